What follows belongs to an exercise in optimizing a design on an open flow for small area, a short achievable clock period and few clock cycles; a production flow would make more cautious choices.
Where RTL was checked, it was by simulation tests only, not by an equivalence proof against the original.
Order is by start time. A run may have started before the one above it ended, and the first run may already hold edits.
The series may have gaps, and a smaller design here may also do less where the tests do not look.
Function not checked in run 14: the RTL went through the layout flow alone.
Power and IR drop assume default switching activity.

**design/flow/design.v**
```verilog
module multiply(a,b,c);
parameter width=16;
parameter decimal=8;
input [width-1:0] a,b;
output [width-1:0] c;
wire[width*2-1:0] mul0,mul1,ones,ab;
assign ones=(~0);
assign mul0=a[width-1]?((ones<<width)|a):a;  
assign mul1=b[width-1]?((ones<<width)|b):b;
assign ab=mul0*mul1;
assign c=ab[width-1+decimal:decimal];
endmodule
module PE(clk,rst,ctl,i_in,i_w,i_out,o_in,o_w,o_out,buffer,mul);
parameter width=16;
parameter decimal=8;
input clk,rst;
input[1:0] ctl;
input[width-1:0] i_in,i_w;
input[width-1:0] i_out;
output reg[width-1:0] o_in,o_w;
output [width-1:0] o_out;
output reg[width-1:0] buffer;
output[width-1:0] mul;
multiply #(.width(width),.decimal(decimal)) m0(i_in,i_w,mul);
always@(posedge clk or negedge rst)begin
	if(!rst)begin
		o_in<=0;
		o_w<=0;
		buffer<=0;
	end
	else if(ctl == 0) begin  
        o_in<=i_in;
		o_w<=i_w;
		buffer<=0;
	end
	else if(ctl == 1) begin  
        buffer<=buffer+mul;
	    o_in<=i_in;
		o_w<=i_w;
	end
	else if(ctl == 2) begin  
	    buffer<=buffer+mul;
	    o_in<=i_in;
		o_w<=i_w;
	end
end
assign o_out = (ctl == 1)?buffer:(ctl == 2)?i_out:0;  
endmodule
module array(clk,rst,ctls,ins,ws,outs,buffer,d1,d2,d3,d4,d5,d6,d7,d8,d9,d10,d11,d12,d13,d14,d15,d16,row1_in_output
,mul1,mul2,mul3,mul4,mul5,mul6,mul7,mul8,mul9,mul10,mul11,mul12,mul13,mul14,mul15,mul16,checkpe01w,checkpe01in);
parameter width=16;
parameter decimal=8;
parameter rows=4;
parameter cols=4;
input clk,rst;
input[rows*cols*2-1:0] ctls;
input[cols*width-1:0] ins;
input[rows*width-1:0] ws;
output[cols*width-1:0] outs;
output[rows*cols*width-1:0] buffer;
output[width-1:0] d1;
output[width-1:0] d2;
output[width-1:0] d3;
output[width-1:0] d4;
output[width-1:0] d5;
output[width-1:0] d6;
output[width-1:0] d7;
output[width-1:0] d8;
output[width-1:0] d9;
output[width-1:0] d10;
output[width-1:0] d11;
output[width-1:0] d12;
output[width-1:0] d13;
output[width-1:0] d14;
output[width-1:0] d15;
output[width-1:0] d16;
output[cols*width-1:0] row1_in_output;
wire[rows*cols*width-1:0] muls;
output[width-1:0] mul1;
output[width-1:0] mul2;
output[width-1:0] mul3;
output[width-1:0] mul4;
output[width-1:0] mul5;
output[width-1:0] mul6;
output[width-1:0] mul7;
output[width-1:0] mul8;
output[width-1:0] mul9;
output[width-1:0] mul10;
output[width-1:0] mul11;
output[width-1:0] mul12;
output[width-1:0] mul13;
output[width-1:0] mul14;
output[width-1:0] mul15;
output[width-1:0] mul16;
assign mul1 = muls[width-1:0];
assign mul2 = muls[2*width-1:width];
assign mul3 = muls[3*width-1:2*width];
assign mul4 = muls[4*width-1:3*width];
assign mul5 = muls[5*width-1:4*width];
assign mul6 = muls[6*width-1:5*width];
assign mul7 = muls[7*width-1:6*width];
assign mul8 = muls[8*width-1:7*width];
assign mul9 = muls[9*width-1:8*width];
assign mul10 = muls[10*width-1:9*width];
assign mul11 = muls[11*width-1:10*width];
assign mul12 = muls[12*width-1:11*width];
assign mul13 = muls[13*width-1:12*width];
assign mul14 = muls[14*width-1:13*width];
assign mul15 = muls[15*width-1:14*width];
assign mul16 = muls[16*width-1:15*width];
assign d1 = buffer[width-1:0];
assign d2 = buffer[2*width-1:width];
assign d3 = buffer[3*width-1:2*width];
assign d4 = buffer[4*width-1:3*width];
assign d5 = buffer[5*width-1:4*width];
assign d6 = buffer[6*width-1:5*width];
assign d7 = buffer[7*width-1:6*width];
assign d8 = buffer[8*width-1:7*width];
assign d9 = buffer[9*width-1:8*width];
assign d10 = buffer[10*width-1:9*width];
assign d11 = buffer[11*width-1:10*width];
assign d12 = buffer[12*width-1:11*width];
assign d13 = buffer[13*width-1:12*width];
assign d14 = buffer[14*width-1:13*width];
assign d15 = buffer[15*width-1:14*width];
assign d16 = buffer[16*width-1:15*width];
output[width-1:0] checkpe01w;
output[width-1:0] checkpe01in;
wire [width-1:0] inwin[rows-1:0][cols-1:0];
wire [width-1:0] inwout[rows-1:0][cols-1:0];
wire [width-1:0] wwin[rows-1:0][cols-1:0];
wire [width-1:0] wwout[rows-1:0][cols-1:0];
wire [width-1:0] outwin[rows-1:0][cols-1:0];
wire [width-1:0] outwout[rows-1:0][cols-1:0];
assign checkpe01w = wwin[0][1];
assign checkpe01in = inwin[0][1];
genvar j;
generate
    for(j = 0; j<cols; j = j+1) begin: gentest
        assign row1_in_output[j*width+width-1:j*width] = inwin[1][j];
    end
endgenerate
genvar gr,gc;
generate
	for (gr=0; gr<rows; gr=gr+1) begin : genper
		for(gc=0;gc<cols;gc=gc+1)begin : genpec
			PE #(.width(width),.decimal(decimal)) PE_gi(clk,rst,ctls[2*((gc*rows)+gr)+1:2*((gc*rows)+gr)], 
			inwin[gr][gc],
			wwin[gr][gc],
			outwin[gr][gc],
			inwout[gr][gc],
			wwout[gr][gc],
			outwout[gr][gc],
			buffer[width*((gr*cols)+gc)+width-1:width*((gr*cols)+gc)],
			muls[width*((gr*cols)+gc)+width-1:width*((gr*cols)+gc)]
			);
		end
	end
endgenerate
reg[cols*width-1:0] ins_reg;
always@(posedge clk or negedge rst)
begin
    if(!rst) 
        ins_reg <= 0;
    else
        ins_reg <= ins;
end
reg[rows*width-1:0] ws_reg;
always@(posedge clk or negedge rst)
begin
    if(!rst)
        ws_reg <= 0;
    else
        ws_reg <= ws;
end
generate
	for (gr=0; gr<rows; gr=gr+1) begin : gencontr
		for(gc=0;gc<cols;gc=gc+1)begin : gencontc
			if(gr==0)begin
				assign inwin[gr][gc]=ins_reg[(gc+1)*width-1:(gc)*width];
			end
			else begin
				assign inwin[gr][gc]=inwout[gr-1][gc];
			end
			if(gr==0)begin
				assign outs[(gc+1)*width-1:(gc)*width]=outwout[gr][gc];
				assign outwin[gr][gc]=outwout[gr+1][gc];
			end
			else if(gr==rows-1)begin
				assign outwin[gr][gc]=0;
			end
			else begin
				assign outwin[gr][gc]=outwout[gr+1][gc];
			end
			if(gc==0)begin
				assign wwin[gr][gc]=ws_reg[(gr+1)*width-1:(gr)*width];
			end
			else begin
				assign wwin[gr][gc]=wwout[gr][gc-1];
			end
		end
	end
endgenerate
endmodule
module IB(clk,rst,ctl,in,out);
parameter width=16;
parameter vector=4;
input clk,rst;
input[1:0] ctl;
input[width-1:0] in;
output reg[width-1:0] out;
reg[width-1:0] buffer[vector-1:0];
reg[7:0] i;
reg[7:0] addr;
always@(posedge clk or negedge rst)begin
	if(!rst)begin
		for(i=0;i<vector;i=i+1)begin
			buffer[i]<=0;
		end
		out<=0;
		addr<=0;
	end
	else begin
	    if(ctl==3)begin
	       for(i=0;i<vector;i=i+1)begin
			buffer[i]<=0;
		   end
		   out<=0;
		   addr<=0;
	    end
		else if(ctl==0)begin 
			addr<=0;
			out<=0;
		end
		else if(ctl==1)begin 
			if(addr<vector)begin
				buffer[addr]<=in;
				addr<=addr+1;
			end		
			out<=0;
		end
		else if(ctl==2)begin 
			if(addr<vector)begin
				out<=buffer[addr];
                addr<=addr+1;
			end
			else begin
				out<=0; 
				addr <= 0;   
			end
		end
	end
end
endmodule
module systolic_array(clk,rst,ctlpe,ctlbw,ctlbin,w,in,buffer,ins_array,ws_array,d1,d2,d3,d4,d5,d6,d7,d8,d9,d10,d11,d12,d13,d14,d15,d16,row1_in_output,outs_array);
parameter width=16;
parameter decimal=8;
parameter rows=4;
parameter cols=4;
parameter vector=4;
input clk,rst;
input[rows*cols*2-1:0] ctlpe;
input[rows*2-1:0] ctlbw;
input[cols*2-1:0] ctlbin;
input[width-1:0] w,in;
output[rows*cols*width-1:0] buffer;
output[width-1:0] d1;
output[width-1:0] d2;
output[width-1:0] d3;
output[width-1:0] d4;
output[width-1:0] d5;
output[width-1:0] d6;
output[width-1:0] d7;
output[width-1:0] d8;
output[width-1:0] d9;
output[width-1:0] d10;
output[width-1:0] d11;
output[width-1:0] d12;
output[width-1:0] d13;
output[width-1:0] d14;
output[width-1:0] d15;
output[width-1:0] d16;
output[cols*width-1:0] row1_in_output;
assign d1 = buffer[width-1:0];
assign d2 = buffer[2*width-1:width];
assign d3 = buffer[3*width-1:2*width];
assign d4 = buffer[4*width-1:3*width];
assign d5 = buffer[5*width-1:4*width];
assign d6 = buffer[6*width-1:5*width];
assign d7 = buffer[7*width-1:6*width];
assign d8 = buffer[8*width-1:7*width];
assign d9 = buffer[9*width-1:8*width];
assign d10 = buffer[10*width-1:9*width];
assign d11 = buffer[11*width-1:10*width];
assign d12 = buffer[12*width-1:11*width];
assign d13 = buffer[13*width-1:12*width];
assign d14 = buffer[14*width-1:13*width];
assign d15 = buffer[15*width-1:14*width];
assign d16 = buffer[16*width-1:15*width];
output[cols*width-1:0] ins_array;  
output[rows*width-1:0] ws_array;  
output[cols*width-1:0] outs_array;  
array #(.width(width),.decimal(decimal),.rows(rows),.cols(cols)) a0(clk,rst,ctlpe,ins_array,ws_array,outs_array,buffer,d1,d2,d3,d4,d5,d6,d7,d8,d9,d10,d11,d12,d13,d14,d15,d16,row1_in_output);
wire [width-1:0] wbin[rows-1:0];  
wire [width-1:0] inbin[cols-1:0];  
wire [width-1:0] outbprev[cols-1:0];  
genvar gi;
generate
	for (gi=0; gi<rows; gi=gi+1) begin : genbr
		IB #(.width(width),.vector(vector)) ibw_gi(clk,rst,ctlbw[2*gi+1:2*gi],wbin[gi],ws_array[(gi+1)*width-1:gi*width]);
	end
	for (gi=0; gi<cols; gi=gi+1) begin : genbc
		IB #(.width(width),.vector(vector)) ibin_gi(clk,rst,ctlbin[2*gi+1:2*gi],inbin[gi],ins_array[(gi+1)*width-1:gi*width]);
	end
endgenerate
generate
	for (gi=0; gi<rows; gi=gi+1) begin : genw
		assign wbin[gi]=w;  
	end
	for (gi=0; gi<cols; gi=gi+1) begin : genin
		assign inbin[gi]=in;  
	end
endgenerate
endmodule
module max_pooling#(
parameter memaddrbit = 14,
parameter width=16
)
(
clk,rst,
enable,
step,
dkr,dkc,dr,dc,di,
dr_out,dc_out,di_out,
ikr,ikc,ir,ic,ii,
ir_out,ic_out,ii_out,
memaddr,inaddr,outaddr,
data_in,
max_pooling_out,
buffer,
state,
store_finish,picture_finish,
count_store,
wea,
checkram
    );
input clk,rst;
input enable;
output wea;
input [2:0] step;
input [memaddrbit-1:0] dkr,dkc,dr,dc,di; 
input [memaddrbit-1:0] dr_out,dc_out,di_out; 
output reg[memaddrbit-1:0] ikr,ikc,ir,ic,ii;   
output reg[memaddrbit-1:0] ir_out,ic_out,ii_out; 
output reg[memaddrbit-1:0] memaddr;
input [memaddrbit-1:0] inaddr,outaddr;
input[width-1:0] data_in;
output[width-1:0] max_pooling_out;
output reg[width-1:0] buffer;
output reg[2:0] state;
reg[2:0] next_state;
localparam IDLE = 0;
localparam STORE = 1; 
localparam OUT = 2; 
localparam CHECK = 3;
always@(posedge clk or negedge rst)
begin
    if(!rst)
        state <= 0;
    else
        state <= next_state;
end
output reg store_finish;
output reg picture_finish;
input checkram;
always@(*)
begin
    case(state)
        IDLE:begin
            if(enable)
                next_state = STORE;
            else
                next_state = IDLE;
        end
        STORE:begin
            if(store_finish)
                next_state = OUT;
            else
                next_state = STORE;
        end
        OUT:begin
            if(picture_finish)
                if(checkram)
                    next_state = CHECK;
                else
                    next_state = IDLE;
            else
                next_state = STORE;
        end
        CHECK:begin
            next_state = CHECK;
        end
        default:begin
            next_state = IDLE;
        end
    endcase
end
output reg[7:0] count_store;  
always@(posedge clk or negedge rst)
begin
    if(!rst) begin
        count_store <= 0;
    end
    else if(state == STORE) begin
        if(count_store == 6)
            count_store <= 7;
        else
            count_store <= count_store+1;
    end
    else begin
        count_store <= 0;
    end
end
always@(posedge clk or negedge rst)
begin
    if(!rst) begin
        ikr <= 0;
        ikc <= 0;
    end
    else if(state == STORE) begin
        if(count_store <= 3) begin
            if(ikc == dkc-1) begin
                ikc <= 0;
                if(ikr == dkr-1)
                    ikr <= 0;
                else
                    ikr <= ikr+1;
            end
            else begin
                ikc <= ikc+1;
            end
        end
        else begin
            ikr <= ikr;
            ikc <= ikc;
        end
    end
    else begin
        ikr <= 0;
        ikc <= 0;
    end
end
always@(posedge clk or negedge rst)
begin
    if(!rst)
        store_finish <= 0;
    else if(count_store == 6)
        store_finish <= 1;
    else
        store_finish <= 0;
end
always@(posedge clk or negedge rst)
begin
    if(!rst) begin
        ir <= 0;
        ic <= 0;
        ii <= 0;
        picture_finish <= 0;
    end
    else if(state == IDLE) begin
        ir <= 0;
        ic <= 0;
        ii <= 0;
        picture_finish <= 0;
    end
    else if(store_finish) begin
        if(ic == dc-2) begin  
            ic <= 0;
            if(ir == dr-2) begin  
                ir <= 0;
                if(ii == di-1) begin
                    ii <= 0;
                    picture_finish <= 1;
                end
                else begin
                    ii <= ii+1;
                end
            end
            else begin
                ir <= ir+step;
            end
        end
        else
            ic <= ic+step;
    end
    else begin
        ir <= ir;
        ic <= ic;
        ii <= ii;
        picture_finish <= picture_finish;
    end
end
always@(posedge clk or negedge rst)
begin
    if(!rst)
        memaddr <= 0;
    else if(state == STORE)
        if(count_store >= 7)
            memaddr <= outaddr+ii_out*dr_out*dc_out+ir_out*dc_out+ic_out;
        else
            memaddr <= inaddr+ii*dr*dc+(ir+ikr)*dc+ic+ikc;
    else
        memaddr <= 0;
end
always@(posedge clk or negedge rst)
begin
    if(!rst) begin
        buffer <= 0;
    end
    else if(state == STORE) begin
        if(count_store == 3)   
            buffer <= data_in;
        else if(count_store > 3&&count_store <= 6)
            if(data_in > buffer)
                buffer <= data_in;
            else
                buffer <= buffer;
        else
            buffer <= buffer; 
    end
end
assign max_pooling_out = (state == OUT)? buffer:0;
always@(posedge clk or negedge rst)
begin
    if(!rst) begin
        ir_out <= 0;
        ic_out <= 0;
        ii_out <= 0;
    end
    else if(state == OUT) begin
        if(ic_out == dc_out-1) begin
            ic_out <= 0;
            if(ir_out == dr_out-1) begin
                ir_out <= 0;
                if(ii_out == di_out-1)
                    ii_out <= 0;
                else
                    ii_out <= ii_out+1;
            end
            else begin
                ir_out <= ir_out+1;
            end
        end
        else begin
            ic_out <= ic_out+1;
        end
    end
    else begin
        ir_out <= ir_out;
        ic_out <= ic_out;
        ii_out <= ii_out;
    end
end
assign wea = (state == OUT)? 1:0;
endmodule
module controller(clk,rst,start,w,in,state,countin,countw,countcal,countpe,ctlpe,ctlbw,ctlbin,loadin_finish,loadw_finish,cal_finish,pixel_finish,picture_finish,output_finish,buffer,ins_array,ws_array,d1,d2,d3,d4,d5,d6,d7,d8,d9,d10,d11,d12,d13,d14,d15,d16,row1_in_output,outs_array,wea_w,memaddr,mem_out,mem_in,
dout_ch,di,dr,dc,dkc,dkr,io,ii,ir,ic,ikr,ikc,filter_size,
inaddr,waddr,outaddr,
checkbram,check_finish,countch,
ir_out,ic_out,io_out,
memaddr_check,memaddr_w,
di_out,dr_out,dc_out,
step,
relu,
filter_finish,
mp_step,
mp_dkr,mp_dkc,mp_dr,mp_dc,mp_di,
mp_dr_out,mp_dc_out,mp_di_out,
mp_inaddr,mp_outaddr,
mp_checkram,
maxpooling_or_not,  
mp_picture_finish,
mp_ikr,mp_ikc,mp_ir,mp_ic,mp_ii,
mp_ir_out,mp_ic_out,mp_ii_out,
mp_enable
);
parameter width=16;
parameter decimal=8;
parameter rows=4;
parameter cols=4;
parameter vector=4;
parameter memaddrbit = 17;
input [2:0] step;
input relu;
input clk,rst;
input start;
output[rows*cols*2-1:0] ctlpe;
output[rows*2-1:0] ctlbw;
output[cols*2-1:0] ctlbin;
output[width-1:0] w,in;
reg[1:0] ctlper[rows*cols-1:0];
reg[1:0] ctlbwr[rows-1:0];
reg[1:0] ctlbinr[cols-1:0];
genvar gr,gc;
generate
    for(gr=0; gr<rows; gr=gr+1) begin:genper
        for(gc=0; gc<cols; gc=gc+1) begin:genpec
            assign ctlpe[2*((gc*rows)+gr)+1:2*((gc*rows)+gr)] = ctlper[gc*rows+gr];
        end
    end
endgenerate
genvar gi;
generate 
    for(gi=0; gi<rows; gi=gi+1) begin:genr
        assign ctlbw[2*gi+1:2*gi] = ctlbwr[gi];
    end
    for(gi=0; gi<cols; gi=gi+1) begin:genc
        assign ctlbin[2*gi+1:2*gi] = ctlbinr[gi];
    end
endgenerate
output reg[7:0] state;
reg[7:0] next_state;
localparam IDLE = 0;localparam LOADW = 1;
localparam LOADIN = 2;
localparam CAL = 3;
localparam OUT = 4;
localparam TEST = 5;  
localparam MAXPOOLING = 6;  
input checkbram;
output reg check_finish;
always@(posedge clk or negedge rst)
begin
    if(!rst)
        state <= 0;
    else
        state <= next_state;
end
output reg loadin_finish;
output reg loadw_finish;
output reg cal_finish;
output reg pixel_finish;
output reg picture_finish;
output reg output_finish;
output mp_picture_finish; 
reg startd,startdd;
always@(posedge clk or negedge rst)
begin
    if(!rst) begin
        startd <= 0;
    end
    else begin
        startd <= start;
    end
end
always@(*)
begin
    case(state)
        IDLE:begin
            if(startd)
                next_state = LOADIN;
            else
                next_state = IDLE;
        end
        LOADIN:begin
            if(loadin_finish)
                next_state = LOADW;
            else
                next_state = LOADIN;
        end
        LOADW:begin
            if(loadw_finish)
                next_state = CAL;
            else
                next_state = LOADW; 
        end
        CAL:begin
            if(cal_finish) begin
                if(pixel_finish) 
                    next_state = OUT;
                else
                    next_state = LOADIN;
            end
            else begin
                next_state = CAL;
            end
        end
        OUT:begin
            if(output_finish) begin
                if(checkbram) begin
                    next_state = TEST;
                end
                else begin
                    if(picture_finish) begin
                        if(maxpooling_or_not)  
                            next_state = MAXPOOLING;
                        else
                            next_state = IDLE;
                    end
                    else begin
                        next_state = LOADIN;
                    end
                end
            end
            else begin
                next_state = OUT;
            end 
        end
        TEST:begin
            if(check_finish) 
                next_state = IDLE;
            else
                next_state = TEST;  
        end
        MAXPOOLING:begin
            if(mp_picture_finish)
                next_state = IDLE;
            else
                next_state = MAXPOOLING;
        end
        default:next_state = IDLE;
    endcase
end
output reg[15:0] countch;  
always@(posedge clk)
begin
    if(state == IDLE) begin
        countch <= 0;
    end
    else if(state == TEST) begin
        if(countch == 15) 
            countch <= 16;
        else
            countch <= countch+1;
    end
    else begin
        countch <= 0;
    end
end
always@(posedge clk or negedge rst)
begin
    if(!rst)
        check_finish <= 0;
    else if(countch == 15)
        check_finish <= 1;
    else
        check_finish <= 0;
end
output reg[15:0] countin;  
output reg[15:0] countw;  
always@(posedge clk)
begin
    if(state == IDLE) begin
        countin <= 0;
    end
    else if(state == LOADIN) begin
        if(countin == 19)
            countin <= 20;  
        else
            countin <= countin + 1;
    end
    else begin
        countin <= 0;
    end
end
always@(posedge clk)
begin
    if(state == IDLE) begin
        countw <= 0;
    end
    else if(state == LOADW) begin
        if(countw == 19)
            countw <= 20;  
        else
            countw <= countw + 1;
    end
    else begin
        countw <= 0;
    end
end
output reg[15:0] countcal;  
always@(posedge clk)
begin
    if(state == IDLE) begin
        countcal <= 0;
    end
    else if(state == CAL) begin
        if(countcal == 11)
            countcal <= 12;  
        else 
            countcal <= countcal + 1;
    end
    else begin
        countcal <= 0;
    end
end
always@(state,countin,countw,countcal) 
begin
    case(state)
        LOADIN: begin
            case(countin)
                16'd4:begin ctlbinr[0] = 1; ctlbinr[1] = 0; ctlbinr[2] = 0; ctlbinr[3] = 0; ctlbwr[0] = 0; ctlbwr[1] = 0; ctlbwr[2] = 0; ctlbwr[3] = 0; end
                16'd5:begin ctlbinr[0] = 1; ctlbinr[1] = 0; ctlbinr[2] = 0; ctlbinr[3] = 0; ctlbwr[0] = 0; ctlbwr[1] = 0; ctlbwr[2] = 0; ctlbwr[3] = 0; end
                16'd6:begin ctlbinr[0] = 1; ctlbinr[1] = 0; ctlbinr[2] = 0; ctlbinr[3] = 0; ctlbwr[0] = 0; ctlbwr[1] = 0; ctlbwr[2] = 0; ctlbwr[3] = 0; end
                16'd7:begin ctlbinr[0] = 1; ctlbinr[1] = 0; ctlbinr[2] = 0; ctlbinr[3] = 0; ctlbwr[0] = 0; ctlbwr[1] = 0; ctlbwr[2] = 0; ctlbwr[3] = 0; end
                16'd8:begin ctlbinr[0] = 0; ctlbinr[1] = 1; ctlbinr[2] = 0; ctlbinr[3] = 0; ctlbwr[0] = 0; ctlbwr[1] = 0; ctlbwr[2] = 0; ctlbwr[3] = 0; end
                16'd9:begin ctlbinr[0] = 0; ctlbinr[1] = 1; ctlbinr[2] = 0; ctlbinr[3] = 0; ctlbwr[0] = 0; ctlbwr[1] = 0; ctlbwr[2] = 0; ctlbwr[3] = 0; end
                16'd10:begin ctlbinr[0] = 0; ctlbinr[1] = 1; ctlbinr[2] = 0; ctlbinr[3] = 0; ctlbwr[0] = 0; ctlbwr[1] = 0; ctlbwr[2] = 0; ctlbwr[3] = 0; end
                16'd11:begin ctlbinr[0] = 0; ctlbinr[1] = 1; ctlbinr[2] = 0; ctlbinr[3] = 0; ctlbwr[0] = 0; ctlbwr[1] = 0; ctlbwr[2] = 0; ctlbwr[3] = 0; end
                16'd12:begin ctlbinr[0] = 0; ctlbinr[1] = 0; ctlbinr[2] = 1; ctlbinr[3] = 0; ctlbwr[0] = 0; ctlbwr[1] = 0; ctlbwr[2] = 0; ctlbwr[3] = 0; end
                16'd13:begin ctlbinr[0] = 0; ctlbinr[1] = 0; ctlbinr[2] = 1; ctlbinr[3] = 0; ctlbwr[0] = 0; ctlbwr[1] = 0; ctlbwr[2] = 0; ctlbwr[3] = 0; end
                16'd14:begin ctlbinr[0] = 0; ctlbinr[1] = 0; ctlbinr[2] = 1; ctlbinr[3] = 0; ctlbwr[0] = 0; ctlbwr[1] = 0; ctlbwr[2] = 0; ctlbwr[3] = 0; end
                16'd15:begin ctlbinr[0] = 0; ctlbinr[1] = 0; ctlbinr[2] = 1; ctlbinr[3] = 0; ctlbwr[0] = 0; ctlbwr[1] = 0; ctlbwr[2] = 0; ctlbwr[3] = 0; end
                16'd16:begin ctlbinr[0] = 0; ctlbinr[1] = 0; ctlbinr[2] = 0; ctlbinr[3] = 1; ctlbwr[0] = 0; ctlbwr[1] = 0; ctlbwr[2] = 0; ctlbwr[3] = 0; end
                16'd17:begin ctlbinr[0] = 0; ctlbinr[1] = 0; ctlbinr[2] = 0; ctlbinr[3] = 1; ctlbwr[0] = 0; ctlbwr[1] = 0; ctlbwr[2] = 0; ctlbwr[3] = 0; end
                16'd18:begin ctlbinr[0] = 0; ctlbinr[1] = 0; ctlbinr[2] = 0; ctlbinr[3] = 1; ctlbwr[0] = 0; ctlbwr[1] = 0; ctlbwr[2] = 0; ctlbwr[3] = 0; end
                16'd19:begin ctlbinr[0] = 0; ctlbinr[1] = 0; ctlbinr[2] = 0; ctlbinr[3] = 1; ctlbwr[0] = 0; ctlbwr[1] = 0; ctlbwr[2] = 0; ctlbwr[3] = 0; end  
                default:begin ctlbinr[0] = 0; ctlbinr[1] = 0; ctlbinr[2] = 0; ctlbinr[3] = 0; ctlbwr[0] = 0; ctlbwr[1] = 0; ctlbwr[2] = 0; ctlbwr[3] = 0; end
            endcase
        end
        LOADW: begin
            case(countw)
                16'd4:begin ctlbinr[0] = 0; ctlbinr[1] = 0; ctlbinr[2] = 0; ctlbinr[3] = 0; ctlbwr[0] = 1; ctlbwr[1] = 0; ctlbwr[2] = 0; ctlbwr[3] = 0; end
                16'd5:begin ctlbinr[0] = 0; ctlbinr[1] = 0; ctlbinr[2] = 0; ctlbinr[3] = 0; ctlbwr[0] = 1; ctlbwr[1] = 0; ctlbwr[2] = 0; ctlbwr[3] = 0; end
                16'd6:begin ctlbinr[0] = 0; ctlbinr[1] = 0; ctlbinr[2] = 0; ctlbinr[3] = 0; ctlbwr[0] = 1; ctlbwr[1] = 0; ctlbwr[2] = 0; ctlbwr[3] = 0; end
                16'd7:begin ctlbinr[0] = 0; ctlbinr[1] = 0; ctlbinr[2] = 0; ctlbinr[3] = 0; ctlbwr[0] = 1; ctlbwr[1] = 0; ctlbwr[2] = 0; ctlbwr[3] = 0; end
                16'd8:begin ctlbinr[0] = 0; ctlbinr[1] = 0; ctlbinr[2] = 0; ctlbinr[3] = 0; ctlbwr[0] = 0; ctlbwr[1] = 1; ctlbwr[2] = 0; ctlbwr[3] = 0; end
                16'd9:begin ctlbinr[0] = 0; ctlbinr[1] = 0; ctlbinr[2] = 0; ctlbinr[3] = 0; ctlbwr[0] = 0; ctlbwr[1] = 1; ctlbwr[2] = 0; ctlbwr[3] = 0; end
                16'd10:begin ctlbinr[0] = 0; ctlbinr[1] = 0; ctlbinr[2] = 0; ctlbinr[3] = 0; ctlbwr[0] = 0; ctlbwr[1] = 1; ctlbwr[2] = 0; ctlbwr[3] = 0; end
                16'd11:begin ctlbinr[0] = 0; ctlbinr[1] = 0; ctlbinr[2] = 0; ctlbinr[3] = 0; ctlbwr[0] = 0; ctlbwr[1] = 1; ctlbwr[2] = 0; ctlbwr[3] = 0; end
                16'd12:begin ctlbinr[0] = 0; ctlbinr[1] = 0; ctlbinr[2] = 0; ctlbinr[3] = 0; ctlbwr[0] = 0; ctlbwr[1] = 0; ctlbwr[2] = 1; ctlbwr[3] = 0; end
                16'd13:begin ctlbinr[0] = 0; ctlbinr[1] = 0; ctlbinr[2] = 0; ctlbinr[3] = 0; ctlbwr[0] = 0; ctlbwr[1] = 0; ctlbwr[2] = 1; ctlbwr[3] = 0; end
                16'd14:begin ctlbinr[0] = 0; ctlbinr[1] = 0; ctlbinr[2] = 0; ctlbinr[3] = 0; ctlbwr[0] = 0; ctlbwr[1] = 0; ctlbwr[2] = 1; ctlbwr[3] = 0; end
                16'd15:begin ctlbinr[0] = 0; ctlbinr[1] = 0; ctlbinr[2] = 0; ctlbinr[3] = 0; ctlbwr[0] = 0; ctlbwr[1] = 0; ctlbwr[2] = 1; ctlbwr[3] = 0; end
                16'd16:begin ctlbinr[0] = 0; ctlbinr[1] = 0; ctlbinr[2] = 0; ctlbinr[3] = 0; ctlbwr[0] = 0; ctlbwr[1] = 0; ctlbwr[2] = 0; ctlbwr[3] = 1; end
                16'd17:begin ctlbinr[0] = 0; ctlbinr[1] = 0; ctlbinr[2] = 0; ctlbinr[3] = 0; ctlbwr[0] = 0; ctlbwr[1] = 0; ctlbwr[2] = 0; ctlbwr[3] = 1; end
                16'd18:begin ctlbinr[0] = 0; ctlbinr[1] = 0; ctlbinr[2] = 0; ctlbinr[3] = 0; ctlbwr[0] = 0; ctlbwr[1] = 0; ctlbwr[2] = 0; ctlbwr[3] = 1; end
                16'd19:begin ctlbinr[0] = 0; ctlbinr[1] = 0; ctlbinr[2] = 0; ctlbinr[3] = 0; ctlbwr[0] = 0; ctlbwr[1] = 0; ctlbwr[2] = 0; ctlbwr[3] = 1; end
                default:begin ctlbinr[0] = 0; ctlbinr[1] = 0; ctlbinr[2] = 0; ctlbinr[3] = 0; ctlbwr[0] = 0; ctlbwr[1] = 0; ctlbwr[2] = 0; ctlbwr[3] = 0; end
            endcase
        end
        CAL: begin
            case(countcal)
                16'd0:begin ctlbinr[0] = 2; ctlbinr[1] = 0; ctlbinr[2] = 0; ctlbinr[3] = 0; ctlbwr[0] = 2; ctlbwr[1] = 0; ctlbwr[2] = 0; ctlbwr[3] = 0; end
                16'd1:begin ctlbinr[0] = 2; ctlbinr[1] = 2; ctlbinr[2] = 0; ctlbinr[3] = 0; ctlbwr[0] = 2; ctlbwr[1] = 2; ctlbwr[2] = 0; ctlbwr[3] = 0; end
                16'd2:begin ctlbinr[0] = 2; ctlbinr[1] = 2; ctlbinr[2] = 2; ctlbinr[3] = 0; ctlbwr[0] = 2; ctlbwr[1] = 2; ctlbwr[2] = 2; ctlbwr[3] = 0; end
                16'd3:begin ctlbinr[0] = 2; ctlbinr[1] = 2; ctlbinr[2] = 2; ctlbinr[3] = 2; ctlbwr[0] = 2; ctlbwr[1] = 2; ctlbwr[2] = 2; ctlbwr[3] = 2; end
                16'd4:begin ctlbinr[0] = 0; ctlbinr[1] = 2; ctlbinr[2] = 2; ctlbinr[3] = 2; ctlbwr[0] = 0; ctlbwr[1] = 2; ctlbwr[2] = 2; ctlbwr[3] = 2; end
                16'd5:begin ctlbinr[0] = 0; ctlbinr[1] = 0; ctlbinr[2] = 2; ctlbinr[3] = 2; ctlbwr[0] = 0; ctlbwr[1] = 0; ctlbwr[2] = 2; ctlbwr[3] = 2; end
                16'd6:begin ctlbinr[0] = 0; ctlbinr[1] = 0; ctlbinr[2] = 0; ctlbinr[3] = 2; ctlbwr[0] = 0; ctlbwr[1] = 0; ctlbwr[2] = 0; ctlbwr[3] = 2; end
                default:begin ctlbinr[0] = 0; ctlbinr[1] = 0; ctlbinr[2] = 0; ctlbinr[3] = 0; ctlbwr[0] = 0; ctlbwr[1] = 0; ctlbwr[2] = 0; ctlbwr[3] = 0; end
            endcase
        end
        OUT: begin
            ctlbinr[0] = 3; ctlbinr[1] = 3; ctlbinr[2] = 3; ctlbinr[3] = 3; ctlbwr[0] = 3; ctlbwr[1] = 3; ctlbwr[2] = 3; ctlbwr[3] = 3;
        end
        default:begin
            ctlbinr[0] = 0; ctlbinr[1] = 0; ctlbinr[2] = 0; ctlbinr[3] = 0; ctlbwr[0] = 0; ctlbwr[1] = 0; ctlbwr[2] = 0; ctlbwr[3] = 0;
        end
    endcase
end
output reg[15:0] countpe;  
always@(posedge clk)
begin
    if(state == IDLE) begin
        countpe <= 0;
    end
    else if(state == OUT) begin
        if(countpe == 16)
            countpe <= 17;  
        else 
            countpe <= countpe + 1;
    end
    else begin
        countpe <= 0;
    end
end
always@(state,countpe)
begin
    case(state)
        IDLE:begin
            ctlper[0] = 0; ctlper[1] = 0; ctlper[2] = 0; ctlper[3] = 0; 
            ctlper[4] = 0; ctlper[5] = 0; ctlper[6] = 0; ctlper[7] = 0; 
            ctlper[8] = 0; ctlper[9] = 0; ctlper[10] = 0; ctlper[11] = 0; 
            ctlper[12] = 0; ctlper[13] = 0; ctlper[14] = 0; ctlper[15] = 0;
        end
        CAL, LOADW, LOADIN:begin 
            ctlper[0] = 2; ctlper[1] = 2; ctlper[2] = 2; ctlper[3] = 2; 
            ctlper[4] = 2; ctlper[5] = 2; ctlper[6] = 2; ctlper[7] = 2; 
            ctlper[8] = 2; ctlper[9] = 2; ctlper[10] = 2; ctlper[11] = 2; 
            ctlper[12] = 2; ctlper[13] = 2; ctlper[14] = 2; ctlper[15] = 2;
        end
        OUT:begin
            case(countpe)
                16'd0:begin
                    ctlper[0] = 2; ctlper[1] = 2; ctlper[2] = 2; ctlper[3] = 2;  
                    ctlper[4] = 2; ctlper[5] = 2; ctlper[6] = 2; ctlper[7] = 2; 
                    ctlper[8] = 2; ctlper[9] = 2; ctlper[10] = 2; ctlper[11] = 2; 
                    ctlper[12] = 2; ctlper[13] = 2; ctlper[14] = 2; ctlper[15] = 2;
                end
                16'd1:begin
                    ctlper[0] = 1; ctlper[1] = 2; ctlper[2] = 2; ctlper[3] = 2;  
                    ctlper[4] = 2; ctlper[5] = 2; ctlper[6] = 2; ctlper[7] = 2; 
                    ctlper[8] = 2; ctlper[9] = 2; ctlper[10] = 2; ctlper[11] = 2; 
                    ctlper[12] = 2; ctlper[13] = 2; ctlper[14] = 2; ctlper[15] = 2;
                end
                16'd2:begin
                    ctlper[0] = 2; ctlper[1] = 1; ctlper[2] = 2; ctlper[3] = 2;  
                    ctlper[4] = 2; ctlper[5] = 2; ctlper[6] = 2; ctlper[7] = 2; 
                    ctlper[8] = 2; ctlper[9] = 2; ctlper[10] = 2; ctlper[11] = 2; 
                    ctlper[12] = 2; ctlper[13] = 2; ctlper[14] = 2; ctlper[15] = 2;
                end
                16'd3:begin
                    ctlper[0] = 2; ctlper[1] = 2; ctlper[2] = 1; ctlper[3] = 2;  
                    ctlper[4] = 2; ctlper[5] = 2; ctlper[6] = 2; ctlper[7] = 2; 
                    ctlper[8] = 2; ctlper[9] = 2; ctlper[10] = 2; ctlper[11] = 2; 
                    ctlper[12] = 2; ctlper[13] = 2; ctlper[14] = 2; ctlper[15] = 2;
                end
                16'd4:begin
                    ctlper[0] = 2; ctlper[1] = 2; ctlper[2] = 2; ctlper[3] = 1;  
                    ctlper[4] = 2; ctlper[5] = 2; ctlper[6] = 2; ctlper[7] = 2; 
                    ctlper[8] = 2; ctlper[9] = 2; ctlper[10] = 2; ctlper[11] = 2; 
                    ctlper[12] = 2; ctlper[13] = 2; ctlper[14] = 2; ctlper[15] = 2;
                end
                16'd5:begin
                    ctlper[0] = 0; ctlper[1] = 0; ctlper[2] = 0; ctlper[3] = 0;  
                    ctlper[4] = 1; ctlper[5] = 2; ctlper[6] = 2; ctlper[7] = 2;  
                    ctlper[8] = 2; ctlper[9] = 2; ctlper[10] = 2; ctlper[11] = 2; 
                    ctlper[12] = 2; ctlper[13] = 2; ctlper[14] = 2; ctlper[15] = 2;
                end
                16'd6:begin
                    ctlper[0] = 0; ctlper[1] = 0; ctlper[2] = 0; ctlper[3] = 0;  
                    ctlper[4] = 2; ctlper[5] = 1; ctlper[6] = 2; ctlper[7] = 2;  
                    ctlper[8] = 2; ctlper[9] = 2; ctlper[10] = 2; ctlper[11] = 2; 
                    ctlper[12] = 2; ctlper[13] = 2; ctlper[14] = 2; ctlper[15] = 2;
                end
                16'd7:begin
                    ctlper[0] = 0; ctlper[1] = 0; ctlper[2] = 0; ctlper[3] = 0;  
                    ctlper[4] = 2; ctlper[5] = 2; ctlper[6] = 1; ctlper[7] = 2;  
                    ctlper[8] = 2; ctlper[9] = 2; ctlper[10] = 2; ctlper[11] = 2; 
                    ctlper[12] = 2; ctlper[13] = 2; ctlper[14] = 2; ctlper[15] = 2;
                end
                16'd8:begin
                    ctlper[0] = 0; ctlper[1] = 0; ctlper[2] = 0; ctlper[3] = 0;  
                    ctlper[4] = 2; ctlper[5] = 2; ctlper[6] = 2; ctlper[7] = 1;  
                    ctlper[8] = 2; ctlper[9] = 2; ctlper[10] = 2; ctlper[11] = 2; 
                    ctlper[12] = 2; ctlper[13] = 2; ctlper[14] = 2; ctlper[15] = 2;
                end
                16'd9:begin
                    ctlper[0] = 0; ctlper[1] = 0; ctlper[2] = 0; ctlper[3] = 0;  
                    ctlper[4] = 0; ctlper[5] = 0; ctlper[6] = 0; ctlper[7] = 0;  
                    ctlper[8] = 1; ctlper[9] = 2; ctlper[10] = 2; ctlper[11] = 2;  
                    ctlper[12] = 2; ctlper[13] = 2; ctlper[14] = 2; ctlper[15] = 2;
                end
                16'd10:begin
                    ctlper[0] = 0; ctlper[1] = 0; ctlper[2] = 0; ctlper[3] = 0;  
                    ctlper[4] = 0; ctlper[5] = 0; ctlper[6] = 0; ctlper[7] = 0;  
                    ctlper[8] = 2; ctlper[9] = 1; ctlper[10] = 2; ctlper[11] = 2;  
                    ctlper[12] = 2; ctlper[13] = 2; ctlper[14] = 2; ctlper[15] = 2;
                end
                16'd11:begin
                    ctlper[0] = 0; ctlper[1] = 0; ctlper[2] = 0; ctlper[3] = 0;  
                    ctlper[4] = 0; ctlper[5] = 0; ctlper[6] = 0; ctlper[7] = 0;  
                    ctlper[8] = 2; ctlper[9] = 2; ctlper[10] = 1; ctlper[11] = 2;  
                    ctlper[12] = 2; ctlper[13] = 2; ctlper[14] = 2; ctlper[15] = 2;
                end
                16'd12:begin
                    ctlper[0] = 0; ctlper[1] = 0; ctlper[2] = 0; ctlper[3] = 0;  
                    ctlper[4] = 0; ctlper[5] = 0; ctlper[6] = 0; ctlper[7] = 0;  
                    ctlper[8] = 2; ctlper[9] = 2; ctlper[10] = 2; ctlper[11] = 1;  
                    ctlper[12] = 2; ctlper[13] = 2; ctlper[14] = 2; ctlper[15] = 2;
                end
                16'd13:begin
                    ctlper[0] = 0; ctlper[1] = 0; ctlper[2] = 0; ctlper[3] = 0;  
                    ctlper[4] = 0; ctlper[5] = 0; ctlper[6] = 0; ctlper[7] = 0;  
                    ctlper[8] = 0; ctlper[9] = 0; ctlper[10] = 0; ctlper[11] = 0;  
                    ctlper[12] = 1; ctlper[13] = 2; ctlper[14] = 2; ctlper[15] = 2;  
                end
                16'd14:begin
                    ctlper[0] = 0; ctlper[1] = 0; ctlper[2] = 0; ctlper[3] = 0;  
                    ctlper[4] = 0; ctlper[5] = 0; ctlper[6] = 0; ctlper[7] = 0;  
                    ctlper[8] = 0; ctlper[9] = 0; ctlper[10] = 0; ctlper[11] = 0;  
                    ctlper[12] = 2; ctlper[13] = 1; ctlper[14] = 2; ctlper[15] = 2;  
                end
                16'd15:begin
                    ctlper[0] = 0; ctlper[1] = 0; ctlper[2] = 0; ctlper[3] = 0;  
                    ctlper[4] = 0; ctlper[5] = 0; ctlper[6] = 0; ctlper[7] = 0;  
                    ctlper[8] = 0; ctlper[9] = 0; ctlper[10] = 0; ctlper[11] = 0;  
                    ctlper[12] = 2; ctlper[13] = 2; ctlper[14] = 1; ctlper[15] = 2;  
                end
                16'd16:begin
                    ctlper[0] = 0; ctlper[1] = 0; ctlper[2] = 0; ctlper[3] = 0;  
                    ctlper[4] = 0; ctlper[5] = 0; ctlper[6] = 0; ctlper[7] = 0;  
                    ctlper[8] = 0; ctlper[9] = 0; ctlper[10] = 0; ctlper[11] = 0;  
                    ctlper[12] = 2; ctlper[13] = 2; ctlper[14] = 2; ctlper[15] = 1;  
                end
                default:begin
                    ctlper[0] = 0; ctlper[1] = 0; ctlper[2] = 0; ctlper[3] = 0; 
                    ctlper[4] = 0; ctlper[5] = 0; ctlper[6] = 0; ctlper[7] = 0; 
                    ctlper[8] = 0; ctlper[9] = 0; ctlper[10] = 0; ctlper[11] = 0; 
                    ctlper[12] = 0; ctlper[13] = 0; ctlper[14] = 0; ctlper[15] = 0;
                end
            endcase
        end
        default:begin
            ctlper[0] = 0; ctlper[1] = 0; ctlper[2] = 0; ctlper[3] = 0; 
            ctlper[4] = 0; ctlper[5] = 0; ctlper[6] = 0; ctlper[7] = 0; 
            ctlper[8] = 0; ctlper[9] = 0; ctlper[10] = 0; ctlper[11] = 0; 
            ctlper[12] = 0; ctlper[13] = 0; ctlper[14] = 0; ctlper[15] = 0;
        end
    endcase
end
always@(posedge clk or negedge rst)
begin
    if(!rst) 
        loadin_finish <= 0;
    else if(countin == 19) 
        loadin_finish <= 1;
    else
        loadin_finish <= 0;
end
always@(posedge clk or negedge rst)
begin
    if(!rst) 
        loadw_finish <= 0;
    else if(countw == 19) 
        loadw_finish <= 1;
    else
        loadw_finish <= 0;
end
always@(posedge clk or negedge rst)
begin
    if(!rst)
        cal_finish <= 0;
    else if(countcal == 11)
        cal_finish <= 1;
    else
        cal_finish <= 0;
end
always@(posedge clk or negedge rst)
begin
    if(!rst)
        output_finish <= 0;
    else if(countpe == 16)
        output_finish <= 1;
    else 
        output_finish <= 0;
end
output[rows*cols*width-1:0] buffer;
output[width-1:0] d1;
output[width-1:0] d2;
output[width-1:0] d3;
output[width-1:0] d4;
output[width-1:0] d5;
output[width-1:0] d6;
output[width-1:0] d7;
output[width-1:0] d8;
output[width-1:0] d9;
output[width-1:0] d10;
output[width-1:0] d11;
output[width-1:0] d12;
output[width-1:0] d13;
output[width-1:0] d14;
output[width-1:0] d15;
output[width-1:0] d16;
output[cols*width-1:0] row1_in_output;
output[cols*width-1:0] ins_array;  
output[rows*width-1:0] ws_array;  
output[cols*width-1:0] outs_array;  
systolic_array #(.width(width),.decimal(decimal),.rows(rows),.cols(cols),.vector(vector)) s0(clk,rst,ctlpe,ctlbw,ctlbin,w,in,buffer,ins_array,ws_array,d1,d2,d3,d4,d5,d6,d7,d8,d9,d10,d11,d12,d13,d14,d15,d16,row1_in_output,outs_array);
reg wea;
output reg[memaddrbit-1:0] memaddr;
input[memaddrbit-1:0] memaddr_check;
output[memaddrbit-1:0] memaddr_w;
wire[memaddrbit-1:0] mp_memaddr; 
assign memaddr_w = (state == MAXPOOLING)? mp_memaddr:((state == TEST)? memaddr_check:memaddr);
input[width-1:0] mem_out;  
output[width-1:0] mem_in;
wire[width-1:0] mem_in_relu; 
assign mem_in_relu = (ctlpe[1:0] == 2'b01 || ctlpe[3:2] == 2'b01 || ctlpe[5:4] == 2'b01 || ctlpe[7:6] == 2'b01)? outs_array[width-1:0]:(ctlpe[9:8] == 2'b01 || ctlpe[11:10] == 2'b01 || ctlpe[13:12] == 2'b01 || ctlpe[15:14] == 2'b01)? outs_array[2*width-1:width]:(ctlpe[17:16] == 2'b01 || ctlpe[19:18] == 2'b01 || ctlpe[21:20] == 2'b01 || ctlpe[23:22] == 2'b01)? outs_array[3*width-1:2*width]:(ctlpe[25:24] == 2'b01 || ctlpe[27:26] == 2'b01 || ctlpe[29:28] == 2'b01 || ctlpe[31:30] == 2'b01)? outs_array[4*width-1:3*width]:0;
wire[width-1:0] max_pooling_out;  
assign mem_in = (state == MAXPOOLING)?max_pooling_out:((relu)? ((mem_in_relu[width-1])? 0:mem_in_relu):mem_in_relu);
assign in = (state == LOADIN)? mem_out:0;
assign w = (state == LOADW)? mem_out:0;
output wea_w;
wire mp_wea; 
assign wea_w = (state == MAXPOOLING)?mp_wea:wea;
input[memaddrbit-1:0] dout_ch,di,dr,dc,dkc,dkr;
output reg[memaddrbit-1:0] io,ii,ir,ic,ikr,ikc;
reg[memaddrbit-1:0] po,pi,pr,pc,pkr,pkc;
input[7:0] filter_size;
output reg filter_finish;
wire filter_finish_wire;
assign filter_finish_wire = (state == LOADIN || state == LOADW)? ((ii == di-1 && ikr == dkr-1 && ikc == dkc-1)?1:0):0;
always@(posedge clk or negedge rst)
begin
    if(!rst)
        filter_finish <= 0;
    else
        filter_finish <= filter_finish_wire;
end
always@(posedge clk)
begin
    case(state)
        IDLE:begin
            ii <= 0;
            ikr<=0;
            ikc<=0;
            pi<=0;
            pkr<=0;
            pkc<=0;
        end
        LOADIN:begin
            case(countin)
                16'd0,16'd4,16'd8,16'd12:begin
                    pkc<=pkc; pkr<=pkr; pi<=pi;  
                    ikc<=pkc; ikr<=pkr; ii<=pi; 
                end
                16'd1,16'd2,16'd3,16'd5,16'd6,16'd7,16'd9,16'd10,16'd11,16'd13,16'd14,16'd15:begin 
                    if(ikc == dkc-1) begin
                        ikc<=0;
                        if(ikr == dkr-1) begin
                            ikr<=0;
                            if(ii == di-1) begin
                                ii<=0;
                            end
                            else begin
                                ii<=ii+1;
                            end
                        end
                        else begin
                            ikr<=ikr+1;
                        end
                    end
                    else begin
                        ikc<=ikc+1;
                    end
                    pi<=pi; pkr<=pkr; pkc<=pkc;  
                end
                default:begin
                    ii<=ii; ikr<=ikr; ikc<=ikc;  
                    pi<=pi; pkr<=pkr; pkc<=pkc;  
                end
            endcase
        end
        LOADW:begin
           case(countw)
                16'd0,16'd4,16'd8,16'd12:begin
                    pkc<=pkc; pkr<=pkr; pi<=pi;  
                    ikc<=pkc; ikr<=pkr; ii<=pi; 
                end
                16'd1,16'd2,16'd3,16'd5,16'd6,16'd7,16'd9,16'd10,16'd11,16'd13,16'd14,16'd15:begin  
                    if(ikc == dkc-1) begin
                        ikc<=0;
                        if(ikr == dkr-1) begin
                            ikr<=0;
                            if(ii == di-1) begin
                                ii<=0;
                            end
                            else begin
                                ii<=ii+1;
                            end
                        end
                        else begin
                            ikr<=ikr+1;
                        end
                    end
                    else begin
                        ikc<=ikc+1;
                    end
                    pi<=pi; pkr<=pkr; pkc<=pkc;  
                end
                16'd16:begin
                    if(filter_finish) begin
                        ii<=0; ikr<=0; ikc<=0;  
                    end
                    else begin
                        if(ikc == dkc-1) begin
                            ikc<=0;
                            if(ikr == dkr-1) begin
                                ikr<=0;
                                if(ii == di-1) begin
                                    ii<=0;
                                end
                                else begin
                                    ii<=ii+1;
                                end
                            end
                            else begin
                                ikr<=ikr+1;
                            end
                        end
                        else begin
                            ikc<=ikc+1;
                        end
                    end
                    pi<=ii; pkr<=ikr; pkc<=ikc;  
                end
                default:begin
                    ii<=ii; ikr<=ikr; ikc<=ikc;  
                    pi<=ii; pkr<=ikr; pkc<=ikc;  
                end
            endcase
        end
        default:begin
            ii<=ii;
            ikr<=ikr;
            ikc<=ikc;
            pi<=pi;
            pkr<=pkr;
            pkc<=pkc;
        end
    endcase
end
always@(posedge clk or negedge rst)
begin
    if(!rst) begin
        pixel_finish <= 0;
    end
    else if(state == LOADIN) begin
        if(ikc == dkc-1 && ikr == dkr-1 && ii == di-1)
            pixel_finish <= 1;
        else
            pixel_finish <= pixel_finish;
    end
    else if(state == OUT) begin
        pixel_finish <= 0;  
    end
    else begin
        pixel_finish <= pixel_finish;
    end
end
reg pixel_finish_d;
always@(posedge clk or negedge rst)
begin
    if(!rst)
        pixel_finish_d <= 0;
    else
        pixel_finish_d <= pixel_finish;
end
always@(posedge clk)
begin
    case(state) 
        IDLE:begin
            ir <= 0;
        end
        OUT:begin
            if(~pixel_finish&pixel_finish_d)  
            begin
                if(ir == dr-filter_size)  
                    ir <= 0;  
                else
                    ir <= ir+step; 
            end
            else 
            begin
                ir <= ir;
            end
        end
        default:begin
            ir <= ir;
        end
    endcase
end
always@(posedge clk)
begin
    case(state)
        IDLE:begin
            io <= 0;
            ic <= 0;
            picture_finish <= 0;
        end
        OUT:begin
            if(~pixel_finish&pixel_finish_d) begin
                if(ir == dr-filter_size) begin
                    if(ic+4 > dc-filter_size) begin  
                        ic <= 0;
                        if(io+4 > dout_ch-1) begin
                            io <= 0;
                            picture_finish <= 1;
                        end
                        else begin
                            io <= io+4;  
                        end
                    end
                    else begin
                        ic <= ic+4*step;
                    end
                end
                else begin
                    ic <= ic;
                end
            end
            else begin
                ic <= ic;
            end
        end
        default:begin
            io <= io;
            ic <= ic;
            picture_finish <= 0;
        end
    endcase
end
input[memaddrbit-1:0] di_out,dr_out,dc_out; 
output reg[memaddrbit-1:0] ir_out,ic_out,io_out; 
always@(posedge clk)
begin
    case(state)
        IDLE:begin
            ir_out <= 0;
            ic_out <= 0;
            io_out <= 0;
        end
        OUT:begin
            if(countpe == 17) begin
                if(ir_out == dr_out-1) begin
                    ir_out <= 0;
                    if(ic_out+4 > dc_out-1) begin
                        ic_out <= 0;
                        if(io_out+4 > di_out-1) 
                            io_out <= 0;
                        else 
                            io_out <= io_out+4;
                    end
                    else begin
                        ic_out <= ic_out+4;
                    end
                end
                else begin
                    ir_out <= ir_out+1;
                end
            end
            else begin
                ir_out <= ir_out;
                ic_out <= ic_out;
                io_out <= io_out;
            end
        end
        default:begin
            ir_out <= ir_out;
            ic_out <= ic_out;
            io_out <= io_out;
        end
    endcase
end
input[memaddrbit-1:0] inaddr,waddr;
input[memaddrbit-1:0] outaddr;
always@(posedge clk)
begin
    case(state)
        IDLE:begin
            memaddr <= 0;  
        end
        LOADIN:begin
            case(countin) 
                16'd1,16'd2,16'd3,16'd4:begin
                    if(filter_finish) begin
                        memaddr <= 0;
                    end
                    else begin
                        if(ic > dc-filter_size)
                            memaddr <= 0;
                        else
                            memaddr <= inaddr+ii*dr*dc+(ir+ikr)*dc+ic+ikc;  
                    end
                end
                16'd5,16'd6,16'd7,16'd8:begin
                    if(filter_finish) begin
                        memaddr <= 0;
                    end
                    else begin
                        if(ic+step > dc-filter_size)
                            memaddr <= 0;
                        else
                            memaddr <= inaddr+ii*dr*dc+(ir+ikr)*dc+ic+ikc+step;  
                    end
                end
                16'd9,16'd10,16'd11,16'd12:begin
                    if(filter_finish) begin
                        memaddr <= 0;
                    end
                    else begin
                        if(ic+2*step > dc-filter_size)
                            memaddr <= 0;
                        else
                            memaddr <= inaddr+ii*dr*dc+(ir+ikr)*dc+ic+ikc+2*step;  
                    end
                end
                16'd13,16'd14,16'd15,16'd16:begin
                    if(filter_finish) begin
                        memaddr <= 0;
                    end
                    else begin
                        if(ic+3*step > dc-filter_size)
                            memaddr <= 0;
                        else
                            memaddr <= inaddr+ii*dr*dc+(ir+ikr)*dc+ic+ikc+3*step;  
                    end
                end
                default:begin
                    memaddr <= 0;
                end
            endcase
        end
        LOADW:begin
            case(countw)
                16'd1,16'd2,16'd3,16'd4:begin
                    if(filter_finish) begin
                        memaddr <= 0;
                    end
                    else begin
                        if(io > dout_ch-1)
                            memaddr <= 0;
                        else
                            memaddr <= waddr+io*di*dkr*dkc+ii*dkr*dkc+ikr*dkc+ikc;  
                    end
                end
                16'd5,16'd6,16'd7,16'd8:begin
                    if(filter_finish) begin
                        memaddr <= 0;
                    end
                    else begin
                        if(io > dout_ch-2)
                            memaddr <= 0;
                        else
                            memaddr <= waddr+(io+1)*di*dkr*dkc+ii*dkr*dkc+ikr*dkc+ikc;  
                    end
                end
                16'd9,16'd10,16'd11,16'd12:begin
                    if(filter_finish) begin
                        memaddr <= 0;
                    end
                    else begin
                        if(io > dout_ch-3)
                            memaddr <= 0;
                        else
                            memaddr <= waddr+(io+2)*di*dkr*dkc+ii*dkr*dkc+ikr*dkc+ikc;  
                    end
                end
                16'd13,16'd14,16'd15,16'd16:begin
                    if(filter_finish) begin
                        memaddr <= 0;
                    end
                    else begin
                        if(io > dout_ch-4)
                            memaddr <= 0;
                        else
                            memaddr <= waddr+(io+3)*di*dkr*dkc+ii*dkr*dkc+ikr*dkc+ikc;  
                    end
                end
                default:begin
                    memaddr <= 0;
                end
            endcase
        end
        OUT:begin
            case(countpe)
                16'd0:begin 
                    if(ic_out+1 > dc_out || io_out+1 > di_out)
                        memaddr <= 1;
                    else 
                        memaddr <= outaddr+io_out*dr_out*dc_out+ir_out*dc_out+ic_out; end
                16'd1:begin  
                    if(ic_out+1 > dc_out || io_out+2 > di_out)
                        memaddr <= 1;
                    else
                        memaddr <= outaddr+(io_out+1)*dr_out*dc_out+ir_out*dc_out+ic_out; end
                16'd2:begin  
                    if(ic_out+1 > dc_out || io_out+3 > di_out)
                        memaddr <= 1;
                    else
                        memaddr <= outaddr+(io_out+2)*dr_out*dc_out+ir_out*dc_out+ic_out; end
                16'd3:begin  
                    if(ic_out+1 > dc_out || io_out+4 > di_out)
                        memaddr <= 1;
                    else
                        memaddr <= outaddr+(io_out+3)*dr_out*dc_out+ir_out*dc_out+ic_out; end
                16'd4:begin  
                    if(ic_out+2 > dc_out || io_out+1 > di_out)
                        memaddr <= 1;
                    else
                        memaddr <= outaddr+io_out*dr_out*dc_out+ir_out*dc_out+(ic_out+1); end
                16'd5:begin   
                    if(ic_out+2 > dc_out || io_out+2 > di_out)
                        memaddr <= 1;
                    else
                        memaddr <= outaddr+(io_out+1)*dr_out*dc_out+ir_out*dc_out+(ic_out+1); end
                16'd6:begin   
                    if(ic_out+2 > dc_out || io_out+3 > di_out)
                        memaddr <= 1;
                    else
                        memaddr <= outaddr+(io_out+2)*dr_out*dc_out+ir_out*dc_out+(ic_out+1); end
                16'd7:begin   
                    if(ic_out+2 > dc_out || io_out+4 > di_out)
                        memaddr <= 1;
                    else
                        memaddr <= outaddr+(io_out+3)*dr_out*dc_out+ir_out*dc_out+(ic_out+1); end
                16'd8:begin   
                    if(ic_out+3 > dc_out || io_out+1 > di_out)
                        memaddr <= 1;
                    else
                        memaddr <= outaddr+io_out*dr_out*dc_out+ir_out*dc_out+(ic_out+2); end
                16'd9:begin    
                    if(ic_out+3 > dc_out || io_out+2 > di_out)
                        memaddr <= 1;
                    else
                        memaddr <= outaddr+(io_out+1)*dr_out*dc_out+ir_out*dc_out+(ic_out+2); end
                16'd10:begin    
                    if(ic_out+3 > dc_out || io_out+3 > di_out)
                        memaddr <= 1;
                    else
                        memaddr <= outaddr+(io_out+2)*dr_out*dc_out+ir_out*dc_out+(ic_out+2); end
                16'd11:begin    
                    if(ic_out+3 > dc_out || io_out+4 > di_out)
                        memaddr <= 1;
                    else
                        memaddr <= outaddr+(io_out+3)*dr_out*dc_out+ir_out*dc_out+(ic_out+2); end
                16'd12:begin    
                    if(ic_out+4 > dc_out || io_out+1 > di_out)
                        memaddr <= 1;
                    else
                        memaddr <= outaddr+io_out*dr_out*dc_out+ir_out*dc_out+(ic_out+3); end
                16'd13:begin     
                    if(ic_out+4 > dc_out || io_out+2 > di_out)
                        memaddr <= 1;
                    else
                        memaddr <= outaddr+(io_out+1)*dr_out*dc_out+ir_out*dc_out+(ic_out+3); end
                16'd14:begin     
                    if(ic_out+4 > dc_out || io_out+3 > di_out)
                        memaddr <= 1;
                    else
                        memaddr <= outaddr+(io_out+2)*dr_out*dc_out+ir_out*dc_out+(ic_out+3); end
                16'd15:begin     
                    if(ic_out+4 > dc_out || io_out+4 > di_out)
                        memaddr <= 1;
                    else
                        memaddr <= outaddr+(io_out+3)*dr_out*dc_out+ir_out*dc_out+(ic_out+3); end
                default:begin
                    memaddr <= 1;
                end
            endcase
        end
        default:begin
            memaddr <= 0;
        end
    endcase
end
always@(state)
begin
    case(state)
        OUT:begin
            wea = 1;
        end
        default:begin
            wea = 0;
        end
    endcase
end
input maxpooling_or_not;
output mp_enable;
input [2:0] mp_step;
input [memaddrbit-1:0] mp_dkr,mp_dkc,mp_dr,mp_dc,mp_di; 
input [memaddrbit-1:0] mp_dr_out,mp_dc_out,mp_di_out; 
output[memaddrbit-1:0] mp_ikr,mp_ikc,mp_ir,mp_ic,mp_ii;   
output[memaddrbit-1:0] mp_ir_out,mp_ic_out,mp_ii_out; 
input [memaddrbit-1:0] mp_inaddr,mp_outaddr;
wire[width-1:0] max_pooling_in;
assign max_pooling_in = (state == MAXPOOLING)? mem_out:0;
wire[width-1:0] mp_buffer;
wire[2:0] mp_state;
wire mp_store_finish;
wire[7:0] mp_count_store;
input mp_checkram;
max_pooling#(
.memaddrbit(memaddrbit),
.width(width)
)
mp(
clk,rst,
mp_enable,
mp_step,
mp_dkr,mp_dkc,mp_dr,mp_dc,mp_di,
mp_dr_out,mp_dc_out,mp_di_out,
mp_ikr,mp_ikc,mp_ir,mp_ic,mp_ii,
mp_ir_out,mp_ic_out,mp_ii_out,
mp_memaddr,mp_inaddr,mp_outaddr,
max_pooling_in,
max_pooling_out,
mp_buffer,
mp_state,
mp_store_finish,mp_picture_finish,
mp_count_store,
mp_wea,
mp_checkram
    );
reg picture_finish_d,picture_finish_dd;
always@(posedge clk or negedge rst)
begin
    if(!rst) begin
        picture_finish_d <= 0;
        picture_finish_dd <= 0;
    end
    else begin
        picture_finish_d <= picture_finish;
        picture_finish_dd <= picture_finish_d;
    end
end
assign mp_enable = (state == MAXPOOLING)? (!picture_finish_d&picture_finish_dd):0;
endmodule
module top#(
parameter width=16,
parameter decimal=12,
parameter rows=4,
parameter cols=4,
parameter vector=4,
parameter memaddrbit = 20,
parameter do1=16,
parameter di1=3,
parameter dr1=32,
parameter dc1=32,
parameter dkc1=3,
parameter dkr1=3,
parameter di_out1=16,
parameter dr_out1=30,
parameter dc_out1=30,
parameter filter_size1 = 3,
parameter step1 = 1,
parameter inaddr1 = 2,
parameter waddr1 = 3074,
parameter outaddr1 = 3506,
parameter mp_di1=16,
parameter mp_dr1=30,
parameter mp_dc1=30,
parameter mp_dkc1=2,
parameter mp_dkr1=2,
parameter mp_di_out1=16,
parameter mp_dr_out1=15,
parameter mp_dc_out1=15,
parameter mp_step1 = 2,
parameter mp_inaddr1 = 3506,
parameter mp_outaddr1 = 17906,
parameter do2=32,
parameter di2=16,
parameter dr2=15,
parameter dc2=15,
parameter dkc2=4,
parameter dkr2=4,
parameter di_out2=32,
parameter dr_out2=12,
parameter dc_out2=12,
parameter filter_size2 = 4,
parameter step2 = 1,
parameter inaddr2 = 17906,
parameter waddr2 = 21506, 
parameter outaddr2 = 29698, 
parameter mp_di2=32,
parameter mp_dr2=12,
parameter mp_dc2=12,
parameter mp_dkc2=2,
parameter mp_dkr2=2,
parameter mp_di_out2=32,
parameter mp_dr_out2=6,
parameter mp_dc_out2=6,
parameter mp_step2 = 2,
parameter mp_inaddr2 = 29698,
parameter mp_outaddr2 = 34306,
parameter do3=64,
parameter di3=32,
parameter dr3=6,
parameter dc3=6,
parameter dkc3=3,
parameter dkr3=3,
parameter di_out3=64,
parameter dr_out3=4,
parameter dc_out3=4,
parameter filter_size3 = 3,
parameter step3 = 1,
parameter inaddr3 = 34306,
parameter waddr3 = 35458, 
parameter outaddr3 = 53890, 
parameter do4=500,
parameter di4=64,
parameter dr4=4,
parameter dc4=4,
parameter dkc4=4,
parameter dkr4=4,
parameter di_out4=500,
parameter dr_out4=1,
parameter dc_out4=1,
parameter filter_size4 = 4,
parameter step4 = 1,
parameter inaddr4 = 53890,
parameter waddr4 = 54914, 
parameter outaddr4 = 566914, 
parameter do5=10,
parameter di5=500,
parameter dr5=1,
parameter dc5=1,
parameter dkc5=1,
parameter dkr5=1,
parameter di_out5=10,
parameter dr_out5=1,
parameter dc_out5=1,
parameter filter_size5 = 1,
parameter step5 = 1,
parameter inaddr5 = 566914,
parameter waddr5 = 567414, 
parameter outaddr5 = 572414
)
(
clk,rst,start,w,in,state,countin,countw,countcal,countpe,ctlpe,ctlbw,ctlbin,loadin_finish,loadw_finish,cal_finish,pixel_finish,picture_finish,output_finish,buffer,ins_array,ws_array,d1,d2,d3,d4,d5,d6,d7,d8,d9,d10,d11,d12,d13,d14,d15,d16,row1_in_output,outs_array,wea_w,memaddr,mem_out,mem_in,
dout_ch,di,dr,dc,dkc,dkr,io,ii,ir,ic,ikr,ikc,filter_size,
inaddr,waddr,outaddr,
checkbram,check_finish,countch,
ir_out,ic_out,io_out,
memaddr_check,memaddr_w,
di_out,dr_out,dc_out,
step,
relu,
filter_finish,
mp_step,
mp_dkr,mp_dkc,mp_dr,mp_dc,mp_di,
mp_dr_out,mp_dc_out,mp_di_out,
mp_inaddr,mp_outaddr,
mp_checkram,
maxpooling_or_not,  
mp_picture_finish,
mp_ikr,mp_ikc,mp_ir,mp_ic,mp_ii,
mp_ir_out,mp_ic_out,mp_ii_out,
mp_enable,
cnn_start,cnn_state,cnn_finish
);
input clk,rst;
output start;
output [2:0] step;
output relu;
output filter_finish;
output[width-1:0] w,in;
output [7:0] state;
output [15:0] countin;  
output [15:0] countw;  
output [15:0] countcal;  
output [15:0] countpe;  
output[rows*cols*2-1:0] ctlpe;
output[rows*2-1:0] ctlbw;
output[cols*2-1:0] ctlbin;
output loadin_finish;
output loadw_finish;
output cal_finish;
output pixel_finish;
output picture_finish;
output output_finish;
output[rows*cols*width-1:0] buffer;
output[width-1:0] d1;
output[width-1:0] d2;
output[width-1:0] d3;
output[width-1:0] d4;
output[width-1:0] d5;
output[width-1:0] d6;
output[width-1:0] d7;
output[width-1:0] d8;
output[width-1:0] d9;
output[width-1:0] d10;
output[width-1:0] d11;
output[width-1:0] d12;
output[width-1:0] d13;
output[width-1:0] d14;
output[width-1:0] d15;
output[width-1:0] d16;
output[cols*width-1:0] row1_in_output;
output[cols*width-1:0] ins_array;  
output[rows*width-1:0] ws_array;  
output[cols*width-1:0] outs_array;  
output wea_w;
output [memaddrbit-1:0] memaddr;
input[width-1:0] mem_out;
output[width-1:0] mem_in;
output [memaddrbit-1:0] dout_ch,di,dr,dc,dkc,dkr;
output [memaddrbit-1:0] io,ii,ir,ic,ikr,ikc;
output[7:0] filter_size;
output [memaddrbit-1:0] inaddr,waddr;
output [memaddrbit-1:0] outaddr;
output [memaddrbit-1:0] ir_out,ic_out,io_out; 
output [memaddrbit-1:0] di_out,dr_out,dc_out; 
input checkbram;
output check_finish;
output [15:0] countch;  
input [memaddrbit-1:0] memaddr_check;
output [memaddrbit-1:0] memaddr_w;
output maxpooling_or_not;
output mp_enable;
output [2:0] mp_step;
output [memaddrbit-1:0] mp_dkr,mp_dkc,mp_dr,mp_dc,mp_di; 
output [memaddrbit-1:0] mp_dr_out,mp_dc_out,mp_di_out; 
output[memaddrbit-1:0] mp_ikr,mp_ikc,mp_ir,mp_ic,mp_ii;   
output[memaddrbit-1:0] mp_ir_out,mp_ic_out,mp_ii_out; 
output [memaddrbit-1:0] mp_inaddr,mp_outaddr;
input mp_checkram;
output mp_picture_finish; 
controller #(.width(width),
.decimal(decimal),
.rows(rows),
.cols(cols),
.vector(vector),
.memaddrbit(memaddrbit))
u1(clk,rst,start,w,in,state,countin,countw,countcal,countpe,ctlpe,ctlbw,ctlbin,loadin_finish,loadw_finish,cal_finish,pixel_finish,picture_finish,output_finish,buffer,ins_array,ws_array,d1,d2,d3,d4,d5,d6,d7,d8,d9,d10,d11,d12,d13,d14,d15,d16,row1_in_output,outs_array,wea_w,memaddr,mem_out,mem_in,
dout_ch,di,dr,dc,dkc,dkr,io,ii,ir,ic,ikr,ikc,filter_size,
inaddr,waddr,outaddr,
checkbram,check_finish,countch,
ir_out,ic_out,io_out,
memaddr_check,memaddr_w,
di_out,dr_out,dc_out,
step,
relu,
filter_finish,
mp_step,
mp_dkr,mp_dkc,mp_dr,mp_dc,mp_di,
mp_dr_out,mp_dc_out,mp_di_out,
mp_inaddr,mp_outaddr,
mp_checkram,
maxpooling_or_not,  
mp_picture_finish,
mp_ikr,mp_ikc,mp_ir,mp_ic,mp_ii,
mp_ir_out,mp_ic_out,mp_ii_out,
mp_enable
);
input cnn_start;
output reg[7:0] cnn_state;
reg[7:0] next_cnn_state;
output cnn_finish;
localparam IDLE = 0;
localparam CONV1 = 1;
localparam CONV2 = 2;
localparam CONV3 = 3;
localparam FC1 = 4;
localparam FC2 = 5;
always@(posedge clk or negedge rst)
begin
    if(!rst)
        cnn_state <= 0;
    else
        cnn_state <= next_cnn_state;
end
reg mp_picture_finish_d,mp_picture_finish_dd;
always@(posedge clk or negedge rst)
begin
    if(!rst) begin
        mp_picture_finish_d <= 0;
        mp_picture_finish_dd <= 0;
    end
    else begin
        mp_picture_finish_d <= mp_picture_finish;
        mp_picture_finish_dd <= mp_picture_finish_d;
    end
end
reg picture_finish_d,picture_finish_dd;
always@(posedge clk or negedge rst)
begin
    if(!rst) begin
        picture_finish_d <= 0;
        picture_finish_dd <= 0;
    end
    else begin
        picture_finish_d <= picture_finish;
        picture_finish_dd <= picture_finish_d;
    end
end
always@(*)
begin
    case(cnn_state)
        IDLE:begin
            if(cnn_start)
                next_cnn_state = CONV1;
            else
                next_cnn_state = IDLE;
        end
        CONV1:begin
            if(!mp_picture_finish&mp_picture_finish_d)
                next_cnn_state = CONV2;
            else
                next_cnn_state = CONV1;
        end
        CONV2:begin
            if(!mp_picture_finish&mp_picture_finish_d)
                next_cnn_state = CONV3;
            else
                next_cnn_state = CONV2;
        end
        CONV3:begin
            if(!picture_finish&picture_finish_d)
                next_cnn_state = FC1;
            else
                next_cnn_state = CONV3;
        end
        FC1:begin
            if(!picture_finish&picture_finish_d)
                next_cnn_state = FC2;
            else
                next_cnn_state = FC1;
        end
        FC2:begin
            if(!picture_finish&picture_finish_d)
                next_cnn_state = IDLE;
            else
                next_cnn_state = FC2;
        end
        default:begin
            next_cnn_state = IDLE;
        end
    endcase
end
assign cnn_finish = (cnn_state == FC2)? (!picture_finish&picture_finish_d)? 1:0:0;
reg cnn_start_d,cnn_start_dd;
always@(posedge clk or negedge rst)
begin
    if(!rst) begin
        cnn_start_d <= 0;
        cnn_start_dd <= 0;
    end
    else begin
        cnn_start_d <= cnn_start;
        cnn_start_dd <= cnn_start_d;
    end
end
assign start = (cnn_state == CONV1)? cnn_start_dd:(cnn_state == CONV2||cnn_state == CONV3)? (!mp_picture_finish_d&mp_picture_finish_dd):(cnn_state == FC1||cnn_state == FC2)? (!picture_finish_d&picture_finish_dd):0;
assign dout_ch = (cnn_state == CONV1)? do1:(cnn_state == CONV2)? do2:(cnn_state == CONV3)? do3:(cnn_state == FC1)? do4:(cnn_state == FC2)? do5:0;
assign di = (cnn_state == CONV1)? di1:(cnn_state == CONV2)? di2:(cnn_state == CONV3)? di3:(cnn_state == FC1)? di4:(cnn_state == FC2)? di5:0;
assign dr = (cnn_state == CONV1)? dr1:(cnn_state == CONV2)? dr2:(cnn_state == CONV3)? dr3:(cnn_state == FC1)? dr4:(cnn_state == FC2)? dr5:0;
assign dc = (cnn_state == CONV1)? dc1:(cnn_state == CONV2)? dc2:(cnn_state == CONV3)? dc3:(cnn_state == FC1)? dc4:(cnn_state == FC2)? dc5:0;
assign dkr = (cnn_state == CONV1)? dkr1:(cnn_state == CONV2)? dkr2:(cnn_state == CONV3)? dkr3:(cnn_state == FC1)? dkr4:(cnn_state == FC2)? dkr5:0;
assign dkc = (cnn_state == CONV1)? dkc1:(cnn_state == CONV2)? dkc2:(cnn_state == CONV3)? dkc3:(cnn_state == FC1)? dkc4:(cnn_state == FC2)? dkc5:0;
assign di_out = (cnn_state == CONV1)? di_out1:(cnn_state == CONV2)? di_out2:(cnn_state == CONV3)? di_out3:(cnn_state == FC1)? di_out4:(cnn_state == FC2)? di_out5:0;
assign dr_out = (cnn_state == CONV1)? dr_out1:(cnn_state == CONV2)? dr_out2:(cnn_state == CONV3)? dr_out3:(cnn_state == FC1)? dr_out4:(cnn_state == FC2)? dr_out5:0;
assign dc_out = (cnn_state == CONV1)? dc_out1:(cnn_state == CONV2)? dc_out2:(cnn_state == CONV3)? dc_out3:(cnn_state == FC1)? dc_out4:(cnn_state == FC2)? dc_out5:0;
assign filter_size = (cnn_state == CONV1)? filter_size1:(cnn_state == CONV2)? filter_size2:(cnn_state == CONV3)? filter_size3:(cnn_state == FC1)? filter_size4:(cnn_state == FC2)? filter_size5:0;
assign step = (cnn_state == CONV1)? step1:(cnn_state == CONV2)? step2:(cnn_state == CONV3)? step3:(cnn_state == FC1)? step4:(cnn_state == FC2)? step5:0;
assign inaddr = (cnn_state == CONV1)? inaddr1:(cnn_state == CONV2)? inaddr2:(cnn_state == CONV3)? inaddr3:(cnn_state == FC1)? inaddr4:(cnn_state == FC2)? inaddr5:0;
assign waddr = (cnn_state == CONV1)? waddr1:(cnn_state == CONV2)? waddr2:(cnn_state == CONV3)? waddr3:(cnn_state == FC1)? waddr4:(cnn_state == FC2)? waddr5:0;
assign outaddr = (cnn_state == CONV1)? outaddr1:(cnn_state == CONV2)? outaddr2:(cnn_state == CONV3)? outaddr3:(cnn_state == FC1)? outaddr4:(cnn_state == FC2)? outaddr5:0;
assign maxpooling_or_not = (cnn_state == CONV1||cnn_state == CONV2)? 1:0;
assign mp_di=(cnn_state == CONV1)?mp_di1:(cnn_state == CONV2)?mp_di2:0;
assign mp_dr=(cnn_state == CONV1)?mp_dr1:(cnn_state == CONV2)?mp_dr2:0;
assign mp_dc=(cnn_state == CONV1)?mp_dc1:(cnn_state == CONV2)?mp_dc2:0;
assign mp_dkc=(cnn_state == CONV1)?mp_dkc1:(cnn_state == CONV2)?mp_dkc2:0;
assign mp_dkr=(cnn_state == CONV1)?mp_dkr1:(cnn_state == CONV2)?mp_dkr2:0;
assign mp_di_out=(cnn_state == CONV1)?mp_di_out1:(cnn_state == CONV2)?mp_di_out2:0;
assign mp_dr_out=(cnn_state == CONV1)?mp_dr_out1:(cnn_state == CONV2)?mp_dr_out2:0;
assign mp_dc_out=(cnn_state == CONV1)?mp_dc_out1:(cnn_state == CONV2)?mp_dc_out2:0;
assign mp_step = 2;
assign mp_inaddr = (cnn_state == CONV1)?mp_inaddr1:(cnn_state == CONV2)?mp_inaddr2:0;
assign mp_outaddr = (cnn_state == CONV1)?mp_outaddr1:(cnn_state == CONV2)?mp_outaddr2:0;
assign relu = (cnn_state == FC2)?0:1;
endmodule
module cnn_accel (
    input         clk,
    input         rst_n,       
    input         cnn_start,   
    output        cnn_finish,  
    output        mem_we,
    output [19:0] mem_addr,
    output [15:0] mem_wdata,
    input  [15:0] mem_rdata
);
top u_top (
    .clk(clk),
    .rst(rst_n),
    .wea_w(mem_we),
    .memaddr_w(mem_addr),
    .mem_out(mem_rdata),
    .mem_in(mem_wdata),
    .checkbram(1'b0),
    .memaddr_check(20'd0),
    .mp_checkram(1'b0),
    .cnn_start(cnn_start),
    .cnn_finish(cnn_finish)
);
endmodule
```
**design/flow/run.sh**
```bash
#!/bin/bash
# synth_recipe.tcl (not shown) runs the flow's synth.tcl, then flattens the netlist and writes it again
# the make line also repeats each setting of config.mk as NAME=value (left out here)
make -C /OpenROAD-flow-scripts/flow DESIGN_CONFIG=/design/flow/config.mk WORK_HOME=/design/flow/orfs CLKGATE_MAP_FILE= SYNTH_SCRIPT=/design/flow/synth_recipe.tcl finish
```
**design/flow/config.mk**
```make
export PLATFORM = sky130hd
export DESIGN_NAME = cnn_accel
export DESIGN_NICKNAME = cnn_accel
export VERILOG_FILES = /design/flow/design.v
export SDC_FILE = /design/flow/constraint.sdc
export NUM_CORES = 4
export LEC_CHECK = 0
export CAP_MARGIN = 20
export CORE_MARGIN = 2
export CORE_UTILIZATION = 40
export SLEW_MARGIN = 20
```
**design/flow/constraint.sdc**
```tcl
create_clock -name core_clock -period 20.0 [get_ports {clk}]
set_input_delay 4.0000 -clock core_clock [delete_from_list [all_inputs] [get_ports {clk}]]
set_output_delay 4.0000 -clock core_clock [all_outputs]
set_load 0.01 [all_outputs]
```
==> results of run 1 <==
-- metal layers --
layer / global-route usage, % / wire length (um) / vias up
met5: 0 / 161 / -
met4: 9.61 / 56600 / 28
met3: 3.61 / 80100 / 1801
met2: 40.4 / 563000 / 9265
met1: 33.5 / 529000 / 152000
li1: - / - / 136000
-- area by class of cell --
cell class	count	area (um2)
timing repair buffer	732	5740
tap	13200	16500
antenna	87	218
sequential	2040	51800
multi-input combinational	30900	302000
clock inverter	119	1340
fill	97000	566000
inverter	9638	36200
clock buffer	362	7840
-- cell families (layout without fill, tap and decap cells) --
family,Yosys count,in the layout,synth area share [%]
DFF,2040,2040,13.1
xor gates and xnor gates,2554,2554,5.72
buffers and inverters,11400,10900,10.8
muxes,210,210,0.593
AOI/OAI and AO/OA,4590,4590,7.31
and+or+nand+nor,11800,11800,13.4
adders and majority gates,11800,11800,49.1
other,2,114,0.00190
-- final timing paths --
| kind | from | to | slack [ns] | depth (start not counted) |
|---|---|---|---|---|
| max in group asynchronous | rst_n | u_top.u1.s0.a0.genper[0].genpec[0].PE_gi.o_w[13] | 12.79 | 6 |
| max | u_top.cnn_state[1] | u_top.u1.memaddr[19] | 2.90 | 63 |
| min | u_top.u1.s0.genbr[3].ibw_gi.out[3] | u_top.u1.s0.a0.ws_reg[51] | 0.33 | 0 |
| min reg2reg | u_top.u1.s0.genbr[3].ibw_gi.out[3] | u_top.u1.s0.a0.ws_reg[51] | 0.33 | 0 |
| max reg2reg | u_top.cnn_state[1] | u_top.u1.memaddr[19] | 2.90 | 63 |
| min in group asynchronous | rst_n | u_top.u1.mp.ii[5] | 2.89 | 1 |
-- cell usage in the layout (no fill, tap or decap), drive strengths merged, types with 91 or more instances in the layout --
| cell | netlist | layout |
|---|---|---|
| inv | 9621 | 9644 |
| fa | 6320 | 6320 |
| nand2 | 5493 | 5493 |
| ha | 5433 | 5433 |
| nor2 | 2574 | 2574 |
| xnor2 | 1818 | 1818 |
| dfrtp | 1699 | 1699 |
| o21ai | 1564 | 1564 |
| and2 | 1356 | 1356 |
| a21oi | 1064 | 1064 |
| xor2 | 721 | 721 |
| buf | 170 | 677 |
| a21o | 455 | 455 |
| nand3 | 386 | 386 |
| nor3 | 368 | 368 |
| clkbuf | 1616 | 364 |
| nor2b | 300 | 300 |
| and3 | 285 | 285 |
| nand2b | 257 | 257 |
| edfxtp | 240 | 240 |
| nand4 | 206 | 206 |
| mux2 | 186 | 186 |
| o21a | 183 | 183 |
| a222oi | 167 | 167 |
| or2 | 137 | 137 |
| or3 | 128 | 128 |
| o21bai | 119 | 119 |
| nor4 | 119 | 119 |
| dfxtp | 101 | 101 |
| a31oi | 100 | 100 |
| a21boi | 96 | 96 |
| a221oi | 91 | 91 |
-- through the flow --
step                      setup slack (ns)  hold WS, ns
after detailed placement              3.14        0.335
after floorplan                       4.80        0.331
after CTS                             3.04        0.326
final                                 2.90        0.328
after global placement                1.99        0.332
after global routing                  1.96        0.329
-- critical path: cells and delay by family, from the launching register on --
family          cells  cell delay [ns]
xor+xnor           11             2.42
simple gates        9             2.00
buf+inv            12             1.83
fa+ha+maj          22             7.63
flops               1             1.02
compound gates      9             2.01
==> flow_summary.toml, run 1 <==
[cts]
cts_tree = "done"
cts_root_buf = "clkbuf_16"
cts_sinks = 2040
clk_pin_slew_ns = 0.09
htree_levels = 5
hold_buffers = 0
clock_latency_ns = 1.04
numCtsBuffers = 281
cts_setup_buffers = 0
cts_buffer_depth = 5
cts_resized = 0

[synthesis]
syn_area_um2 = 396000
yosysSeqAreaShare_pct = 13.1
async_flop_share_pct = 83.3
synth_cells = 44300
synth_seq_cells = 2040
yosysMostFrequentCell = "inv_1"
synth_edf_count = 240
yosysUniqueCellTypes = 111
synth_area_leaders = "fa_1 (32%), ha_1 (17%), dfrtp_1 (11%)"
yosysWarnings = 11
synth_area_leader_cell = "fa_1"
synth_common_cells = "inv_1 (9,612), fa_1 (6,320), nand2_1 (5,492), ha_1 (5,433), nor2_1 (2,571)"
synth-main-ff-cell = "dfrtp_1"
avgSynthCellArea_um2 = 8.93
synth_top_area_share_pct = 31.9

[finish]
nets = 55400
stdcell_area_um2 = 422000
largest_registers = "u_top.u1.s0.a0.genper.genpec.PE_gi.buffer: 256 flops, u_top.u1.s0.genbc.ibin_gi.buffer: 256 flops, u_top.u1.s0.genbr.ibw_gi.buffer: 256 flops"
stdcell_count = 57100
drive_above_1_share_pct = 3.70
area.growth.synth_to_final_pct = 6.49
fin_util_pct = 42.7

[place]
placedCellCount = 56500
gp_congestion = 0.974
portBuffers = 56
dp_hpwl_um = 1000000
dpl_cell_area_um2 = 412000

[global_route]
grt_usage_pct = 24.8
grt_start_max_net_pins = 182
first_global_vias = 318000
overflow = 0
grt_pass1_wl_um = 1910000
antenna_found_initial = 84

[sta]
fin_tns_setup_ns = 0
maxSlewViolCount = 0
tightest_slew_ns = 1.30
maxSlewHeadroom_pct = 12.9
layout_min_cycle_time_ns = 17.10
setup_viol = 0
rsz0062_at_grt = "false"
hold_violations = 0
skew_ns = 0.136
layout_worst_path_cycle_share_pct = 85.5
fmax_ghz = 0.0585

[worst_setup_path]
crit_required_ns = 20.88
cpPeakStageDelay_ns = 1.02
end_kind = "flip-flop"
crit_path_start_kind = "flip-flop"
cpMostUsedCell = "ha_1"
cp_max_fo = 48
path_class = "reg -> reg"
slowest_stage = "dfrtp_1"
cp.arrival_ns = 17.98

[floorplan]
die_x_um = 999
die_h_um = 999
io_pins = 57
die-area_um2 = 998000
rows = 365
initial_core_util_pct = 40.1
coreArea_um2 = 987000

[run]
drv_cap = 0

[status]
status = "complete, no violations"

[routing]
firstDrtPassIters = 14
detail-route-antenna-nets = 0
viasPerCell = 5.22
drcViolationCount = 0
first_iter_violations = 22800
num_vias = 298000
wl_per_cell_um = 21.5
routed_wl_um = 1230000

[min_path]
hold_path.class = "reg -> reg"
Testbench counts, summed over its fixed seeds: cycles 10,458,423.
Power of run 1 is not shown: default switching activity piles up to over one toggle a cycle in this logic, so the estimate is an artifact.
==> run 2, diff against run 1 <==
==> design/flow/design.v (replaced) <==
module cnn_accel (
    input         clk,
    input         rst_n,       
    input         cnn_start,   
    output        cnn_finish,  
    output        mem_we,
    output [19:0] mem_addr,
    output [15:0] mem_wdata,
    input  [15:0] mem_rdata
);
localparam P = 8;            
localparam S_IDLE  = 3'd0;
localparam S_INIT  = 3'd1;   
localparam S_X     = 3'd2;   
localparam S_W     = 3'd3;   
localparam S_DRAIN = 3'd4;   
localparam S_WR    = 3'd5;   
localparam S_PR    = 3'd6;   
localparam S_PD    = 3'd7;   
localparam K_NONE = 2'd0;
localparam K_X    = 2'd1;
localparam K_W    = 2'd2;
localparam K_P    = 2'd3;
reg [2:0]  st;
reg        fin_q;
reg        we_q;
reg [19:0] addr_q;
reg [15:0] wdata_q;
assign cnn_finish = fin_q;
assign mem_we     = we_q;
assign mem_addr   = addr_q;
assign mem_wdata  = wdata_q;
reg [2:0]  layer;       
reg [19:0] c_in, c_w, c_out;
reg [10:0] c_n;         
reg [1:0]  c_kmax;      
reg [4:0]  c_ohmax;     
reg [5:0]  c_gmax;      
reg [2:0]  c_orem;      
reg        c_skip;      
reg        c_relu;
reg [19:0] c_xrow;      
reg [19:0] c_xch;       
reg [19:0] c_ohsq;      
reg [19:0] c_wgrp;      
reg [19:0] c_wagrp;     
reg [19:0] c_wapos;     
reg [19:0] c_xgrp, c_xpos, c_xrowend;  
reg [19:0] c_pin, c_pout;
reg [19:0] c_pdown;     
reg [19:0] c_pup;       
reg [3:0]  c_pomax;     
reg [11:0] c_pwin;      
always @(*) begin
    case (layer)
    3'd0: begin
        c_wgrp = 20'd189; c_wagrp = 20'd7200; c_wapos = 20'd1041377; c_xgrp = 20'd1045504; c_xpos = 20'd1045505; c_xrowend = 20'd1045507;
        c_in = 20'd2;      c_w = 20'd3074;   c_out = 20'd3506;   c_n = 11'd27;
        c_kmax = 2'd2; c_ohmax = 5'd29; c_gmax = 6'd1;  c_orem = 3'd0; c_skip = 1'b0; c_relu = 1'b1;
        c_xrow = 20'd30;  c_xch = 20'd958; c_ohsq = 20'd900;
    end
    3'd1: begin
        c_wgrp = 20'd1792; c_wagrp = 20'd1152; c_wapos = 20'd1045121; c_xgrp = 20'd1044976; c_xpos = 20'd1044977; c_xrowend = 20'd1044980;
        c_in = 20'd17906;  c_w = 20'd21506;  c_out = 20'd29698;  c_n = 11'd256;
        c_kmax = 2'd3; c_ohmax = 5'd11; c_gmax = 6'd3;  c_orem = 3'd0; c_skip = 1'b1; c_relu = 1'b1;
        c_xrow = 20'd12;  c_xch = 20'd177; c_ohsq = 20'd144;
    end
    3'd2: begin
        c_wgrp = 20'd2016; c_wagrp = 20'd128; c_wapos = 20'd1047681; c_xgrp = 20'd1047424; c_xpos = 20'd1047425; c_xrowend = 20'd1047427;
        c_in = 20'd34306;  c_w = 20'd35458;  c_out = 20'd53890;  c_n = 11'd288;
        c_kmax = 2'd2; c_ohmax = 5'd3;  c_gmax = 6'd7;  c_orem = 3'd0; c_skip = 1'b1; c_relu = 1'b1;
        c_xrow = 20'd4;   c_xch = 20'd22;  c_ohsq = 20'd16;
    end
    3'd3: begin
        c_wgrp = 20'd7168; c_wagrp = 20'd8; c_wapos = 20'd1048081; c_xgrp = 20'd1047552; c_xpos = 20'd1047553; c_xrowend = 20'd1047556;
        c_in = 20'd53890;  c_w = 20'd54914;  c_out = 20'd566914; c_n = 11'd1024;
        c_kmax = 2'd3; c_ohmax = 5'd0;  c_gmax = 6'd62; c_orem = 3'd4; c_skip = 1'b1; c_relu = 1'b1;
        c_xrow = 20'd1;   c_xch = 20'd1;   c_ohsq = 20'd1;
    end
    default: begin
        c_wgrp = 20'd3500; c_wagrp = 20'd8; c_wapos = 20'd1048569; c_xgrp = 20'd1048076; c_xpos = 20'd1048077; c_xrowend = 20'd1048077;
        c_in = 20'd566914; c_w = 20'd567414; c_out = 20'd572414; c_n = 11'd500;
        c_kmax = 2'd0; c_ohmax = 5'd0;  c_gmax = 6'd1;  c_orem = 3'd2; c_skip = 1'b1; c_relu = 1'b0;
        c_xrow = 20'd1;   c_xch = 20'd1;   c_ohsq = 20'd1;
    end
    endcase
    if (layer == 3'd0) begin
        c_pin = 20'd3506;  c_pout = 20'd17906; c_pdown = 20'd29; c_pup = 20'd1048547; c_pomax = 4'd14; c_pwin = 12'd3600;
    end else begin
        c_pin = 20'd29698; c_pout = 20'd34306; c_pdown = 20'd11; c_pup = 20'd1048565; c_pomax = 4'd5;  c_pwin = 12'd1152;
    end
end
reg [19:0] xa;          
reg [19:0] wt;          
reg [19:0] wa;          
reg [11:0] tr;          
reg [1:0]  kc, kr;      
reg [3:0]  k;           
reg [5:0]  og;          
reg [4:0]  oc, orow;    
reg        ft;          
reg        pv;          
reg [1:0]  i_kind;      
reg        i_f;         
wire last_term  = (tr == 12'd1);
wire skip_term  = c_skip && (tr == 12'd4);
wire last_group = (og == c_gmax);
wire last_oc    = (oc == c_ohmax);
wire last_pos   = last_oc && (orow == c_ohmax);
wire last_k     = (k == P - 1);
wire p_rowend   = (oc[3:0] == c_pomax);
wire [19:0] addr_add = addr_q + ((st == S_W) ? {9'd0, c_n} : c_ohsq);
reg  [19:0] xa_inc;
always @(*) begin
    if (st == S_X)
        xa_inc = (kc != c_kmax) ? 20'd1 : (kr != c_kmax) ? c_xrow : c_xch;
    else if (st == S_WR)
        xa_inc = (!last_group) ? c_xgrp : last_oc ? c_xrowend : c_xpos;
    else if (k == 4'd1)
        xa_inc = c_pdown;
    else if (k == 4'd4)
        xa_inc = p_rowend ? 20'd1 : c_pup;
    else
        xa_inc = 20'd1;
end
wire [19:0] xa_add = xa + xa_inc;
wire [19:0] wt_add = wt + ((st == S_W) ? 20'd1 : c_wgrp);
wire [19:0] wa_add = wa + ((st != S_WR) ? 20'd1 :
                           (!last_group) ? c_wagrp : c_wapos);
always @(posedge clk or negedge rst_n) begin
    if (!rst_n) begin
        st    <= S_IDLE;
        fin_q <= 1'b0;
        we_q  <= 1'b0;
    end else begin
        fin_q <= 1'b0;
        we_q  <= 1'b0;
        case (st)
        S_IDLE:  if (cnn_start) st <= S_INIT;
        S_INIT:  st <= S_X;
        S_X:     st <= S_W;
        S_W:     if (last_k) st <= last_term ? S_DRAIN : S_X;
        S_DRAIN: if (k == 4'd5) st <= S_WR;
        S_WR: begin
            we_q <= !(last_group && c_orem != 3'd0 && k >= c_orem);
            if (last_k) begin
                if (!last_group || !last_pos) st <= S_X;
                else if (layer <= 3'd1)       st <= S_PR;
                else if (layer == 3'd4) begin fin_q <= 1'b1; st <= S_IDLE; end
                else                          st <= S_INIT;
            end
        end
        S_PR: begin
            if (k == 4'd3) we_q <= pv;
            if (k == 4'd4 && last_term) st <= S_PD;
        end
        S_PD: begin
            if (k == 4'd3) begin
                we_q <= 1'b1;
                st   <= S_INIT;
            end
        end
        endcase
    end
end
always @(posedge clk) begin
    i_kind <= K_NONE;
    i_f    <= 1'b0;
    addr_q <= addr_add;
    case (st)
    S_IDLE: begin
        layer <= 3'd0;
    end
    S_INIT: begin
        xa <= c_in; wt <= c_w; wa <= c_out; tr <= {1'b0, c_n};
        kc <= 2'd0; kr <= 2'd0; og <= 6'd0; oc <= 5'd0; orow <= 5'd0; ft <= 1'b1;
    end
    S_X: begin
        addr_q <= xa;
        i_kind <= K_X;
        xa <= xa_add;
        kc <= (kc == c_kmax) ? 2'd0 : kc + 2'd1;
        if (kc == c_kmax) kr <= (kr == c_kmax) ? 2'd0 : kr + 2'd1;
        k  <= 4'd0;
    end
    S_W: begin
        if (k == 4'd0) begin
            addr_q <= wt;
            wt <= wt_add;
        end
        i_kind <= skip_term ? K_NONE : K_W;
        i_f <= ft;
        k <= k + 4'd1;
        if (last_k) begin
            ft <= 1'b0;
            tr <= tr - 12'd1;
            k  <= 4'd0;
        end
    end
    S_DRAIN: begin
        k <= (k == 4'd5) ? 4'd0 : k + 4'd1;
    end
    S_WR: begin
        if (k == 4'd0) addr_q <= wa;
        k <= k + 4'd1;
        if (last_k) begin
            k  <= 4'd0;
            tr <= {1'b0, c_n};
            ft <= 1'b1;
            kc <= 2'd0; kr <= 2'd0;
            xa <= xa_add;
            wa <= wa_add;
            if (!last_group) begin
                og <= og + 6'd1;
                wt <= wt_add;
            end else if (!last_pos) begin
                og <= 6'd0;
                wt <= c_w;
                oc <= last_oc ? 5'd0 : oc + 5'd1;
                if (last_oc) orow <= orow + 5'd1;
            end else if (layer <= 3'd1) begin
                xa <= c_pin; wa <= c_pout; tr <= c_pwin; oc <= 5'd0; pv <= 1'b0;
            end else begin
                layer <= layer + 3'd1;
            end
        end
    end
    S_PR: begin
        addr_q <= xa;
        if (k != 4'd3) begin
            i_kind <= K_P;
            xa <= xa_add;
        end else begin
            addr_q <= wa;
            if (pv) wa <= wa_add;
            pv <= 1'b1;
        end
        i_f <= (k == 4'd0);
        k <= k + 4'd1;
        if (k == 4'd4) begin
            k  <= 4'd0;
            oc <= p_rowend ? 5'd0 : oc + 5'd1;
            tr <= tr - 12'd1;
        end
    end
    S_PD: begin
        addr_q <= wa;
        k <= k + 4'd1;
        if (k == 4'd3) begin
            k     <= 4'd0;
            layer <= layer + 3'd1;
        end
    end
    endcase
end
reg [1:0] d1_kind, d2_kind, d3_kind;
reg       d1_f, d2_f, d3_f;
always @(posedge clk) begin
    d1_kind <= i_kind;  d1_f <= i_f;
    d2_kind <= d1_kind; d2_f <= d1_f;
    d3_kind <= d2_kind; d3_f <= d2_f;
end
reg [15:0] rd_q;        
reg [15:0] xr;          
reg [19:0] ph;          
reg [23:0] pl;          
reg        e_v, e_f;    
reg [15:0] ring [0:P];
wire signed [15:0] xs  = xr;
wire signed [7:0]  wsh = rd_q[15:8];
wire signed [8:0]  wsl = {1'b0, rd_q[7:0]};
wire signed [23:0] ph_full = xs * wsh;
wire signed [24:0] pl_full = xs * wsl;
wire [27:0] psum = {ph, 8'd0} + {{4{pl[23]}}, pl};
wire [15:0] prod = e_v ? psum[27:12] : 16'd0;
integer j;
always @(posedge clk) begin
    rd_q <= mem_rdata;
    if (d3_kind == K_X) xr <= rd_q;
    ph  <= ph_full[19:0];
    pl  <= pl_full[23:0];
    e_v <= (d3_kind == K_W);
    e_f <= d3_f;
    ring[0] <= (e_f ? 16'd0 : ring[P]) + prod;
    for (j = 1; j <= P; j = j + 1) ring[j] <= ring[j-1];
    if (d3_kind == K_P) begin
        if (d3_f || rd_q > wdata_q) wdata_q <= rd_q;
    end else if (st == S_WR) begin
        wdata_q <= (c_relu && ring[P][15]) ? 16'd0 : ring[P];
    end
end
endmodule
==> flow_summary.toml, run 2 <==
[finish]
antennaDiodeCount = 0
largest_register_ffs = 144
layout_commonest_cell = "inv_1"
fin_util_pct = 45.0
largest-register = "ring"
most-common-layout-cells = "inv_1 (304), dfxtp_1 (230), ha_1 (210)"
nets = 3114
drive_above_1_share_pct = 4.46
stdcell_count = 3579
area.growth.synth_to_final_pct = 11.4

[synthesis]
synth_seq_cells = 368
synth-main-ff-cell = "dfxtp_1"
synth_common_cells = "inv_1 (304), dfxtp_1 (230), ha_1 (210), nand2_1 (207), nor2_1 (190)"
yosysMostFrequentCell = "inv_1"
synth_cells = 2672
synth_area_leader_cell = "dfxtp_1"
async_flop_share_pct = 1.36
synth_area_leaders = "dfxtp_1 (18%), edfxtp_1 (16%), fa_1 (15%)"
synth_edf_count = 133
synth_top_area_share_pct = 18.1
syn_area_um2 = 25500
avgSynthCellArea_um2 = 9.55
yosysWarnings = 2
yosysSeqAreaShare_pct = 34.2
yosysUniqueCellTypes = 86

[routing]
first_iter_violations = 1485
firstDrtPassIters = 7
num_vias = 19200
viasPerCell = 5.38
detail-route-antenna-nets = 0
routed_wl_um = 67700
wl_per_cell_um = 18.9
drcViolationCount = 0

[global_route]
first_global_vias = 19500
grt_pass1_wl_um = 109000
antenna_found_initial = 0
grt_usage_pct = 20.7
overflow = 0
grt_start_max_net_pins = 41

[worst_setup_path]
rr_worst_depth = 18
crit_required_ns = 20.32
cp.arrival_ns = 6.09
r2r_end = "xa[14]"
end_kind = "flip-flop"
cp_max_fo = 19
path_class = "reg -> reg"
rr_startpoint = "layer[1]"
crit_path_start_kind = "flip-flop"
r2r_slack_ns = 14.23

[cts]
cts_resized = 0
cts_buffer_depth = 3
clock_latency_ns = 0.59
cts_tree = "done"
clk_pin_slew_ns = 0.06
cts_sinks = 368
hold_buffers = 0
numCtsBuffers = 43
cts_setup_buffers = 0
htree_levels = 2
cts_root_buf = "clkbuf_16"

[sta]
hold_violations = 0
maxSlewHeadroom_pct = 27.0
rsz0062_at_grt = "false"
fmax_ghz = 0.173
skew_ns = 0.0275
maxSlewViolCount = 0
tightest_slew_ns = 1.10
layout_worst_path_cycle_share_pct = 28.9
fin_ws_ns = 14.23
fin_tns_setup_ns = 0
layout_min_cycle_time_ns = 5.77
setup_viol = 0

[floorplan]
die-area_um2 = 65800
die_h_um = 257
die_x_um = 257
coreArea_um2 = 63100
initial_core_util_pct = 40.4
rows = 92
io_pins = 57

[status]
status = "complete, no violations"

[place]
placedCellCount = 3499
gp_congestion = 0.963
dp_hpwl_um = 51200
portBuffers = 56
dpl_worst_slack_ns = 14.40

[min_path]
hold_path.class = "reg -> reg"
hold_end = "ring[1][1]"
hp-start = "ring[0][1]"
hold_path_depth = 0

[run]
drv_cap = 0
run 2: cell types whose count changed after synthesis, sizes merged, moves of 681 or more:
cell	previous run	this run
xor2	721	40
xnor2	1818	113
dfrtp	1699	5
ha	5433	210
o21ai	1564	151
nand2	5493	207
clkbuf	1616	75
inv	9621	304
a21oi	1064	117
fa	6320	187
nor2	2574	190
and2	1356	167
run 2: kinds of logic (layout without fill, tap and decap cells):
group           Yosys count  count (layout)  share of synthesized area, %
simple gates            837             837                          16.4
compound gates          513             513                          13.0
buf+inv                 400             461                          5.97
fa+ha+maj               397             397                          25.0
flops                   368             368                          34.2
xor+xnor                153             153                          5.25
mux                       4               4                         0.167
run 2: area by class of cell:
type	count	area, um2
fillers	6058	34700
multi-input cells	1904	15300
flip-flops and latches	368	8720
clock buffers	60	1290
inverters	306	1150
well taps	846	1060
repair buffers	75	703
clock inverters	20	201
run 2: how the worst max path moves through the flow:
stage / start / to / slack (ns) / depth (start not counted)
floorplan: rd_q[1] / pl[23] / 15.03 / 17
global placement: layer[1] / addr_q[19] / 14.60 / 13
detailed placement: layer[1] / xa[16] / 14.40 / 18
CTS: addr_q[11] / mem_addr[11] / 14.28 / 1
global route: layer[1] / xa[18] / 13.76 / 18
finish: layer[1] / xa[14] / 14.23 / 18
run 2: stage by stage:
stage          hold slack, ns  cell area [um2]
2_1_floorplan           0.310            25500
3_3_place_gp            0.310            26900
3_5_place_dp            0.312            26900
4_1_cts                 0.323            28400
5_1_grt                 0.325            28400
6_report                0.312            28400
run 2: per-layer routing:
metal	up-vias	routed length, um	global-route usage [%]
li1	9102	-	-
met4	0	2870	9.09
met1	9431	29500	27.2
met5	-	0	0
met2	565	32000	34.0
met3	149	3310	2.54
run 2: critical path, stage by stage, from the launching register on:
cell      delay, ns
edfxtp_1       0.67
inv_1          0.25
ha_1           0.65
nor2b_1        0.59
and4b_1        0.27
o21ai_0        0.14
nand3_1        0.22
a21oi_1        0.09
o21ai_0        0.33
o32ai_1        0.16
ha_1           0.35
nor2b_1        0.16
o21ai_0        0.21
a21oi_1        0.12
o21ai_0        0.46
a211oi_1       0.22
or3_1          0.38
a21oi_1        0.14
o21ai_0        0.10
Testbench counts for the RTL of run 2, summed over its fixed seeds: cycles 8,236,887.
Power of run 2 is not shown: the default activity estimate is doubtful for this run.
==> run 3, diff against run 2 <==
==> design/flow/design.v (replaced) <==
module booth_enc (
    input  [15:0] x,
    output [7:0]  one,
    output [7:0]  two,
    output [7:0]  neg
);
wire [16:0] xe = {x, 1'b0};
genvar k;
generate
    for (k = 0; k < 8; k = k + 1) begin : g_d
        assign one[k] = xe[2*k+1] ^ xe[2*k];
        assign two[k] = (xe[2*k+2] & ~xe[2*k+1] & ~xe[2*k]) | (~xe[2*k+2] & xe[2*k+1] & xe[2*k]);
        assign neg[k] = xe[2*k+2];
    end
endgenerate
endmodule
module mul_cs (
    input  [7:0]  one,
    input  [7:0]  two,
    input  [7:0]  neg,
    input  [15:0] w,
    output [15:0] s,
    output [15:0] c,
    output        c12
);
wire [15:0] wg = w;
wire pp_0_0 = ((one[0] & wg[0])) ^ neg[0];
wire pp_0_1 = ((one[0] & wg[1]) | (two[0] & wg[0])) ^ neg[0];
wire pp_0_2 = ((one[0] & wg[2]) | (two[0] & wg[1])) ^ neg[0];
wire pp_0_3 = ((one[0] & wg[3]) | (two[0] & wg[2])) ^ neg[0];
wire pp_0_4 = ((one[0] & wg[4]) | (two[0] & wg[3])) ^ neg[0];
wire pp_0_5 = ((one[0] & wg[5]) | (two[0] & wg[4])) ^ neg[0];
wire pp_0_6 = ((one[0] & wg[6]) | (two[0] & wg[5])) ^ neg[0];
wire pp_0_7 = ((one[0] & wg[7]) | (two[0] & wg[6])) ^ neg[0];
wire pp_0_8 = ((one[0] & wg[8]) | (two[0] & wg[7])) ^ neg[0];
wire pp_0_9 = ((one[0] & wg[9]) | (two[0] & wg[8])) ^ neg[0];
wire pp_0_10 = ((one[0] & wg[10]) | (two[0] & wg[9])) ^ neg[0];
wire pp_0_11 = ((one[0] & wg[11]) | (two[0] & wg[10])) ^ neg[0];
wire pp_0_12 = ((one[0] & wg[12]) | (two[0] & wg[11])) ^ neg[0];
wire pp_0_13 = ((one[0] & wg[13]) | (two[0] & wg[12])) ^ neg[0];
wire pp_0_14 = ((one[0] & wg[14]) | (two[0] & wg[13])) ^ neg[0];
wire pp_0_15 = ((one[0] & wg[15]) | (two[0] & wg[14])) ^ neg[0];
wire pp_0_16 = ~(((one[0] & wg[15]) | (two[0] & wg[15])) ^ neg[0]);
wire pp_1_0 = ((one[1] & wg[0])) ^ neg[1];
wire pp_1_1 = ((one[1] & wg[1]) | (two[1] & wg[0])) ^ neg[1];
wire pp_1_2 = ((one[1] & wg[2]) | (two[1] & wg[1])) ^ neg[1];
wire pp_1_3 = ((one[1] & wg[3]) | (two[1] & wg[2])) ^ neg[1];
wire pp_1_4 = ((one[1] & wg[4]) | (two[1] & wg[3])) ^ neg[1];
wire pp_1_5 = ((one[1] & wg[5]) | (two[1] & wg[4])) ^ neg[1];
wire pp_1_6 = ((one[1] & wg[6]) | (two[1] & wg[5])) ^ neg[1];
wire pp_1_7 = ((one[1] & wg[7]) | (two[1] & wg[6])) ^ neg[1];
wire pp_1_8 = ((one[1] & wg[8]) | (two[1] & wg[7])) ^ neg[1];
wire pp_1_9 = ((one[1] & wg[9]) | (two[1] & wg[8])) ^ neg[1];
wire pp_1_10 = ((one[1] & wg[10]) | (two[1] & wg[9])) ^ neg[1];
wire pp_1_11 = ((one[1] & wg[11]) | (two[1] & wg[10])) ^ neg[1];
wire pp_1_12 = ((one[1] & wg[12]) | (two[1] & wg[11])) ^ neg[1];
wire pp_1_13 = ((one[1] & wg[13]) | (two[1] & wg[12])) ^ neg[1];
wire pp_1_14 = ((one[1] & wg[14]) | (two[1] & wg[13])) ^ neg[1];
wire pp_1_15 = ((one[1] & wg[15]) | (two[1] & wg[14])) ^ neg[1];
wire pp_1_16 = ~(((one[1] & wg[15]) | (two[1] & wg[15])) ^ neg[1]);
wire pp_2_0 = ((one[2] & wg[0])) ^ neg[2];
wire pp_2_1 = ((one[2] & wg[1]) | (two[2] & wg[0])) ^ neg[2];
wire pp_2_2 = ((one[2] & wg[2]) | (two[2] & wg[1])) ^ neg[2];
wire pp_2_3 = ((one[2] & wg[3]) | (two[2] & wg[2])) ^ neg[2];
wire pp_2_4 = ((one[2] & wg[4]) | (two[2] & wg[3])) ^ neg[2];
wire pp_2_5 = ((one[2] & wg[5]) | (two[2] & wg[4])) ^ neg[2];
wire pp_2_6 = ((one[2] & wg[6]) | (two[2] & wg[5])) ^ neg[2];
wire pp_2_7 = ((one[2] & wg[7]) | (two[2] & wg[6])) ^ neg[2];
wire pp_2_8 = ((one[2] & wg[8]) | (two[2] & wg[7])) ^ neg[2];
wire pp_2_9 = ((one[2] & wg[9]) | (two[2] & wg[8])) ^ neg[2];
wire pp_2_10 = ((one[2] & wg[10]) | (two[2] & wg[9])) ^ neg[2];
wire pp_2_11 = ((one[2] & wg[11]) | (two[2] & wg[10])) ^ neg[2];
wire pp_2_12 = ((one[2] & wg[12]) | (two[2] & wg[11])) ^ neg[2];
wire pp_2_13 = ((one[2] & wg[13]) | (two[2] & wg[12])) ^ neg[2];
wire pp_2_14 = ((one[2] & wg[14]) | (two[2] & wg[13])) ^ neg[2];
wire pp_2_15 = ((one[2] & wg[15]) | (two[2] & wg[14])) ^ neg[2];
wire pp_2_16 = ~(((one[2] & wg[15]) | (two[2] & wg[15])) ^ neg[2]);
wire pp_3_0 = ((one[3] & wg[0])) ^ neg[3];
wire pp_3_1 = ((one[3] & wg[1]) | (two[3] & wg[0])) ^ neg[3];
wire pp_3_2 = ((one[3] & wg[2]) | (two[3] & wg[1])) ^ neg[3];
wire pp_3_3 = ((one[3] & wg[3]) | (two[3] & wg[2])) ^ neg[3];
wire pp_3_4 = ((one[3] & wg[4]) | (two[3] & wg[3])) ^ neg[3];
wire pp_3_5 = ((one[3] & wg[5]) | (two[3] & wg[4])) ^ neg[3];
wire pp_3_6 = ((one[3] & wg[6]) | (two[3] & wg[5])) ^ neg[3];
wire pp_3_7 = ((one[3] & wg[7]) | (two[3] & wg[6])) ^ neg[3];
wire pp_3_8 = ((one[3] & wg[8]) | (two[3] & wg[7])) ^ neg[3];
wire pp_3_9 = ((one[3] & wg[9]) | (two[3] & wg[8])) ^ neg[3];
wire pp_3_10 = ((one[3] & wg[10]) | (two[3] & wg[9])) ^ neg[3];
wire pp_3_11 = ((one[3] & wg[11]) | (two[3] & wg[10])) ^ neg[3];
wire pp_3_12 = ((one[3] & wg[12]) | (two[3] & wg[11])) ^ neg[3];
wire pp_3_13 = ((one[3] & wg[13]) | (two[3] & wg[12])) ^ neg[3];
wire pp_3_14 = ((one[3] & wg[14]) | (two[3] & wg[13])) ^ neg[3];
wire pp_3_15 = ((one[3] & wg[15]) | (two[3] & wg[14])) ^ neg[3];
wire pp_3_16 = ~(((one[3] & wg[15]) | (two[3] & wg[15])) ^ neg[3]);
wire pp_4_0 = ((one[4] & wg[0])) ^ neg[4];
wire pp_4_1 = ((one[4] & wg[1]) | (two[4] & wg[0])) ^ neg[4];
wire pp_4_2 = ((one[4] & wg[2]) | (two[4] & wg[1])) ^ neg[4];
wire pp_4_3 = ((one[4] & wg[3]) | (two[4] & wg[2])) ^ neg[4];
wire pp_4_4 = ((one[4] & wg[4]) | (two[4] & wg[3])) ^ neg[4];
wire pp_4_5 = ((one[4] & wg[5]) | (two[4] & wg[4])) ^ neg[4];
wire pp_4_6 = ((one[4] & wg[6]) | (two[4] & wg[5])) ^ neg[4];
wire pp_4_7 = ((one[4] & wg[7]) | (two[4] & wg[6])) ^ neg[4];
wire pp_4_8 = ((one[4] & wg[8]) | (two[4] & wg[7])) ^ neg[4];
wire pp_4_9 = ((one[4] & wg[9]) | (two[4] & wg[8])) ^ neg[4];
wire pp_4_10 = ((one[4] & wg[10]) | (two[4] & wg[9])) ^ neg[4];
wire pp_4_11 = ((one[4] & wg[11]) | (two[4] & wg[10])) ^ neg[4];
wire pp_4_12 = ((one[4] & wg[12]) | (two[4] & wg[11])) ^ neg[4];
wire pp_4_13 = ((one[4] & wg[13]) | (two[4] & wg[12])) ^ neg[4];
wire pp_4_14 = ((one[4] & wg[14]) | (two[4] & wg[13])) ^ neg[4];
wire pp_4_15 = ((one[4] & wg[15]) | (two[4] & wg[14])) ^ neg[4];
wire pp_4_16 = ~(((one[4] & wg[15]) | (two[4] & wg[15])) ^ neg[4]);
wire pp_5_0 = ((one[5] & wg[0])) ^ neg[5];
wire pp_5_1 = ((one[5] & wg[1]) | (two[5] & wg[0])) ^ neg[5];
wire pp_5_2 = ((one[5] & wg[2]) | (two[5] & wg[1])) ^ neg[5];
wire pp_5_3 = ((one[5] & wg[3]) | (two[5] & wg[2])) ^ neg[5];
wire pp_5_4 = ((one[5] & wg[4]) | (two[5] & wg[3])) ^ neg[5];
wire pp_5_5 = ((one[5] & wg[5]) | (two[5] & wg[4])) ^ neg[5];
wire pp_5_6 = ((one[5] & wg[6]) | (two[5] & wg[5])) ^ neg[5];
wire pp_5_7 = ((one[5] & wg[7]) | (two[5] & wg[6])) ^ neg[5];
wire pp_5_8 = ((one[5] & wg[8]) | (two[5] & wg[7])) ^ neg[5];
wire pp_5_9 = ((one[5] & wg[9]) | (two[5] & wg[8])) ^ neg[5];
wire pp_5_10 = ((one[5] & wg[10]) | (two[5] & wg[9])) ^ neg[5];
wire pp_5_11 = ((one[5] & wg[11]) | (two[5] & wg[10])) ^ neg[5];
wire pp_5_12 = ((one[5] & wg[12]) | (two[5] & wg[11])) ^ neg[5];
wire pp_5_13 = ((one[5] & wg[13]) | (two[5] & wg[12])) ^ neg[5];
wire pp_5_14 = ((one[5] & wg[14]) | (two[5] & wg[13])) ^ neg[5];
wire pp_5_15 = ((one[5] & wg[15]) | (two[5] & wg[14])) ^ neg[5];
wire pp_5_16 = ~(((one[5] & wg[15]) | (two[5] & wg[15])) ^ neg[5]);
wire pp_6_0 = ((one[6] & wg[0])) ^ neg[6];
wire pp_6_1 = ((one[6] & wg[1]) | (two[6] & wg[0])) ^ neg[6];
wire pp_6_2 = ((one[6] & wg[2]) | (two[6] & wg[1])) ^ neg[6];
wire pp_6_3 = ((one[6] & wg[3]) | (two[6] & wg[2])) ^ neg[6];
wire pp_6_4 = ((one[6] & wg[4]) | (two[6] & wg[3])) ^ neg[6];
wire pp_6_5 = ((one[6] & wg[5]) | (two[6] & wg[4])) ^ neg[6];
wire pp_6_6 = ((one[6] & wg[6]) | (two[6] & wg[5])) ^ neg[6];
wire pp_6_7 = ((one[6] & wg[7]) | (two[6] & wg[6])) ^ neg[6];
wire pp_6_8 = ((one[6] & wg[8]) | (two[6] & wg[7])) ^ neg[6];
wire pp_6_9 = ((one[6] & wg[9]) | (two[6] & wg[8])) ^ neg[6];
wire pp_6_10 = ((one[6] & wg[10]) | (two[6] & wg[9])) ^ neg[6];
wire pp_6_11 = ((one[6] & wg[11]) | (two[6] & wg[10])) ^ neg[6];
wire pp_6_12 = ((one[6] & wg[12]) | (two[6] & wg[11])) ^ neg[6];
wire pp_6_13 = ((one[6] & wg[13]) | (two[6] & wg[12])) ^ neg[6];
wire pp_6_14 = ((one[6] & wg[14]) | (two[6] & wg[13])) ^ neg[6];
wire pp_6_15 = ((one[6] & wg[15]) | (two[6] & wg[14])) ^ neg[6];
wire pp_7_0 = ((one[7] & wg[0])) ^ neg[7];
wire pp_7_1 = ((one[7] & wg[1]) | (two[7] & wg[0])) ^ neg[7];
wire pp_7_2 = ((one[7] & wg[2]) | (two[7] & wg[1])) ^ neg[7];
wire pp_7_3 = ((one[7] & wg[3]) | (two[7] & wg[2])) ^ neg[7];
wire pp_7_4 = ((one[7] & wg[4]) | (two[7] & wg[3])) ^ neg[7];
wire pp_7_5 = ((one[7] & wg[5]) | (two[7] & wg[4])) ^ neg[7];
wire pp_7_6 = ((one[7] & wg[6]) | (two[7] & wg[5])) ^ neg[7];
wire pp_7_7 = ((one[7] & wg[7]) | (two[7] & wg[6])) ^ neg[7];
wire pp_7_8 = ((one[7] & wg[8]) | (two[7] & wg[7])) ^ neg[7];
wire pp_7_9 = ((one[7] & wg[9]) | (two[7] & wg[8])) ^ neg[7];
wire pp_7_10 = ((one[7] & wg[10]) | (two[7] & wg[9])) ^ neg[7];
wire pp_7_11 = ((one[7] & wg[11]) | (two[7] & wg[10])) ^ neg[7];
wire pp_7_12 = ((one[7] & wg[12]) | (two[7] & wg[11])) ^ neg[7];
wire pp_7_13 = ((one[7] & wg[13]) | (two[7] & wg[12])) ^ neg[7];
wire hs0 = pp_0_10 ^ pp_1_8;
wire hc0 = pp_0_10 & pp_1_8;
wire hs1 = pp_0_11 ^ pp_1_9;
wire hc1 = pp_0_11 & pp_1_9;
wire tfs0 = pp_0_12 ^ pp_1_10;
wire fs0 = tfs0 ^ pp_2_8;
wire fc0 = (pp_0_12 & pp_1_10) | (tfs0 & pp_2_8);
wire hs2 = pp_3_6 ^ pp_4_4;
wire hc2 = pp_3_6 & pp_4_4;
wire tfs1 = pp_0_13 ^ pp_1_11;
wire fs1 = tfs1 ^ pp_2_9;
wire fc1 = (pp_0_13 & pp_1_11) | (tfs1 & pp_2_9);
wire hs3 = pp_3_7 ^ pp_4_5;
wire hc3 = pp_3_7 & pp_4_5;
wire tfs2 = pp_0_14 ^ pp_1_12;
wire fs2 = tfs2 ^ pp_2_10;
wire fc2 = (pp_0_14 & pp_1_12) | (tfs2 & pp_2_10);
wire tfs3 = pp_3_8 ^ pp_4_6;
wire fs3 = tfs3 ^ pp_5_4;
wire fc3 = (pp_3_8 & pp_4_6) | (tfs3 & pp_5_4);
wire hs4 = pp_6_2 ^ pp_7_0;
wire hc4 = pp_6_2 & pp_7_0;
wire tfs4 = pp_0_15 ^ pp_1_13;
wire fs4 = tfs4 ^ pp_2_11;
wire fc4 = (pp_0_15 & pp_1_13) | (tfs4 & pp_2_11);
wire tfs5 = pp_3_9 ^ pp_4_7;
wire fs5 = tfs5 ^ pp_5_5;
wire fc5 = (pp_3_9 & pp_4_7) | (tfs5 & pp_5_5);
wire hs5 = pp_6_3 ^ pp_7_1;
wire hc5 = pp_6_3 & pp_7_1;
wire tfs6 = pp_0_16 ^ pp_1_14;
wire fs6 = tfs6 ^ pp_2_12;
wire fc6 = (pp_0_16 & pp_1_14) | (tfs6 & pp_2_12);
wire tfs7 = pp_3_10 ^ pp_4_8;
wire fs7 = tfs7 ^ pp_5_6;
wire fc7 = (pp_3_10 & pp_4_8) | (tfs7 & pp_5_6);
wire tfs8 = pp_6_4 ^ pp_7_2;
wire fs8 = tfs8 ^ 1'b1;
wire fc8 = (pp_6_4 & pp_7_2) | (tfs8 & 1'b1);
wire tfs9 = pp_1_15 ^ pp_2_13;
wire fs9 = tfs9 ^ pp_3_11;
wire fc9 = (pp_1_15 & pp_2_13) | (tfs9 & pp_3_11);
wire tfs10 = pp_4_9 ^ pp_5_7;
wire fs10 = tfs10 ^ pp_6_5;
wire fc10 = (pp_4_9 & pp_5_7) | (tfs10 & pp_6_5);
wire hs6 = pp_7_3 ^ 1'b1;
wire hc6 = pp_7_3 & 1'b1;
wire tfs11 = pp_1_16 ^ pp_2_14;
wire fs11 = tfs11 ^ pp_3_12;
wire fc11 = (pp_1_16 & pp_2_14) | (tfs11 & pp_3_12);
wire tfs12 = pp_4_10 ^ pp_5_8;
wire fs12 = tfs12 ^ pp_6_6;
wire fc12 = (pp_4_10 & pp_5_8) | (tfs12 & pp_6_6);
wire tfs13 = pp_2_15 ^ pp_3_13;
wire fs13 = tfs13 ^ pp_4_11;
wire fc13 = (pp_2_15 & pp_3_13) | (tfs13 & pp_4_11);
wire hs7 = pp_5_9 ^ pp_6_7;
wire hc7 = pp_5_9 & pp_6_7;
wire tfs14 = pp_2_16 ^ pp_3_14;
wire fs14 = tfs14 ^ pp_4_12;
wire fc14 = (pp_2_16 & pp_3_14) | (tfs14 & pp_4_12);
wire hs8 = pp_3_15 ^ pp_4_13;
wire hc8 = pp_3_15 & pp_4_13;
wire hs9 = pp_0_6 ^ pp_1_4;
wire hc9 = pp_0_6 & pp_1_4;
wire hs10 = pp_0_7 ^ pp_1_5;
wire hc10 = pp_0_7 & pp_1_5;
wire tfs15 = pp_0_8 ^ pp_1_6;
wire fs15 = tfs15 ^ pp_2_4;
wire fc15 = (pp_0_8 & pp_1_6) | (tfs15 & pp_2_4);
wire hs11 = pp_3_2 ^ pp_4_0;
wire hc11 = pp_3_2 & pp_4_0;
wire tfs16 = pp_0_9 ^ pp_1_7;
wire fs16 = tfs16 ^ pp_2_5;
wire fc16 = (pp_0_9 & pp_1_7) | (tfs16 & pp_2_5);
wire hs12 = pp_3_3 ^ pp_4_1;
wire hc12 = pp_3_3 & pp_4_1;
wire tfs17 = hs0 ^ pp_2_6;
wire fs17 = tfs17 ^ pp_3_4;
wire fc17 = (hs0 & pp_2_6) | (tfs17 & pp_3_4);
wire tfs18 = pp_4_2 ^ pp_5_0;
wire fs18 = tfs18 ^ neg[5];
wire fc18 = (pp_4_2 & pp_5_0) | (tfs18 & neg[5]);
wire tfs19 = hc0 ^ hs1;
wire fs19 = tfs19 ^ pp_2_7;
wire fc19 = (hc0 & hs1) | (tfs19 & pp_2_7);
wire tfs20 = pp_3_5 ^ pp_4_3;
wire fs20 = tfs20 ^ pp_5_1;
wire fc20 = (pp_3_5 & pp_4_3) | (tfs20 & pp_5_1);
wire tfs21 = hc1 ^ fs0;
wire fs21 = tfs21 ^ hs2;
wire fc21 = (hc1 & fs0) | (tfs21 & hs2);
wire tfs22 = pp_5_2 ^ pp_6_0;
wire fs22 = tfs22 ^ neg[6];
wire fc22 = (pp_5_2 & pp_6_0) | (tfs22 & neg[6]);
wire tfs23 = fc0 ^ hc2;
wire fs23 = tfs23 ^ fs1;
wire fc23 = (fc0 & hc2) | (tfs23 & fs1);
wire tfs24 = hs3 ^ pp_5_3;
wire fs24 = tfs24 ^ pp_6_1;
wire fc24 = (hs3 & pp_5_3) | (tfs24 & pp_6_1);
wire tfs25 = fc1 ^ hc3;
wire fs25 = tfs25 ^ fs2;
wire fc25 = (fc1 & hc3) | (tfs25 & fs2);
wire tfs26 = fs3 ^ hs4;
wire fs26 = tfs26 ^ neg[7];
wire fc26 = (fs3 & hs4) | (tfs26 & neg[7]);
wire tfs27 = fc2 ^ fc3;
wire fs27 = tfs27 ^ hc4;
wire fc27 = (fc2 & fc3) | (tfs27 & hc4);
wire tfs28 = fs4 ^ fs5;
wire fs28 = tfs28 ^ hs5;
wire fc28 = (fs4 & fs5) | (tfs28 & hs5);
wire tfs29 = fc4 ^ fc5;
wire fs29 = tfs29 ^ hc5;
wire fc29 = (fc4 & fc5) | (tfs29 & hc5);
wire tfs30 = fs6 ^ fs7;
wire fs30 = tfs30 ^ fs8;
wire fc30 = (fs6 & fs7) | (tfs30 & fs8);
wire tfs31 = fc6 ^ fc7;
wire fs31 = tfs31 ^ fc8;
wire fc31 = (fc6 & fc7) | (tfs31 & fc8);
wire tfs32 = fs9 ^ fs10;
wire fs32 = tfs32 ^ hs6;
wire fc32 = (fs9 & fs10) | (tfs32 & hs6);
wire tfs33 = fc9 ^ fc10;
wire fs33 = tfs33 ^ hc6;
wire fc33 = (fc9 & fc10) | (tfs33 & hc6);
wire tfs34 = fs11 ^ fs12;
wire fs34 = tfs34 ^ pp_7_4;
wire fc34 = (fs11 & fs12) | (tfs34 & pp_7_4);
wire tfs35 = fc11 ^ fc12;
wire fs35 = tfs35 ^ fs13;
wire fc35 = (fc11 & fc12) | (tfs35 & fs13);
wire tfs36 = hs7 ^ pp_7_5;
wire fs36 = tfs36 ^ 1'b1;
wire fc36 = (hs7 & pp_7_5) | (tfs36 & 1'b1);
wire tfs37 = fc13 ^ hc7;
wire fs37 = tfs37 ^ fs14;
wire fc37 = (fc13 & hc7) | (tfs37 & fs14);
wire tfs38 = pp_5_10 ^ pp_6_8;
wire fs38 = tfs38 ^ pp_7_6;
wire fc38 = (pp_5_10 & pp_6_8) | (tfs38 & pp_7_6);
wire tfs39 = fc14 ^ hs8;
wire fs39 = tfs39 ^ pp_5_11;
wire fc39 = (fc14 & hs8) | (tfs39 & pp_5_11);
wire tfs40 = pp_6_9 ^ pp_7_7;
wire fs40 = tfs40 ^ 1'b1;
wire fc40 = (pp_6_9 & pp_7_7) | (tfs40 & 1'b1);
wire tfs41 = hc8 ^ pp_3_16;
wire fs41 = tfs41 ^ pp_4_14;
wire fc41 = (hc8 & pp_3_16) | (tfs41 & pp_4_14);
wire tfs42 = pp_5_12 ^ pp_6_10;
wire fs42 = tfs42 ^ pp_7_8;
wire fc42 = (pp_5_12 & pp_6_10) | (tfs42 & pp_7_8);
wire tfs43 = pp_4_15 ^ pp_5_13;
wire fs43 = tfs43 ^ pp_6_11;
wire fc43 = (pp_4_15 & pp_5_13) | (tfs43 & pp_6_11);
wire hs13 = pp_7_9 ^ 1'b1;
wire hc13 = pp_7_9 & 1'b1;
wire tfs44 = pp_4_16 ^ pp_5_14;
wire fs44 = tfs44 ^ pp_6_12;
wire fc44 = (pp_4_16 & pp_5_14) | (tfs44 & pp_6_12);
wire hs14 = pp_5_15 ^ pp_6_13;
wire hc14 = pp_5_15 & pp_6_13;
wire hs15 = pp_0_4 ^ pp_1_2;
wire hc15 = pp_0_4 & pp_1_2;
wire hs16 = pp_0_5 ^ pp_1_3;
wire hc16 = pp_0_5 & pp_1_3;
wire tfs45 = hs9 ^ pp_2_2;
wire fs45 = tfs45 ^ pp_3_0;
wire fc45 = (hs9 & pp_2_2) | (tfs45 & pp_3_0);
wire tfs46 = hc9 ^ hs10;
wire fs46 = tfs46 ^ pp_2_3;
wire fc46 = (hc9 & hs10) | (tfs46 & pp_2_3);
wire tfs47 = hc10 ^ fs15;
wire fs47 = tfs47 ^ hs11;
wire fc47 = (hc10 & fs15) | (tfs47 & hs11);
wire tfs48 = fc15 ^ hc11;
wire fs48 = tfs48 ^ fs16;
wire fc48 = (fc15 & hc11) | (tfs48 & fs16);
wire tfs49 = fc16 ^ hc12;
wire fs49 = tfs49 ^ fs17;
wire fc49 = (fc16 & hc12) | (tfs49 & fs17);
wire tfs50 = fc17 ^ fc18;
wire fs50 = tfs50 ^ fs19;
wire fc50 = (fc17 & fc18) | (tfs50 & fs19);
wire tfs51 = fc19 ^ fc20;
wire fs51 = tfs51 ^ fs21;
wire fc51 = (fc19 & fc20) | (tfs51 & fs21);
wire tfs52 = fc21 ^ fc22;
wire fs52 = tfs52 ^ fs23;
wire fc52 = (fc21 & fc22) | (tfs52 & fs23);
wire tfs53 = fc23 ^ fc24;
wire fs53 = tfs53 ^ fs25;
wire fc53 = (fc23 & fc24) | (tfs53 & fs25);
wire tfs54 = fc25 ^ fc26;
wire fs54 = tfs54 ^ fs27;
wire fc54 = (fc25 & fc26) | (tfs54 & fs27);
wire tfs55 = fc27 ^ fc28;
wire fs55 = tfs55 ^ fs29;
wire fc55 = (fc27 & fc28) | (tfs55 & fs29);
wire tfs56 = fc29 ^ fc30;
wire fs56 = tfs56 ^ fs31;
wire fc56 = (fc29 & fc30) | (tfs56 & fs31);
wire tfs57 = fc31 ^ fc32;
wire fs57 = tfs57 ^ fs33;
wire fc57 = (fc31 & fc32) | (tfs57 & fs33);
wire tfs58 = fc33 ^ fc34;
wire fs58 = tfs58 ^ fs35;
wire fc58 = (fc33 & fc34) | (tfs58 & fs35);
wire tfs59 = fc35 ^ fc36;
wire fs59 = tfs59 ^ fs37;
wire fc59 = (fc35 & fc36) | (tfs59 & fs37);
wire tfs60 = fc37 ^ fc38;
wire fs60 = tfs60 ^ fs39;
wire fc60 = (fc37 & fc38) | (tfs60 & fs39);
wire tfs61 = fc39 ^ fc40;
wire fs61 = tfs61 ^ fs41;
wire fc61 = (fc39 & fc40) | (tfs61 & fs41);
wire tfs62 = fc41 ^ fc42;
wire fs62 = tfs62 ^ fs43;
wire fc62 = (fc41 & fc42) | (tfs62 & fs43);
wire tfs63 = fc43 ^ hc13;
wire fs63 = tfs63 ^ fs44;
wire fc63 = (fc43 & hc13) | (tfs63 & fs44);
wire tfs64 = fc44 ^ hs14;
wire fs64 = tfs64 ^ pp_7_11;
wire fc64 = (fc44 & hs14) | (tfs64 & pp_7_11);
wire tfs65 = hc14 ^ pp_5_16;
wire fs65 = tfs65 ^ pp_6_14;
wire fc65 = (hc14 & pp_5_16) | (tfs65 & pp_6_14);
wire hs17 = pp_6_15 ^ pp_7_13;
wire hc17 = pp_6_15 & pp_7_13;
wire hs18 = pp_0_2 ^ pp_1_0;
wire hc18 = pp_0_2 & pp_1_0;
wire hs19 = pp_0_3 ^ pp_1_1;
wire hc19 = pp_0_3 & pp_1_1;
wire tfs66 = hs15 ^ pp_2_0;
wire fs66 = tfs66 ^ neg[2];
wire fc66 = (hs15 & pp_2_0) | (tfs66 & neg[2]);
wire tfs67 = hc15 ^ hs16;
wire fs67 = tfs67 ^ pp_2_1;
wire fc67 = (hc15 & hs16) | (tfs67 & pp_2_1);
wire tfs68 = hc16 ^ fs45;
wire fs68 = tfs68 ^ neg[3];
wire fc68 = (hc16 & fs45) | (tfs68 & neg[3]);
wire tfs69 = fc45 ^ fs46;
wire fs69 = tfs69 ^ pp_3_1;
wire fc69 = (fc45 & fs46) | (tfs69 & pp_3_1);
wire tfs70 = fc46 ^ fs47;
wire fs70 = tfs70 ^ neg[4];
wire fc70 = (fc46 & fs47) | (tfs70 & neg[4]);
wire tfs71 = fc47 ^ fs48;
wire fs71 = tfs71 ^ hs12;
wire fc71 = (fc47 & fs48) | (tfs71 & hs12);
wire tfs72 = fc48 ^ fs49;
wire fs72 = tfs72 ^ fs18;
wire fc72 = (fc48 & fs49) | (tfs72 & fs18);
wire tfs73 = fc49 ^ fs50;
wire fs73 = tfs73 ^ fs20;
wire fc73 = (fc49 & fs50) | (tfs73 & fs20);
wire tfs74 = fc50 ^ fs51;
wire fs74 = tfs74 ^ fs22;
wire fc74 = (fc50 & fs51) | (tfs74 & fs22);
wire tfs75 = fc51 ^ fs52;
wire fs75 = tfs75 ^ fs24;
wire fc75 = (fc51 & fs52) | (tfs75 & fs24);
wire tfs76 = fc52 ^ fs53;
wire fs76 = tfs76 ^ fs26;
wire fc76 = (fc52 & fs53) | (tfs76 & fs26);
wire tfs77 = fc53 ^ fs54;
wire fs77 = tfs77 ^ fs28;
wire fc77 = (fc53 & fs54) | (tfs77 & fs28);
wire tfs78 = fc54 ^ fs55;
wire fs78 = tfs78 ^ fs30;
wire fc78 = (fc54 & fs55) | (tfs78 & fs30);
wire tfs79 = fc55 ^ fs56;
wire fs79 = tfs79 ^ fs32;
wire fc79 = (fc55 & fs56) | (tfs79 & fs32);
wire tfs80 = fc56 ^ fs57;
wire fs80 = tfs80 ^ fs34;
wire fc80 = (fc56 & fs57) | (tfs80 & fs34);
wire tfs81 = fc57 ^ fs58;
wire fs81 = tfs81 ^ fs36;
wire fc81 = (fc57 & fs58) | (tfs81 & fs36);
wire tfs82 = fc58 ^ fs59;
wire fs82 = tfs82 ^ fs38;
wire fc82 = (fc58 & fs59) | (tfs82 & fs38);
wire tfs83 = fc59 ^ fs60;
wire fs83 = tfs83 ^ fs40;
wire fc83 = (fc59 & fs60) | (tfs83 & fs40);
wire tfs84 = fc60 ^ fs61;
wire fs84 = tfs84 ^ fs42;
wire fc84 = (fc60 & fs61) | (tfs84 & fs42);
wire tfs85 = fc61 ^ fs62;
wire fs85 = tfs85 ^ hs13;
wire fc85 = (fc61 & fs62) | (tfs85 & hs13);
wire tfs86 = fc62 ^ fs63;
wire fs86 = tfs86 ^ pp_7_10;
wire fc86 = (fc62 & fs63) | (tfs86 & pp_7_10);
wire tfs87 = fc63 ^ fs64;
wire fs87 = tfs87 ^ 1'b1;
wire fc87 = (fc63 & fs64) | (tfs87 & 1'b1);
wire tfs88 = fc64 ^ fs65;
wire fs88 = tfs88 ^ pp_7_12;
wire fc88 = (fc64 & fs65) | (tfs88 & pp_7_12);
wire tfs89 = fc65 ^ hs17;
wire fs89 = tfs89 ^ 1'b1;
wire fc89 = (fc65 & hs17) | (tfs89 & 1'b1);
wire [27:0] ra = {fc88, fc87, fc86, fc85, fc84, fc83, fc82, fc81, fc80, fc79, fc78, fc77, fc76, fc75, fc74, fc73, fc72, fc71, fc70, fc69, fc68, fc67, fc66, hc19, hc18, hs18, pp_0_1, pp_0_0};
wire [27:0] rb = {fs89, fs88, fs87, fs86, fs85, fs84, fs83, fs82, fs81, fs80, fs79, fs78, fs77, fs76, fs75, fs74, fs73, fs72, fs71, fs70, fs69, fs68, fs67, fs66, hs19, neg[1], 1'b0, neg[0]};
wire [12:0] lo = {1'b0, ra[11:0]} + {1'b0, rb[11:0]};
assign s = ra[27:12];
assign c = rb[27:12];
assign c12 = lo[12];
endmodule
module cnn_accel (
    input         clk,
    input         rst_n,       
    input         cnn_start,   
    output        cnn_finish,  
    output        mem_we,
    output [19:0] mem_addr,
    output [15:0] mem_wdata,
    input  [15:0] mem_rdata
);
localparam P = 8;            
localparam S_IDLE  = 3'd0;
localparam S_INIT  = 3'd1;   
localparam S_X     = 3'd2;   
localparam S_W     = 3'd3;   
localparam S_DRAIN = 3'd4;   
localparam S_WR    = 3'd5;   
localparam S_PR    = 3'd6;   
localparam S_PD    = 3'd7;   
localparam K_NONE = 2'd0;
localparam K_X    = 2'd1;
localparam K_W    = 2'd2;
localparam K_P    = 2'd3;
reg [2:0]  st;
reg        fin_q;
reg        we_q;
reg [19:0] addr_q;
reg [15:0] wdata_q;
assign cnn_finish = fin_q;
assign mem_we     = we_q;
assign mem_addr   = addr_q;
assign mem_wdata  = wdata_q;
reg [4:0] lay;
wire [19:0] c_in      = ({20{lay[0]}} & 20'd2) | ({20{lay[1]}} & 20'd17906) | ({20{lay[2]}} & 20'd34306) | ({20{lay[3]}} & 20'd53890) | ({20{lay[4]}} & 20'd566914);  
wire [19:0] c_w       = ({20{lay[0]}} & 20'd3074) | ({20{lay[1]}} & 20'd21506) | ({20{lay[2]}} & 20'd35458) | ({20{lay[3]}} & 20'd54914) | ({20{lay[4]}} & 20'd567414);  
wire [19:0] c_out     = ({20{lay[0]}} & 20'd3506) | ({20{lay[1]}} & 20'd29698) | ({20{lay[2]}} & 20'd53890) | ({20{lay[3]}} & 20'd566914) | ({20{lay[4]}} & 20'd572414);  
wire [10:0] c_n       = ({11{lay[0]}} & 11'd27) | ({11{lay[1]}} & 11'd256) | ({11{lay[2]}} & 11'd288) | ({11{lay[3]}} & 11'd1024) | ({11{lay[4]}} & 11'd500);  
wire [1:0] c_kmax    = ({2{lay[0]}} & 2'd2) | ({2{lay[1]}} & 2'd3) | ({2{lay[2]}} & 2'd2) | ({2{lay[3]}} & 2'd3);  
wire [4:0] c_ohmax   = ({5{lay[0]}} & 5'd29) | ({5{lay[1]}} & 5'd11) | ({5{lay[2]}} & 5'd3);  
wire [5:0] c_gmax    = ({6{lay[0]}} & 6'd1) | ({6{lay[1]}} & 6'd3) | ({6{lay[2]}} & 6'd7) | ({6{lay[3]}} & 6'd62) | ({6{lay[4]}} & 6'd1);  
wire [2:0] c_orem    = ({3{lay[3]}} & 3'd4) | ({3{lay[4]}} & 3'd2);  
wire c_skip    = (lay[1] & 1'b1) | (lay[2] & 1'b1) | (lay[3] & 1'b1) | (lay[4] & 1'b1);  
wire [19:0] c_xrow    = ({20{lay[0]}} & 20'd30) | ({20{lay[1]}} & 20'd12) | ({20{lay[2]}} & 20'd4) | ({20{lay[3]}} & 20'd1) | ({20{lay[4]}} & 20'd1);  
wire [19:0] c_xch     = ({20{lay[0]}} & 20'd958) | ({20{lay[1]}} & 20'd177) | ({20{lay[2]}} & 20'd22) | ({20{lay[3]}} & 20'd1) | ({20{lay[4]}} & 20'd1);  
wire [19:0] c_ohsq    = ({20{lay[0]}} & 20'd900) | ({20{lay[1]}} & 20'd144) | ({20{lay[2]}} & 20'd16) | ({20{lay[3]}} & 20'd1) | ({20{lay[4]}} & 20'd1);  
wire [19:0] c_wgrp    = ({20{lay[0]}} & 20'd189) | ({20{lay[1]}} & 20'd1792) | ({20{lay[2]}} & 20'd2016) | ({20{lay[3]}} & 20'd7168) | ({20{lay[4]}} & 20'd3500);  
wire [19:0] c_wagrp   = ({20{lay[0]}} & 20'd7200) | ({20{lay[1]}} & 20'd1152) | ({20{lay[2]}} & 20'd128) | ({20{lay[3]}} & 20'd8) | ({20{lay[4]}} & 20'd8);  
wire [19:0] c_wapos   = ({20{lay[0]}} & 20'd1041377) | ({20{lay[1]}} & 20'd1045121) | ({20{lay[2]}} & 20'd1047681) | ({20{lay[3]}} & 20'd1048081) | ({20{lay[4]}} & 20'd1048569);  
wire [19:0] c_xgrp    = ({20{lay[0]}} & 20'd1045504) | ({20{lay[1]}} & 20'd1044976) | ({20{lay[2]}} & 20'd1047424) | ({20{lay[3]}} & 20'd1047552) | ({20{lay[4]}} & 20'd1048076);  
wire [19:0] c_xpos    = ({20{lay[0]}} & 20'd1045505) | ({20{lay[1]}} & 20'd1044977) | ({20{lay[2]}} & 20'd1047425) | ({20{lay[3]}} & 20'd1047553) | ({20{lay[4]}} & 20'd1048077);  
wire [19:0] c_xrowend = ({20{lay[0]}} & 20'd1045507) | ({20{lay[1]}} & 20'd1044980) | ({20{lay[2]}} & 20'd1047427) | ({20{lay[3]}} & 20'd1047556) | ({20{lay[4]}} & 20'd1048077);  
wire [19:0] c_pin     = lay[0] ? 20'd3506 : 20'd29698;  
wire [19:0] c_pout    = lay[0] ? 20'd17906 : 20'd34306;  
wire [19:0] c_pdown   = lay[0] ? 20'd29 : 20'd11;  
wire [19:0] c_pup     = lay[0] ? 20'd1048547 : 20'd1048565;  
wire [3:0] c_pomax   = lay[0] ? 4'd14 : 4'd5;  
wire [11:0] c_pwin    = lay[0] ? 12'd3600 : 12'd1152;  
wire c_relu = ~lay[4];
reg [19:0] xa;          
reg [19:0] wt;          
reg [19:0] wa;          
reg [11:0] tr;          
reg [1:0]  kc, kr;      
reg [3:0]  k;           
reg [5:0]  og;          
reg [4:0]  oc, orow;    
reg        ft;          
reg        pv;          
reg f_tr1, f_skip, f_kc, f_kr, f_lg, f_loc, f_lpos, f_prow;
always @(posedge clk) begin
    f_tr1  <= (tr == 12'd1);
    f_skip <= c_skip && (tr == 12'd4);
    f_kc   <= (kc == c_kmax);
    f_kr   <= (kr == c_kmax);
    f_lg   <= (og == c_gmax);
    f_loc  <= (oc == c_ohmax);
    f_lpos <= (oc == c_ohmax) && (orow == c_ohmax);
    f_prow <= (oc[3:0] == c_pomax);
end
wire last_k = (k == P - 1);
reg [1:0]  i_kind;      
reg        i_f;         
wire [19:0] addr_add = addr_q + ((st == S_W) ? {9'd0, c_n} : c_ohsq);
reg  [19:0] xa_inc;
always @(*) begin
    if (st == S_X)
        xa_inc = !f_kc ? 20'd1 : !f_kr ? c_xrow : c_xch;
    else if (st == S_WR)
        xa_inc = !f_lg ? c_xgrp : f_loc ? c_xrowend : c_xpos;
    else if (k == 4'd1)
        xa_inc = c_pdown;
    else if (k == 4'd4)
        xa_inc = f_prow ? 20'd1 : c_pup;
    else
        xa_inc = 20'd1;
end
wire [19:0] xa_add = xa + xa_inc;
wire [19:0] wt_add = wt + ((st == S_W) ? 20'd1 : c_wgrp);
wire [19:0] wa_add = wa + ((st != S_WR) ? 20'd1 : !f_lg ? c_wagrp : c_wapos);
always @(posedge clk or negedge rst_n) begin
    if (!rst_n) begin
        st    <= S_IDLE;
        fin_q <= 1'b0;
        we_q  <= 1'b0;
    end else begin
        fin_q <= 1'b0;
        we_q  <= 1'b0;
        case (st)
        S_IDLE:  if (cnn_start) st <= S_INIT;
        S_INIT:  st <= S_X;
        S_X:     st <= S_W;
        S_W:     if (last_k) st <= f_tr1 ? S_DRAIN : S_X;
        S_DRAIN: if (k == 4'd5) st <= S_WR;
        S_WR: begin
            we_q <= !(f_lg && c_orem != 3'd0 && k >= c_orem);
            if (last_k) begin
                if (!f_lg || !f_lpos)     st <= S_X;
                else if (lay[0] | lay[1]) st <= S_PR;
                else if (lay[4]) begin fin_q <= 1'b1; st <= S_IDLE; end
                else                      st <= S_INIT;
            end
        end
        S_PR: begin
            if (k == 4'd3) we_q <= pv;
            if (k == 4'd4 && f_tr1) st <= S_PD;
        end
        S_PD: begin
            if (k == 4'd3) begin
                we_q <= 1'b1;
                st   <= S_INIT;
            end
        end
        endcase
    end
end
always @(posedge clk) begin
    i_kind <= K_NONE;
    i_f    <= 1'b0;
    addr_q <= addr_add;
    case (st)
    S_IDLE: begin
        lay <= 5'b00001;
        kc  <= 2'd0;
        kr  <= 2'd0;
    end
    S_INIT: begin
        xa <= c_in; wt <= c_w; wa <= c_out; tr <= {1'b0, c_n};
        og <= 6'd0; oc <= 5'd0; orow <= 5'd0; ft <= 1'b1;
    end
    S_X: begin
        addr_q <= xa;
        i_kind <= K_X;
        xa <= xa_add;
        kc <= f_kc ? 2'd0 : kc + 2'd1;
        if (f_kc) kr <= f_kr ? 2'd0 : kr + 2'd1;
        k  <= 4'd0;
    end
    S_W: begin
        if (k == 4'd0) begin
            addr_q <= wt;
            wt <= wt_add;
        end
        i_kind <= f_skip ? K_NONE : K_W;
        i_f <= ft;
        k <= k + 4'd1;
        if (last_k) begin
            ft <= 1'b0;
            tr <= tr - 12'd1;
            k  <= 4'd0;
        end
    end
    S_DRAIN: begin
        k <= (k == 4'd5) ? 4'd0 : k + 4'd1;
    end
    S_WR: begin
        if (k == 4'd0) addr_q <= wa;
        k <= k + 4'd1;
        if (last_k) begin
            k  <= 4'd0;
            tr <= {1'b0, c_n};
            ft <= 1'b1;
            xa <= xa_add;
            wa <= wa_add;
            if (!f_lg) begin
                og <= og + 6'd1;
                wt <= wt_add;
            end else if (!f_lpos) begin
                og <= 6'd0;
                wt <= c_w;
                oc <= f_loc ? 5'd0 : oc + 5'd1;
                if (f_loc) orow <= orow + 5'd1;
            end else if (lay[0] | lay[1]) begin
                xa <= c_pin; wa <= c_pout; tr <= c_pwin; oc <= 5'd0; pv <= 1'b0;
            end else begin
                lay <= {lay[3:0], 1'b0};
            end
        end
    end
    S_PR: begin
        addr_q <= xa;
        if (k != 4'd3) begin
            i_kind <= K_P;
            xa <= xa_add;
        end else begin
            addr_q <= wa;
            if (pv) wa <= wa_add;
            pv <= 1'b1;
        end
        i_f <= (k == 4'd0);
        k <= k + 4'd1;
        if (k == 4'd4) begin
            k  <= 4'd0;
            oc <= f_prow ? 5'd0 : oc + 5'd1;
            tr <= tr - 12'd1;
        end
    end
    S_PD: begin
        addr_q <= wa;
        k <= k + 4'd1;
        if (k == 4'd3) begin
            k   <= 4'd0;
            lay <= {lay[3:0], 1'b0};
        end
    end
    endcase
end
reg [1:0] d1_kind, d2_kind, d3_kind;
reg       d1_f, d2_f, d3_f, d3_w;
always @(posedge clk) begin
    d1_kind <= i_kind;  d1_f <= i_f;
    d2_kind <= d1_kind; d2_f <= d1_f;
    d3_kind <= d2_kind; d3_f <= d2_f;
    d3_w    <= (d2_kind == K_W);
end
reg [15:0] rd_q;        
reg [7:0]  x_one, x_two, x_neg;   
reg [15:0] ps, pc;      
reg        pc12;        
reg        e_v;         
reg        e_f;         
reg [15:0] ring [0:P];
wire [7:0] b_one, b_two, b_neg;
booth_enc u_enc (.x(rd_q), .one(b_one), .two(b_two), .neg(b_neg));
wire [15:0] ms, mc;
wire        mc12;
mul_cs u_mul (.one(x_one), .two(x_two), .neg(x_neg), .w(rd_q),
              .s(ms), .c(mc), .c12(mc12));
wire [15:0] base = e_f ? 16'd0 : ring[P];
wire [15:0] qs   = e_v ? ps : 16'd0;
wire [15:0] qc   = e_v ? pc : 16'd0;
wire [15:0] as   = base ^ qs ^ qc;
wire [15:0] ac   = (base & qs) | (base & qc) | (qs & qc);
wire [15:0] acc  = as + {ac[14:0], e_v & pc12};
integer j;
always @(posedge clk) begin
    rd_q <= mem_rdata;
    if (d3_kind == K_X) begin
        x_one <= b_one;
        x_two <= b_two;
        x_neg <= b_neg;
    end
    ps   <= ms;
    pc   <= mc;
    pc12 <= mc12;
    e_v  <= d3_w;
    e_f  <= d3_f;
    ring[0] <= acc;
    for (j = 1; j <= P; j = j + 1) ring[j] <= ring[j-1];
    if (d3_kind == K_P) begin
        if (d3_f || rd_q > wdata_q) wdata_q <= rd_q;
    end else if (st == S_WR) begin
        wdata_q <= (c_relu && ring[P][15]) ? 16'd0 : ring[P];
    end
end
endmodule
==> flow_summary.toml, run 3 <==
[power]
ir_drop_uv = 80.8
p_per_area_nw_per_um2 = 92.4
swShare_pct = 27.7
pwr-share-comb_pct = 19.4
total_power_mw = 2.36
p_leak_nw = 10.3
pwr-share-seq_pct = 44.0
p_switching_uw = 652
p_int_mw = 1.70
p_clk_share_pct = 36.6

[sta]
fmax_ghz = 0.179
layout_worst_path_cycle_share_pct = 28.0
rsz0062_at_grt = "false"
hold_violations = 0
setup_viol = 0
layout_min_cycle_time_ns = 5.59
maxSlewHeadroom_pct = 20.8
tightest_slew_ns = 1.18
fin_tns_setup_ns = 0
skew_ns = 0.0371
maxSlewViolCount = 0

[cts]
cts_root_buf = "clkbuf_16"
cts_setup_buffers = 0
cts_sinks = 384
numCtsBuffers = 45
clk_pin_slew_ns = 0.06
cts_buffer_depth = 3
clock_latency_ns = 0.60
cts_resized = 0
htree_levels = 2
cts_tree = "done"
hold_buffers = 0

[finish]
most-common-layout-cells = "dfxtp_1 (236), inv_1 (151), nor2_1 (147)"
layout_commonest_cell = "dfxtp_1"
antennaDiodeCount = 0
largest_register_ffs = 144
nets = 2542
area.growth.synth_to_final_pct = 12.6
drive_above_1_share_pct = 6.16
largest-register = "ring"

[worst_setup_path]
end_kind = "output pin"
path_class = "reg -> out"
slowest_stage = "clkdlybuf4s50_1"
crit_required_ns = 16.00
cp.arrival_ns = 1.59
crit_family = "buffers and inverters"
cpPeakStageDelay_ns = 0.58
path_cells = "clkdlybuf4s50_1"
crit_path_start_kind = "flip-flop"
worst-path-buf-inv = 1
cp_max_fo = 6

[synthesis]
synth_top_area_share_pct = 20.9
yosysMostFrequentCell = "dfxtp_1"
synth-main-ff-cell = "dfxtp_1"
synth_seq_cells = 384
synth_cells = 2273
synth_common_cells = "dfxtp_1 (236), inv_1 (151), nor2_1 (148), edfxtp_1 (143), ha_1 (138)"
yosysWarnings = 2
synth_area_leaders = "dfxtp_1 (21%), edfxtp_1 (19%), fa_1 (8.8%)"
synth_edf_count = 143
yosysUniqueCellTypes = 77
avgSynthCellArea_um2 = 9.96
async_flop_share_pct = 1.30
yosysSeqAreaShare_pct = 40.4
syn_area_um2 = 22600
synth_area_leader_cell = "dfxtp_1"

[routing]
drcViolationCount = 0
detail-route-antenna-nets = 0
viasPerCell = 5.65
wl_per_cell_um = 20.3
num_vias = 17400
routed_wl_um = 62500
firstDrtPassIters = 6
first_iter_violations = 1662

[global_route]
first_global_vias = 17200
grt_start_max_net_pins = 34
antenna_found_initial = 1
grt_usage_pct = 21.3
overflow = 0
grt_pass1_wl_um = 98300

[floorplan]
die_h_um = 242
rows = 87
die-area_um2 = 58500
die_x_um = 242
initial_core_util_pct = 40.3
coreArea_um2 = 56200
io_pins = 57

[min_path]
hold_path.class = "reg -> reg"

[status]
status = "complete, no violations"

[place]
dp_hpwl_um = 44400
portBuffers = 56
gp_congestion = 0.951

[run]
drv_cap = 0
==> run 3: cell count changes after synthesis, moves of 72 or more <==
| cell | change |
|---|---|
| a22oi_1 | +117 |
| xor2_1 | +72 |
| ha_1 | -72 |
| fa_1 | -87 |
| inv_1 | -153 |
| and2_1 | -121 |
==> run 3: path summary, 6_finish.rpt <==
kind	start	endpoint	slack, ns	depth (start not counted)
max	addr_q[16]	mem_addr[16]	14.41	1
min	ring[7][11]	ring[8][11]	0.29	0
max reg2reg	st[0]	xa[18]	15.46	16
min reg2reg	ring[7][11]	ring[8][11]	0.29	0
max in group asynchronous	rst_n	st[0]	16.15	1
min in group asynchronous	rst_n	we_q	3.65	1
==> run 3: cell type report <==
type	count	area, um2
Clock buffer	53	1200
Clock inverter	30	355
Fill cell	5408	30700
Inverter	152	571
Multi-Input combinational cell	1612	12500
Sequential cell	384	9140
Tap cell	756	946
Timing Repair Buffer	90	816
==> run 3: kinds of logic (layout without fill, tap and decap cells) <==
group | Yosys count | in the layout | share of synthesized area [%]
AOI/OAI and AO/OA | 589 | 589 | 17.5
and+or+nand+nor | 549 | 549 | 11.8
DFF | 384 | 384 | 40.4
buffers and inverters | 277 | 325 | 4.63
adders and majority gates | 238 | 238 | 16.5
xor gates and xnor gates | 227 | 227 | 8.78
muxes | 9 | 9 | 0.420
==> run 3: metal layers <==
metal	track usage (%)	wire length, um	vias to the layer above
met5	0	0	-
met4	7.84	2230	0
met3	3.86	4300	140
met2	33.7	28500	641
met1	29.0	27500	8514
li1	-	-	8082
==> run 3: power groups by stage <==
stage	clock, mW	combinational, mW	sequential [mW]
floorplan	0	0.348	1.03
global placement	0	0.455	1.05
detailed placement	0	0.460	1.05
CTS	0.884	0.467	1.04
global route	0.917	0.525	1.05
finish	0.862	0.457	1.04
==> run 3: metrics by stage <==
stage,hold WS (ns),setup WS [ns],std cells,instance area (um2),util [%]
2_1_floorplan,0.310,15.33,2273,22600,-
3_3_place_gp,0.310,14.88,2994,24000,42.6
3_5_place_dp,0.312,14.84,2994,24000,42.7
4_1_cts,0.304,14.36,3077,25500,45.4
5_1_grt,0.309,14.31,3077,25500,45.4
6_report,0.295,14.41,3077,25500,45.4
Testbench counts for the RTL of run 3, summed over its fixed seeds: cycles 8,236,887.
==> run 4, diff against run 3 <==
--- a/design/flow/design.v
+++ b/design/flow/design.v
@@ -488,10 +488,9 @@
 localparam S_INIT  = 3'd1;   
 localparam S_X     = 3'd2;   
 localparam S_W     = 3'd3;   
-localparam S_DRAIN = 3'd4;   
-localparam S_WR    = 3'd5;   
-localparam S_PR    = 3'd6;   
-localparam S_PD    = 3'd7;   
+localparam S_WR    = 3'd4;   
+localparam S_PR    = 3'd5;   
+localparam S_PD    = 3'd6;   
 localparam K_NONE = 2'd0;
 localparam K_X    = 2'd1;
 localparam K_W    = 2'd2;
@@ -518,12 +517,11 @@
 wire [19:0] c_xrow    = ({20{lay[0]}} & 20'd30) | ({20{lay[1]}} & 20'd12) | ({20{lay[2]}} & 20'd4) | ({20{lay[3]}} & 20'd1) | ({20{lay[4]}} & 20'd1);  
 wire [19:0] c_xch     = ({20{lay[0]}} & 20'd958) | ({20{lay[1]}} & 20'd177) | ({20{lay[2]}} & 20'd22) | ({20{lay[3]}} & 20'd1) | ({20{lay[4]}} & 20'd1);  
 wire [19:0] c_ohsq    = ({20{lay[0]}} & 20'd900) | ({20{lay[1]}} & 20'd144) | ({20{lay[2]}} & 20'd16) | ({20{lay[3]}} & 20'd1) | ({20{lay[4]}} & 20'd1);  
-wire [19:0] c_wgrp    = ({20{lay[0]}} & 20'd189) | ({20{lay[1]}} & 20'd1792) | ({20{lay[2]}} & 20'd2016) | ({20{lay[3]}} & 20'd7168) | ({20{lay[4]}} & 20'd3500);  
-wire [19:0] c_wagrp   = ({20{lay[0]}} & 20'd7200) | ({20{lay[1]}} & 20'd1152) | ({20{lay[2]}} & 20'd128) | ({20{lay[3]}} & 20'd8) | ({20{lay[4]}} & 20'd8);  
-wire [19:0] c_wapos   = ({20{lay[0]}} & 20'd1041377) | ({20{lay[1]}} & 20'd1045121) | ({20{lay[2]}} & 20'd1047681) | ({20{lay[3]}} & 20'd1048081) | ({20{lay[4]}} & 20'd1048569);  
-wire [19:0] c_xgrp    = ({20{lay[0]}} & 20'd1045504) | ({20{lay[1]}} & 20'd1044976) | ({20{lay[2]}} & 20'd1047424) | ({20{lay[3]}} & 20'd1047552) | ({20{lay[4]}} & 20'd1048076);  
-wire [19:0] c_xpos    = ({20{lay[0]}} & 20'd1045505) | ({20{lay[1]}} & 20'd1044977) | ({20{lay[2]}} & 20'd1047425) | ({20{lay[3]}} & 20'd1047553) | ({20{lay[4]}} & 20'd1048077);  
-wire [19:0] c_xrowend = ({20{lay[0]}} & 20'd1045507) | ({20{lay[1]}} & 20'd1044980) | ({20{lay[2]}} & 20'd1047427) | ({20{lay[3]}} & 20'd1047556) | ({20{lay[4]}} & 20'd1048077);  
+wire [19:0] c_wnext   = ({20{lay[0]}} & 20'd1048388) | ({20{lay[1]}} & 20'd1046785) | ({20{lay[2]}} & 20'd1046561) | ({20{lay[3]}} & 20'd1041409) | ({20{lay[4]}} & 20'd1045077);  
+wire [19:0] c_wapos7  = ({20{lay[0]}} & 20'd1035077) | ({20{lay[1]}} & 20'd1044113) | ({20{lay[2]}} & 20'd1047569) | ({20{lay[3]}} & 20'd1048074) | ({20{lay[4]}} & 20'd1048562);  
+wire [19:0] c_xlg     = ({20{lay[0]}} & 20'd1046462) | ({20{lay[1]}} & 20'd1045153) | ({20{lay[2]}} & 20'd1047446) | ({20{lay[3]}} & 20'd1047553) | ({20{lay[4]}} & 20'd1048077);  
+wire [19:0] c_xlp     = ({20{lay[0]}} & 20'd1046463) | ({20{lay[1]}} & 20'd1045154) | ({20{lay[2]}} & 20'd1047447) | ({20{lay[3]}} & 20'd1047554) | ({20{lay[4]}} & 20'd1048078);  
+wire [19:0] c_xlr     = ({20{lay[0]}} & 20'd1046465) | ({20{lay[1]}} & 20'd1045157) | ({20{lay[2]}} & 20'd1047449) | ({20{lay[3]}} & 20'd1047557) | ({20{lay[4]}} & 20'd1048078);  
 wire [19:0] c_pin     = lay[0] ? 20'd3506 : 20'd29698;  
 wire [19:0] c_pout    = lay[0] ? 20'd17906 : 20'd34306;  
 wire [19:0] c_pdown   = lay[0] ? 20'd29 : 20'd11;  
@@ -541,6 +539,7 @@
 reg [4:0]  oc, orow;    
 reg        ft;          
 reg        pv;          
+reg [1:0]  wsel;        
 reg f_tr1, f_skip, f_kc, f_kr, f_lg, f_loc, f_lpos, f_prow;
 always @(posedge clk) begin
     f_tr1  <= (tr == 12'd1);
@@ -555,23 +554,19 @@
 wire last_k = (k == P - 1);
 reg [1:0]  i_kind;      
 reg        i_f;         
-wire [19:0] addr_add = addr_q + ((st == S_W) ? {9'd0, c_n} : c_ohsq);
-reg  [19:0] xa_inc;
+reg  [19:0] ainc;
 always @(*) begin
-    if (st == S_X)
-        xa_inc = !f_kc ? 20'd1 : !f_kr ? c_xrow : c_xch;
-    else if (st == S_WR)
-        xa_inc = !f_lg ? c_xgrp : f_loc ? c_xrowend : c_xpos;
-    else if (k == 4'd1)
-        xa_inc = c_pdown;
-    else if (k == 4'd4)
-        xa_inc = f_prow ? 20'd1 : c_pup;
-    else
-        xa_inc = 20'd1;
+    case (st)
+    S_X:     ainc = wsel[1] ? c_wapos7 : ft ? c_ohsq : c_wnext;
+    S_W:     ainc = (k != 4'd0) ? {9'd0, c_n} :
+                    f_tr1 ? (!f_lg ? c_xlg : f_loc ? c_xlr : c_xlp) :
+                    !f_kc ? 20'd1 : !f_kr ? c_xrow : c_xch;
+    S_WR:    ainc = (k != 4'd0) ? c_ohsq : 20'd1;
+    default: ainc = (k == 4'd0) ? (f_prow ? 20'd1 : c_pup) :
+                    (k == 4'd2) ? c_pdown : 20'd1;
+    endcase
 end
-wire [19:0] xa_add = xa + xa_inc;
-wire [19:0] wt_add = wt + ((st == S_W) ? 20'd1 : c_wgrp);
-wire [19:0] wa_add = wa + ((st != S_WR) ? 20'd1 : !f_lg ? c_wagrp : c_wapos);
+wire [19:0] a_add = addr_q + ainc;
 always @(posedge clk or negedge rst_n) begin
     if (!rst_n) begin
         st    <= S_IDLE;
@@ -584,8 +579,7 @@
         S_IDLE:  if (cnn_start) st <= S_INIT;
         S_INIT:  st <= S_X;
         S_X:     st <= S_W;
-        S_W:     if (last_k) st <= f_tr1 ? S_DRAIN : S_X;
-        S_DRAIN: if (k == 4'd5) st <= S_WR;
+        S_W:     if (last_k) st <= f_tr1 ? S_WR : S_X;
         S_WR: begin
             we_q <= !(f_lg && c_orem != 3'd0 && k >= c_orem);
             if (last_k) begin
@@ -605,13 +599,14 @@
                 st   <= S_INIT;
             end
         end
+        default: st <= S_IDLE;
         endcase
     end
 end
 always @(posedge clk) begin
     i_kind <= K_NONE;
     i_f    <= 1'b0;
-    addr_q <= addr_add;
+    addr_q <= a_add;
     case (st)
     S_IDLE: begin
         lay <= 5'b00001;
@@ -620,12 +615,14 @@
     end
     S_INIT: begin
         xa <= c_in; wt <= c_w; wa <= c_out; tr <= {1'b0, c_n};
-        og <= 6'd0; oc <= 5'd0; orow <= 5'd0; ft <= 1'b1;
+        og <= 6'd0; oc <= 5'd0; orow <= 5'd0; ft <= 1'b1; wsel <= 2'b00;
     end
     S_X: begin
         addr_q <= xa;
         i_kind <= K_X;
-        xa <= xa_add;
+        if (!ft) wt <= a_add;
+        if (wsel != 2'b00) wa <= a_add;
+        wsel <= 2'b00;
         kc <= f_kc ? 2'd0 : kc + 2'd1;
         if (f_kc) kr <= f_kr ? 2'd0 : kr + 2'd1;
         k  <= 4'd0;
@@ -633,7 +630,7 @@
     S_W: begin
         if (k == 4'd0) begin
             addr_q <= wt;
-            wt <= wt_add;
+            xa <= a_add;
         end
         i_kind <= f_skip ? K_NONE : K_W;
         i_f <= ft;
@@ -644,24 +641,21 @@
             k  <= 4'd0;
         end
     end
-    S_DRAIN: begin
-        k <= (k == 4'd5) ? 4'd0 : k + 4'd1;
-    end
     S_WR: begin
-        if (k == 4'd0) addr_q <= wa;
+        if (k == 4'd0) begin
+            addr_q <= wa;
+            wt <= f_lg ? c_w : a_add;
+        end
         k <= k + 4'd1;
         if (last_k) begin
             k  <= 4'd0;
             tr <= {1'b0, c_n};
             ft <= 1'b1;
-            xa <= xa_add;
-            wa <= wa_add;
+            wsel <= {f_lg, ~f_lg};
             if (!f_lg) begin
                 og <= og + 6'd1;
-                wt <= wt_add;
             end else if (!f_lpos) begin
                 og <= 6'd0;
-                wt <= c_w;
                 oc <= f_loc ? 5'd0 : oc + 5'd1;
                 if (f_loc) orow <= orow + 5'd1;
             end else if (lay[0] | lay[1]) begin
@@ -672,22 +666,22 @@
         end
     end
     S_PR: begin
-        addr_q <= xa;
-        if (k != 4'd3) begin
-            i_kind <= K_P;
-            xa <= xa_add;
-        end else begin
-            addr_q <= wa;
-            if (pv) wa <= wa_add;
-            pv <= 1'b1;
-        end
+        if (k != 4'd3) i_kind <= K_P;
         i_f <= (k == 4'd0);
         k <= k + 4'd1;
-        if (k == 4'd4) begin
+        case (k)
+        4'd0: if (!pv) addr_q <= xa;   
+        4'd3: begin addr_q <= wa; xa <= a_add; end
+        4'd4: begin
+            addr_q <= xa;
+            if (pv) wa <= a_add;
+            pv <= 1'b1;
             k  <= 4'd0;
             oc <= f_prow ? 5'd0 : oc + 5'd1;
             tr <= tr - 12'd1;
         end
+        default: ;
+        endcase
     end
     S_PD: begin
         addr_q <= wa;
@@ -697,6 +691,7 @@
             lay <= {lay[3:0], 1'b0};
         end
     end
+    default: ;
     endcase
 end
 reg [1:0] d1_kind, d2_kind, d3_kind;
@@ -744,7 +739,7 @@
     if (d3_kind == K_P) begin
         if (d3_f || rd_q > wdata_q) wdata_q <= rd_q;
     end else if (st == S_WR) begin
-        wdata_q <= (c_relu && ring[P][15]) ? 16'd0 : ring[P];
+        wdata_q <= (c_relu && ring[2][15]) ? 16'd0 : ring[2];
     end
 end
 endmodule
==> flow_summary.toml, run 4 <==
[place]
placedCellCount = 2834
portBuffers = 56
gp_congestion = 0.981
dpl_worst_slack_ns = 14.61
dp_hpwl_um = 44600

[synthesis]
synth-main-ff-cell = "dfxtp_1"
synth_top_area_share_pct = 21.6
synth_area_leaders = "dfxtp_1 (22%), edfxtp_1 (20%), fa_1 (9.1%)"
yosysMostFrequentCell = "dfxtp_1"
avgSynthCellArea_um2 = 9.89
synth_edf_count = 145
synth_cells = 2207
syn_area_um2 = 21800
yosysWarnings = 2
yosysSeqAreaShare_pct = 42.2
async_flop_share_pct = 1.30
synth_common_cells = "dfxtp_1 (236), inv_1 (157), nor2_1 (149), edfxtp_1 (145), a22oi_1 (142)"
synth_seq_cells = 386
synth_area_leader_cell = "dfxtp_1"
yosysUniqueCellTypes = 88

[cts]
cts_sinks = 386
cts_root_buf = "clkbuf_16"
cts_buffer_depth = 3
numCtsBuffers = 44
cts_resized = 0
clock_latency_ns = 0.59
cts_setup_buffers = 0
hold_buffers = 0
cts_tree = "done"
htree_levels = 2
clk_pin_slew_ns = 0.06

[routing]
firstDrtPassIters = 6
wl_met2_um = 30900
routed_wl_um = 64800
num_vias = 17100
wl_met1_um = 25900
viasPerCell = 5.85
first_iter_violations = 1820
top_layer_used = "met4"
routed-wl-met3_um = 4750
detail-route-antenna-nets = 0
wl_per_cell_um = 22.2
drcViolationCount = 0

[sta]
fin_tns_setup_ns = 0
skew_ns = 0.0252
fmax_ghz = 0.174
layout_worst_path_cycle_share_pct = 28.7
rsz0062_at_grt = "false"
layout_min_cycle_time_ns = 5.74
tightest_slew_ns = 1.15
fin_ws_ns = 14.26
setup_viol = 0
maxSlewHeadroom_pct = 23.4
hold_violations = 0
maxSlewViolCount = 0

[worst_setup_path]
crit_family = "buffers and inverters"
path_class = "reg -> out"
worst-path-buf-inv = 1
end_kind = "output pin"
cp_max_fo = 2
r2r_slack_ns = 14.79
cp.arrival_ns = 1.74
slowest_stage = "clkdlybuf4s50_1"
crit_required_ns = 16.00
r2r_end = "wa[12]"
path_cells = "clkdlybuf4s50_1"
crit_path_start_kind = "flip-flop"
rr_startpoint = "lay[0]"
cpPeakStageDelay_ns = 0.62
rr_worst_depth = 18

[floorplan]
io_pins = 57
rows = 85
coreArea_um2 = 53900
die-area_um2 = 56400
die_h_um = 238
die_x_um = 238
initial_core_util_pct = 40.5

[global_route]
grt_start_max_net_pins = 56
antenna_found_initial = 0
first_global_vias = 17500
grt_usage_pct = 23.0
overflow = 0
grt_pass1_wl_um = 101000

[finish]
stdcell_count = 2915
area.growth.synth_to_final_pct = 11.8
drive_above_1_share_pct = 6.62
fillCellCount = 5048
nets = 2394
multiInputGateArea_um2 = 11400
largest_register_ffs = 144
largest-register = "ring"
antennaDiodeCount = 0
layout_commonest_cell = "dfxtp_1"
most-common-layout-cells = "dfxtp_1 (236), inv_1 (157), nor2_1 (146)"
regArea_um2 = 9200

[min_path]
hold_path_depth = 0
hp-start = "ring[5][3]"
hold_end = "ring[6][3]"
hold_path.class = "reg -> reg"

[run]
drv_cap = 0

[status]
status = "complete, no violations"
==> run 4: cell types whose count changed after synthesis, sizes merged, moves of 11 or more <==
cell | previous run | this run
xor2 | 112 | 95
o21a | 37 | 15
ha | 138 | 92
o21ai | 123 | 139
a21o | 22 | 10
o22ai | 11 | 27
clkbuf | 101 | 134
nand2 | 138 | 127
a21oi | 98 | 133
a22oi | 122 | 142
==> run 4: logic make-up after synthesis <==
family | share of synthesized area (%)
AOI/OAI and AO/OA | 18.5
xor gates and xnor gates | 8.06
adders and majority gates | 14.4
buffers and inverters | 5.67
DFF | 42.2
muxes | 0.762
and+or+nand+nor | 10.5
==> run 4: per-stage QoR <==
| step | cell area [um2] | utilization (%) | hold slack [ns] |
|---|---|---|---|
| 6_report | 24400 | 45.3 | 0.318 |
| 3_5_place_dp | 22900 | 42.6 | 0.312 |
| 2_1_floorplan | 21800 | - | 0.310 |
| 4_1_cts | 24400 | 45.2 | 0.318 |
| 3_3_place_gp | 22900 | 42.6 | 0.310 |
| 5_1_grt | 24400 | 45.3 | 0.319 |
==> run 4: layer usage <==
layer | vias up | global-route usage, %
met5 | - | 0
met4 | 0 | 11.1
met3 | 218 | 3.72
met2 | 825 | 38.7
met1 | 8298 | 28.8
li1 | 7709 | -
==> run 4: area by class of cell <==
type	instances	share of cell area, %
multi-input cells	1498	46.9
flip-flops and latches	386	37.7
clock buffers	62	5.13
well taps	696	3.57
repair buffers	93	3.44
inverters	161	2.48
clock inverters	19	0.815
==> run 4: worst max-delay path by stage <==
stage | slack (ns) | start | end | depth (start not counted)
after floorplan | 15.32 | cnn_start | st[2] | 4
after global placement | 14.63 | cnn_start | st[2] | 5
after detailed placement | 14.61 | cnn_start | st[2] | 5
after CTS | 14.25 | addr_q[6] | mem_addr[6] | 1
after global routing | 14.23 | addr_q[6] | mem_addr[6] | 1
final | 14.26 | addr_q[6] | mem_addr[6] | 1
Testbench counts for the RTL of run 4, summed over its fixed seeds: cycles 8,190,645.
Power of run 4 is not shown: the default activity estimate is doubtful for this run.
==> run 5, diff against run 4 <==
==> design/flow/flow/run.sh (new file) <==
#!/bin/bash
# The standard layout (standard.sh: ORFS with the standard synthesis,
# floorplan, power grid and tap cells), with one change: every input and
# output port is still given its own buffer, but a plain sky130 buffer
# (buf_2) instead of the delay cell (clkdlybuf4s50_1) buffer_ports picks by
# default, which adds about 0.6 ns to every path into or out of the design.
set -euo pipefail
export BUFFER_PORTS_ARGS="-buffer_cell sky130_fd_sc_hd__buf_2"
bash standard.sh > standard_make.log 2>&1
==> design/flow/standard.sh (new file) <==
#!/bin/bash
# synth_recipe.tcl (not shown) runs the flow's synth.tcl, then flattens the netlist and writes it again
# the make line also repeats each setting of config.mk as NAME=value (left out here)
make -C /OpenROAD-flow-scripts/flow DESIGN_CONFIG=/design/flow/config.mk WORK_HOME=/design/flow/orfs CLKGATE_MAP_FILE= SYNTH_SCRIPT=/design/flow/synth_recipe.tcl "${@:-finish}"
removed: design/flow/run.sh
==> flow_summary.toml, run 5 <==
[global_route]
grt_pass1_wl_um = 98400
overflow = 0
grt_start_max_net_pins = 56
antenna_found_initial = 1
grt_usage_pct = 22.4
first_global_vias = 17200

[synthesis]
synth_area_leader_cell = "dfxtp_1"
synth_common_cells = "dfxtp_1 (236), inv_1 (157), nor2_1 (149), edfxtp_1 (145), a22oi_1 (142)"
synth_cells = 2207
synth_top_area_share_pct = 21.6
synth_seq_cells = 386
synth_area_leaders = "dfxtp_1 (22%), edfxtp_1 (20%), fa_1 (9.1%)"
yosysMostFrequentCell = "dfxtp_1"
synth_edf_count = 145
avgSynthCellArea_um2 = 9.89
syn_area_um2 = 21800
synth-main-ff-cell = "dfxtp_1"
yosysSeqAreaShare_pct = 42.2
yosysUniqueCellTypes = 88
yosysWarnings = 2
async_flop_share_pct = 1.30

[routing]
routed_wl_um = 63000
wl_per_cell_um = 21.6
drcViolationCount = 0
viasPerCell = 5.77
first_iter_violations = 1779
num_vias = 16800
detail-route-antenna-nets = 0
firstDrtPassIters = 5

[sta]
layout_worst_path_cycle_share_pct = 26.9
setup_viol = 0
maxSlewHeadroom_pct = 26.1
tightest_slew_ns = 1.11
rsz0062_at_grt = "false"
fmax_ghz = 0.186
maxSlewViolCount = 0
hold_ws_ns = 0.322
skew_ns = 0.0236
hold_violations = 0
fin_tns_setup_ns = 0
layout_min_cycle_time_ns = 5.39

[cts]
cts_root_buf = "clkbuf_16"
cts_tree = "done"
clock_latency_ns = 0.58
cts_sinks = 386
cts_buffer_depth = 3
clk_pin_slew_ns = 0.06
htree_levels = 2
hold_buffers = 0
cts_resized = 0
numCtsBuffers = 42
cts_setup_buffers = 0

[worst_setup_path]
cp_max_fo = 46
crit_path_start_kind = "flip-flop"
end_kind = "flip-flop"
crit_required_ns = 20.52
path_class = "reg -> reg"
cp.arrival_ns = 5.91

[floorplan]
coreArea_um2 = 53900
initial_core_util_pct = 40.5
io_pins = 57
rows = 85
die-area_um2 = 56400
die_h_um = 238
die_x_um = 238

[finish]
layout_commonest_cell = "dfxtp_1"
largest-register = "ring"
fillCellCount = 5104
most-common-layout-cells = "dfxtp_1 (236), inv_1 (157), nor2_1 (145), edfxtp_1 (145), a22oi_1 (142)"
area.growth.synth_to_final_pct = 10.2
drive_above_1_share_pct = 9.13
largest_register_ffs = 144
nets = 2390
antennaDiodeCount = 0

[run]
drv_cap = 0

[status]
status = "complete, no violations"

[place]
gp_congestion = 0.956
portBuffers = 56
dp_hpwl_um = 43800

[min_path]
hold_path.class = "reg -> reg"
-- run 5: cell counts after synthesis --
No cell type changed its count.
-- run 5: worst paths after layout --
check | slack, ns | from | cells after the start | endpoint
setup reg to reg | 14.61 | st[2] | 18 | addr_q[10]
hold / removal | 0.32 | ring[5][4] | 0 | ring[6][4]
setup / recovery | 14.61 | st[2] | 18 | addr_q[10]
hold reg to reg | 0.32 | ring[5][4] | 0 | ring[6][4]
max in group asynchronous | 16.61 | rst_n | 1 | we_q
min in group asynchronous | 3.24 | rst_n | 1 | st[2]
-- run 5: per-stage QoR --
step	worst slack, ns	instance area, um2	util, %	cells
after floorplan	15.32	21800	-	2207
after global placement	14.78	22700	42.0	2832
after detailed placement	14.76	22700	42.0	2832
after CTS	14.73	24100	44.6	2909
after global routing	14.43	24100	44.6	2909
final	14.61	24100	44.6	2909
-- run 5: cell type report --
type / instances / area (um2) / share of cell area, %
multi-input combinational: 1498 / 11400 / 47.5
sequential: 386 / 9200 / 38.3
clock buffer: 57 / 1200 / 4.99
tap: 696 / 871 / 3.62
inverter: 161 / 604 / 2.51
timing repair buffer: 91 / 543 / 2.26
clock inverter: 20 / 201 / 0.837
-- run 5: cells by family after synthesis --
logic type / count (synthesis) / share of synthesized area, %
fa+ha+maj: 191 / 14.4
compound gates: 614 / 18.5
simple gates: 478 / 10.5
buf+inv: 323 / 5.67
flops: 386 / 42.2
mux: 15 / 0.762
xor+xnor: 200 / 8.06
-- run 5: worst max-delay path, cell delays in order, from the launching register on --
cell      delay [ns]
dfrtp_1         0.33
buf_4           0.46
inv_2           0.28
nand2_4         0.26
inv_2           0.19
nand2_1         0.55
a211oi_1        0.12
a2111o_1        0.48
ha_1            0.24
inv_1           0.08
fa_1            0.20
nor2b_1         0.06
o31a_1          0.28
o41ai_2         0.38
o21ai_0         0.18
xor2_1          0.64
a222oi_1        0.21
o22ai_1         0.22
o21a_1          0.15
-- run 5: per-layer routing --
metal  vias to the layer above  share of wire [%]  track usage, %
li1                       7705                  -               -
met2                       751                 48            37.6
met5                         -              0.027               0
met3                       197                7.1            4.12
met4                         2                5.0            11.4
met1                      8138                 40            27.7
Power of run 5 is not shown: the default activity estimate is doubtful for this run.
==> run 6, diff against run 5 <==
--- a/design/flow/design.v
+++ b/design/flow/design.v
@@ -496,6 +496,7 @@
 localparam K_W    = 2'd2;
 localparam K_P    = 2'd3;
 reg [2:0]  st;
+reg        start_q;     
 reg        fin_q;
 reg        we_q;
 reg [19:0] addr_q;
@@ -540,43 +541,50 @@
 reg        ft;          
 reg        pv;          
 reg [1:0]  wsel;        
+wire n_tr1  = (tr == 12'd1);
+wire n_kc   = (kc == c_kmax);
+wire n_kr   = (kr == c_kmax);
+wire n_lg   = (og == c_gmax);
+wire n_loc  = (oc == c_ohmax);
+wire n_prow = (oc[3:0] == c_pomax);
 reg f_tr1, f_skip, f_kc, f_kr, f_lg, f_loc, f_lpos, f_prow;
 always @(posedge clk) begin
-    f_tr1  <= (tr == 12'd1);
+    f_tr1  <= n_tr1;
     f_skip <= c_skip && (tr == 12'd4);
-    f_kc   <= (kc == c_kmax);
-    f_kr   <= (kr == c_kmax);
-    f_lg   <= (og == c_gmax);
-    f_loc  <= (oc == c_ohmax);
-    f_lpos <= (oc == c_ohmax) && (orow == c_ohmax);
-    f_prow <= (oc[3:0] == c_pomax);
+    f_kc   <= n_kc;
+    f_kr   <= n_kr;
+    f_lg   <= n_lg;
+    f_loc  <= n_loc;
+    f_lpos <= n_loc && (orow == c_ohmax);
+    f_prow <= n_prow;
 end
 wire last_k = (k == P - 1);
 reg [1:0]  i_kind;      
 reg        i_f;         
 reg  [19:0] ainc;
-always @(*) begin
+always @(posedge clk) begin
     case (st)
-    S_X:     ainc = wsel[1] ? c_wapos7 : ft ? c_ohsq : c_wnext;
-    S_W:     ainc = (k != 4'd0) ? {9'd0, c_n} :
-                    f_tr1 ? (!f_lg ? c_xlg : f_loc ? c_xlr : c_xlp) :
-                    !f_kc ? 20'd1 : !f_kr ? c_xrow : c_xch;
-    S_WR:    ainc = (k != 4'd0) ? c_ohsq : 20'd1;
-    default: ainc = (k == 4'd0) ? (f_prow ? 20'd1 : c_pup) :
-                    (k == 4'd2) ? c_pdown : 20'd1;
+    S_X:     ainc <= n_tr1 ? (!n_lg ? c_xlg : n_loc ? c_xlr : c_xlp) :
+                     !n_kc ? 20'd1 : !n_kr ? c_xrow : c_xch;
+    S_W:     ainc <= !last_k ? {9'd0, c_n} : f_tr1 ? 20'd1 : c_wnext;
+    S_WR:    ainc <= !last_k ? c_ohsq : f_lg ? c_wapos7 : c_ohsq;
+    default: ainc <= (k == 4'd4) ? (n_prow ? 20'd1 : c_pup) :
+                     (k == 4'd1) ? c_pdown : 20'd1;
     endcase
 end
 wire [19:0] a_add = addr_q + ainc;
 always @(posedge clk or negedge rst_n) begin
     if (!rst_n) begin
-        st    <= S_IDLE;
-        fin_q <= 1'b0;
-        we_q  <= 1'b0;
+        st      <= S_IDLE;
+        start_q <= 1'b0;
+        fin_q   <= 1'b0;
+        we_q    <= 1'b0;
     end else begin
-        fin_q <= 1'b0;
-        we_q  <= 1'b0;
+        start_q <= cnn_start;
+        fin_q   <= 1'b0;
+        we_q    <= 1'b0;
         case (st)
-        S_IDLE:  if (cnn_start) st <= S_INIT;
+        S_IDLE:  if (start_q) st <= S_INIT;
         S_INIT:  st <= S_X;
         S_X:     st <= S_W;
         S_W:     if (last_k) st <= f_tr1 ? S_WR : S_X;
==> design/flow/flow/run.sh (replaced) <==
#!/bin/bash
# The standard layout (standard.sh: ORFS with the standard synthesis,
# floorplan, power grid and tap cells, at the design's clock and SDC), with
# two changes in how it is made:
# - every input and output port still gets its own buffer, but a plain sky130
#   buffer (buf_2) instead of the delay cell (clkdlybuf4s50_1) buffer_ports
#   picks by default, which adds about 0.6 ns to each path into or out of
#   the design;
# - ORFS's timing repair aims for SETUP_SLACK_MARGIN ns of setup slack, so
#   that it sizes the paths between registers for speed.
set -euo pipefail
export BUFFER_PORTS_ARGS="-buffer_cell sky130_fd_sc_hd__buf_2"
export SETUP_SLACK_MARGIN=15.2
bash standard.sh > standard_make.log 2>&1
==> flow_summary.toml, run 6 <==
[status]
status = "complete, no violations"

[finish]
layout_commonest_cell = "dfxtp_1"
most-common-layout-cells = "dfxtp_1 (231), inv_1 (160), edfxtp_1 (145)"
stdcell_area_um2 = 24400
drive_above_1_share_pct = 11.8
antennaDiodeCount = 0
area.growth.synth_to_final_pct = 13.2
nets = 2340
largest-register = "ring"
largest_register_ffs = 144

[floorplan]
die_x_um = 236
initial_core_util_pct = 40.3
rows = 85
die_h_um = 236
io_pins = 57
die-area_um2 = 55800
coreArea_um2 = 53600

[synthesis]
synth_area_leader_cell = "dfxtp_1"
yosysSeqAreaShare_pct = 44.2
yosysWarnings = 2
synth-main-ff-cell = "dfxtp_1"
synth_cells = 2105
synth_common_cells = "dfxtp_1 (251), inv_1 (160), edfxtp_1 (145), a22oi_1 (139), nor2_1 (136)"
synth_top_area_share_pct = 23.3
avgSynthCellArea_um2 = 10.3
synth_seq_cells = 402
syn_area_um2 = 21600
yosysMostFrequentCell = "dfxtp_1"
yosysUniqueCellTypes = 81
synth_edf_count = 145
async_flop_share_pct = 1.49
synth_area_leaders = "dfxtp_1 (23%), edfxtp_1 (20%), fa_1 (9.2%)"

[place]
dpl_worst_slack_ns = 15.46
dpl_cell_area_um2 = 22500
portBuffers = 56
gp_congestion = 0.914
dp_hpwl_um = 40300

[cts]
clk_pin_slew_ns = 0.06
cts_tree = "done"
cts_root_buf = "clkbuf_16"
cts_buffer_depth = 3
clock_latency_ns = 0.59
hold_buffers = 0
numCtsBuffers = 44
htree_levels = 2
cts_sinks = 402

[worst_setup_path]
cp.arrival_ns = 1.13
rr_startpoint = "rd_q[6]"
worst-path-buf-inv = 1
r2r_end = "pc12"
crit_family = "flip-flops"
end_kind = "output pin"
cp_max_fo = 2
path_class = "reg -> out"
cpPeakStageDelay_ns = 0.39
crit_required_ns = 16.00
r2r_slack_ns = 16.01
path_cells = "buf_2"
slowest_stage = "edfxtp_1"
crit_path_start = "wdata_q[0]"
rr_worst_depth = 12
crit_path_start_kind = "flip-flop"

[routing]
first_iter_violations = 1770
num_vias = 16200
detail-route-antenna-nets = 0
viasPerCell = 5.67
routed_wl_um = 58700
drcViolationCount = 0
firstDrtPassIters = 6
wl_per_cell_um = 20.5

[min_path]
hp-start = "d1_kind[1]"
hold_path_depth = 0
hold_end = "d2_kind[1]"
hold_path.class = "reg -> reg"

[sta]
skew_ns = 0.0512
tightest_slew_ns = 1.08
maxSlewViolCount = 0
hold_ws_ns = 0.292
setup_viol = 0
layout_worst_path_cycle_share_pct = 25.6
hold_violations = 0
fin_ws_ns = 14.87
fmax_ghz = 0.195
layout_min_cycle_time_ns = 5.13
maxSlewHeadroom_pct = 27.7
rsz0062_at_grt = "true"
fin_tns_setup_ns = 0

[run]
drv_cap = 0

[global_route]
antenna_found_initial = 2
grt_start_max_net_pins = 50
grt_usage_pct = 20.9
grt_pass1_wl_um = 92000
overflow = 0
first_global_vias = 15900
-- run 6: cell count changes after synthesis, moves of 15 or more --
cell,previous run,this run
clkbuf_1,134,112
dfxtp_1,236,251
a21oi_1,132,103
o21ai_0,136,120
xor2_1,94,78
xnor2_1,105,123
-- run 6: metrics by stage --
| step | utilization, % | cells |
|---|---|---|
| 2_1_floorplan | - | 2105 |
| 3_3_place_gp | 42.0 | 2754 |
| 3_5_place_dp | 42.0 | 2754 |
| 4_1_cts | 45.4 | 2850 |
| 5_1_grt | 45.6 | 2862 |
| 6_report | 45.6 | 2862 |
-- run 6: per-layer routing --
metal | up-vias | track usage (%) | share of wire (%)
met3 | 129 | 4.10 | 8.1
li1 | 7436 | - | -
met1 | 7926 | 28.5 | 43
met4 | 0 | 7.59 | 3.1
met2 | 738 | 33.1 | 46
met5 | - | 0 | 0
-- run 6: logic make-up (layout without fill, tap and decap cells) --
| family | Yosys count | in the layout | synth area share, % |
|---|---|---|---|
| AO/OA/AOI/OAI | 564 | 564 | 17.7 |
| AND/OR/NAND/NOR | 434 | 434 | 9.60 |
| flip-flops | 402 | 402 | 44.2 |
| buffers and inverters | 300 | 361 | 5.23 |
| XOR/XNOR | 201 | 201 | 8.16 |
| adder cells (fa/ha/maj) | 191 | 191 | 14.5 |
| multiplexers | 13 | 13 | 0.620 |
-- run 6: worst max path at each step --
stage,cells after the start,end
after detailed placement,1,mem_wdata[0]
after global routing,1,mem_wdata[0]
after floorplan,0,mem_wdata[0]
final,1,mem_wdata[0]
after CTS,1,mem_wdata[0]
after global placement,1,mem_wdata[0]
-- run 6: final cells by class --
class                   instances  area, um2
inverters                     165        619
clock inverters                15        153
well taps                     696        871
clock buffers                  67       1450
fillers                      4972      29200
multi-input cells            1403      10900
flip-flops and latches        402       9550
repair buffers                114        841
-- run 6: what timing repair did --
action                                  in CTS  in global routing
hold endpoints to repair                     0                  0
gates resized for setup                     40                  0
gates cloned                                 0                  0
buffers inserted                            14                 12
endpoints found under the setup margin      38                 38
Testbench counts for the RTL of run 6, summed over its fixed seeds: cycles 8,190,648.
Power of run 6 is not shown: the default activity estimate is doubtful for this run.
==> run 7, diff against run 6 <==
==> design/flow/flow/run.sh (replaced) <==
#!/bin/bash
# The standard layout (standard.sh: ORFS with the standard synthesis,
# floorplan, power grid and tap cells), with one change: every input and
# output port is still given its own buffer, but a plain sky130 buffer
# (buf_2) instead of the delay cell (clkdlybuf4s50_1) buffer_ports picks by
# default, which adds about 0.6 ns to every path into or out of the design.
set -euo pipefail
export BUFFER_PORTS_ARGS="-buffer_cell sky130_fd_sc_hd__buf_2"
bash standard.sh > standard_make.log 2>&1
==> flow_summary.toml, run 7 <==
[status]
status = "complete, no violations"

[cts]
numCtsBuffers = 44
cts_buffer_depth = 3
htree_levels = 2
cts_root_buf = "clkbuf_16"
clock_latency_ns = 0.59
cts_resized = 0
clk_pin_slew_ns = 0.06
cts_tree = "done"
cts_setup_buffers = 0
cts_sinks = 402
hold_buffers = 0

[synthesis]
synth-main-ff-cell = "dfxtp_1"
synth_area_leaders = "dfxtp_1 (23%), edfxtp_1 (20%), fa_1 (9.2%)"
yosysSeqAreaShare_pct = 44.2
synth_seq_cells = 402
async_flop_share_pct = 1.49
synth_cells = 2105
yosysMostFrequentCell = "dfxtp_1"
yosysUniqueCellTypes = 81
synth_top_area_share_pct = 23.3
yosysWarnings = 2
avgSynthCellArea_um2 = 10.3
synth_common_cells = "dfxtp_1 (251), inv_1 (160), edfxtp_1 (145), a22oi_1 (139), nor2_1 (136)"
synth_area_leader_cell = "dfxtp_1"
syn_area_um2 = 21600
synth_edf_count = 145

[place]
gp_congestion = 0.914
portBuffers = 56
dp_hpwl_um = 40300

[global_route]
grt_start_max_net_pins = 50
grt_pass1_wl_um = 91700
first_global_vias = 15900
overflow = 0
antenna_found_initial = 2
grt_usage_pct = 20.9

[sta]
tightest_slew_ns = 1.10
rsz0062_at_grt = "false"
setup_viol = 0
layout_min_cycle_time_ns = 5.15
layout_worst_path_cycle_share_pct = 25.7
skew_ns = 0.0474
fmax_ghz = 0.194
fin_tns_setup_ns = 0
hold_violations = 0
maxSlewHeadroom_pct = 26.4
maxSlewViolCount = 0

[finish]
antennaDiodeCount = 0
largest-register = "ring"
largest_register_ffs = 144
fillCellCount = 5011
area.growth.synth_to_final_pct = 11.6
nets = 2314
drive_above_1_share_pct = 9.77
most-common-layout-cells = "dfxtp_1 (251), inv_1 (160), edfxtp_1 (145)"
layout_commonest_cell = "dfxtp_1"

[worst_setup_path]
path_cells = "buf_2"
crit_required_ns = 16.00
cp_max_fo = 2
cp.arrival_ns = 1.15
end_kind = "output pin"
slowest_stage = "edfxtp_1"
worst-path-buf-inv = 1
cpPeakStageDelay_ns = 0.41
crit_path_start_kind = "flip-flop"
path_class = "reg -> out"
crit_family = "flip-flops"

[min_path]
hold_path.class = "reg -> reg"

[routing]
viasPerCell = 5.66
first_iter_violations = 1812
num_vias = 16100
firstDrtPassIters = 7
wl_per_cell_um = 20.6
routed_wl_um = 58500
detail-route-antenna-nets = 0
drcViolationCount = 0

[floorplan]
die_x_um = 236
die-area_um2 = 55800
initial_core_util_pct = 40.3
coreArea_um2 = 53600
die_h_um = 236
io_pins = 57
rows = 85

[run]
drv_cap = 0
-- run 7: worst paths after layout --
check | cells after the start | slack, ns | endpoint | from
max | 1 | 14.85 | mem_wdata[0] | wdata_q[0]
min reg2reg | 0 | 0.30 | d2_kind[1] | d1_kind[1]
min in group asynchronous | 1 | 3.23 | fin_q | rst_n
min | 0 | 0.30 | d2_kind[1] | d1_kind[1]
max reg2reg | 12 | 16.02 | pc12 | rd_q[6]
max in group asynchronous | 1 | 16.63 | st[1] | rst_n
-- run 7: layout make-up --
cell class,count,area [um2],share of cell area [%]
clock inverters,15,153,0.634
flip-flops and latches,402,9530,39.6
well taps,696,871,3.61
inverters,165,619,2.57
multi-input cells,1403,10900,45.5
clock buffers,67,1450,6.01
repair buffers,88,520,2.16
-- run 7: kinds of logic after synthesis --
logic type               Yosys count  share of synthesized area (%)
multiplexers                      13                          0.620
flip-flops                       402                           44.2
AO/OA/AOI/OAI                    564                           17.7
buffers and inverters            300                           5.23
XOR/XNOR                         201                           8.16
adder cells (fa/ha/maj)          191                           14.5
AND/OR/NAND/NOR                  434                           9.60
-- run 7: stage by stage --
stage	std cells	hold WS [ns]	area, um2	worst slack [ns]	util, %
6_report	2836	0.298	24100	14.85	44.9
2_1_floorplan	2105	0.310	21600	15.59	-
3_3_place_gp	2754	0.310	22500	15.48	42.0
4_1_cts	2836	0.306	24100	14.84	44.9
3_5_place_dp	2754	0.312	22500	15.46	42.0
5_1_grt	2836	0.322	24100	14.80	44.9
-- run 7: per-layer routing --
metal | wire (um) | track usage [%] | share of wire, %
met5 | 0 | 0 | 0
met4 | 1790 | 7.48 | 3.1
met3 | 4770 | 4.08 | 8.2
met2 | 26800 | 32.9 | 46
met1 | 25200 | 28.5 | 43
-- run 7: worst reg2reg max path, cell delays in order, from the launching register on --
cell and delay (ns):
dfxtp_1 0.96, a22oi_1 0.25, xnor2_1 0.19, fa_1 0.54
inv_1 0.05, fa_1 0.49, fa_1 0.51, inv_1 0.05
ha_1 0.28, a211oi_1 0.24, nand2_1 0.08, a31oi_1 0.14
o21ai_0 0.09
Power of run 7 is not shown: the default activity estimate is doubtful for this run.
==> run 8, diff against run 7 <==
==> design/flow/flow/run.sh (replaced) <==
#!/bin/bash
# The standard layout (standard.sh: ORFS with the standard synthesis,
# floorplan, power grid and tap cells, at the design's clock and SDC), with
# two changes in how it is made:
# - every input and output port still gets its own buffer, but a plain sky130
#   buffer (buf_2) instead of the delay cell (clkdlybuf4s50_1) buffer_ports
#   picks by default, which adds about 0.6 ns to each path into or out of
#   the design;
# - ORFS's timing repair aims for SETUP_SLACK_MARGIN ns of setup slack, so
#   that it sizes the paths between registers for speed.
set -euo pipefail
export BUFFER_PORTS_ARGS="-buffer_cell sky130_fd_sc_hd__buf_2"
export SETUP_SLACK_MARGIN=15.2
bash standard.sh > standard_make.log 2>&1
--- a/design/flow/config.mk
+++ b/design/flow/config.mk
@@ -8,4 +8,6 @@
 export CAP_MARGIN = 20
 export CORE_MARGIN = 2
 export CORE_UTILIZATION = 40
+export CTS_CLUSTER_DIAMETER = 80
+export CTS_CLUSTER_SIZE = 24
 export SLEW_MARGIN = 20
==> flow_summary.toml, run 8 <==
[status]
status = "complete, no violations"

[finish]
nets = 2320
drive_above_1_share_pct = 10.4
antennaDiodeCount = 0
stdcell_area_um2 = 23700
regArea_um2 = 9550
multiInputGateArea_um2 = 10900
layout_commonest_cell = "dfxtp_1"
fillCellCount = 5046
most-common-layout-cells = "dfxtp_1 (231), inv_1 (160), edfxtp_1 (145)"
largest_register_ffs = 144
area.growth.synth_to_final_pct = 10.0
largest-register = "ring"

[floorplan]
coreArea_um2 = 53600
rows = 85
io_pins = 57
die-area_um2 = 55800
initial_core_util_pct = 40.3
die_h_um = 236
die_x_um = 236

[worst_setup_path]
r2r_end = "pc12"
path_class = "reg -> out"
rr_startpoint = "rd_q[6]"
crit_required_ns = 16.00
crit_path_start = "wdata_q[0]"
cp_max_fo = 2
rr_worst_depth = 12
crit_family = "flip-flops"
end_kind = "output pin"
slowest_stage = "edfxtp_1"
path_cells = "buf_2"
r2r_slack_ns = 15.93
critPathCapture = "mem_wdata[0]"
cp.depth = 1
worst-path-buf-inv = 1
crit_path_start_kind = "flip-flop"
cp.arrival_ns = 1.16
cpPeakStageDelay_ns = 0.41

[routing]
detail-route-antenna-nets = 0
num_vias = 16000
routed_wl_um = 58200
firstDrtPassIters = 6
drcViolationCount = 0
wl_per_cell_um = 20.6
viasPerCell = 5.66
first_iter_violations = 1594

[sta]
fin_tns_setup_ns = 0
hold_violations = 0
maxSlewHeadroom_pct = 24.7
maxSlewViolCount = 0
layout_min_cycle_time_ns = 5.16
skew_ns = 0.0314
tightest_slew_ns = 1.12
rsz0062_at_grt = "true"
fmax_ghz = 0.194
layout_worst_path_cycle_share_pct = 25.8
setup_viol = 0

[synthesis]
async_flop_share_pct = 1.49
synth_cells = 2105
yosysWarnings = 2
avgSynthCellArea_um2 = 10.3
yosysMostFrequentCell = "dfxtp_1"
synth_area_leaders = "dfxtp_1 (23%), edfxtp_1 (20%), fa_1 (9.2%)"
synth_edf_count = 145
synth_top_area_share_pct = 23.3
synth_common_cells = "dfxtp_1 (251), inv_1 (160), edfxtp_1 (145), a22oi_1 (139), nor2_1 (136)"
synth-main-ff-cell = "dfxtp_1"
synth_seq_cells = 402
synth_area_leader_cell = "dfxtp_1"
yosysSeqAreaShare_pct = 44.2
syn_area_um2 = 21600
yosysUniqueCellTypes = 81

[cts]
cts_tree = "done"
numCtsBuffers = 27
hold_buffers = 0
cts_buffer_depth = 3
clock_latency_ns = 0.60
clk_pin_slew_ns = 0.10
cts_root_buf = "clkbuf_16"
htree_levels = 1
cts_sinks = 402

[place]
dp_hpwl_um = 40300
dpl_cell_area_um2 = 22500
portBuffers = 56
gp_congestion = 0.914

[global_route]
grt_pass1_wl_um = 91100
grt_start_max_net_pins = 50
antenna_found_initial = 1
first_global_vias = 15700
overflow = 0
grt_usage_pct = 20.5

[min_path]
hold_path.class = "reg -> reg"

[run]
drv_cap = 0
run 8: layer usage:
layer,wire length [um],GRT usage [%],vias to the layer above
met1,25200,28.6,7805
met2,26900,33.2,711
met5,0,0,-
li1,-,-,7375
met4,1560,5.52,0
met3,4510,3.21,114
run 8: stage by stage:
stage,util [%],worst slack [ns],cells,hold slack (ns)
after CTS,44.2,14.81,2817,0.313
after global placement,42.0,15.48,2754,0.310
final,44.3,14.84,2826,0.313
after global routing,44.3,14.77,2826,0.318
after floorplan,-,15.59,2105,0.310
after detailed placement,42.0,15.46,2754,0.312
run 8: worst min-delay path by stage:
stage | from | cells after the start | slack, ns | end
floorplan | i_f | 0 | 0.31 | d1_f
global placement | ring[5][6] | 0 | 0.31 | ring[6][6]
detailed placement | ring[0][15] | 0 | 0.31 | ring[1][15]
CTS | ring[5][13] | 0 | 0.31 | ring[6][13]
global route | ring[5][13] | 0 | 0.32 | ring[6][13]
finish | ring[5][13] | 0 | 0.31 | ring[6][13]
run 8: timing repair:
action | CTS | global route
buffers inserted | 14 | 9
setup endpoints to repair | 38 | 38
resized for setup | 40 | 0
run 8: final cells by class:
| class | instances | share of cell area (%) |
|---|---|---|
| multi-input cells | 1403 | 46.1 |
| flip-flops and latches | 402 | 40.2 |
| well taps | 696 | 3.67 |
| repair buffers | 111 | 3.45 |
| clock buffers | 32 | 3.01 |
| inverters | 165 | 2.61 |
| clock inverters | 17 | 0.917 |
run 8: kinds of logic after synthesis:
kind of cell	share of synthesized area, %
AOI/OAI and AO/OA	17.7
xor gates and xnor gates	8.16
adders and majority gates	14.5
buffers and inverters	5.23
DFF	44.2
muxes	0.620
and+or+nand+nor	9.60
Power of run 8 is not shown: the default activity estimate is doubtful for this run.
==> run 9, diff against run 8 <==
==> design/flow/flow/run.sh (replaced) <==
#!/bin/bash
# The standard layout (standard.sh: ORFS with the standard synthesis,
# floorplan, power grid and tap cells), with one change: every input and
# output port is still given its own buffer, but a plain sky130 buffer
# (buf_2) instead of the delay cell (clkdlybuf4s50_1) buffer_ports picks by
# default, which adds about 0.6 ns to every path into or out of the design.
set -euo pipefail
export BUFFER_PORTS_ARGS="-buffer_cell sky130_fd_sc_hd__buf_2"
bash standard.sh > standard_make.log 2>&1
--- a/design/flow/config.mk
+++ b/design/flow/config.mk
@@ -8,6 +8,5 @@
 export CAP_MARGIN = 20
 export CORE_MARGIN = 2
 export CORE_UTILIZATION = 40
-export CTS_CLUSTER_DIAMETER = 80
-export CTS_CLUSTER_SIZE = 24
+export CTS_BUF_LIST = sky130_fd_sc_hd__clkbuf_8
 export SLEW_MARGIN = 20
==> flow_summary.toml, run 9 <==
[status]
status = "complete, no violations"

[sta]
layout_worst_path_cycle_share_pct = 26.0
layout_min_cycle_time_ns = 5.20
fin_tns_setup_ns = 0
tightest_slew_ns = 1.14
fmax_ghz = 0.192
rsz0062_at_grt = "false"
maxSlewHeadroom_pct = 24.0
setup_viol = 0
hold_violations = 0
skew_ns = 0.0453
maxSlewViolCount = 0

[cts]
htree_levels = 3
cts_sinks = 402
clk_pin_slew_ns = 0.06
hold_buffers = 0
numCtsBuffers = 73
cts_setup_buffers = 0
cts_tree = "done"
cts_buffer_depth = 3
clock_latency_ns = 0.66
cts_root_buf = "clkbuf_8"
cts_resized = 0

[worst_setup_path]
cpPeakStageDelay_ns = 0.41
crit_family = "flip-flops"
crit_required_ns = 16.00
worst-path-buf-inv = 1
path_class = "reg -> out"
rr_worst_depth = 12
slowest_stage = "edfxtp_1"
path_cells = "buf_2"
cp_max_fo = 2
crit_path_start_kind = "flip-flop"
critPathCapture = "mem_wdata[0]"
cp.arrival_ns = 1.20
rr_startpoint = "rd_q[6]"
r2r_end = "pc12"
r2r_slack_ns = 16.01
crit_path_start = "wdata_q[0]"
end_kind = "output pin"
cp.depth = 1

[finish]
layout_commonest_cell = "dfxtp_1"
area.growth.synth_to_final_pct = 11.5
most-common-layout-cells = "dfxtp_1 (251), inv_1 (185), edfxtp_1 (145)"
drive_above_1_share_pct = 11.1
largest-register = "ring"
largest_register_ffs = 144
nets = 2343
fillCellCount = 5049

[global_route]
first_global_vias = 16200
overflow = 0
antenna_found_initial = 3
grt_usage_pct = 21.2
grt_pass1_wl_um = 92800
grt_start_max_net_pins = 50

[routing]
num_vias = 16200
drcViolationCount = 0
routed_wl_um = 59300
firstDrtPassIters = 6
viasPerCell = 5.62
first_iter_violations = 1772
wl_per_cell_um = 20.5
detail-route-antenna-nets = 0

[place]
gp_congestion = 0.914
portBuffers = 56
dp_hpwl_um = 40300

[floorplan]
initial_core_util_pct = 40.3
rows = 85
die-area_um2 = 55800
coreArea_um2 = 53600
die_x_um = 236
io_pins = 57
die_h_um = 236

[synthesis]
synth_common_cells = "dfxtp_1 (251), inv_1 (160), edfxtp_1 (145), a22oi_1 (139), nor2_1 (136)"
async_flop_share_pct = 1.49
yosysMostFrequentCell = "dfxtp_1"
synth_top_area_share_pct = 23.3
synth_cells = 2105
synth_area_leaders = "dfxtp_1 (23%), edfxtp_1 (20%), fa_1 (9.2%)"
yosysSeqAreaShare_pct = 44.2
synth_edf_count = 145
syn_area_um2 = 21600
synth_area_leader_cell = "dfxtp_1"
yosysWarnings = 2
avgSynthCellArea_um2 = 10.3
synth_seq_cells = 402
synth-main-ff-cell = "dfxtp_1"
yosysUniqueCellTypes = 81

[min_path]
hold_path.class = "reg -> reg"

[run]
drv_cap = 0
==> run 9: worst min-delay path by stage <==
stage,startpoint,endpoint,slack (ns),cells after the start
final,d3_w,e_v,0.32,0
after global routing,ring[3][8],ring[4][8],0.32,0
after CTS,ring[4][14],ring[5][14],0.32,0
after detailed placement,ring[0][15],ring[1][15],0.31,0
after global placement,ring[5][6],ring[6][6],0.31,0
after floorplan,i_f,d1_f,0.31,0
==> run 9: logic make-up after synthesis <==
logic type | Yosys count | synth area share, %
AOI/OAI and AO/OA | 564 | 17.7
DFF | 402 | 44.2
adders and majority gates | 191 | 14.5
muxes | 13 | 0.620
and+or+nand+nor | 434 | 9.60
xor gates and xnor gates | 201 | 8.16
buffers and inverters | 300 | 5.23
==> run 9: layout make-up <==
| type | count | area, um2 | area share [%] |
|---|---|---|---|
| Antenna cell | 1 | 2.50 | 0.0104 |
| Clock buffer | 92 | 1270 | 5.26 |
| Clock inverter | 44 | 309 | 1.28 |
| Inverter | 165 | 619 | 2.57 |
| Multi-Input combinational cell | 1403 | 10900 | 45.5 |
| Sequential cell | 402 | 9530 | 39.6 |
| Tap cell | 696 | 871 | 3.62 |
| Timing Repair Buffer | 88 | 520 | 2.16 |
==> run 9: layer usage <==
layer	vias to the layer above	global-route usage (%)	part of all wire [%]
met5	-	0	0
met4	0	8.02	3.4
met3	158	4.92	8.4
met2	770	33.3	46
met1	7867	28.3	42
li1	7454	-	-
==> run 9: stage by stage <==
stage | util [%] | std cells | setup WS (ns) | instance area (um2) | hold slack (ns)
detailed placement | 42.0 | 2754 | 15.46 | 22500 | 0.312
global route | 44.9 | 2891 | 14.74 | 24100 | 0.323
global placement | 42.0 | 2754 | 15.48 | 22500 | 0.310
floorplan | - | 2105 | 15.59 | 21600 | 0.310
CTS | 44.9 | 2890 | 14.77 | 24100 | 0.319
finish | 44.9 | 2891 | 14.80 | 24100 | 0.318
Power of run 9 is not shown: the default activity estimate is doubtful for this run.
==> run 10, diff against run 9 <==
--- a/design/flow/config.mk
+++ b/design/flow/config.mk
@@ -8,5 +8,6 @@
 export CAP_MARGIN = 20
 export CORE_MARGIN = 2
 export CORE_UTILIZATION = 40
-export CTS_BUF_LIST = sky130_fd_sc_hd__clkbuf_8
+export CTS_CLUSTER_DIAMETER = 100
+export CTS_CLUSTER_SIZE = 30
 export SLEW_MARGIN = 20
==> flow_summary.toml, run 10 <==
[finish]
largest-register = "ring"
largest_register_ffs = 144
antennaDiodeCount = 0
regArea_um2 = 9530
fin_util_pct = 43.5
fillCellCount = 5088
area.growth.synth_to_final_pct = 7.98
multiInputGateArea_um2 = 10900
most-common-layout-cells = "dfxtp_1 (251), inv_1 (161), edfxtp_1 (145)"
layout_commonest_cell = "dfxtp_1"
nets = 2292
stdcell_area_um2 = 23300
drive_above_1_share_pct = 8.10

[sta]
setup_viol = 0
layout_worst_path_cycle_share_pct = 25.9
layout_min_cycle_time_ns = 5.17
fmax_ghz = 0.193
skew_ns = 0.0357
tightest_slew_ns = 1.11
hold_violations = 0
rsz0062_at_grt = "false"
maxSlewHeadroom_pct = 26.0
maxSlewViolCount = 0
fin_tns_setup_ns = 0
fin_ws_ns = 14.83

[synthesis]
yosysSeqAreaShare_pct = 44.2
yosysUniqueCellTypes = 81
synth_top_area_share_pct = 23.3
synth_area_leaders = "dfxtp_1 (23%), edfxtp_1 (20%), fa_1 (9.2%)"
yosysMostFrequentCell = "dfxtp_1"
syn_area_um2 = 21600
async_flop_share_pct = 1.49
synth_area_leader_cell = "dfxtp_1"
yosysWarnings = 2
synth_common_cells = "dfxtp_1 (251), inv_1 (160), edfxtp_1 (145), a22oi_1 (139), nor2_1 (136)"
avgSynthCellArea_um2 = 10.3
synth_cells = 2105
synth_edf_count = 145
synth_seq_cells = 402
synth-main-ff-cell = "dfxtp_1"

[global_route]
overflow = 0
antenna_found_initial = 2
grt_start_max_net_pins = 50
grt_pass1_wl_um = 90800
first_global_vias = 15700
grt_usage_pct = 20.5

[worst_setup_path]
crit_required_ns = 16.00
slowest_stage = "edfxtp_1"
cpPeakStageDelay_ns = 0.43
cp.arrival_ns = 1.17
crit_path_start_kind = "flip-flop"
crit_family = "flip-flops"
cp_max_fo = 2
path_cells = "buf_2"
end_kind = "output pin"
worst-path-buf-inv = 1
path_class = "reg -> out"

[place]
dpl_worst_slack_ns = 15.46
gp_congestion = 0.914
dp_hpwl_um = 40300
portBuffers = 56
dpl_cell_area_um2 = 22500

[routing]
viasPerCell = 5.67
detail-route-antenna-nets = 0
routed_wl_um = 58000
first_iter_violations = 1608
drcViolationCount = 0
num_vias = 15800
firstDrtPassIters = 8
wl_per_cell_um = 20.8

[floorplan]
rows = 85
initial_core_util_pct = 40.3
die-area_um2 = 55800
io_pins = 57
coreArea_um2 = 53600
die_h_um = 236
die_x_um = 236

[cts]
htree_levels = 1
cts_sinks = 402
hold_buffers = 0
cts_buffer_depth = 3
cts_resized = 0
numCtsBuffers = 22
cts_setup_buffers = 0
cts_tree = "done"
clock_latency_ns = 0.59
cts_root_buf = "clkbuf_16"
clk_pin_slew_ns = 0.11

[run]
drv_cap = 0

[status]
status = "complete, no violations"

[min_path]
hold_path.class = "reg -> reg"
run 10: cell counts after synthesis:
No cell type changed its count.
run 10: area by class of cell:
class / count / share of cell area (%)
clock buffers: 27 / 2.54
clock inverters: 13 / 0.966
inverters: 165 / 2.66
multi-input cells: 1403 / 47.0
flip-flops and latches: 402 / 40.9
well taps: 696 / 3.74
repair buffers: 88 / 2.23
run 10: logic make-up (layout without fill, tap and decap cells):
family                     count (synthesis)  after routing  synth area share [%]
AOI/OAI and AO/OA                        564            564                  17.7
and+or+nand+nor                          434            434                  9.60
DFF                                      402            402                  44.2
buffers and inverters                    300            293                  5.23
xor gates and xnor gates                 201            201                  8.16
adders and majority gates                191            191                  14.5
muxes                                     13             13                 0.620
run 10: through the flow:
step / instances / hold slack [ns]
after global placement: 2754 / 0.310
after global routing: 2794 / 0.316
after detailed placement: 2754 / 0.312
after floorplan: 2105 / 0.310
after CTS: 2794 / 0.312
final: 2794 / 0.308
run 10: final timing paths:
check / slack, ns / depth (start not counted) / to / start
min in group asynchronous: 3.21 / 1 / fin_q / rst_n
max: 14.83 / 1 / mem_wdata[0] / wdata_q[0]
min: 0.31 / 0 / ring[2][11] / ring[1][11]
max in group asynchronous: 16.65 / 1 / st[1] / rst_n
min reg2reg: 0.31 / 0 / ring[2][11] / ring[1][11]
max reg2reg: 15.96 / 12 / pc12 / rd_q[6]
run 10: routing by layer:
metal  track usage [%]  vias to the layer above  share of wire, %  wire length [um]
li1                  -                     7314                 -                 -
met1              28.2                     7722                43             25000
met2              32.7                      686                45             26300
met3              3.67                      116               8.1              4680
met4              6.58                        0               3.4              1980
met5                 0                        -                 0                 0
Power of run 10 is not shown: the default activity estimate is doubtful for this run.
==> run 11, diff against run 10 <==
--- a/design/flow/config.mk
+++ b/design/flow/config.mk
@@ -7,7 +7,7 @@
 export LEC_CHECK = 0
 export CAP_MARGIN = 20
 export CORE_MARGIN = 2
-export CORE_UTILIZATION = 40
-export CTS_CLUSTER_DIAMETER = 100
-export CTS_CLUSTER_SIZE = 30
+export CORE_UTILIZATION = 80
+export CTS_CLUSTER_DIAMETER = 80
+export CTS_CLUSTER_SIZE = 24
 export SLEW_MARGIN = 20
==> flow_summary.toml, run 11 <==
[synthesis]
synth_edf_count = 145
yosysUniqueCellTypes = 81
avgSynthCellArea_um2 = 10.3
yosysWarnings = 2
synth_xor_xnor_area_share_pct = 8.16
synthAdderAreaFrac_pct = 14.5
synth_area_leader_cell = "dfxtp_1"
synth_seq_cells = 402
synth_compound_area_share_pct = 17.7
synth_top_family_by_area = "compound AO/OA/AOI/OAI gates"
yosysMostFrequentCell = "dfxtp_1"
synth_area_leaders = "dfxtp_1 (23%), edfxtp_1 (20%), fa_1 (9.2%)"
async_flop_share_pct = 1.49
muxShareOfSynthArea_pct = 0.620
synth_top_area_share_pct = 23.3
synth_common_cells = "dfxtp_1 (251), inv_1 (160), edfxtp_1 (145), a22oi_1 (139), nor2_1 (136)"
syn_area_um2 = 21600
yosysSeqAreaShare_pct = 44.2
synth-main-ff-cell = "dfxtp_1"
synth_cells = 2105
yosys.area_share.simple_pct = 9.60

[routing]
firstDrtPassIters = 9
first_iter_violations = 2691
routed_wl_um = 60500
drcViolationCount = 0
viasPerCell = 7.04
wl_per_cell_um = 24.9
num_vias = 17100
detail-route-antenna-nets = 0

[finish]
nets = 2287
stdcell_area_um2 = 22700
most-common-layout-cells = "dfxtp_1 (251), inv_1 (160), edfxtp_1 (145)"
area.growth.synth_to_final_pct = 5.09
layout_commonest_cell = "dfxtp_1"
largest_register_ffs = 144
largest-register = "ring"
fin_util_pct = 84.9
drive_above_1_share_pct = 7.46
antennaDiodeCount = 0

[cts]
cts_resized = 0
cts_tree = "done"
cts_sinks = 402
cts_setup_buffers = 0
clock_latency_ns = 0.56
numCtsBuffers = 22
cts_buffer_depth = 3
cts_root_buf = "clkbuf_16"
hold_buffers = 0
htree_levels = 1
clk_pin_slew_ns = 0.10

[min_path]
hold_path.class = "reg -> reg"
hold_end = "ring[1][15]"
hp-start = "ring[0][15]"
hold_path_depth = 0

[place]
portBuffers = 56
dp_hpwl_um = 41600
dpl_cell_area_um2 = 22000
gp_congestion = 1.04

[sta]
fmax_ghz = 0.194
rsz0062_at_grt = "false"
tightest_slew_ns = 1.23
maxSlewViolCount = 0
skew_ns = 0.0236
layout_min_cycle_time_ns = 5.15
fin_tns_setup_ns = 0
layout_worst_path_cycle_share_pct = 25.8
hold_violations = 0
maxSlewHeadroom_pct = 18.3
setup_viol = 0

[floorplan]
die-area_um2 = 28300
coreArea_um2 = 26700
die_x_um = 168
die_h_um = 168
io_pins = 57
rows = 60
initial_core_util_pct = 80.8

[worst_setup_path]
crit_family = "flip-flops"
path_class = "reg -> out"
r2r_slack_ns = 15.63
slowest_stage = "edfxtp_1"
cpPeakStageDelay_ns = 0.43
rr_startpoint = "e_v"
crit_required_ns = 16.00
cp.arrival_ns = 1.15
worst-path-buf-inv = 1
crit_path_start = "wdata_q[4]"
path_cells = "buf_2"
r2r_end = "ring[0][14]"
crit_path_start_kind = "flip-flop"
rr_worst_depth = 12
end_kind = "output pin"
cp_max_fo = 2

[global_route]
overflow = 0
grt_pass1_wl_um = 93500
grt_start_max_net_pins = 50
antenna_found_initial = 1
first_global_vias = 16900
grt_usage_pct = 42.8

[run]
drv_cap = 0

[status]
status = "complete, no violations"
[run 11: cell counts after synthesis]
Identical to the previous run, type by type.
[run 11: stage by stage]
step / hold slack (ns) / std cells / setup WS [ns]
CTS: 0.323 / 2431 / 14.85
floorplan: 0.310 / 2105 / 15.59
global placement: 0.310 / 2394 / 15.49
global route: 0.333 / 2431 / 14.84
detailed placement: 0.312 / 2394 / 15.44
finish: 0.321 / 2431 / 14.85
[run 11: worst max-delay path by stage]
stage | end | slack [ns] | cells after the start
3_3_place_gp | mem_wdata[0] | 15.49 | 1
2_1_floorplan | mem_wdata[0] | 15.59 | 0
6_report | mem_wdata[4] | 14.85 | 1
4_1_cts | mem_wdata[4] | 14.85 | 1
3_5_place_dp | mem_wdata[4] | 15.44 | 1
5_1_grt | mem_wdata[4] | 14.84 | 1
[run 11: kinds of logic after synthesis]
logic type / count (synthesis)
AO/OA/AOI/OAI: 564
XOR/XNOR: 201
adder cells (fa/ha/maj): 191
buffers and inverters: 300
flip-flops: 402
multiplexers: 13
AND/OR/NAND/NOR: 434
[run 11: layout make-up]
type / instances / area [um2]
Multi-Input combinational cell: 1403 / 10900
Sequential cell: 402 / 9530
Fill cell: 1441 / 4040
Inverter: 165 / 619
Clock buffer: 32 / 609
Timing Repair Buffer: 83 / 483
Tap cell: 341 / 427
Clock inverter: 5 / 66.3
[run 11: per-layer routing]
layer | share of wire [%] | global-route usage (%) | vias up
met5 | 0.021 | 0 | -
met4 | 9.4 | 31.1 | 2
met3 | 11 | 8.70 | 454
met2 | 46 | 69.9 | 1420
met1 | 33 | 50.7 | 7946
li1 | - | - | 7300
Power of run 11 is not shown: the default activity estimate is doubtful for this run.
==> run 12, diff against run 11 <==
--- a/design/flow/config.mk
+++ b/design/flow/config.mk
@@ -7,7 +7,7 @@
 export LEC_CHECK = 0
 export CAP_MARGIN = 20
 export CORE_MARGIN = 2
-export CORE_UTILIZATION = 80
-export CTS_CLUSTER_DIAMETER = 80
-export CTS_CLUSTER_SIZE = 24
+export CORE_UTILIZATION = 65
+export CTS_CLUSTER_DIAMETER = 60
+export CTS_CLUSTER_SIZE = 28
 export SLEW_MARGIN = 20
==> flow_summary.toml, run 12 <==
[floorplan]
die_x_um = 186
die_h_um = 186
rows = 66
die-area_um2 = 34700
initial_core_util_pct = 66.2
io_pins = 57
coreArea_um2 = 32600

[global_route]
grt_usage_pct = 34.4
grt_start_max_net_pins = 43
first_global_vias = 16200
grt_pass1_wl_um = 90800
antenna_found_initial = 2
overflow = 0

[min_path]
hold_path.class = "reg -> reg"
hp-start = "ring[4][15]"
hold_path_depth = 0

[cts]
cts_resized = 0
cts_root_buf = "clkbuf_16"
cts_setup_buffers = 0
cts_buffer_depth = 3
clk_pin_slew_ns = 0.09
clock_latency_ns = 0.61
numCtsBuffers = 30
cts_sinks = 402
cts_tree = "done"
htree_levels = 1
hold_buffers = 0

[routing]
wl_met1_um = 22000
drcViolationCount = 0
viasPerCell = 6.38
wl_met2_um = 27800
detail-route-antenna-nets = 0
wl_per_cell_um = 22.9
routed-wl-met3_um = 4860
top_layer_used = "met5"
first_iter_violations = 1726
firstDrtPassIters = 6
num_vias = 16300
routed_wl_um = 58600

[run]
drv_cap = 0

[finish]
drive_above_1_share_pct = 9.07
antennaDiodeCount = 0
largest-register = "ring"
largest_register_ffs = 144
layout_commonest_cell = "dfxtp_1"
stdcell_count = 2558
area.growth.synth_to_final_pct = 8.43
nets = 2302
most-common-layout-cells = "dfxtp_1 (251), inv_1 (160), edfxtp_1 (145)"

[sta]
tightest_slew_ns = 1.15
hold_violations = 0
setup_viol = 0
fin_tns_setup_ns = 0
maxSlewViolCount = 0
maxSlewHeadroom_pct = 23.5
layout_worst_path_cycle_share_pct = 25.9
rsz0062_at_grt = "false"
layout_min_cycle_time_ns = 5.17
fmax_ghz = 0.193
skew_ns = 0.0157

[synthesis]
synth_area_leader_cell = "dfxtp_1"
synth_compound_area_share_pct = 17.7
synthAdderAreaFrac_pct = 14.5
yosysWarnings = 2
syn_area_um2 = 21600
yosysUniqueCellTypes = 81
synth_cells = 2105
avgSynthCellArea_um2 = 10.3
synth_xor_xnor_area_share_pct = 8.16
synth_top_area_share_pct = 23.3
muxShareOfSynthArea_pct = 0.620
yosysSeqAreaShare_pct = 44.2
synth_common_cells = "dfxtp_1 (251), inv_1 (160), edfxtp_1 (145), a22oi_1 (139), nor2_1 (136)"
async_flop_share_pct = 1.49
yosysMostFrequentCell = "dfxtp_1"
synth_area_leaders = "dfxtp_1 (23%), edfxtp_1 (20%), fa_1 (9.2%)"
synth_seq_cells = 402
synth-main-ff-cell = "dfxtp_1"
synth_top_family_by_area = "compound AO/OA/AOI/OAI gates"
yosys.area_share.simple_pct = 9.60
synth_edf_count = 145

[worst_setup_path]
cpPeakStageDelay_ns = 0.42
end_kind = "output pin"
worst-path-buf-inv = 1
path_cells = "buf_2"
crit_family = "flip-flops"
path_class = "reg -> out"
crit_path_start = "addr_q[1]"
cp_max_fo = 3
r2r_slack_ns = 15.83
cp.depth = 1
cp.arrival_ns = 1.17
crit_required_ns = 16.00
rr_startpoint = "e_v"
crit_path_start_kind = "flip-flop"
rr_worst_depth = 12
slowest_stage = "dfxtp_1"

[place]
portBuffers = 56
gp_congestion = 0.975
placedCellCount = 2502
dp_hpwl_um = 41000

[status]
status = "complete, no violations"
[run 12: cell counts after synthesis]
No cell type changed its count.
[run 12: path summary, 6_finish.rpt]
path,endpoint
hold reg to reg,ring[5][15]
min in group asynchronous,st[0]
hold / removal,ring[5][15]
max in group asynchronous,start_q
setup / recovery,mem_addr[1]
setup reg to reg,ring[0][14]
[run 12: per-stage QoR]
stage | instance area (um2) | utilization, % | hold WS, ns | setup WS, ns
5_1_grt | 23400 | 71.7 | 0.325 | 14.78
4_1_cts | 23400 | 71.7 | 0.314 | 14.81
2_1_floorplan | 21600 | - | 0.310 | 15.59
6_report | 23400 | 71.7 | 0.322 | 14.83
3_5_place_dp | 22200 | 68.0 | 0.312 | 15.47
3_3_place_gp | 22200 | 68.0 | 0.310 | 15.48
[run 12: layer usage]
layer / global-route usage, % / vias to the layer above
met5: 0 / -
met4: 19.3 / 4
met3: 5.90 / 265
met2: 57.0 / 873
met1: 42.8 / 7830
li1: - / 7345
[run 12: final cells by class]
| cell class | instances | area [um2] |
|---|---|---|
| sequential | 402 | 9530 |
| fill | 2416 | 9220 |
| clock inverter | 23 | 403 |
| tap | 442 | 553 |
| inverter | 165 | 619 |
| clock buffer | 33 | 815 |
| timing repair buffer | 90 | 536 |
| multi-input combinational | 1403 | 10900 |
[run 12: logic make-up after synthesis]
family,count (synthesis)
AO/OA/AOI/OAI,564
XOR/XNOR,201
adder cells (fa/ha/maj),191
buffers and inverters,300
flip-flops,402
multiplexers,13
AND/OR/NAND/NOR,434
Power of run 12 is not shown: the default activity estimate is doubtful for this run.
==> run 13, diff against run 12 <==
--- a/design/flow/config.mk
+++ b/design/flow/config.mk
@@ -8,6 +8,6 @@
 export CAP_MARGIN = 20
 export CORE_MARGIN = 2
 export CORE_UTILIZATION = 65
-export CTS_CLUSTER_DIAMETER = 60
-export CTS_CLUSTER_SIZE = 28
+export CTS_CLUSTER_DIAMETER = 80
+export CTS_CLUSTER_SIZE = 24
 export SLEW_MARGIN = 20
==> flow_summary.toml, run 13 <==
[cts]
cts_buffer_depth = 3
cts_setup_buffers = 0
cts_sinks = 402
clk_pin_slew_ns = 0.10
clock_latency_ns = 0.56
cts_resized = 0
cts_root_buf = "clkbuf_16"
htree_levels = 1
numCtsBuffers = 22
hold_buffers = 0
cts_tree = "done"

[global_route]
grt_pass1_wl_um = 89900
grt_start_max_net_pins = 43
overflow = 0
grt_usage_pct = 34.0
antenna_found_initial = 2
first_global_vias = 15900

[worst_setup_path]
crit_path_start_kind = "flip-flop"
cp_max_fo = 2
end_kind = "output pin"
path_cells = "buf_2"
cp.depth = 1
slowest_stage = "edfxtp_1"
cpPeakStageDelay_ns = 0.40
rr_worst_depth = 12
cp.arrival_ns = 1.11
path_class = "reg -> out"
worst-path-buf-inv = 1
crit_required_ns = 16.00
crit_family = "flip-flops"

[synthesis]
synth_edf_count = 145
yosysWarnings = 2
synth_common_cells = "dfxtp_1 (251), inv_1 (160), edfxtp_1 (145), a22oi_1 (139), nor2_1 (136)"
synth_area_leaders = "dfxtp_1 (23%), edfxtp_1 (20%), fa_1 (9.2%)"
syn_area_um2 = 21600
avgSynthCellArea_um2 = 10.3
synth-main-ff-cell = "dfxtp_1"
yosysSeqAreaShare_pct = 44.2
synth_top_area_share_pct = 23.3
async_flop_share_pct = 1.49
synth_cells = 2105
yosysUniqueCellTypes = 81
synth_area_leader_cell = "dfxtp_1"
synth_seq_cells = 402
yosysMostFrequentCell = "dfxtp_1"

[finish]
most-common-layout-cells = "dfxtp_1 (251), inv_1 (160), edfxtp_1 (145)"
largest_register_ffs = 144
stdcell_count = 2540
antennaDiodeCount = 0
layout_commonest_cell = "dfxtp_1"
largest-register = "ring"
area.growth.synth_to_final_pct = 5.99
drive_above_1_share_pct = 7.91
nets = 2294

[sta]
maxSlewHeadroom_pct = 25.0
fin_tns_setup_ns = 0
layout_min_cycle_time_ns = 5.11
layout_worst_path_cycle_share_pct = 25.6
hold_violations = 0
setup_viol = 0
tightest_slew_ns = 1.12
rsz0062_at_grt = "false"
fmax_ghz = 0.196
maxSlewViolCount = 0
skew_ns = 0.0252

[routing]
num_vias = 16200
top_layer_used = "met5"
firstDrtPassIters = 7
wl_met1_um = 22000
routed-wl-met3_um = 4570
wl_per_cell_um = 22.8
wl_met2_um = 28100
drcViolationCount = 0
routed_wl_um = 58000
first_iter_violations = 1693
detail-route-antenna-nets = 0
viasPerCell = 6.36

[min_path]
hold_path_depth = 0
hold_path.class = "reg -> reg"

[run]
drv_cap = 0

[floorplan]
initial_core_util_pct = 66.2
die_h_um = 186
die_x_um = 186
coreArea_um2 = 32600
io_pins = 57
die-area_um2 = 34700
rows = 66

[place]
dp_hpwl_um = 41000
portBuffers = 56
placedCellCount = 2502
gp_congestion = 0.975

[status]
status = "complete, no violations"
## run 13: cell counts after synthesis
Identical to the previous run, type by type.
## run 13: cells by family after synthesis
family | count (synthesis) | share of synthesized area, %
xor gates and xnor gates | 201 | 8.16
muxes | 13 | 0.620
AOI/OAI and AO/OA | 564 | 17.7
adders and majority gates | 191 | 14.5
and+or+nand+nor | 434 | 9.60
buffers and inverters | 300 | 5.23
DFF | 402 | 44.2
## run 13: final cells by class
class,instances,area (um2)
inverter,165,619
sequential,402,9530
clock buffer,32,631
timing repair buffer,90,536
fill,2497,9740
clock inverter,6,60.1
tap,442,553
multi-input combinational,1403,10900
## run 13: final timing paths
path	startpoint	end	slack [ns]
worst max-delay path	wdata_q[1]	mem_wdata[1]	14.89
worst min-delay path	ring[7][3]	ring[8][3]	0.32
worst max register to register	e_v	ring[0][14]	15.88
worst min register to register	ring[7][3]	ring[8][3]	0.32
max in group asynchronous	rst_n	st[2]	16.60
min in group asynchronous	rst_n	we_q	3.24
## run 13: routing by layer
metal / vias to the layer above / track usage [%]
met2: 849 / 57.7
met5: - / 0
met3: 215 / 5.67
li1: 7314 / -
met4: 4 / 16.6
met1: 7768 / 42.4
## run 13: per-stage QoR
stage	util (%)	hold slack [ns]	cell area, um2	worst slack (ns)
after detailed placement	68.0	0.312	22200	15.47
after global placement	68.0	0.310	22200	15.48
after global routing	70.1	0.324	22900	14.84
final	70.1	0.325	22900	14.89
after CTS	70.1	0.322	22900	14.86
after floorplan	-	0.310	21600	15.59
Power of run 13 is not shown: the default activity estimate is doubtful for this run.
==> run 14, diff against run 13 <==
--- a/design/flow/design.v
+++ b/design/flow/design.v
@@ -473,6 +473,45 @@
 assign c = rb[27:12];
 assign c12 = lo[12];
 endmodule
+module bk_add #(parameter W = 16, parameter L = 5) (   
+    input  [W-1:0] a,
+    input  [W-1:0] b,
+    input          ci,
+    output [W-1:0] s
+);
+wire [W:0] g0 = {a & b, ci};
+wire [W:0] p0 = {a ^ b, 1'b0};
+wire [W:0] g [0:2*L];
+wire [W:0] p [0:2*L];
+assign g[0] = g0;
+assign p[0] = p0;
+genvar lv, i;
+generate
+    for (lv = 0; lv < L; lv = lv + 1) begin : up
+        for (i = 0; i <= W; i = i + 1) begin : b
+            if ((i % (2 << lv)) == ((2 << lv) - 1)) begin : m
+                assign g[lv+1][i] = g[lv][i] | (p[lv][i] & g[lv][i - (1 << lv)]);
+                assign p[lv+1][i] = p[lv][i] & p[lv][i - (1 << lv)];
+            end else begin : k
+                assign g[lv+1][i] = g[lv][i];
+                assign p[lv+1][i] = p[lv][i];
+            end
+        end
+    end
+    for (lv = L - 2; lv >= 0; lv = lv - 1) begin : dn
+        for (i = 0; i <= W; i = i + 1) begin : b
+            if (i >= (3 << lv) - 1 && ((i + 1 - (1 << lv)) % (2 << lv)) == 0) begin : m
+                assign g[2*L-1-lv][i] = g[2*L-2-lv][i] | (p[2*L-2-lv][i] & g[2*L-2-lv][i - (1 << lv)]);
+                assign p[2*L-1-lv][i] = p[2*L-2-lv][i] & p[2*L-2-lv][i - (1 << lv)];
+            end else begin : k
+                assign g[2*L-1-lv][i] = g[2*L-2-lv][i];
+                assign p[2*L-1-lv][i] = p[2*L-2-lv][i];
+            end
+        end
+    end
+endgenerate
+assign s = p0[W:1] ^ g[2*L-1][W-1:0];
+endmodule
 module cnn_accel (
     input         clk,
     input         rst_n,       
@@ -572,7 +611,8 @@
                      (k == 4'd1) ? c_pdown : 20'd1;
     endcase
 end
-wire [19:0] a_add = addr_q + ainc;
+wire [19:0] a_add;
+bk_add #(.W(20), .L(5)) u_aadd (.a(addr_q), .b(ainc), .ci(1'b0), .s(a_add));
 always @(posedge clk or negedge rst_n) begin
     if (!rst_n) begin
         st      <= S_IDLE;
@@ -728,7 +768,8 @@
 wire [15:0] qc   = e_v ? pc : 16'd0;
 wire [15:0] as   = base ^ qs ^ qc;
 wire [15:0] ac   = (base & qs) | (base & qc) | (qs & qc);
-wire [15:0] acc  = as + {ac[14:0], e_v & pc12};
+wire [15:0] acc;
+bk_add #(.W(16), .L(5)) u_acc (.a(as), .b({ac[14:0], e_v & pc12}), .ci(1'b0), .s(acc));
 integer j;
 always @(posedge clk) begin
     rd_q <= mem_rdata;
==> flow_summary.toml, run 14 <==
[status]
status = "complete, no violations"

[synthesis]
synth_xor_xnor_area_share_pct = 7.90
async_flop_share_pct = 1.49
synth_edf_count = 145
synth_area_leaders = "dfxtp_1 (23%), edfxtp_1 (20%), fa_1 (11%)"
yosysWarnings = 4
synth_seq_cells = 402
yosysUniqueCellTypes = 78
muxShareOfSynthArea_pct = 0.608
synthAdderAreaFrac_pct = 16.0
syn_area_um2 = 21400
synth-main-ff-cell = "dfxtp_1"
synth_cells = 2056
synth_common_cells = "dfxtp_1 (251), inv_1 (186), edfxtp_1 (145), a22oi_1 (130), nor2_1 (119)"
yosysSeqAreaShare_pct = 44.5
yosysMostFrequentCell = "dfxtp_1"
synth_compound_area_share_pct = 15.9
yosys.area_share.simple_pct = 9.28
synth_top_family_by_area = "adder cells"
synth_top_area_share_pct = 23.5
avgSynthCellArea_um2 = 10.4
synth_area_leader_cell = "dfxtp_1"

[global_route]
grt_usage_pct = 32.9
overflow = 0
grt_pass1_wl_um = 86200
antenna_found_initial = 0
first_global_vias = 15400
grt_start_max_net_pins = 66

[cts]
hold_buffers = 0
clock_latency_ns = 0.56
numCtsBuffers = 23
cts_root_buf = "clkbuf_16"
cts_resized = 0
cts_tree = "done"
clk_pin_slew_ns = 0.09
cts_sinks = 402
cts_buffer_depth = 3
cts_setup_buffers = 0
htree_levels = 1

[worst_setup_path]
slowest_stage = "edfxtp_1"
r2r_end = "pc12"
crit_family = "flip-flops"
cp.depth = 1
worst-path-buf-inv = 1
cpPeakStageDelay_ns = 0.42
cp_max_fo = 2
rr_startpoint = "rd_q[7]"
r2r_slack_ns = 15.92
path_cells = "buf_2"
path_class = "reg -> out"
crit_path_start_kind = "flip-flop"
cp.arrival_ns = 1.12
crit_required_ns = 16.00
rr_worst_depth = 13
end_kind = "output pin"

[sta]
hold_ws_ns = 0.325
layout_worst_path_cycle_share_pct = 25.6
skew_ns = 0.0356
hold_violations = 0
rsz0062_at_grt = "false"
maxSlewViolCount = 0
setup_viol = 0
layout_min_cycle_time_ns = 5.12
maxSlewHeadroom_pct = 24.3
fin_tns_setup_ns = 0
fmax_ghz = 0.195
tightest_slew_ns = 1.13

[run]
drv_cap = 0

[min_path]
hp-start = "ring[7][1]"
hold_path.class = "reg -> reg"
hold_end = "ring[8][1]"
hold_path_depth = 0

[finish]
drive_above_1_share_pct = 6.82
stdcell_count = 2479
largest_register_ffs = 144
largest-register = "ring"
nets = 2246
layout_commonest_cell = "dfxtp_1"
area.growth.synth_to_final_pct = 5.86
most-common-layout-cells = "dfxtp_1 (250), inv_1 (186), edfxtp_1 (145)"
fillCellCount = 2468
antennaDiodeCount = 0

[floorplan]
die_x_um = 185
io_pins = 57
die-area_um2 = 34400
initial_core_util_pct = 65.9
coreArea_um2 = 32500
die_h_um = 185
rows = 66

[routing]
num_vias = 15600
viasPerCell = 6.28
detail-route-antenna-nets = 0
wl_per_cell_um = 22.6
drcViolationCount = 0
first_iter_violations = 1547
routed_wl_um = 56100
firstDrtPassIters = 6

[place]
portBuffers = 56
placedCellCount = 2439
gp_congestion = 0.938
dp_hpwl_um = 38500
run 14: metrics by stage:
step	worst slack, ns	cell area (um2)	utilization (%)
6_report	14.88	22600	69.8
5_1_grt	14.85	22600	69.8
4_1_cts	14.86	22600	69.8
3_5_place_dp	15.46	21900	67.5
3_3_place_gp	15.49	21900	67.5
2_1_floorplan	14.88	21400	-
run 14: how the worst max path moves through the flow:
stage                           from           end  slack (ns)
after floorplan                 k[0]         xa[0]       14.88
after global placement    wdata_q[4]  mem_wdata[4]       15.49
after detailed placement  wdata_q[8]  mem_wdata[8]       15.46
after CTS                 wdata_q[8]  mem_wdata[8]       14.86
after global routing      wdata_q[4]  mem_wdata[4]       14.85
final                     wdata_q[8]  mem_wdata[8]       14.88
run 14: kinds of logic after synthesis:
logic type,after synthesis
buffers and inverters,327
adder cells (fa/ha/maj),205
AO/OA/AOI/OAI,509
XOR/XNOR,193
multiplexers,12
flip-flops,402
AND/OR/NAND/NOR,408
run 14: area by class of cell:
| class | count | area [um2] | area share [%] |
|---|---|---|---|
| flip-flops and latches | 402 | 9530 | 42.1 |
| inverters | 187 | 702 | 3.10 |
| clock buffers | 32 | 641 | 2.83 |
| well taps | 442 | 553 | 2.44 |
| repair buffers | 81 | 468 | 2.07 |
| clock inverters | 8 | 104 | 0.459 |
| multi-input cells | 1327 | 10600 | 47.0 |
run 14: worst reg2reg max path: cells and delay by family (launching register included):
kind	cells	cell delay (ns)
buffers and inverters	4	0.20
XOR/XNOR	1	0.19
adder cells (fa/ha/maj)	5	2.05
AO/OA/AOI/OAI	3	0.47
flip-flops	1	1.08
run 14: layer usage:
metal / up-vias / part of all wire [%] / global-route usage, %
met5: - / 0 / 0
met1: 7598 / 38 / 41.3
met2: 789 / 49 / 55.8
li1: 7024 / - / -
met4: 0 / 5.6 / 17.2
met3: 165 / 7.2 / 3.97
Power of run 14 is not shown: the default activity estimate is doubtful for this run.
==> run 15, diff against run 14 <==
--- a/design/flow/design.v
+++ b/design/flow/design.v
@@ -743,18 +743,17 @@
     endcase
 end
 reg [1:0] d1_kind, d2_kind, d3_kind;
-reg       d1_f, d2_f, d3_f, d3_w;
+reg       d1_f, d2_f, d3_f, d2_z;
 always @(posedge clk) begin
     d1_kind <= i_kind;  d1_f <= i_f;
     d2_kind <= d1_kind; d2_f <= d1_f;
     d3_kind <= d2_kind; d3_f <= d2_f;
-    d3_w    <= (d2_kind == K_W);
+    d2_z    <= (d1_kind == K_NONE);
 end
 reg [15:0] rd_q;        
 reg [7:0]  x_one, x_two, x_neg;   
 reg [15:0] ps, pc;      
 reg        pc12;        
-reg        e_v;         
 reg        e_f;         
 reg [15:0] ring [0:P];
 wire [7:0] b_one, b_two, b_neg;
@@ -764,15 +763,13 @@
 mul_cs u_mul (.one(x_one), .two(x_two), .neg(x_neg), .w(rd_q),
               .s(ms), .c(mc), .c12(mc12));
 wire [15:0] base = e_f ? 16'd0 : ring[P];
-wire [15:0] qs   = e_v ? ps : 16'd0;
-wire [15:0] qc   = e_v ? pc : 16'd0;
-wire [15:0] as   = base ^ qs ^ qc;
-wire [15:0] ac   = (base & qs) | (base & qc) | (qs & qc);
+wire [15:0] as   = base ^ ps ^ pc;
+wire [15:0] ac   = (base & ps) | (base & pc) | (ps & pc);
 wire [15:0] acc;
-bk_add #(.W(16), .L(5)) u_acc (.a(as), .b({ac[14:0], e_v & pc12}), .ci(1'b0), .s(acc));
+bk_add #(.W(16), .L(5)) u_acc (.a(as), .b({ac[14:0], pc12}), .ci(1'b0), .s(acc));
 integer j;
 always @(posedge clk) begin
-    rd_q <= mem_rdata;
+    rd_q <= d2_z ? 16'd0 : mem_rdata;
     if (d3_kind == K_X) begin
         x_one <= b_one;
         x_two <= b_two;
@@ -781,7 +778,6 @@
     ps   <= ms;
     pc   <= mc;
     pc12 <= mc12;
-    e_v  <= d3_w;
     e_f  <= d3_f;
     ring[0] <= acc;
     for (j = 1; j <= P; j = j + 1) ring[j] <= ring[j-1];
==> flow_summary.toml, run 15 <==
[sta]
fin_ws_ns = 14.86
hold_violations = 0
tightest_slew_ns = 1.13
rsz0062_at_grt = "false"
setup_viol = 0
layout_worst_path_cycle_share_pct = 25.7
fin_tns_setup_ns = 0
maxSlewViolCount = 0
maxSlewHeadroom_pct = 24.5
fmax_ghz = 0.195
skew_ns = 0.0213
layout_min_cycle_time_ns = 5.14

[finish]
largest_register_ffs = 144
largest-register = "ring"
nets = 2226
area.growth.synth_to_final_pct = 5.82
layout_commonest_cell = "dfxtp_1"
multiInputGateArea_um2 = 10500
fin_util_pct = 69.5
most-common-layout-cells = "dfxtp_1 (250), inv_1 (172), edfxtp_1 (145)"
fillCellCount = 2473
antennaDiodeCount = 0
regArea_um2 = 9510
drive_above_1_share_pct = 6.60
stdcell_count = 2458

[synthesis]
async_flop_share_pct = 1.50
syn_area_um2 = 21200
synth-main-ff-cell = "dfxtp_1"
synth_cells = 2029
synth_top_area_share_pct = 23.6
synth_edf_count = 145
yosysUniqueCellTypes = 75
synth_common_cells = "dfxtp_1 (250), inv_1 (172), edfxtp_1 (145), a22oi_1 (128), nor2_1 (123)"
synth_area_leader_cell = "dfxtp_1"
avgSynthCellArea_um2 = 10.4
synth_area_leaders = "dfxtp_1 (24%), edfxtp_1 (21%), fa_1 (11%)"
synth_seq_cells = 401
yosysMostFrequentCell = "dfxtp_1"
yosysSeqAreaShare_pct = 44.9
yosysWarnings = 4

[global_route]
grt_start_max_net_pins = 75
grt_usage_pct = 32.5
first_global_vias = 15200
grt_pass1_wl_um = 84900
overflow = 0
antenna_found_initial = 0

[cts]
cts_resized = 0
clock_latency_ns = 0.57
cts_sinks = 401
cts_tree = "done"
numCtsBuffers = 22
clk_pin_slew_ns = 0.09
cts_buffer_depth = 3
hold_buffers = 0
htree_levels = 1
cts_root_buf = "clkbuf_16"
cts_setup_buffers = 0

[worst_setup_path]
crit_required_ns = 16.00
path_cells = "buf_2"
cp_max_fo = 2
slowest_stage = "edfxtp_1"
worst-path-buf-inv = 1
path_class = "reg -> out"
cp.arrival_ns = 1.14
crit_path_start_kind = "flip-flop"
crit_family = "flip-flops"
cpPeakStageDelay_ns = 0.42
rr_worst_depth = 11
cp.depth = 1
end_kind = "output pin"

[min_path]
hold_path_depth = 0
hold_path.class = "reg -> reg"

[place]
placedCellCount = 2420
gp_congestion = 0.932
portBuffers = 56
dp_hpwl_um = 38100
dpl_worst_slack_ns = 15.44

[routing]
routed_wl_um = 54900
detail-route-antenna-nets = 0
first_iter_violations = 1439
drcViolationCount = 0
firstDrtPassIters = 8
wl_per_cell_um = 22.3
num_vias = 15500
viasPerCell = 6.29

[floorplan]
rows = 66
die-area_um2 = 34100
die_h_um = 185
die_x_um = 185
initial_core_util_pct = 65.6
coreArea_um2 = 32300
io_pins = 57

[status]
status = "complete, no violations"

[run]
drv_cap = 0
-- run 15: cell count changes after synthesis, sizes merged, moves of 7 or more --
cell    change
nor2b      +15
inv        -14
and2       -29
o221ai      -7
a21oi      -11
nand2       +9
o21ai      +11
a21o        +8
clkbuf      -8
-- run 15: routing by layer --
metal  GRT usage (%)  share of wire, %  up-vias
li1                -                 -     6981
met1            41.1                39     7565
met2            54.9                48      750
met3            4.62               7.4      175
met4            15.8               5.3        0
met5               0                 0        -
-- run 15: kinds of logic (layout without fill, tap and decap cells) --
logic type	Yosys count	after routing	share of synthesized area (%)
DFF	401	401	44.9
xor gates and xnor gates	191	191	7.89
buffers and inverters	308	295	5.54
adders and majority gates	205	205	16.1
and+or+nand+nor	395	395	8.85
muxes	6	6	0.295
AOI/OAI and AO/OA	523	523	16.5
-- run 15: layout make-up --
cell class	count	area share, %
flip-flops and latches	401	42.4
inverters	174	2.91
clock buffers	33	2.87
multi-input cells	1320	46.9
well taps	442	2.47
clock inverters	5	0.251
repair buffers	83	2.15
-- run 15: per-stage QoR --
step                area, um2  hold WS [ns]
floorplan               21200         0.310
global placement        21700         0.310
detailed placement      21700         0.312
CTS                     22400         0.333
global route            22400         0.336
finish                  22400         0.329
-- run 15: worst paths after layout --
kind                                      end  slack, ns        start
worst max-delay path            mem_wdata[12]      14.86  wdata_q[12]
max in group asynchronous               st[2]      16.51        rst_n
worst min-delay path               ring[4][9]       0.33   ring[3][9]
min in group asynchronous               st[0]       3.29        rst_n
worst max register to register    ring[0][14]      15.39          e_f
worst min register to register     ring[4][9]       0.33   ring[3][9]
-- run 15: worst register-to-register path, cell delays in order, from the launching register on --
cell       delay (ns)
dfxtp_1          0.78
nor2b_1          0.16
fa_1             0.53
ha_1             0.32
a21o_1           0.18
a21o_1           0.20
a2111oi_0        0.85
o31ai_1          0.32
a211oi_1         0.45
o21bai_1         0.15
fa_1             0.39
xor2_1           0.16
Testbench counts for the RTL of run 15, summed over its fixed seeds: cycles 8,190,648.
Power of run 15 is not shown: default switching activity piles up to over one toggle a cycle in this logic, so the estimate is an artifact.
==> run 16, diff against run 15 <==
--- a/design/flow/design.v
+++ b/design/flow/design.v
@@ -598,6 +598,14 @@
     f_prow <= n_prow;
 end
 wire last_k = (k == P - 1);
+wire [11:0] tr_b  = {~tr[10:0] & tr_b[10:0], 1'b1};    
+wire [11:0] tr_m1 = tr ^ tr_b;
+wire [5:0]  og_c  = {og[4:0] & og_c[4:0], 1'b1};       
+wire [5:0]  og_p1 = og ^ og_c;
+wire [4:0]  oc_c  = {oc[3:0] & oc_c[3:0], 1'b1};
+wire [4:0]  oc_p1 = oc ^ oc_c;
+wire [4:0]  or_c  = {orow[3:0] & or_c[3:0], 1'b1};
+wire [4:0]  or_p1 = orow ^ or_c;
 reg [1:0]  i_kind;      
 reg        i_f;         
 reg  [19:0] ainc;
@@ -685,7 +693,7 @@
         k <= k + 4'd1;
         if (last_k) begin
             ft <= 1'b0;
-            tr <= tr - 12'd1;
+            tr <= tr_m1;
             k  <= 4'd0;
         end
     end
@@ -701,11 +709,11 @@
             ft <= 1'b1;
             wsel <= {f_lg, ~f_lg};
             if (!f_lg) begin
-                og <= og + 6'd1;
+                og <= og_p1;
             end else if (!f_lpos) begin
                 og <= 6'd0;
-                oc <= f_loc ? 5'd0 : oc + 5'd1;
-                if (f_loc) orow <= orow + 5'd1;
+                oc <= f_loc ? 5'd0 : oc_p1;
+                if (f_loc) orow <= or_p1;
             end else if (lay[0] | lay[1]) begin
                 xa <= c_pin; wa <= c_pout; tr <= c_pwin; oc <= 5'd0; pv <= 1'b0;
             end else begin
@@ -725,8 +733,8 @@
             if (pv) wa <= a_add;
             pv <= 1'b1;
             k  <= 4'd0;
-            oc <= f_prow ? 5'd0 : oc + 5'd1;
-            tr <= tr - 12'd1;
+            oc <= f_prow ? 5'd0 : oc_p1;
+            tr <= tr_m1;
         end
         default: ;
         endcase
@@ -767,6 +775,8 @@
 wire [15:0] ac   = (base & ps) | (base & pc) | (ps & pc);
 wire [15:0] acc;
 bk_add #(.W(16), .L(5)) u_acc (.a(as), .b({ac[14:0], pc12}), .ci(1'b0), .s(acc));
+wire [15:0] gt_c = {(rd_q[14:0] & ~wdata_q[14:0]) | (~(rd_q[14:0] ^ wdata_q[14:0]) & gt_c[14:0]), 1'b0};
+wire        rd_gt = (rd_q[15] & ~wdata_q[15]) | (~(rd_q[15] ^ wdata_q[15]) & gt_c[15]);
 integer j;
 always @(posedge clk) begin
     rd_q <= d2_z ? 16'd0 : mem_rdata;
@@ -782,7 +792,7 @@
     ring[0] <= acc;
     for (j = 1; j <= P; j = j + 1) ring[j] <= ring[j-1];
     if (d3_kind == K_P) begin
-        if (d3_f || rd_q > wdata_q) wdata_q <= rd_q;
+        if (d3_f || rd_gt) wdata_q <= rd_q;
     end else if (st == S_WR) begin
         wdata_q <= (c_relu && ring[2][15]) ? 16'd0 : ring[2];
     end
==> flow_summary.toml, run 16 <==
[floorplan]
rows = 65
initial_core_util_pct = 66.1
die-area_um2 = 33600
io_pins = 57
die_h_um = 183
die_x_um = 183
coreArea_um2 = 31600

[synthesis]
yosysUniqueCellTypes = 77
synth_common_cells = "dfxtp_1 (250), inv_1 (168), a22oi_1 (164), edfxtp_1 (145), fa_1 (113)"
yosysMostFrequentCell = "dfxtp_1"
synthAdderAreaFrac_pct = 17.2
synth-main-ff-cell = "dfxtp_1"
async_flop_share_pct = 1.50
avgSynthCellArea_um2 = 10.7
synth_seq_cells = 401
syn_area_um2 = 20900
yosysWarnings = 4
synth_top_area_share_pct = 24.0
yosys.area_share.simple_pct = 8.11
synth_xor_xnor_area_share_pct = 7.43
synth_cells = 1949
synth_compound_area_share_pct = 16.0
synth_top_family_by_area = "adder cells"
synth_area_leader_cell = "dfxtp_1"
synth_area_leaders = "dfxtp_1 (24%), edfxtp_1 (21%), fa_1 (11%)"
synth_edf_count = 145
muxShareOfSynthArea_pct = 0.252
yosysSeqAreaShare_pct = 45.6

[sta]
hold_ws_ns = 0.329
tightest_slew_ns = 1.16
fin_tns_setup_ns = 0
layout_worst_path_cycle_share_pct = 25.6
hold_violations = 0
skew_ns = 0.0197
rsz0062_at_grt = "false"
fmax_ghz = 0.195
layout_min_cycle_time_ns = 5.12
setup_viol = 0
maxSlewHeadroom_pct = 22.7
maxSlewViolCount = 0

[min_path]
hold_path.class = "reg -> reg"
hp-start = "ring[3][15]"
hold_path_depth = 0
hold_end = "ring[4][15]"

[cts]
cts_resized = 0
cts_setup_buffers = 0
cts_buffer_depth = 3
numCtsBuffers = 23
cts_sinks = 401
hold_buffers = 0
cts_root_buf = "clkbuf_16"
htree_levels = 1
clock_latency_ns = 0.56
cts_tree = "done"
clk_pin_slew_ns = 0.09

[routing]
drcViolationCount = 0
num_vias = 14700
firstDrtPassIters = 6
viasPerCell = 6.27
routed_wl_um = 51400
detail-route-antenna-nets = 0
first_iter_violations = 1331
wl_per_cell_um = 21.9

[finish]
drive_above_1_share_pct = 7.29
most-common-layout-cells = "dfxtp_1 (250), inv_1 (168), a22oi_1 (164)"
fin_util_pct = 70.2
antennaDiodeCount = 0
largest_register_ffs = 144
area.growth.synth_to_final_pct = 6.12
layout_commonest_cell = "dfxtp_1"
largest-register = "ring"
nets = 2172

[global_route]
grtUsageMet1_pct = 39.4
grt_use_met3_pct = 3.40
antenna_found_initial = 1
grt_start_max_net_pins = 48
grt_pass1_wl_um = 82300
first_global_vias = 15100
gr-usage-met2_pct = 54.4
overflow = 0
grt_usage_pct = 31.4
grt-busiest-layer = "met2"

[worst_setup_path]
r2r_end = "ring[0][13]"
slowest_stage = "edfxtp_1"
path_cells = "buf_2"
crit_family = "flip-flops"
r2r_slack_ns = 15.94
cpPeakStageDelay_ns = 0.40
end_kind = "output pin"
cp_max_fo = 2
path_class = "reg -> out"
crit_required_ns = 16.00
cp.arrival_ns = 1.12
crit_path_start_kind = "flip-flop"
worst-path-buf-inv = 1
rr_worst_depth = 10
rr_startpoint = "e_f"

[status]
status = "complete, no violations"

[place]
gp_congestion = 0.938
dp_hpwl_um = 36300
portBuffers = 56

[run]
drv_cap = 0
## run 16: changes by cell type after synthesis, sizes merged, moves of 9 or more
| cell | change |
|---|---|
| buf | -10 |
| a22oi | +36 |
| nand2 | -23 |
| a221oi | -10 |
| and2 | +9 |
| a21o | -11 |
| nor2 | -20 |
| o22ai | -9 |
| nand3 | -12 |
| ha | +14 |
## run 16: how the worst max path moves through the flow
stage	from	end	slack (ns)	cells past startpoint
2_1_floorplan	wdata_q[10]	mem_wdata[10]	15.59	0
3_3_place_gp	wdata_q[9]	mem_wdata[9]	15.49	1
3_5_place_dp	wdata_q[1]	mem_wdata[1]	15.46	1
4_1_cts	wdata_q[3]	mem_wdata[3]	14.86	1
5_1_grt	addr_q[1]	mem_addr[1]	14.83	1
6_report	wdata_q[3]	mem_wdata[3]	14.88	1
## run 16: layout make-up
cell class	instances	area (um2)
Multi-Input combinational cell	1250	10300
Sequential cell	401	9510
Clock inverter	8	103
Inverter	169	634
Fill cell	2390	9410
Timing Repair Buffer	89	528
Clock buffer	32	609
Tap cell	402	503
## run 16: cell families after synthesis
group	after synthesis
multiplexers	5
AO/OA/AOI/OAI	502
XOR/XNOR	177
buffers and inverters	298
AND/OR/NAND/NOR	347
adder cells (fa/ha/maj)	219
flip-flops	401
## run 16: per-layer routing
metal  wire (um)  share of wire [%]
met1       20100                 39
met2       25700                 50
met3        3070                6.0
met4        2620                5.1
met5           0                  0
## run 16: through the flow
stage	setup slack, ns	area, um2	cells
after floorplan	15.59	20900	1949
after global placement	15.49	21400	2311
after detailed placement	15.46	21400	2311
after CTS	14.86	22100	2351
after global routing	14.83	22100	2351
final	14.88	22100	2351
Testbench counts for the RTL of run 16, summed over its fixed seeds: cycles 8,190,648.
Power of run 16 is left out for the same reason.
==> run 17, diff against run 16 <==
==> design/flow/flow/run.sh (replaced) <==
#!/bin/bash
# The standard layout (standard.sh: ORFS with the standard synthesis,
# floorplan, power grid and tap cells), with one change: every input and
# output port is still given its own buffer, but a plain sky130 buffer
# (buf_4) instead of the delay cell (clkdlybuf4s50_1) buffer_ports picks by
# default, which adds about 0.6 ns to every path into or out of the design.
set -euo pipefail
export BUFFER_PORTS_ARGS="-buffer_cell sky130_fd_sc_hd__buf_4"
bash standard.sh > standard_make.log 2>&1
==> flow_summary.toml, run 17 <==
[synthesis]
yosysSeqAreaShare_pct = 45.6
synth_common_cells = "dfxtp_1 (250), inv_1 (168), a22oi_1 (164), edfxtp_1 (145), fa_1 (113)"
async_flop_share_pct = 1.50
synth-main-ff-cell = "dfxtp_1"
synth_area_leaders = "dfxtp_1 (24%), edfxtp_1 (21%), fa_1 (11%)"
yosysUniqueCellTypes = 77
avgSynthCellArea_um2 = 10.7
yosysWarnings = 4
synth_cells = 1949
synth_area_leader_cell = "dfxtp_1"
syn_area_um2 = 20900
yosysMostFrequentCell = "dfxtp_1"
synth_edf_count = 145
synth_top_area_share_pct = 24.0
synth_seq_cells = 401

[worst_setup_path]
cp.arrival_ns = 1.13
worst-path-buf-inv = 1
crit_family = "flip-flops"
rr_worst_depth = 10
r2r_end = "ring[0][13]"
crit_path_start = "wdata_q[12]"
crit_required_ns = 16.00
crit_path_start_kind = "flip-flop"
cp_max_fo = 2
cpPeakStageDelay_ns = 0.42
path_class = "reg -> out"
slowest_stage = "edfxtp_1"
r2r_slack_ns = 15.97
end_kind = "output pin"
path_cells = "buf_4"
rr_startpoint = "e_f"

[floorplan]
coreArea_um2 = 31600
io_pins = 57
die_h_um = 183
rows = 65
die-area_um2 = 33600
initial_core_util_pct = 66.1
die_x_um = 183

[min_path]
hold_path.class = "reg -> reg"
hold_path_depth = 0
hold_end = "ring[8][13]"
hp-start = "ring[7][13]"

[cts]
cts_root_buf = "clkbuf_16"
hold_buffers = 0
cts_setup_buffers = 0
clock_latency_ns = 0.56
htree_levels = 1
numCtsBuffers = 23
cts_tree = "done"
clk_pin_slew_ns = 0.09
cts_buffer_depth = 3
cts_resized = 0
cts_sinks = 401

[finish]
largest-register = "ring"
nets = 2170
antennaDiodeCount = 0
fin_util_pct = 70.5
most-common-layout-cells = "dfxtp_1 (250), inv_1 (168), a22oi_1 (164)"
drive_above_1_share_pct = 7.30
largest_register_ffs = 144
layout_commonest_cell = "dfxtp_1"
area.growth.synth_to_final_pct = 6.68

[routing]
firstDrtPassIters = 6
num_vias = 14700
first_iter_violations = 1470
detail-route-antenna-nets = 0
routed_wl_um = 51000
drcViolationCount = 0
wl_per_cell_um = 21.7
viasPerCell = 6.26

[sta]
fin_tns_setup_ns = 0
tightest_slew_ns = 1.15
maxSlewHeadroom_pct = 23.5
fmax_ghz = 0.195
hold_violations = 0
skew_ns = 0.0229
maxSlewViolCount = 0
rsz0062_at_grt = "false"
hold_ws_ns = 0.323
layout_min_cycle_time_ns = 5.13
setup_viol = 0
layout_worst_path_cycle_share_pct = 25.7

[global_route]
antenna_found_initial = 0
grt_start_max_net_pins = 43
grt_usage_pct = 31.0
first_global_vias = 15000
grt_pass1_wl_um = 81600
overflow = 0

[place]
gp_congestion = 0.961
portBuffers = 56
dp_hpwl_um = 35500

[run]
drv_cap = 0

[status]
status = "complete, no violations"
[run 17: cell counts after synthesis]
No cell type changed its count.
[run 17: layout make-up]
class / count / area [um2]
sequential: 401 / 9510
inverter: 169 / 634
tap: 402 / 503
clock buffer: 30 / 612
multi-input combinational: 1250 / 10300
fill: 2429 / 9300
clock inverter: 9 / 91.3
timing repair buffer: 87 / 653
[run 17: routing by layer]
| layer | vias to the layer above | share of wire, % | global-route usage [%] |
|---|---|---|---|
| li1 | 6732 | - | - |
| met1 | 7197 | 39 | 38.6 |
| met2 | 622 | 50 | 53.8 |
| met3 | 144 | 6.4 | 3.75 |
| met4 | 0 | 5.2 | 15.1 |
| met5 | - | 0 | 0 |
[run 17: worst max-delay path by stage]
stage	endpoint	depth (start not counted)
floorplan	mem_wdata[10]	0
global placement	mem_wdata[12]	1
detailed placement	mem_wdata[12]	1
CTS	mem_wdata[12]	1
global route	mem_wdata[11]	1
finish	mem_wdata[12]	1
[run 17: stage by stage]
stage,setup WS [ns],area [um2],cells
5_1_grt,14.83,22300,2348
2_1_floorplan,15.59,20900,1949
3_3_place_gp,15.48,21500,2308
3_5_place_dp,15.44,21500,2308
4_1_cts,14.85,22300,2347
6_report,14.87,22300,2348
[run 17: kinds of logic after synthesis]
kind of cell / count (synthesis) / synth area share [%]
xor+xnor: 177 / 7.43
simple gates: 347 / 8.11
mux: 5 / 0.252
compound gates: 502 / 16.0
buf+inv: 298 / 5.42
fa+ha+maj: 219 / 17.2
flops: 401 / 45.6
Power of run 17 is left out for the same reason.
==> run 18, diff against run 17 <==
==> design/flow/flow/run.sh (replaced) <==
#!/bin/bash
# The standard layout (standard.sh: ORFS with the standard synthesis,
# floorplan, power grid and tap cells), with one change: every input and
# output port is still given its own buffer, but a plain sky130 buffer
# (buf_2) instead of the delay cell (clkdlybuf4s50_1) buffer_ports picks by
# default, which adds about 0.6 ns to every path into or out of the design.
set -euo pipefail
export BUFFER_PORTS_ARGS="-buffer_cell sky130_fd_sc_hd__buf_2"
bash standard.sh > standard_make.log 2>&1
--- a/design/flow/config.mk
+++ b/design/flow/config.mk
@@ -5,9 +5,9 @@
 export SDC_FILE = /design/flow/constraint.sdc
 export NUM_CORES = 4
 export LEC_CHECK = 0
-export CAP_MARGIN = 20
+export CAP_MARGIN = 5
 export CORE_MARGIN = 2
 export CORE_UTILIZATION = 65
 export CTS_CLUSTER_DIAMETER = 80
 export CTS_CLUSTER_SIZE = 24
-export SLEW_MARGIN = 20
+export SLEW_MARGIN = 5
==> flow_summary.toml, run 18 <==
[synthesis]
synth_cells = 1949
yosysMostFrequentCell = "dfxtp_1"
synth_area_leaders = "dfxtp_1 (24%), edfxtp_1 (21%), fa_1 (11%)"
synth_common_cells = "dfxtp_1 (250), inv_1 (168), a22oi_1 (164), edfxtp_1 (145), fa_1 (113)"
yosysSeqAreaShare_pct = 45.6
synth-main-ff-cell = "dfxtp_1"
synth_top_area_share_pct = 24.0
synth_edf_count = 145
synth_area_leader_cell = "dfxtp_1"
avgSynthCellArea_um2 = 10.7
syn_area_um2 = 20900
synth_seq_cells = 401
yosysWarnings = 4
async_flop_share_pct = 1.50
yosysUniqueCellTypes = 77

[global_route]
grt_usage_pct = 31.4
grt_pass1_wl_um = 82300
antenna_found_initial = 1
grt_start_max_net_pins = 48
overflow = 0
first_global_vias = 15100

[finish]
nets = 2172
fillCellCount = 2390
drive_above_1_share_pct = 7.29
antennaDiodeCount = 0
area.growth.synth_to_final_pct = 6.12
most-common-layout-cells = "dfxtp_1 (250), inv_1 (168), a22oi_1 (164)"
largest_register_ffs = 144
largest-register = "ring"
layout_commonest_cell = "dfxtp_1"

[cts]
cts_sinks = 401
htree_levels = 1
clk_pin_slew_ns = 0.09
cts_root_buf = "clkbuf_16"
clock_latency_ns = 0.56
hold_buffers = 0
cts_resized = 0
cts_tree = "done"
cts_buffer_depth = 3
numCtsBuffers = 23
cts_setup_buffers = 0

[worst_setup_path]
path_class = "reg -> out"
worst-path-buf-inv = 1
cp.arrival_ns = 1.12
path_cells = "buf_2"
crit_required_ns = 16.00
crit_path_start_kind = "flip-flop"
cpPeakStageDelay_ns = 0.40
rr_startpoint = "e_f"
crit_family = "flip-flops"
r2r_end = "ring[0][13]"
slowest_stage = "edfxtp_1"
rr_worst_depth = 10
cp_max_fo = 2
r2r_slack_ns = 15.94
end_kind = "output pin"

[min_path]
hold_path_depth = 0
hp-start = "ring[3][15]"
hold_path.class = "reg -> reg"
hold_end = "ring[4][15]"

[status]
status = "complete, no violations"

[sta]
fin_tns_setup_ns = 0
rsz0062_at_grt = "false"
tightest_slew_ns = 1.16
maxSlewViolCount = 0
layout_min_cycle_time_ns = 5.12
maxSlewHeadroom_pct = 22.7
fmax_ghz = 0.195
hold_ws_ns = 0.329
setup_viol = 0
hold_violations = 0
skew_ns = 0.0197
layout_worst_path_cycle_share_pct = 25.6

[place]
portBuffers = 56
dp_hpwl_um = 36300
gp_congestion = 0.938

[floorplan]
die_h_um = 183
rows = 65
die-area_um2 = 33600
io_pins = 57
initial_core_util_pct = 66.1
die_x_um = 183
coreArea_um2 = 31600

[routing]
drcViolationCount = 0
viasPerCell = 6.27
routed_wl_um = 51400
detail-route-antenna-nets = 0
num_vias = 14700
firstDrtPassIters = 6
wl_per_cell_um = 21.9
first_iter_violations = 1331

[run]
drv_cap = 0
==> run 18: changes by cell type in the layout (fill, tap and decap cells not counted), sizes merged <==
cell / change
clkinv: -1
buf: +2
clkbuf: +2
==> run 18: cell type report <==
cell class,count,area [um2],area share (%)
clock inverter,8,103,0.463
clock buffer,32,609,2.75
multi-input combinational,1250,10300,46.3
inverter,169,634,2.86
timing repair buffer,89,528,2.38
sequential,401,9510,42.9
tap,402,503,2.27
==> run 18: worst max path at each step <==
stage                      startpoint             to  cells past startpoint
after global placement     wdata_q[9]   mem_wdata[9]                      1
after floorplan           wdata_q[10]  mem_wdata[10]                      0
after detailed placement   wdata_q[1]   mem_wdata[1]                      1
final                      wdata_q[3]   mem_wdata[3]                      1
after global routing        addr_q[1]    mem_addr[1]                      1
after CTS                  wdata_q[3]   mem_wdata[3]                      1
==> run 18: kinds of logic after synthesis <==
logic type / synth area share [%]
DFF: 45.6
muxes: 0.252
xor gates and xnor gates: 7.43
AOI/OAI and AO/OA: 16.0
adders and majority gates: 17.2
and+or+nand+nor: 8.11
buffers and inverters: 5.42
==> run 18: per-layer routing <==
| layer | up-vias | routed length (um) | GRT usage, % |
|---|---|---|---|
| li1 | 6753 | - | - |
| met1 | 7187 | 20100 | 39.4 |
| met2 | 636 | 25700 | 54.4 |
| met3 | 155 | 3070 | 3.40 |
| met4 | 0 | 2620 | 15.3 |
| met5 | - | 0 | 0 |
==> run 18: through the flow <==
step	cells	util [%]	instance area (um2)	setup slack, ns
after floorplan	1949	-	20900	15.59
after global placement	2311	67.9	21400	15.49
after detailed placement	2311	67.9	21400	15.46
after CTS	2351	70.2	22100	14.86
after global routing	2351	70.2	22100	14.83
final	2351	70.2	22100	14.88
Power of run 18 is left out for the same reason.
==> run 19, diff against run 18 <==
--- a/design/flow/config.mk
+++ b/design/flow/config.mk
@@ -5,9 +5,10 @@
 export SDC_FILE = /design/flow/constraint.sdc
 export NUM_CORES = 4
 export LEC_CHECK = 0
-export CAP_MARGIN = 5
+export CAP_MARGIN = 20
 export CORE_MARGIN = 2
 export CORE_UTILIZATION = 65
 export CTS_CLUSTER_DIAMETER = 80
 export CTS_CLUSTER_SIZE = 24
-export SLEW_MARGIN = 5
+export GPL_TIMING_DRIVEN = 0
+export SLEW_MARGIN = 20
==> flow_summary.toml, run 19 <==
[worst_setup_path]
r2r_end = "ring[0][13]"
cp.depth = 1
crit_required_ns = 16.00
cp.arrival_ns = 1.21
crit_path_start_kind = "flip-flop"
crit_path_start = "wdata_q[6]"
rr_startpoint = "e_f"
end_kind = "output pin"
r2r_slack_ns = 15.11
slowest_stage = "edfxtp_1"
rr_worst_depth = 11
cpPeakStageDelay_ns = 0.47
path_class = "reg -> out"
cp_max_fo = 2
path_cells = "buf_2"
worst-path-buf-inv = 1
crit_family = "flip-flops"
critPathCapture = "mem_wdata[6]"

[cts]
cts_setup_buffers = 0
cts_root_buf = "clkbuf_16"
cts_buffer_depth = 3
cts_resized = 0
hold_buffers = 0
cts_tree = "done"
cts_sinks = 401
clock_latency_ns = 0.58
htree_levels = 1
numCtsBuffers = 23
clk_pin_slew_ns = 0.09

[synthesis]
yosysMostFrequentCell = "dfxtp_1"
synth_cells = 1949
synth_top_area_share_pct = 24.0
synth_area_leaders = "dfxtp_1 (24%), edfxtp_1 (21%), fa_1 (11%)"
yosysWarnings = 4
async_flop_share_pct = 1.50
avgSynthCellArea_um2 = 10.7
yosysUniqueCellTypes = 77
synth_common_cells = "dfxtp_1 (250), inv_1 (168), a22oi_1 (164), edfxtp_1 (145), fa_1 (113)"
yosysSeqAreaShare_pct = 45.6
syn_area_um2 = 20900
synth_edf_count = 145
synth_seq_cells = 401
synth-main-ff-cell = "dfxtp_1"
synth_area_leader_cell = "dfxtp_1"

[place]
portBuffers = 56
gp_congestion = 0.990
dpl_cell_area_um2 = 21700
dp_hpwl_um = 43900

[finish]
largest_register_ffs = 144
area.growth.synth_to_final_pct = 7.80
fillCellCount = 2370
largest-register = "ring"
stdcell_area_um2 = 22500
nets = 2272
most-common-layout-cells = "dfxtp_1 (250), inv_1 (168), a22oi_1 (164)"
fin_util_pct = 71.3
drive_above_1_share_pct = 5.80
layout_commonest_cell = "dfxtp_1"

[sta]
layout_min_cycle_time_ns = 5.21
fin_tns_setup_ns = 0
fmax_ghz = 0.192
layout_worst_path_cycle_share_pct = 26.1
rsz0062_at_grt = "false"
maxSlewViolCount = 0
tightest_slew_ns = 1.05
setup_viol = 0
skew_ns = 0.0284
hold_violations = 0
maxSlewHeadroom_pct = 29.6

[routing]
drcViolationCount = 0
detail-route-antenna-nets = 0
num_vias = 15800
routed_wl_um = 59900
viasPerCell = 6.43
first_iter_violations = 2043
firstDrtPassIters = 9
wl_per_cell_um = 24.4

[floorplan]
die-area_um2 = 33600
rows = 65
coreArea_um2 = 31600
die_h_um = 183
die_x_um = 183
io_pins = 57
initial_core_util_pct = 66.1

[min_path]
hold_path.class = "reg -> reg"

[global_route]
first_global_vias = 16100
antenna_found_initial = 1
overflow = 0
grt_usage_pct = 36.2
grt_start_max_net_pins = 26
grt_pass1_wl_um = 92000

[status]
status = "complete, no violations"

[run]
drv_cap = 0
run 19: cell counts after synthesis:
No cell type changed its count.
run 19: final cells by class:
type,count,area [um2],share of cell area (%)
multi-input cells,1250,10300,45.6
flip-flops and latches,401,9510,42.3
inverters,169,634,2.82
repair buffers,60,342,1.52
clock inverters,7,118,0.523
clock buffers,34,617,2.74
diodes,3,7.51,0.0334
plain buffers,129,497,2.21
well taps,402,503,2.24
run 19: cell families (layout without fill, tap and decap cells):
group	after synthesis	count (layout)	share of synthesized area (%)
buffers and inverters	298	399	5.42
XOR/XNOR	177	177	7.43
flip-flops	401	401	45.6
adder cells (fa/ha/maj)	219	219	17.2
AND/OR/NAND/NOR	347	347	8.11
AO/OA/AOI/OAI	502	502	16.0
multiplexers	5	5	0.252
other	0	3	0
run 19: worst min path at each step:
stage	startpoint	end	slack, ns	cells past startpoint
after floorplan	i_f	d1_f	0.31	0
after global placement	ring[4][10]	ring[5][10]	0.31	0
after detailed placement	ring[1][8]	ring[2][8]	0.31	0
after CTS	ring[0][3]	ring[1][3]	0.32	0
after global routing	ring[0][3]	ring[1][3]	0.33	0
final	ring[0][3]	ring[1][3]	0.32	0
run 19: layer usage:
layer / track usage [%] / wire [um]
met5: 0 / 0
met4: 19.3 / 3720
met1: 43.6 / 21800
met3: 6.39 / 5150
met2: 62.3 / 29200
run 19: per-stage QoR:
step	std cells	setup slack (ns)	hold slack [ns]
after floorplan	1949	15.59	0.310
after global placement	2407	15.14	0.310
after detailed placement	2411	15.10	0.312
after CTS	2452	14.79	0.316
after global routing	2452	14.79	0.330
final	2455	14.79	0.321
Power of run 19 is left out for the same reason.

static timing again, ports no longer ideal:
Ports are ideal in the flow. The routed layouts listed here were re-timed in OpenROAD.
Step 1: set_driving_cell puts a clkbuf_16 on clk and a buf_2 on each other input, an assumption about the parent block.
Step 2 also shifts input and output timing later by t, the mid clock arrival at the registers, as if the neighbouring blocks saw the same clock.
a / b / c = no drivers / after step 1 / after step 2; a / b = the first two.
| run | shift t [ns] | setup slack, ns | worst setup path after step 2 | pins driven straight from the clock port |
|---|---|---|---|---|
| run 1 | 1.101 | 2.905 / 2.905 / 2.905 | register to register | 1 |
| run 2 | 0.639 | 14.227 / 14.227 / 14.227 | register to register | 1 |
| run 3 | 0.637 | 14.408 / 14.354 / 14.824 | input to register | 1 |
| run 4 | 0.632 | 14.256 / 14.199 / 14.634 | input to register | 1 |
| run 5 | 0.626 | 14.611 / 14.611 / 14.611 | register to register | 1 |
| run 6 | 0.623 | 14.872 / 14.818 / 15.441 | register to output | 1 |
| run 7 | 0.623 | 14.852 / 14.797 / 15.420 | register to output | 1 |
| run 8 | 0.643 | 14.844 / 14.791 / 15.434 | register to output | 1 |
| run 9 | 0.694 | 14.803 / 14.744 / 15.438 | register to output | 1 |
| run 10 | 0.627 | 14.827 / 14.769 / 15.396 | register to output | 1 |
| run 11 | 0.604 | 14.848 / 14.797 / 15.401 | register to output | 1 |
| run 12 | 0.651 | 14.827 / 14.775 / 15.426 | register to output | 1 |
| run 13 | 0.597 | 14.887 / 14.835 / 15.431 | register to output | 1 |
| run 14 | 0.595 | 14.879 / 14.828 / 15.424 | register to output | 1 |
| run 15 | 0.609 | 14.862 / 14.809 / 15.395 | register to register | 1 |
| run 16 | 0.603 | 14.880 / 14.826 / 15.429 | register to output | 1 |
| run 17 | 0.598 | 14.866 / 14.814 / 15.412 | register to output | 1 |
| run 18 | 0.603 | 14.880 / 14.826 / 15.429 | register to output | 1 |
| run 19 | 0.615 | 14.789 / 14.736 / 15.105 | register to register | 1 |
After both steps every run listed still meets setup and hold.
